Source: an optimization exercise on an open RTL-to-GDS flow (aim: small area). Production flows keep margins and buffers that such runs may drop. RTL that was checked went through simulation tests only; none was proved equivalent to the original. The runs stand in the order in which they began. Some may have run side by side, so a run need not build on the results above it, and the first need not be the original design. Not every run is shown, and edits may drop behaviour that the tests do not exercise. No functional check of the RTL was part of run 2. Power figures rest on the tool's default switching activity, not on a simulated workload.

`flow/run.sh`:
```
#!/bin/bash
# synth_recipe.tcl (not shown) runs the flow's synth.tcl, then flattens the netlist and writes it again
# the make line also repeats each setting of config.mk as NAME=value (left out here)
make -C /OpenROAD-flow-scripts/flow DESIGN_CONFIG=/design/flow/config.mk WORK_HOME=/design/flow/orfs CLKGATE_MAP_FILE= SYNTH_SCRIPT=/design/flow/synth_recipe.tcl finish
```
`flow/config.mk`:
```
export PLATFORM = sky130hd
export DESIGN_NAME = APB_UART
export DESIGN_NICKNAME = APB_UART
export VERILOG_FILES = /design/flow/design.v
export SDC_FILE = /design/flow/constraint.sdc
export NUM_CORES = 4
export LEC_CHECK = 0
export CAP_MARGIN = 20
export CORE_MARGIN = 2
export CORE_UTILIZATION = 40
export SLEW_MARGIN = 20
```
`flow/constraint.sdc`:
```
create_clock -name core_clock -period 10.0 [get_ports {PCLK}]
set_input_delay 2.0000 -clock core_clock [delete_from_list [all_inputs] [get_ports {PCLK}]]
set_output_delay 2.0000 -clock core_clock [all_outputs]
set_load 0.01 [all_outputs]
```
`flow/design.v`:
```
module APB_UART(
input         PCLK            ,  
input         PRST_N          ,  
input         PSEL            , 
input         PENABLE         ,
input         PWRITE          ,
input  [31:0] PADDR           ,
input  [31:0] PWDATA          ,
output [31:0] PRDATA          ,
output        IRQ             ,
input         Rxd_i           ,
input         ExtClk_i        ,
output        Txd_o           
);
parameter    CTRL_ADDR    = 6'b000001;
parameter    STATUS_ADDR  = 6'b000010;
parameter    SCALER_ADDR  = 6'b000100;
parameter    RHOLD_ADDR   = 6'b001000;
parameter    THOLD_ADDR   = 6'b010000;
reg    [31:0]SCALER          ;
reg          RE              ;  
reg          TE              ;  
reg          PE              ;  
reg          PS              ;  
reg          ECE             ;  
reg          ExtClkQ         ;  
reg    [31:0]ScalerCnt       ;  
reg          iIRQ            ;  
wire   [31:0]ScalerCntNext = ScalerCnt - 1'b1;
wire         Tick          = ECE ? (ExtClk_i & ~ExtClkQ) : (((ScalerCnt[31] == 1'b0) && (ScalerCntNext[31] == 1'b1)) ? 1'b1 : 1'b0);
always @(posedge PCLK or negedge PRST_N) begin
    if (!PRST_N) begin
        SCALER <= 'b0         ; 
    end
    else if(PSEL && PENABLE && PWRITE && (PADDR[5:0] == SCALER_ADDR)) begin
        SCALER <= PWDATA      ;
    end
end
always @(posedge PCLK or negedge PRST_N) begin
    if (!PRST_N) begin
        RE     <= 'b0         ; 
        TE     <= 'b0         ; 
        PE     <= 'b0         ; 
        PS     <= 'b0         ; 
        ECE    <= 'b0         ; 
    end
    else if(PSEL && PENABLE && PWRITE && (PADDR[5:0] == CTRL_ADDR)) begin
        {RE,TE,PE,PS,ECE} <= PWDATA[4:0] ;
    end
end
always @(posedge PCLK or negedge PRST_N) begin
    if (!PRST_N) begin
        ExtClkQ <= 1'b0 ;
    end
    else begin
        ExtClkQ <= ExtClk_i ;
    end
end
always @(posedge PCLK or negedge PRST_N) begin
    if (!PRST_N) begin
        ScalerCnt <= 'b0;
    end 
    else if((ScalerCnt[31] == 1'b0) && (ScalerCntNext[31] == 1'b1) ) begin
        ScalerCnt <= SCALER        ;
    end
    else begin
        ScalerCnt <= ScalerCntNext ;
    end
end
reg          StateRxIdle     ;
reg          StateRxStart    ;
reg          StateRxData     ;
reg          StateRxParity   ;
reg          StateRxStop     ;
reg          Rxd             ;
reg          RxdQ            ;
reg    [ 2:0]RxTickCnt       ; 
reg          RxTick          ;
reg          BreakReceive    ;
reg          OverRun         ;
reg          ParityErr       ;
reg          FrmErr          ;
reg    [ 7:0]RHold[7:0]      ;  
reg    [ 7:0]RShift          ;  
reg          RSEmpty         ;
reg    [ 2:0]RRAddr          ; 
reg    [ 2:0]RWAddr          ; 
reg    [ 3:0]RCnt            ;
reg          RxDataParity    ;
wire         StartRxIdle     ;
wire         StartRxStart    ;
wire         StartRxData     ;
wire         StartRxParity   ;
wire         StartRxStop     ;
wire   [ 2:0]RxTickCntNext   ;
wire         StartToggle     ;
wire         iRFifoFull      ; 
wire         iRFifoHalfFull  ; 
wire         iDataReady      ; 
assign  iRFifoFull    = (RCnt == 8) ? 1'b1 : 1'b0 ;
assign  iRFifoHalfFull= RCnt[3] | RCnt[2] ;
assign  iDataReady    = |RCnt                     ;
assign  RxTickCntNext = RxTickCnt + 1'b1  ;
assign  StartToggle   = ~Rxd & RxdQ ;
assign  StartRxIdle   = (StateRxStart & RxTick & Rxd) | (StateRxStop & RxTick) ;
assign  StartRxStart  = RE & StateRxIdle & StartToggle  ;
assign  StartRxData   = StateRxStart & RxTick & ~Rxd ;
assign  StartRxParity = PE & StateRxData & RxTick & ~RShift[0] ;
assign  StartRxStop   = (~PE & StateRxData & RxTick & ~RShift[0]) | (StateRxParity & RxTick) ;
always @(posedge PCLK or negedge PRST_N) begin
    if (!PRST_N) begin
        RxTickCnt <= 'b0 ;
    end
    else if(StartRxStart) begin
        RxTickCnt <= 3'b100    ;
    end
    else if(Tick) begin
        RxTickCnt <= RxTickCntNext ;
    end
end
always @(posedge PCLK or negedge PRST_N) begin
    if (!PRST_N) begin
        RxTick  <= 1'b0 ;
    end
    else if(StartRxStart) begin
        RxTick  <= 1'b0 ;
    end
    else begin
        RxTick  <= ((RxTickCnt[2] == 1'b1) && (RxTickCntNext[2] == 1'b0) && Tick) ? 1'b1 : 1'b0;
    end
end
reg          RxdQ1            ;
reg          RxdQ2            ;
reg          RxdFilterQ1      ;
reg          RxdFilterQ2      ;
reg          RxdFilterQ3      ;
always @(posedge PCLK or negedge PRST_N) begin
    if (!PRST_N) begin
        RxdQ1       <= 1'b0 ;
        RxdQ2       <= 1'b0 ;
        RxdFilterQ1 <= 1'b0 ;
        RxdFilterQ2 <= 1'b0 ;
        RxdFilterQ3 <= 1'b0 ;
        Rxd         <= 1'b0 ;
        RxdQ        <= 1'b0 ;
    end
    else begin
        RxdQ1       <= Rxd_i ;
        RxdQ2       <= RxdQ1 ;
        if(Tick) begin
            RxdFilterQ1 <= RxdQ2       ;
            RxdFilterQ2 <= RxdFilterQ1 ;
            RxdFilterQ3 <= RxdFilterQ2 ;
        end
        Rxd         <= (RxdFilterQ3 & RxdFilterQ2) | (RxdFilterQ3 & RxdFilterQ1) | (RxdFilterQ2 & RxdFilterQ1) ;
        RxdQ        <= Rxd  ;
    end
end
always @(posedge PCLK or negedge PRST_N) begin
    if (!PRST_N) begin
        StateRxIdle    <= 1'b1  ;
        StateRxStart   <= 1'b0  ;
        StateRxData    <= 1'b0  ;
        StateRxParity  <= 1'b0  ;
        StateRxStop    <= 1'b0  ;
    end
    else begin
        if(StartRxStart)     StateRxIdle <= 1'b0  ;
        else if(StartRxIdle) StateRxIdle <= 1'b1  ;
        if(StartRxIdle | StartRxData) StateRxStart <= 1'b0  ;
        else if(StartRxStart)         StateRxStart <= 1'b1  ;
        if(StartRxParity | StartRxStop) StateRxData <= 1'b0 ;
        else if(StartRxData)            StateRxData <= 1'b1 ;
        if(StartRxStop)        StateRxParity <= 1'b0  ;
        else if(StartRxParity) StateRxParity <= 1'b1  ;
        if(StartRxIdle)        StateRxStop <= 1'b0 ;
        else if(StartRxStop)   StateRxStop <= 1'b1 ;
    end
end
integer      i               ;
always @(posedge PCLK or negedge PRST_N) begin
    if (!PRST_N) begin
        RWAddr     <= 3'b0 ;
        for(i = 0; i < 8; i = i + 1) begin
            RHold[i] <= 'b0;
        end
    end
    else if((StateRxIdle & ~RSEmpty & ~iRFifoFull) | (StateRxStop & RxTick & Rxd & ~RxDataParity & ~RSEmpty & ~iRFifoFull)) begin
        RHold[RWAddr] <= RShift  ;
        RWAddr      <= RWAddr + 1'b1 ;
    end
end
always @(posedge PCLK or negedge PRST_N) begin
    if (!PRST_N) begin
        RCnt <= 4'b0 ;
    end
    else if((StateRxIdle & ~RSEmpty & ~iRFifoFull) | (StateRxStop & RxTick & Rxd & ~RxDataParity & ~RSEmpty & ~iRFifoFull)) begin
        RCnt <= RCnt + 1'b1 ;
    end
    else if(PSEL && PENABLE && ~PWRITE && (PADDR[5:0] == RHOLD_ADDR) && (|RCnt)) begin
        RCnt <= RCnt - 1'b1 ;
    end
end
always @(posedge PCLK or negedge PRST_N) begin
    if (!PRST_N) begin
        RRAddr <= 'b0 ;
    end
    else if(PSEL && PENABLE && ~PWRITE && (PADDR[5:0] == RHOLD_ADDR) && (|RCnt)) begin
        RRAddr <= RRAddr + 1'b1 ;
    end
end
always @(posedge PCLK or negedge PRST_N) begin
    if (!PRST_N) begin
        RShift       <= 8'b0 ;
        RSEmpty      <= 1'b1 ;
        RxDataParity <= 1'b0;
    end
    else begin
        case({StateRxStop, StateRxParity, StateRxData, StateRxStart, StateRxIdle})
            5'b00001 : begin
                if(~RSEmpty & ~iRFifoFull) begin
                    RSEmpty      <= 1'b1 ;
                end
                if(StartRxStart) begin
                    RSEmpty      <= 1'b0  ;
                    RShift       <= 8'hFF ;
                    RxDataParity <= PS    ;
                end
            end
            5'b00010 : begin
                if(RxTick) begin
                    RShift <= {Rxd, RShift[7:1]} ;
                end
                if(StartRxIdle) begin
                    RSEmpty <= 1'b1 ;
                end
            end
            5'b00100 : begin
                if(RxTick) begin
                    RShift <= {Rxd, RShift[7:1]} ;
                    RxDataParity <= RxDataParity ^ Rxd ;
                end
            end
            5'b01000 : begin
                if(RxTick) begin
                    RxDataParity <= RxDataParity ^ Rxd ;
                end
            end
            5'b10000 : begin
                if(RxTick) begin
                    if(Rxd) begin
                        if(~RxDataParity & ~iRFifoFull) begin
                            RSEmpty <= 1'b1 ;
                        end
                    end
                    else begin
                        RSEmpty <= 1'b1 ;
                        RShift  <= 8'b0 ;
                    end
                end
            end
        endcase
    end
end
always @(posedge PCLK or negedge PRST_N) begin
    if (!PRST_N) begin
        FrmErr       <= 1'b0;
        BreakReceive <= 1'b0 ;
        OverRun      <= 1'b0;
        ParityErr    <= 1'b0;
    end
    else if(PSEL && PENABLE && PWRITE && (PADDR[5:0] == STATUS_ADDR)) begin
        {FrmErr, BreakReceive, OverRun, ParityErr} <= PWDATA[3:0] ;
    end
    else begin
        if((StateRxStop & RxTick & ~Rxd) & |RShift) begin
            FrmErr <= 1'b1 ;
        end
        if((StateRxStop & RxTick & ~Rxd) & ~(|RShift)) begin
            BreakReceive <= 1'b1 ;
        end
        if(StateRxIdle & StartToggle & ~RSEmpty) begin
            OverRun <= 1'b1 ;
        end
        if((StateRxStop & RxTick & Rxd) & (ParityErr | RxDataParity)) begin
            ParityErr <= 1'b1 ;
        end
    end
end
reg    [ 7:0]THold[7:0]      ;  
reg    [10:0]TShift          ;  
reg          TSEmpty         ;
reg          TxDataParity    ;
reg    [ 2:0]TWAddr          ; 
reg    [ 2:0]TRAddr          ; 
reg    [ 3:0]TCnt            ;
reg    [ 2:0]TxTickCnt       ; 
reg          TxTick          ;
reg          StateTxIdle     ;
reg          StateTxData     ;
reg          StateTxParity   ;
reg          StateTxStop     ;
wire         StartTxIdle     ;
wire         StartTxData     ;
wire         StartTxParity   ;
wire         StartTxStop     ;
wire   [ 2:0]TxTickCntNext   ;
wire         iTFifoHalfFull  ;
wire         iTFifoFull      ;
wire         iTHEmpty        ;
assign  TxTickCntNext  = TxTickCnt + 1'b1  ;
assign  iTFifoFull     = (TCnt == 8) ? 1'b1 : 1'b0 ;
assign  iTFifoHalfFull = TCnt[3] | TCnt[2] ;
assign  iTHEmpty       = ~(|TCnt)  ;
always @(posedge PCLK or negedge PRST_N) begin
    if (!PRST_N) begin
        TxTickCnt <= 'b0 ;
    end
    else if(StartTxData) begin
        TxTickCnt <= {2'b00,Tick} ;
    end
    else if(Tick) begin
        TxTickCnt <= TxTickCntNext ;
    end
end
always @(posedge PCLK or negedge PRST_N) begin
    if (!PRST_N) begin
        TxTick <= 1'b0 ;
    end
    else if(StartTxData) begin
        TxTick <= 1'b0 ;
    end
    else begin
        TxTick <= ((TxTickCnt[2] == 1'b1) && (TxTickCntNext[2] == 1'b0) && Tick) ? 1'b1 : 1'b0;
    end
end
assign       StartTxIdle   = (StateTxStop & TxTick) ? 1'b1 : 1'b0 ;
assign       StartTxData   = (StateTxIdle & TE & ~iTHEmpty & TxTick) ? 1'b1 : 1'b0 ;
assign       StartTxParity = (StateTxData && TShift[10:1] == 10'b11_1111_1110 && TxTick && PE) ? 1'b1 : 1'b0 ;
assign       StartTxStop   = ((StateTxData && TShift[10:1] == 10'b11_1111_1110 && TxTick && ~PE) | (StateTxParity & TxTick)) ? 1'b1 : 1'b0 ;
always @(posedge PCLK or negedge PRST_N) begin
    if (!PRST_N) begin
        StateTxIdle    <= 1'b1 ;
        StateTxData    <= 1'b0 ;
        StateTxParity  <= 1'b0 ;
        StateTxStop    <= 1'b0 ;
    end
    else begin
        if(StartTxData)       StateTxIdle <= 1'b0 ;
        else if(StartTxIdle)  StateTxIdle <= 1'b1 ;
        if(StartTxParity | StartTxStop) StateTxData <= 1'b0 ;
        else if(StartTxData)            StateTxData <= 1'b1 ;
        if(StartTxStop)       StateTxParity <= 1'b0 ;
        else if(StartTxParity)StateTxParity <= 1'b1 ;
        if(StartTxIdle)       StateTxStop   <= 1'b0 ;
        else if(StartTxStop)  StateTxStop   <= 1'b1 ;
    end
end
always @(posedge PCLK or negedge PRST_N) begin
    if (!PRST_N) begin
        TWAddr     <= 3'b0 ;
        for(i = 0; i < 8; i = i + 1)  begin
            THold[i] <= 8'b0 ;
        end
    end
    else if(PSEL && PENABLE && PWRITE && (PADDR[5:0] == THOLD_ADDR) && ~iTFifoFull) begin
        THold[TWAddr] <= PWDATA[7:0] ;
        TWAddr        <= TWAddr + 1'b1 ;
    end
end
always @(posedge PCLK or negedge PRST_N) begin
    if (!PRST_N) begin
        TRAddr <= 3'b0 ;
    end
    else if(StartTxData) begin
        TRAddr <= TRAddr + 1'b1 ;
    end
end
always @(posedge PCLK or negedge PRST_N) begin
    if (!PRST_N) begin
        TCnt <= 4'b0 ;
    end
    else if(PSEL && PENABLE && PWRITE && (PADDR[5:0] == THOLD_ADDR) && ~iTFifoFull) begin
        TCnt <= TCnt + 1'b1 ;
    end
    else if(StartTxData) begin
        TCnt <= TCnt - 1'b1 ;
    end
end
always @(posedge PCLK or negedge PRST_N) begin
    if (!PRST_N) begin
        TShift       <= 11'b111_1111_1111 ;
        TSEmpty      <= 1'b1 ;
        TxDataParity <= 1'b0 ;
    end
    else begin
        case({StateTxStop, StateTxParity, StateTxData, StateTxIdle})
            4'b0001 : begin
                TSEmpty      <= 1'b1 ;
                if(StartTxData) begin
                    TSEmpty      <= 1'b0 ;
                    TxDataParity <= PS ;
                    TShift       <= {2'b10,THold[TRAddr],1'b0} ;
                end
            end
            4'b0010 : begin
                if(TxTick) begin
                    TShift       <= {1'b1, TShift[10:1]} ;
                    TxDataParity <= TxDataParity ^ TShift[1];
                end
                if(StartTxParity) begin
                    TShift[0]    <= TxDataParity ;
                end
                else if(StartTxStop) begin
                    TShift[0]    <= 1'b1         ;
                end
            end
            4'b0100 : begin
                if(TxTick) begin
                    TShift       <= {1'b1, TShift[10:1]} ;
                end
            end
            4'b1000 : begin
                if(TxTick) begin
                    TShift       <= {1'b1, TShift[10:1]} ;
                end
            end
        endcase
    end
end
reg          Txd             ;
always @(posedge PCLK or negedge PRST_N) begin
    if (!PRST_N) begin
        Txd  <= 1'b0 ;
    end
    else begin
        Txd <= TShift[0] ;
    end
end
reg    [31:0]iPRDATA         ;
always @(*) begin
    iPRDATA = 32'b0 ;
    if(PSEL && PENABLE && ~PWRITE) begin
        case(PADDR[5:0])
            CTRL_ADDR   : begin 
                iPRDATA = {27'b0,RE,TE,PE,PS,ECE}  ;
            end
            STATUS_ADDR : begin 
                iPRDATA =  {28'b0, FrmErr, BreakReceive, OverRun, ParityErr}  ;
            end
            SCALER_ADDR : begin 
                iPRDATA = SCALER  ;
            end
            RHOLD_ADDR  : begin 
                iPRDATA = {24'b0, RHold[RRAddr]} ;
            end
            default     : begin
                iPRDATA = 32'b0 ;
            end
        endcase
    end
    else begin
        iPRDATA = 32'b0 ;
    end
end
always @(posedge PCLK or negedge PRST_N) begin
    if (!PRST_N) begin
        iIRQ <= 1'b0 ;
    end
    else begin
        iIRQ <= iRFifoFull | iTFifoFull | (StateRxStop & RxTick) ;
    end
end
assign       PRDATA = iPRDATA ;
assign       Txd_o  = Txd     ;
assign       IRQ    = iIRQ    ;
endmodule
```
==> impl_metrics.csv, run 1 <==
group,metric,value,unit
run_status,status,"complete, no violations",
floorplanning,ios,105,
critical_path,r2r_slack,5.95,ns
critical_path,required,8.00,ns
routing,postRouteAntennaNets,0,
timing,finalHoldViolCount,0,
global_routing,grt_pass1_wl,48.2,mm
cells_and_area,final_util,0.477,
flow_run,cap_viol_max_count,0,
clock_network,cts.sinks,269,
yosys,synthesis.area,13000,um^2
power,p_int,0.00197,W
routing,wire_per_inst,18.3,um
yosys,ys_warn_count,3,
critical_path,path_class,"in2out",
yosys,seq_area_frac_synth,0.520,
floorplanning,coreArea,31800,um^2
cells_and_area,diodes,0,
power,peakVddDrop,0.000145,V
yosys,synth.area.top_cells,"dfrtp_1, mux2_2, ha_1, nand2_1, dfstp_2",
critical_path,crit_path_cell_trace,"clkdlybuf4s50_1 -> or4_4 -> nor3b_1 -> a22oi_1 -> a31oi_1 -> clkdlybuf4s50_1",
power,pwr-share-comb,0.086,
global_routing,grtUsageMet2,0.301,
power,power_density,173,nW/um^2
yosys,postSynthCellCount,1118,
cells_and_area,layout_common_cells,"dfrtp_1, mux2_2, nand2_1",
critical_path,slowest_stage,"nor3b_1",
global_routing,gr-max-usage-layer,"met2",
timing,min_period,6.79,ns
cells_and_area,drive_gt1_frac,0.231,
clock_network,clk_pin_slew,0.06,ns
clock_network,cts_tree,"done",
critical_path,r2r-end,"RxdFilterQ2",
clock_network,cts_htree_levels,1,
yosys,async_reset_ff_frac,1.00,
critical_path,path_common_cell,"clkdlybuf4s50_1",
floorplanning,dieHeight,184,um
power,power_frac_clock,0.434,
critical_path,cp-start-kind,"primary input",
critical_path,critPathMaxStageDelay,0.69,ns
placement,dp_hpwl,20.0,mm
timing,fin_skew,0.0237,ns
yosys,synth_cell_types,70,
clock_network,post-cts-setup-buffer-count,0,
power,p_leak,6.75,nW
critical_path,path_max_fanout,5,
cells_and_area,mostFrequentLayoutCell,"dfrtp_1",
hold_path,hold_depth,0,
timing,worst_pin_slew,1.03,ns
global_routing,grt_pass1_vias,8879,
routing,num_vias,8703,
critical_path,crit_arrival,4.79,ns
critical_path,endpoint,"PRDATA[2]",
global_routing,grt_max_degree,163,
placement,io_buffers,78,
clock_network,cts.hold.buffers_added,0,
critical_path,rr_worst_depth,10,
cells_and_area,nets,1281,
floorplanning,start_util,0.408,
cells_and_area,area_delta_synth_final,16.8,%
routing,via_per_inst,5.33,
clock_network,post_cts_resized,0,
clock_network,clk_latency,0.56,ns
timing,layout_worst_path_cycle_share,0.679,
yosys,synth_top_cell_area_share,0.493,
global_routing,use_met3,0.0231,
critical_path,r2r_start,"ScalerCnt[12]",
power,switching_share,0.245,
cells_and_area,fillers,2855,
timing,fmax,0.147,GHz
global_routing,antenna_found_initial,0,
yosys,synth.avg_cell_area,11.6,um^2
critical_path,cp-startpoint,"PADDR[3]",
global_routing,grt-ovfl-total,0,
yosys,synth_area_leader_cell,"dfrtp_1",
clock_network,root_buffer,"clkbuf_16",
floorplanning,rows,65,
yosys,synth_flop_cell,"dfrtp_1",
global_routing,track_usage,0.178,
placement,place_congestion,0.763,
critical_path,endpoint_kind,"primary output",
timing,rsz0062_at_grt,"no",
yosys,synth_edf_count,0,
timing,max_slew_margin,0.314,
routing,route.detailed.drc,0,
yosys,syn-num-nets,1226,
yosys,ys_seq_elements,269,
clock_network,cts_inserted_buffers,30,
floorplanning,fp.dieArea,33900,um^2
clock_network,cts.path.max_buffers,3,
timing,setup_violations,0,
hold_path,hp-class,"reg2reg",
routing,firstDrtPassIters,8,
routing,drt_iter0_drc,545,
routing,wl,29.9,mm
timing,tns,0,ns
timing,slew_violations,0,
floorplanning,chipWidth,184,um
global_routing,use_met1,0.242,
power,power_switching,0.000641,W
power,seqPwrFrac,0.480,
-- cell usage after synthesis (all sizes together) (6+ instances only) --
library cell,number
a221oi,6
a22oi,8
a22o,10
nand4,15
nand4b,6
nand2,117
and2,31
a31oi,16
inv,30
mux2,186
xnor2,19
or4,7
dfstp,13
dfrtp,256
o21ai,45
a2bb2oi,8
xor2,24
nand3,17
and3,6
nor2,50
a21oi,30
nor4b,6
ha,35
clkbuf,47
buf,16
nor3,10
a222oi,16
nand3b,6
o211ai,15
nor4,11
-- cell families after synthesis --
family | synth area share
buffers and inverters | 0.0285
adder cells (fa/ha/maj) | 0.0376
XOR/XNOR | 0.0290
multiplexers | 0.165
AND/OR/NAND/NOR | 0.123
flip-flops | 0.520
AO/OA/AOI/OAI | 0.0969
-- layer usage --
metal  wire length, um  vias to the layer above
met4               697                        0
met2             14200                      164
li1                  -                     4135
met3              1070                       45
met5                 0                        -
met1             13900                     4359
-- power by group through the flow --
| stage | combinational, W | sequential (W) | clock [W] |
|---|---|---|---|
| finish | 0.000225 | 0.00126 | 0.00113 |
| global route | 0.000261 | 0.00127 | 0.00121 |
| CTS | 0.000230 | 0.00126 | 0.00116 |
| detailed placement | 0.000228 | 0.00127 | 0 |
| global placement | 0.000222 | 0.00127 | 0 |
| floorplan | 0.000156 | 0.00125 | 0 |
-- cell type report --
cell class              instances  area, um^2  share of cell area
clock inverters                11         141             0.00933
well taps                     435         544              0.0359
inverters                      30         113             0.00743
clock buffers                  45         887              0.0585
flip-flops and latches        269        6750               0.445
repair buffers                 86         858              0.0566
multi-input cells             756        5870               0.387
-- worst min-delay path by stage --
stage	startpoint	endpoint	slack (ns)
final	RxdQ1	RxdQ2	0.35
after global routing	RxdQ1	RxdQ2	0.37
after CTS	RxdQ1	RxdQ2	0.36
after detailed placement	RxdQ1	RxdQ2	0.34
after global placement	RxdQ1	RxdQ2	0.33
after floorplan	RxdQ1	RxdQ2	0.33
-- state kept, by name (all words and copies together), names as in the netlist, 3 cells and up --
signal / cells
RHold: 64
THold: 64
SCALER: 32
ScalerCnt: 32
TShift: 10
RShift: 8
RCnt: 4
TCnt: 4
RRAddr: 3
RWAddr: 3
RxTickCnt: 3
TRAddr: 3
TWAddr: 3
TxTickCnt: 3
-- through the flow --
step	setup WS, ns	hold WS, ns	instance area (um^2)	power [W]	cells
after CTS	3.24	0.357	15200	0.00265	1632
after global placement	3.24	0.333	14100	0.00149	1576
final	3.21	0.353	15200	0.00262	1632
after detailed placement	3.24	0.343	14100	0.00150	1576
after floorplan	4.65	0.331	13000	0.00141	1118
after global routing	3.08	0.370	15200	0.00274	1632
-- worst max-delay path: cells and delay by family --
kind	cells	cell delay, ns
compound gates	2	0.41
simple gates	2	1.26
buf+inv	2	1.12
==> inputs of run 2 (changes only) <==
==> flow/design.v (replaced) <==
module APB_UART(
input         PCLK            ,  
input         PRST_N          ,  
input         PSEL            ,
input         PENABLE         ,
input         PWRITE          ,
input  [31:0] PADDR           ,
input  [31:0] PWDATA          ,
output [31:0] PRDATA          ,
output        IRQ             ,
input         Rxd_i           ,
input         ExtClk_i        ,
output        Txd_o
);
parameter    CTRL_ADDR    = 6'b000001;
parameter    STATUS_ADDR  = 6'b000010;
parameter    SCALER_ADDR  = 6'b000100;
parameter    RHOLD_ADDR   = 6'b001000;
parameter    THOLD_ADDR   = 6'b010000;
wire         Wr   = PSEL & PENABLE &  PWRITE;
wire         Rd   = PSEL & PENABLE & ~PWRITE;
wire         WrCtrl   = Wr & (PADDR[5:0] == CTRL_ADDR);
wire         WrStatus = Wr & (PADDR[5:0] == STATUS_ADDR);
wire         WrScaler = Wr & (PADDR[5:0] == SCALER_ADDR);
wire         WrThold  = Wr & (PADDR[5:0] == THOLD_ADDR);
wire         RdRhold  = Rd & (PADDR[5:0] == RHOLD_ADDR);
reg          RE, TE, PE, PS, ECE;
always @(posedge PCLK or negedge PRST_N) begin
    if (!PRST_N)
        {RE,TE,PE,PS,ECE} <= 5'b0;
    else if (WrCtrl)
        {RE,TE,PE,PS,ECE} <= PWDATA[4:0];
end
reg    [31:0]SCALER;
reg          ScVld;
reg    [31:0]ScalerCnt;
reg          CntVld;
reg          ExtClkQ;
always @(posedge PCLK) begin
    if (WrScaler) SCALER <= PWDATA;
end
always @(posedge PCLK or negedge PRST_N) begin
    if (!PRST_N)       ScVld <= 1'b0;
    else if (WrScaler) ScVld <= 1'b1;
end
wire         CntZero = ~CntVld | (ScalerCnt == 32'b0);
always @(posedge PCLK) begin
    if (CntZero) ScalerCnt <= SCALER;
    else         ScalerCnt <= ScalerCnt - 1'b1;
end
always @(posedge PCLK or negedge PRST_N) begin
    if (!PRST_N)      CntVld <= 1'b0;
    else if (CntZero) CntVld <= ScVld;
end
always @(posedge PCLK or negedge PRST_N) begin
    if (!PRST_N) ExtClkQ <= 1'b0;
    else         ExtClkQ <= ExtClk_i;
end
wire         Tick = ECE ? (ExtClk_i & ~ExtClkQ) : CntZero;
reg          StateRxIdle, StateRxStart, StateRxData, StateRxParity, StateRxStop;
reg          RxdQ1, RxdQ2, RxdFilterQ1, RxdFilterQ2, RxdFilterQ3, Rxd, RxdQ;
reg    [ 2:0]RxTickCnt;
reg          RxTick;
reg          BreakReceive, OverRun, ParityErr, FrmErr;
reg    [ 7:0]RShift;
reg          RSEmpty;
reg          RxDataParity;
reg    [ 2:0]RRAddr, RWAddr;
reg          RWrap;
reg    [ 3:0]RCnt;
reg    [ 7:0]RHold[0:7];
wire         iRFifoFull  = RCnt[3];
wire         StartToggle = ~Rxd & RxdQ;
wire         StartRxIdle   = (StateRxStart & RxTick & Rxd) | (StateRxStop & RxTick);
wire         StartRxStart  = RE & StateRxIdle & StartToggle;
wire         StartRxData   = StateRxStart & RxTick & ~Rxd;
wire         StartRxParity = PE & StateRxData & RxTick & ~RShift[0];
wire         StartRxStop   = (~PE & StateRxData & RxTick & ~RShift[0]) | (StateRxParity & RxTick);
wire         StopTick  = StateRxStop & RxTick;
wire         RWrite    = ~RSEmpty & ~iRFifoFull & (StateRxIdle | (StopTick & Rxd & ~RxDataParity));
wire         RRead     = RdRhold & (|RCnt);
always @(posedge PCLK) begin
    if (StartRxStart) begin
        RxTickCnt <= 3'b100;
        RxTick    <= 1'b0;
    end
    else begin
        if (Tick) RxTickCnt <= RxTickCnt + 1'b1;
        RxTick <= (&RxTickCnt) & Tick;
    end
end
always @(posedge PCLK or negedge PRST_N) begin
    if (!PRST_N) begin
        RxdQ1       <= 1'b0;
        RxdQ2       <= 1'b0;
        RxdFilterQ1 <= 1'b0;
        RxdFilterQ2 <= 1'b0;
        RxdFilterQ3 <= 1'b0;
        Rxd         <= 1'b0;
        RxdQ        <= 1'b0;
    end
    else begin
        RxdQ1 <= Rxd_i;
        RxdQ2 <= RxdQ1;
        if (Tick) begin
            RxdFilterQ1 <= RxdQ2;
            RxdFilterQ2 <= RxdFilterQ1;
            RxdFilterQ3 <= RxdFilterQ2;
        end
        Rxd  <= (RxdFilterQ3 & RxdFilterQ2) | (RxdFilterQ3 & RxdFilterQ1) | (RxdFilterQ2 & RxdFilterQ1);
        RxdQ <= Rxd;
    end
end
always @(posedge PCLK or negedge PRST_N) begin
    if (!PRST_N) begin
        StateRxIdle   <= 1'b1;
        StateRxStart  <= 1'b0;
        StateRxData   <= 1'b0;
        StateRxParity <= 1'b0;
        StateRxStop   <= 1'b0;
    end
    else begin
        if (StartRxStart)     StateRxIdle <= 1'b0;
        else if (StartRxIdle) StateRxIdle <= 1'b1;
        if (StartRxIdle | StartRxData) StateRxStart <= 1'b0;
        else if (StartRxStart)         StateRxStart <= 1'b1;
        if (StartRxParity | StartRxStop) StateRxData <= 1'b0;
        else if (StartRxData)            StateRxData <= 1'b1;
        if (StartRxStop)        StateRxParity <= 1'b0;
        else if (StartRxParity) StateRxParity <= 1'b1;
        if (StartRxIdle)        StateRxStop <= 1'b0;
        else if (StartRxStop)   StateRxStop <= 1'b1;
    end
end
always @(posedge PCLK) begin
    if (StartRxStart) begin
        RShift       <= 8'hFF;
        RxDataParity <= PS;
    end
    else if (RxTick) begin
        if (StateRxStart | StateRxData)
            RShift <= {Rxd, RShift[7:1]};
        if (StateRxData | StateRxParity)
            RxDataParity <= RxDataParity ^ Rxd;
        if (StateRxStop & ~Rxd)
            RShift <= 8'b0;
    end
end
always @(posedge PCLK or negedge PRST_N) begin
    if (!PRST_N)
        RSEmpty <= 1'b1;
    else if (StartRxStart)
        RSEmpty <= 1'b0;
    else if ((StateRxIdle & ~iRFifoFull) | (StateRxStart & StartRxIdle) |
             (StopTick & (~Rxd | (~RxDataParity & ~iRFifoFull))))
        RSEmpty <= 1'b1;
end
always @(posedge PCLK) begin
    if (RWrite) RHold[RWAddr] <= RShift;
end
always @(posedge PCLK or negedge PRST_N) begin
    if (!PRST_N) begin
        RWAddr <= 3'b0;
        RWrap  <= 1'b0;
    end
    else if (RWrite) begin
        RWAddr <= RWAddr + 1'b1;
        if (&RWAddr) RWrap <= 1'b1;
    end
end
always @(posedge PCLK or negedge PRST_N) begin
    if (!PRST_N)     RCnt <= 4'b0;
    else if (RWrite) RCnt <= RCnt + 1'b1;
    else if (RRead)  RCnt <= RCnt - 1'b1;
end
always @(posedge PCLK or negedge PRST_N) begin
    if (!PRST_N)    RRAddr <= 3'b0;
    else if (RRead) RRAddr <= RRAddr + 1'b1;
end
wire         RHoldVld = RWrap | (RRAddr < RWAddr);
always @(posedge PCLK or negedge PRST_N) begin
    if (!PRST_N) begin
        FrmErr       <= 1'b0;
        BreakReceive <= 1'b0;
        OverRun      <= 1'b0;
        ParityErr    <= 1'b0;
    end
    else if (WrStatus) begin
        {FrmErr, BreakReceive, OverRun, ParityErr} <= PWDATA[3:0];
    end
    else begin
        if (StopTick & ~Rxd &  (|RShift)) FrmErr       <= 1'b1;
        if (StopTick & ~Rxd & ~(|RShift)) BreakReceive <= 1'b1;
        if (StateRxIdle & StartToggle & ~RSEmpty) OverRun <= 1'b1;
        if (StopTick & Rxd & RxDataParity) ParityErr <= 1'b1;
    end
end
reg    [ 7:0]THold[0:7];
reg    [ 9:1]TShift;            
reg          TShift0;
reg          TxDataParity;
reg    [ 2:0]TWAddr, TRAddr;
reg          TWrap;
reg    [ 3:0]TCnt;
reg    [ 2:0]TxTickCnt;
reg          TxTick;
reg          StateTxIdle, StateTxData, StateTxParity, StateTxStop;
wire         iTFifoFull = TCnt[3];
wire         iTHEmpty   = ~(|TCnt);
wire         TWrite     = WrThold & ~iTFifoFull;
wire         TLast         = (&TShift[9:2]) & ~TShift[1];
wire         StartTxIdle   = StateTxStop & TxTick;
wire         StartTxData   = StateTxIdle & TE & ~iTHEmpty & TxTick;
wire         StartTxParity = StateTxData & TLast & TxTick & PE;
wire         StartTxStop   = (StateTxData & TLast & TxTick & ~PE) | (StateTxParity & TxTick);
always @(posedge PCLK or negedge PRST_N) begin
    if (!PRST_N)
        TxTickCnt <= 3'b0;
    else if (StartTxData)
        TxTickCnt <= {2'b00, Tick};
    else if (Tick)
        TxTickCnt <= TxTickCnt + 1'b1;
end
always @(posedge PCLK or negedge PRST_N) begin
    if (!PRST_N)
        TxTick <= 1'b0;
    else
        TxTick <= ~StartTxData & (&TxTickCnt) & Tick;
end
always @(posedge PCLK or negedge PRST_N) begin
    if (!PRST_N) begin
        StateTxIdle   <= 1'b1;
        StateTxData   <= 1'b0;
        StateTxParity <= 1'b0;
        StateTxStop   <= 1'b0;
    end
    else begin
        if (StartTxData)      StateTxIdle <= 1'b0;
        else if (StartTxIdle) StateTxIdle <= 1'b1;
        if (StartTxParity | StartTxStop) StateTxData <= 1'b0;
        else if (StartTxData)            StateTxData <= 1'b1;
        if (StartTxStop)        StateTxParity <= 1'b0;
        else if (StartTxParity) StateTxParity <= 1'b1;
        if (StartTxIdle)        StateTxStop <= 1'b0;
        else if (StartTxStop)   StateTxStop <= 1'b1;
    end
end
always @(posedge PCLK) begin
    if (TWrite) THold[TWAddr] <= PWDATA[7:0];
end
always @(posedge PCLK or negedge PRST_N) begin
    if (!PRST_N) begin
        TWAddr <= 3'b0;
        TWrap  <= 1'b0;
    end
    else if (TWrite) begin
        TWAddr <= TWAddr + 1'b1;
        if (&TWAddr) TWrap <= 1'b1;
    end
end
always @(posedge PCLK or negedge PRST_N) begin
    if (!PRST_N)          TRAddr <= 3'b0;
    else if (StartTxData) TRAddr <= TRAddr + 1'b1;
end
always @(posedge PCLK or negedge PRST_N) begin
    if (!PRST_N)          TCnt <= 4'b0;
    else if (TWrite)      TCnt <= TCnt + 1'b1;
    else if (StartTxData) TCnt <= TCnt - 1'b1;
end
wire   [ 7:0]THead = (TWrap | (TRAddr < TWAddr)) ? THold[TRAddr] : 8'b0;
always @(posedge PCLK) begin
    if (StartTxData) begin
        TShift       <= {1'b0, THead};
        TxDataParity <= PS;
    end
    else if (TxTick & ~StateTxIdle) begin
        TShift <= {1'b1, TShift[9:2]};
        if (StateTxData) TxDataParity <= TxDataParity ^ TShift[1];
    end
end
always @(posedge PCLK or negedge PRST_N) begin
    if (!PRST_N)
        TShift0 <= 1'b1;
    else if (StartTxData)
        TShift0 <= 1'b0;
    else if (StartTxParity)
        TShift0 <= TxDataParity;
    else if (StartTxStop)
        TShift0 <= 1'b1;
    else if (TxTick & ~StateTxIdle)
        TShift0 <= TShift[1];
end
reg          Txd;
always @(posedge PCLK or negedge PRST_N) begin
    if (!PRST_N) Txd <= 1'b0;
    else         Txd <= TShift0;
end
reg          iIRQ;
always @(posedge PCLK or negedge PRST_N) begin
    if (!PRST_N) iIRQ <= 1'b0;
    else         iIRQ <= iRFifoFull | iTFifoFull | StopTick;
end
wire         RdSel = Rd;
assign PRDATA[31:8] = (RdSel & (PADDR[5:0] == SCALER_ADDR) & ScVld) ? SCALER[31:8] : 24'b0;
assign PRDATA[7:0]  = ((RdSel & (PADDR[5:0] == SCALER_ADDR) & ScVld) ? SCALER[7:0] : 8'b0) |
                      ((RdSel & (PADDR[5:0] == RHOLD_ADDR) & RHoldVld) ? RHold[RRAddr] : 8'b0) |
                      ((RdSel & (PADDR[5:0] == CTRL_ADDR)) ? {3'b0,RE,TE,PE,PS,ECE} : 8'b0) |
                      ((RdSel & (PADDR[5:0] == STATUS_ADDR)) ? {4'b0,FrmErr,BreakReceive,OverRun,ParityErr} : 8'b0);
assign IRQ   = iIRQ;
assign Txd_o = Txd;
endmodule
==> run 2 against run 1 <==
Worst hold slack got worse by 0.0019 ns. Largest cell class unchanged. Combinational power increased by 35%. Clock power fell by 6%. Sequential share of layout area grew 10 points. Critical path depth up 1. Cell count down 19%. Largest power group unchanged.
==> impl_metrics.csv, run 2 <==
group,metric,value,unit
critical_path,required,8.00,ns
yosys,seq_area_frac_synth,0.649,
global_routing,track_usage,0.158,
flow_run,cap_viol_max_count,0,
critical_path,crit_path_cell_trace,"clkdlybuf4s50_1 -> or4_4 -> nor3b_1 -> and3_1 -> a222oi_1 -> o21ai_0 -> clkdlybuf4s50_1",
placement,dp_hpwl,16.0,mm
floorplanning,fp.dieArea,30100,um^2
power,power_density,204,nW/um^2
yosys,synth_top_cell_area_share,0.444,
timing,max_slew_margin,0.336,
cells_and_area,nets,1004,
yosys,synth.area.mux_share,0.0970,
clock_network,post-cts-setup-buffer-count,0,
clock_network,cts_tree,"done",
yosys,synth_top_family_by_area,"simple AND/OR/NAND/NOR gates",
yosys,synth_flop_cell,"edfxtp_1",
global_routing,antenna_found_initial,0,
yosys,synth_edf_count,170,
critical_path,crit_arrival,5.67,ns
timing,min_period,7.67,ns
yosys,synthesis.area,11500,um^2
timing,layout_worst_path_cycle_share,0.767,
power,p_int,0.00209,W
routing,num_vias,6793,
yosys,synth_most_common_cell,"edfxtp_1",
floorplanning,start_util,0.404,
cells_and_area,diodes,0,
global_routing,grt-ovfl-total,0,
power,switching_share,0.251,
power,p_leak,4.89,nW
floorplanning,dieHeight,174,um
timing,worst_pin_slew,0.993,ns
routing,route.detailed.drc,0,
routing,wire_per_inst,18.0,um
yosys,synth_adder_area_share,0.0239,
cells_and_area,area_delta_synth_final,18.7,%
routing,wl,23.7,mm
timing,finalHoldViolCount,0,
yosys,synth_area_leader_cell,"edfxtp_1",
cells_and_area,final_util,0.479,
critical_path,critPathMaxStageDelay,0.92,ns
timing,tns,0,ns
power,pwr-share-comb,0.109,
critical_path,cp-start-kind,"primary input",
yosys,synth_cell_types,63,
routing,postRouteAntennaNets,0,
timing,slew_violations,0,
cells_and_area,layout_common_cells,"edfxtp_1, nand2_1, clkdlybuf4s50_1",
floorplanning,ios,105,
global_routing,grt_pass1_wl,37.9,mm
power,power,0.00279,W
power,seqPwrFrac,0.511,
placement,place_congestion,0.751,
floorplanning,rows,62,
yosys,yosys-top-cells-count,"edfxtp_1, nand2_1, dfrtp_1",
floorplanning,chipWidth,174,um
critical_path,path_class,"in2out",
global_routing,grt_max_degree,63,
yosys,synthSimpleGateAreaFrac,0.119,
routing,firstDrtPassIters,4,
yosys,synth-compound-area-share,0.0605,
clock_network,cts.path.max_buffers,3,
critical_path,path_buf_inv,2,
critical_path,path_max_fanout,32,
power,power_switching,0.000700,W
floorplanning,coreArea,28500,um^2
yosys,syn-num-nets,920,
critical_path,endpoint_kind,"primary output",
routing,drt_iter0_drc,489,
clock_network,root_buffer,"clkbuf_16",
yosys,synth.avg_cell_area,13.9,um^2
power,peakVddDrop,0.000145,V
clock_network,cts.hold.buffers_added,0,
cells_and_area,drive_gt1_frac,0.131,
cells_and_area,final_cells,1320,
critical_path,crit_family,"simple AND/OR/NAND/NOR gates",
yosys,synth.area.top_cells,"edfxtp_1, dfrtp_1, dfxtp_1, mux4_2, nand2_1",
yosys,ys_seq_elements,273,
clock_network,post_cts_resized,0,
routing,via_per_inst,5.15,
cells_and_area,mostFrequentLayoutCell,"edfxtp_1",
clock_network,cts_htree_levels,1,
cells_and_area,largest_registers,"RHold: 64 flops, THold: 64 flops",
cells_and_area,fillers,2528,
yosys,async_reset_ff_frac,0.212,
clock_network,clk_pin_slew,0.06,ns
run_status,status,"complete, no violations",
clock_network,cts.sinks,273,
clock_network,cts_inserted_buffers,29,
critical_path,slowest_stage,"and3_1",
placement,placedCellCount,1266,
timing,fmax,0.130,GHz
yosys,ys_warn_count,1,
timing,rsz0062_at_grt,"no",
timing,setup_violations,0,
critical_path,path_common_cell,"clkdlybuf4s50_1",
hold_path,hp-class,"reg2reg",
clock_network,clk_latency,0.55,ns
power,power_frac_clock,0.380,
yosys,postSynthCellCount,829,
placement,io_buffers,78,
global_routing,grt_pass1_vias,6846,
yosys,synth_xor_area_frac,0.0327,
timing,fin_skew,0.0194,ns
==> run 2: worst paths after layout <==
kind	slack, ns	depth (start not counted)	to	startpoint
min reg2reg	0.35	0	RxdQ2	RxdQ1
max reg2reg	7.01	5	RHold[6][6]	RxTick
min	0.35	0	RxdQ2	RxdQ1
max	2.33	7	PRDATA[0]	PADDR[1]
min in group asynchronous	1.62	2	Txd	PRST_N
max in group asynchronous	7.86	2	ExtClkQ	PRST_N
==> run 2: layer usage <==
| layer | vias to the layer above | global-route usage | share of wire |
|---|---|---|---|
| met5 | - | 0 | 0 |
| met4 | 0 | 0.0477 | 0.025 |
| met3 | 42 | 0.0261 | 0.044 |
| met2 | 133 | 0.251 | 0.46 |
| met1 | 3354 | 0.225 | 0.47 |
| li1 | 3264 | - | - |
==> run 2: cells by family (layout without fill, tap and decap cells) <==
family	after synthesis	after routing
adder cells (fa/ha/maj)	21	21
multiplexers	69	69
XOR/XNOR	43	43
flip-flops	273	273
AND/OR/NAND/NOR	259	259
AO/OA/AOI/OAI	114	114
buffers and inverters	50	157
==> run 2: power groups by stage <==
stage               combinational, W  sequential [W]  clock, W
detailed placement          0.000306         0.00144         0
finish                      0.000304         0.00142   0.00106
CTS                         0.000309         0.00142   0.00108
global placement            0.000299         0.00144         0
floorplan                   0.000239         0.00141         0
global route                0.000348         0.00144   0.00113
==> run 2: layout make-up <==
cell class	instances	area, um^2	area share
Clock buffer	41	821	0.0601
Clock inverter	13	133	0.00972
Inverter	17	63.8	0.00468
Multi-Input combinational cell	506	3850	0.282
Sequential cell	273	7460	0.547
Tap cell	384	480	0.0352
Timing Repair Buffer	86	836	0.0612
==> run 2: per-stage QoR <==
step	cell area [um^2]	worst slack (ns)	hold slack, ns
after floorplan	11500	4.56	0.331
after global placement	12700	2.38	0.334
after detailed placement	12700	2.38	0.341
after CTS	13600	2.37	0.355
after global routing	13600	2.23	0.365
final	13600	2.33	0.351
==> inputs of run 3 (changes only) <==
--- a/flow/design.v
+++ b/flow/design.v
@@ -43,10 +43,18 @@
     if (!PRST_N)       ScVld <= 1'b0;
     else if (WrScaler) ScVld <= 1'b1;
 end
-wire         CntZero = ~CntVld | (ScalerCnt == 32'b0);
+wire   [32:0]Borrow;
+assign Borrow[0] = 1'b1;
+genvar gi;
+generate
+    for (gi = 0; gi < 32; gi = gi + 1) begin : g_borrow
+        assign Borrow[gi+1] = Borrow[gi] & ~ScalerCnt[gi];
+    end
+endgenerate
+wire         CntZero = ~CntVld | Borrow[32];
 always @(posedge PCLK) begin
     if (CntZero) ScalerCnt <= SCALER;
-    else         ScalerCnt <= ScalerCnt - 1'b1;
+    else         ScalerCnt <= ScalerCnt ^ Borrow[31:0];
 end
 always @(posedge PCLK or negedge PRST_N) begin
     if (!PRST_N)      CntVld <= 1'b0;
@@ -111,26 +119,27 @@
         RxdQ <= Rxd;
     end
 end
+reg    [ 2:0]RxState;
+always @(*) begin
+    StateRxIdle   = (RxState == 3'b000);
+    StateRxStart  = ~RxState[1] & RxState[0];
+    StateRxData   = RxState[1] & ~RxState[0];
+    StateRxParity = RxState[1] & RxState[0];
+    StateRxStop   = RxState[2];
+end
 always @(posedge PCLK or negedge PRST_N) begin
-    if (!PRST_N) begin
-        StateRxIdle   <= 1'b1;
-        StateRxStart  <= 1'b0;
-        StateRxData   <= 1'b0;
-        StateRxParity <= 1'b0;
-        StateRxStop   <= 1'b0;
-    end
-    else begin
-        if (StartRxStart)     StateRxIdle <= 1'b0;
-        else if (StartRxIdle) StateRxIdle <= 1'b1;
-        if (StartRxIdle | StartRxData) StateRxStart <= 1'b0;
-        else if (StartRxStart)         StateRxStart <= 1'b1;
-        if (StartRxParity | StartRxStop) StateRxData <= 1'b0;
-        else if (StartRxData)            StateRxData <= 1'b1;
-        if (StartRxStop)        StateRxParity <= 1'b0;
-        else if (StartRxParity) StateRxParity <= 1'b1;
-        if (StartRxIdle)        StateRxStop <= 1'b0;
-        else if (StartRxStop)   StateRxStop <= 1'b1;
-    end
+    if (!PRST_N)
+        RxState <= 3'b000;
+    else if (StartRxStart)
+        RxState <= 3'b001;
+    else if (StartRxIdle)
+        RxState <= 3'b000;
+    else if (StartRxData)
+        RxState <= 3'b010;
+    else if (StartRxParity)
+        RxState <= 3'b011;
+    else if (StartRxStop)
+        RxState <= 3'b100;
 end
 always @(posedge PCLK) begin
     if (StartRxStart) begin
@@ -142,8 +151,6 @@
             RShift <= {Rxd, RShift[7:1]};
         if (StateRxData | StateRxParity)
             RxDataParity <= RxDataParity ^ Rxd;
-        if (StateRxStop & ~Rxd)
-            RShift <= 8'b0;
     end
 end
 always @(posedge PCLK or negedge PRST_N) begin
@@ -227,23 +234,24 @@
     else
         TxTick <= ~StartTxData & (&TxTickCnt) & Tick;
 end
+reg    [ 1:0]TxState;
+always @(*) begin
+    StateTxIdle   = (TxState == 2'b00);
+    StateTxData   = (TxState == 2'b01);
+    StateTxParity = (TxState == 2'b10);
+    StateTxStop   = (TxState == 2'b11);
+end
 always @(posedge PCLK or negedge PRST_N) begin
-    if (!PRST_N) begin
-        StateTxIdle   <= 1'b1;
-        StateTxData   <= 1'b0;
-        StateTxParity <= 1'b0;
-        StateTxStop   <= 1'b0;
-    end
-    else begin
-        if (StartTxData)      StateTxIdle <= 1'b0;
-        else if (StartTxIdle) StateTxIdle <= 1'b1;
-        if (StartTxParity | StartTxStop) StateTxData <= 1'b0;
-        else if (StartTxData)            StateTxData <= 1'b1;
-        if (StartTxStop)        StateTxParity <= 1'b0;
-        else if (StartTxParity) StateTxParity <= 1'b1;
-        if (StartTxIdle)        StateTxStop <= 1'b0;
-        else if (StartTxStop)   StateTxStop <= 1'b1;
-    end
+    if (!PRST_N)
+        TxState <= 2'b00;
+    else if (StartTxData)
+        TxState <= 2'b01;
+    else if (StartTxParity)
+        TxState <= 2'b10;
+    else if (StartTxStop)
+        TxState <= 2'b11;
+    else if (StartTxIdle)
+        TxState <= 2'b00;
 end
 always @(posedge PCLK) begin
     if (TWrite) THold[TWAddr] <= PWDATA[7:0];
==> flow/flow/run.sh (new file) <==
#!/bin/bash
# Standard ORFS layout (standard.sh, unchanged synthesis), with
# buf_1 port buffers and a clock tree of clustered clkbuf_4 buffers.
set -o pipefail
export BUFFER_PORTS_ARGS="-buffer_cell sky130_fd_sc_hd__buf_1"
export CTS_ARGS="-sink_clustering_enable -repair_clock_nets -buf_list sky130_fd_sc_hd__clkbuf_4 -dont_use_dummy_load -sink_clustering_size 10 -sink_clustering_max_diameter 60"
bash standard.sh > standard.log 2>&1
==> flow/standard.sh (new file) <==
#!/bin/bash
# synth_recipe.tcl (not shown) runs the flow's synth.tcl, then flattens the netlist and writes it again
# the make line also repeats each setting of config.mk as NAME=value (left out here)
make -C /OpenROAD-flow-scripts/flow DESIGN_CONFIG=/design/flow/config.mk WORK_HOME=/design/flow/orfs CLKGATE_MAP_FILE= SYNTH_SCRIPT=/design/flow/synth_recipe.tcl "${@:-finish}"
removed: flow/run.sh
==> run 3 against run 2 <==
Still clean. Sequential share of layout area up 5.3 points. Clock power is 55% lower. Routed wire length down 5.9%. Combinational power up 25%. Total power is 16% lower. Non-clock buffer count up 7. Register-to-register slack lost 4.5 ns. Fmax is 3.0% higher.
==> impl_metrics.csv, run 3 <==
group,metric,value,unit
run_status,status,"complete, no violations",
timing,slew_violations,0,
timing,fmax,0.134,GHz
cells_and_area,multiInputGateArea,3640,um^2
yosys,synth_most_common_cell,"edfxtp_1",
global_routing,grt-ovfl-total,0,
cells_and_area,fillers,2554,
clock_network,cts.path.max_buffers,3,
clock_network,cts_tree,"done",
routing,num_vias,6436,
power,power_density,190,nW/um^2
cells_and_area,mostFrequentLayoutCell,"edfxtp_1",
timing,setup_violations,0,
yosys,yosys-top-cells-count,"edfxtp_1, nand2_1, o21ai_0",
routing,firstDrtPassIters,5,
global_routing,grt_max_degree,67,
routing,wl,22.3,mm
yosys,synth_flop_cell,"edfxtp_1",
timing,fin_skew,0.0999,ns
yosys,syn-num-nets,927,
yosys,postSynthCellCount,803,
clock_network,cts_htree_levels,1,
floorplanning,fp.dieArea,29500,um^2
yosys,synth_top_cell_area_share,0.453,
clock_network,cts.hold.buffers_added,0,
cells_and_area,drive_gt1_frac,0.120,
routing,drt_iter0_drc,453,
floorplanning,dieHeight,172,um
floorplanning,coreArea,27800,um^2
timing,worst_pin_slew,0.957,ns
timing,worst_slack,2.55,ns
timing,min_period,7.45,ns
yosys,async_reset_ff_frac,0.201,
power,p_int,0.00168,W
power,p_leak,4.45,nW
floorplanning,start_util,0.406,
yosys,synth_edf_count,170,
power,power_frac_clock,0.206,
yosys,synth_area_leader_cell,"edfxtp_1",
routing,wire_per_inst,17.5,um
timing,whs,0.381,ns
clock_network,cts_inserted_buffers,31,
clock_network,clk_latency,0.74,ns
critical_path,path_max_fanout,66,
power,pwr-share-comb,0.164,
yosys,seq_area_frac_synth,0.653,
power,peakVddDrop,0.0000846,V
yosys,synth.area.top_cells,"edfxtp_1, dfrtp_1, dfxtp_1, mux4_2, ha_1",
flow_run,cap_viol_max_count,0,
global_routing,track_usage,0.154,
timing,max_slew_margin,0.357,
clock_network,post_cts_resized,0,
yosys,ys_warn_count,1,
placement,io_buffers,78,
power,seqPwrFrac,0.630,
yosys,synth.avg_cell_area,14.0,um^2
cells_and_area,largest_registers,"RHold: 64 flops, THold: 64 flops",
critical_path,cp-start-kind,"flop",
routing,via_per_inst,5.05,
clock_network,clk_pin_slew,0.12,ns
critical_path,path_class,"reg2reg",
yosys,synth_cell_types,58,
critical_path,crit_arrival,8.01,ns
cells_and_area,area_delta_synth_final,8.94,%
floorplanning,ios,105,
critical_path,critPathMaxStageDelay,0.46,ns
power,power_switching,0.000649,W
clock_network,post-cts-setup-buffer-count,0,
timing,tns,0,ns
global_routing,antenna_found_initial,1,
power,power,0.00233,W
critical_path,path_common_cell,"ha_1",
hold_path,hp-class,"reg2reg",
critical_path,required,10.56,ns
clock_network,root_buffer,"clkbuf_4",
cells_and_area,layout_common_cells,"edfxtp_1, nand2_1, buf_1",
placement,place_congestion,0.770,
floorplanning,rows,61,
timing,finalHoldViolCount,0,
yosys,ys_seq_elements,269,
clock_network,cts.sinks,269,
placement,pre_cts_ws,2.58,ns
cells_and_area,seq_area,7360,um^2
global_routing,grt_pass1_wl,34.9,mm
routing,postRouteAntennaNets,0,
timing,rsz0062_at_grt,"no",
power,switching_share,0.279,
placement,dp_hpwl,14.8,mm
cells_and_area,nets,1021,
global_routing,grt_pass1_vias,6389,
routing,route.detailed.drc,0,
critical_path,endpoint_kind,"flop",
timing,layout_worst_path_cycle_share,0.745,
floorplanning,chipWidth,172,um
critical_path,slowest_stage,"mux2_2",
yosys,synthesis.area,11300,um^2
run 3: cell count changes after synthesis, moves of 6 or more:
cell,previous run,this run
buf_2,12,5
ha_1,18,51
xor2_1,18,5
nor2_1,40,25
nand4_1,10,1
nand3_1,8,17
clkbuf_1,16,22
nor3_1,15,8
a21oi_1,17,9
inv_1,17,44
xnor2_1,25,12
run 3: worst paths after layout:
path                               end  slack (ns)  depth (start not counted)          from
min reg2reg                      RxdQ2        0.38                          0         RxdQ1
min                              RxdQ2        0.38                          0         RxdQ1
max                        RxdFilterQ1        2.55                         36  ScalerCnt[0]
max in group asynchronous    TWAddr[1]        7.97                          2        PRST_N
min in group asynchronous    TRAddr[1]        1.42                          2        PRST_N
max reg2reg                RxdFilterQ1        2.55                         36  ScalerCnt[0]
run 3: power by group through the flow:
| stage | clock, W | sequential, W | combinational (W) |
|---|---|---|---|
| 2_1_floorplan | 0 | 0.00145 | 0.000308 |
| 3_3_place_gp | 0 | 0.00149 | 0.000370 |
| 3_5_place_dp | 0 | 0.00149 | 0.000385 |
| 4_1_cts | 0.000505 | 0.00147 | 0.000388 |
| 5_1_grt | 0.000540 | 0.00149 | 0.000443 |
| 6_report | 0.000479 | 0.00147 | 0.000381 |
run 3: cell type report:
class | instances | area share
tap | 378 | 0.0385
timing repair buffer | 93 | 0.0329
sequential | 269 | 0.599
inverter | 44 | 0.0135
multi-input combinational | 458 | 0.297
clock buffer | 31 | 0.0190
antenna | 1 | 0.000204
run 3: stage by stage:
stage                     cells  utilization  area (um^2)
final                      1274        0.442        12300
after global routing       1274        0.442        12300
after CTS                  1272        0.442        12300
after detailed placement   1241        0.433        12000
after global placement     1241        0.433        12000
after floorplan             803            -        11300
run 3: worst max-delay path: cells and delay by family, from the launching register on:
| family | cells | cell delay [ns] |
|---|---|---|
| buf+inv | 2 | 0.34 |
| fa+ha+maj | 31 | 5.67 |
| simple gates | 1 | 0.16 |
| mux | 2 | 0.76 |
| flops | 1 | 0.34 |
run 3: cells by family after synthesis:
kind of cell    share of synthesized area
flops                               0.653
simple gates                        0.100
compound gates                     0.0501
buf+inv                            0.0259
mux                                0.0967
fa+ha+maj                          0.0611
xor+xnor                           0.0132
run 3: per-layer routing:
metal,vias to the layer above,track usage,part of all wire
met5,-,0,0
met2,137,0.241,0.46
met3,30,0.0249,0.052
met1,3163,0.227,0.48
li1,3106,-,-
met4,0,0.0358,0.014
==> inputs of run 4 (changes only) <==
--- a/flow/config.mk
+++ b/flow/config.mk
@@ -7,5 +7,5 @@
 export LEC_CHECK = 0
 export CAP_MARGIN = 20
 export CORE_MARGIN = 2
-export CORE_UTILIZATION = 40
+export CORE_UTILIZATION = 65
 export SLEW_MARGIN = 20
==> run 4 against run 3 <==
Clock power fell by 5.8%. Global-route usage rose by 8.8 points. Register-to-register slack got worse by 0.39 ns. Sequential power barely moved. Setup slack got worse by 0.39 ns. Synthesized area did not move. Critical path type unchanged. Largest cell class unchanged.
==> impl_metrics.csv, run 4 <==
group,metric,value,unit
run_status,status,"complete, no violations",
clock_network,root_buffer,"clkbuf_4",
critical_path,path_class,"reg2reg",
clock_network,cts.hold.buffers_added,0,
yosys,synth_area_leader_cell,"edfxtp_1",
yosys,synth_edf_count,170,
power,power_density,191,nW/um^2
cells_and_area,drive_gt1_frac,0.116,
clock_network,cts.sinks,269,
critical_path,crit_arrival,8.34,ns
timing,finalHoldViolCount,0,
clock_network,post-cts-setup-buffer-count,0,
timing,fmax,0.127,GHz
timing,worst_pin_slew,1.00,ns
routing,postRouteAntennaNets,0,
global_routing,grt_pass1_wl,34.1,mm
yosys,async_reset_ff_frac,0.201,
timing,min_period,7.84,ns
clock_network,clk_pin_slew,0.12,ns
critical_path,crit_family,"adder cells",
timing,setup_violations,0,
critical_path,path_common_cell,"ha_1",
yosys,syn-num-nets,927,
timing,rsz0062_at_grt,"no",
yosys,seq_area_frac_synth,0.653,
timing,layout_worst_path_cycle_share,0.784,
yosys,yosys-top-cells-count,"edfxtp_1, nand2_1, o21ai_0",
flow_run,cap_viol_max_count,0,
critical_path,r2r-end,"RxdFilterQ2",
yosys,ys_seq_elements,269,
hold_path,hold_end,"RxdQ2",
yosys,synth.avg_cell_area,14.0,um^2
clock_network,cts_tree,"done",
critical_path,required,10.49,ns
yosys,synth_cell_types,58,
power,p_leak,4.44,nW
floorplanning,chipWidth,136,um
cells_and_area,layout_common_cells,"edfxtp_1, nand2_1, buf_1",
yosys,ys_warn_count,1,
hold_path,hold_depth,0,
placement,place_congestion,0.873,
clock_network,clk_latency,0.69,ns
critical_path,rr_worst_depth,35,
floorplanning,ios,105,
routing,route.detailed.drc,0,
floorplanning,rows,48,
cells_and_area,largest_registers,"RHold: 64 flops, THold: 64 flops",
hold_path,min_from,"RxdQ1",
yosys,synth.area.top_cells,"edfxtp_1, dfrtp_1, dfxtp_1, mux4_2, ha_1",
routing,firstDrtPassIters,5,
critical_path,cp-start-kind,"flop",
floorplanning,fp.dieArea,18400,um^2
cells_and_area,nets,1017,
timing,max_slew_margin,0.332,
yosys,synthesis.area,11300,um^2
routing,wl,21.1,mm
cells_and_area,mostFrequentLayoutCell,"edfxtp_1",
power,peakVddDrop,0.000143,V
critical_path,r2r_slack,2.16,ns
timing,fin_skew,0.0896,ns
yosys,postSynthCellCount,803,
timing,whs,0.362,ns
routing,drt_iter0_drc,387,
hold_path,hp-class,"reg2reg",
global_routing,antenna_found_initial,1,
floorplanning,coreArea,17100,um^2
clock_network,cts.path.max_buffers,3,
placement,dp_hpwl,14.6,mm
routing,num_vias,6459,
timing,slew_violations,0,
clock_network,post_cts_resized,0,
global_routing,grt_max_degree,67,
routing,via_per_inst,5.78,
critical_path,path_max_fanout,66,
critical_path,critPathMaxStageDelay,0.67,ns
critical_path,r2r_start,"ScalerCnt[0]",
yosys,synth_flop_cell,"edfxtp_1",
floorplanning,dieHeight,136,um
timing,tns,0,ns
floorplanning,start_util,0.659,
cells_and_area,final_util,0.705,
cells_and_area,area_delta_synth_final,6.99,%
clock_network,cts_htree_levels,1,
critical_path,slowest_stage,"mux2_2",
clock_network,cts_inserted_buffers,30,
routing,wire_per_inst,18.9,um
critical_path,endpoint_kind,"flop",
global_routing,grt_pass1_vias,6639,
yosys,synth_most_common_cell,"edfxtp_1",
critical_path,path_buf_inv,1,
yosys,synth_top_cell_area_share,0.453,
placement,io_buffers,78,
global_routing,grt-ovfl-total,0,
global_routing,track_usage,0.242,
==> run 4: cell counts after synthesis <==
No cell type changed its count.
==> run 4: layer usage <==
metal  up-vias  wire [um]  share of wire  track usage
met2       139      10800           0.51        0.421
met4         0        528          0.025       0.0747
met3        47        936          0.044       0.0434
met1      3175       8800           0.42        0.314
met5         -          0              0            0
li1       3098          -              -            -
==> run 4: how the worst max path moves through the flow <==
stage                      start     endpoint  cells past startpoint
finish              ScalerCnt[0]  RxdFilterQ2                     35
global route        ScalerCnt[0]  RxdFilterQ2                     35
CTS                 ScalerCnt[0]  RxdFilterQ2                     35
detailed placement  ScalerCnt[0]  RxdFilterQ1                     35
global placement    ScalerCnt[0]  RxdFilterQ3                     35
floorplan           ScalerCnt[0]  RxdFilterQ1                     36
==> run 4: metrics by stage <==
| step | power (W) | std cells | instance area, um^2 | worst slack (ns) |
|---|---|---|---|---|
| final | 0.00230 | 1117 | 12100 | 2.16 |
| after global routing | 0.00245 | 1117 | 12100 | 1.63 |
| after CTS | 0.00233 | 1116 | 12100 | 2.09 |
| after detailed placement | 0.00188 | 1086 | 11800 | 2.15 |
| after global placement | 0.00184 | 1086 | 11800 | 2.26 |
| after floorplan | 0.00176 | 803 | 11300 | 3.25 |
==> run 4: cell families (layout without fill, tap and decap cells) <==
kind of cell	count (synthesis)	count (layout)	synth area share
flip-flops	269	269	0.653
other	0	1	0
multiplexers	67	67	0.0967
XOR/XNOR	17	17	0.0132
buffers and inverters	76	164	0.0259
AO/OA/AOI/OAI	94	94	0.0501
adder cells (fa/ha/maj)	54	54	0.0611
AND/OR/NAND/NOR	226	226	0.100
==> run 4: power breakdown <==
| part | switching, W | total, W | internal, W |
|---|---|---|---|
| Clock | 0.000313 | 0.000451 | 0.000137 |
| Combinational | 0.000200 | 0.000383 | 0.000182 |
| Sequential | 0.000115 | 0.00147 | 0.00135 |
==> run 4: layout make-up <==
cell class,instances,area (um^2)
multi-input cells,458,3640
flip-flops and latches,269,7360
inverters,44,165
clock buffers,30,225
fillers,1215,5060
repair buffers,90,384
diodes,1,2.50
well taps,225,282
==> inputs of run 5 (changes only) <==
--- a/flow/design.v
+++ b/flow/design.v
@@ -76,7 +76,6 @@
 reg    [ 2:0]RRAddr, RWAddr;
 reg          RWrap;
 reg    [ 3:0]RCnt;
-reg    [ 7:0]RHold[0:7];
 wire         iRFifoFull  = RCnt[3];
 wire         StartToggle = ~Rxd & RxdQ;
 wire         StartRxIdle   = (StateRxStart & RxTick & Rxd) | (StateRxStop & RxTick);
@@ -143,11 +142,12 @@
 end
 always @(posedge PCLK) begin
     if (StartRxStart) begin
-        RShift       <= 8'hFF;
         RxDataParity <= PS;
     end
     else if (RxTick) begin
-        if (StateRxStart | StateRxData)
+        if (StateRxStart)
+            RShift <= {Rxd, 7'h7F};
+        if (StateRxData)
             RShift <= {Rxd, RShift[7:1]};
         if (StateRxData | StateRxParity)
             RxDataParity <= RxDataParity ^ Rxd;
@@ -162,9 +162,32 @@
              (StopTick & (~Rxd | (~RxDataParity & ~iRFifoFull))))
         RSEmpty <= 1'b1;
 end
-always @(posedge PCLK) begin
-    if (RWrite) RHold[RWAddr] <= RShift;
+reg    [63:0]RRing;
+reg    [ 2:0]RPh;
+reg          RPend;
+wire   [ 2:0]RWEntry = RPend ? RWAddr - 1'b1 : RWAddr;
+wire   [ 2:0]RWStage = RWEntry + RPh;
+wire         RWrNow  = (RWrite | RPend) & (&RWStage[1:0]);
+always @(posedge PCLK or negedge PRST_N) begin
+    if (!PRST_N) begin
+        RPh   <= 3'b0;
+        RPend <= 1'b0;
+    end
+    else begin
+        RPh   <= RPh + 1'b1;
+        RPend <= (RWrite | RPend) & ~RWrNow;
+    end
 end
+always @(posedge PCLK) begin
+    RRing[ 7: 0] <= (RWrNow &  RWStage[2]) ? RShift : RRing[63:56];
+    RRing[31: 8] <= RRing[23: 0];
+    RRing[39:32] <= (RWrNow & ~RWStage[2]) ? RShift : RRing[31:24];
+    RRing[63:40] <= RRing[55:32];
+end
+wire   [ 2:0]RRStage = RRAddr + RPh;
+wire   [ 7:0]RRingOut = RRing[RRStage*8 +: 8];
+wire         RBypass  = RPend & (RRAddr == RWAddr - 1'b1);
+wire   [ 7:0]RHoldOut = RBypass ? RShift : RRingOut;
 always @(posedge PCLK or negedge PRST_N) begin
     if (!PRST_N) begin
         RWAddr <= 3'b0;
@@ -311,7 +334,7 @@
 wire         RdSel = Rd;
 assign PRDATA[31:8] = (RdSel & (PADDR[5:0] == SCALER_ADDR) & ScVld) ? SCALER[31:8] : 24'b0;
 assign PRDATA[7:0]  = ((RdSel & (PADDR[5:0] == SCALER_ADDR) & ScVld) ? SCALER[7:0] : 8'b0) |
-                      ((RdSel & (PADDR[5:0] == RHOLD_ADDR) & RHoldVld) ? RHold[RRAddr] : 8'b0) |
+                      ((RdSel & (PADDR[5:0] == RHOLD_ADDR) & RHoldVld) ? RHoldOut : 8'b0) |
                       ((RdSel & (PADDR[5:0] == CTRL_ADDR)) ? {3'b0,RE,TE,PE,PS,ECE} : 8'b0) |
                       ((RdSel & (PADDR[5:0] == STATUS_ADDR)) ? {4'b0,FrmErr,BreakReceive,OverRun,ParityErr} : 8'b0);
 assign IRQ   = iIRQ;
==> flow/flow/run.sh (replaced) <==
#!/bin/bash
# Standard ORFS layout (standard.sh, unchanged synthesis), with
# buf_1 port buffers, a clock tree of clustered clkbuf_4 buffers and
# power recovery (downsizing of cells off the critical paths) after
# global routing.
set -o pipefail
export BUFFER_PORTS_ARGS="-buffer_cell sky130_fd_sc_hd__buf_1"
export CTS_ARGS="-sink_clustering_enable -repair_clock_nets -buf_list sky130_fd_sc_hd__clkbuf_4 -dont_use_dummy_load -sink_clustering_size 10 -sink_clustering_max_diameter 60"
export RECOVER_POWER=100
bash standard.sh > standard.log 2>&1
==> run 5 against run 4 <==
The layout now fails its checks (max-capacitance violations, max-slew violations). Critical path depth up 1. Routed wire length about the same. Sequential share of layout area down 2.9 points. Worst hold slack worse by 0.013 ns. Critical path type unchanged. First-iteration DRC count up 4.9%. Largest cell class unchanged. Die area down 0.70%. Non-clock buffer count down 9. Combinational power up 3%. Clock skew down 0.022 ns. Via count up 3.7%. Sequential power down 7%.
==> impl_metrics.csv, run 5 <==
group,metric,value,unit
timing,fin_skew,0.0679,ns
hold_path,hp-class,"reg2reg",
floorplanning,fp.dieArea,18300,um^2
clock_network,cts.path.max_buffers,3,
power,p_leak,4.60,nW
critical_path,r2r_start,"ScalerCnt[0]",
timing,slew_violations,102,
clock_network,post-cts-setup-buffer-count,0,
flow_run,cap_viol_max_count,3,
critical_path,path_max_fanout,66,
timing,layout_worst_path_cycle_share,0.758,
routing,postRouteAntennaNets,0,
yosys,synth.avg_cell_area,13.2,um^2
yosys,synth_area_leader_cell,"edfxtp_1",
clock_network,cts.sinks,273,
critical_path,cp-start-kind,"flop",
timing,max_slew_margin,-1.08,
cells_and_area,layout_common_cells,"edfxtp_1, dfxtp_1, nand2_1",
routing,drt_iter0_drc,406,
timing,setup_violations,0,
timing,whs,0.349,ns
yosys,syn-num-nets,978,
placement,dp_hpwl,14.8,mm
yosys,synthesis.area,11200,um^2
clock_network,root_buffer,"clkbuf_4",
critical_path,slowest_stage,"mux2_2",
yosys,yosys-top-cells-count,"edfxtp_1, dfxtp_1, nand2_1",
yosys,synth_edf_count,114,
timing,worst_pin_slew,3.12,ns
timing,tns,0,ns
critical_path,required,10.58,ns
placement,place_congestion,0.892,
timing,finalHoldViolCount,0,
yosys,synth_cell_types,59,
global_routing,track_usage,0.238,
yosys,synth_most_common_cell,"edfxtp_1",
critical_path,crit_arrival,8.16,ns
cells_and_area,diodes,0,
cells_and_area,area_delta_synth_final,6.00,%
clock_network,cts.hold.buffers_added,0,
floorplanning,ios,105,
clock_network,clk_latency,0.70,ns
cells_and_area,mostFrequentLayoutCell,"edfxtp_1",
routing,via_per_inst,5.83,
run_status,status,"failed layout checks",
critical_path,r2r_slack,2.42,ns
critical_path,rr_worst_depth,36,
global_routing,grt_pass1_wl,34.1,mm
critical_path,endpoint,"RxdFilterQ1",
cells_and_area,nets,1062,
critical_path,cp-startpoint,"ScalerCnt[0]",
placement,io_buffers,78,
timing,rsz0062_at_grt,"no",
floorplanning,rows,47,
run_status,check.faults,"max-capacitance violations, max-slew violations",
floorplanning,start_util,0.670,
critical_path,r2r-end,"RxdFilterQ1",
cells_and_area,largest_registers,"RRing: 64 flops, THold: 64 flops",
yosys,ys_seq_elements,273,
timing,min_period,7.58,ns
global_routing,grt-ovfl-total,0,
clock_network,cts_inserted_buffers,31,
routing,num_vias,6696,
yosys,ys_warn_count,1,
yosys,synth.area.top_cells,"edfxtp_1, dfxtp_1, dfrtp_1, mux4_2, ha_1",
power,power_density,189,nW/um^2
cells_and_area,fillers,1194,
floorplanning,dieHeight,135,um
power,peakVddDrop,0.000134,V
global_routing,grt_max_degree,67,
clock_network,cts_htree_levels,1,
floorplanning,chipWidth,135,um
routing,route.detailed.drc,0,
yosys,synth_top_cell_area_share,0.306,
routing,wire_per_inst,18.3,um
cells_and_area,drive_gt1_frac,0.107,
clock_network,clk_pin_slew,0.11,ns
yosys,synth_flop_cell,"edfxtp_1",
clock_network,cts_tree,"done",
yosys,seq_area_frac_synth,0.617,
yosys,async_reset_ff_frac,0.212,
global_routing,grt_pass1_vias,6939,
critical_path,critPathMaxStageDelay,0.41,ns
routing,wl,21.1,mm
critical_path,path_common_cell,"ha_1",
critical_path,endpoint_kind,"flop",
routing,firstDrtPassIters,5,
clock_network,post_cts_resized,0,
floorplanning,coreArea,16700,um^2
timing,fmax,0.132,GHz
yosys,postSynthCellCount,847,
global_routing,antenna_found_initial,0,
critical_path,path_class,"reg2reg",
[run 5: changes by cell type after synthesis, sizes merged, moves of 7 or more]
| cell | change |
|---|---|
| edfxtp | -56 |
| mux2i | -8 |
| mux2 | +14 |
| and3 | +10 |
| xnor2 | +7 |
| nand3 | -14 |
| inv | +7 |
| dfxtp | +56 |
| nor2 | +10 |
[run 5: critical path: cells and delay by family (launching register included)]
kind,cells,cell delay (ns)
adder cells (fa/ha/maj),31,5.75
AND/OR/NAND/NOR,2,0.62
multiplexers,1,0.41
flip-flops,1,0.35
AO/OA/AOI/OAI,1,0.26
buffers and inverters,1,0.05
[run 5: area by class of cell]
class / count / area (um^2) / share of cell area
inverters: 51 / 191 / 0.0161
clock buffers: 31 / 233 / 0.0196
multi-input cells: 493 / 3960 / 0.334
repair buffers: 81 / 305 / 0.0257
flip-flops and latches: 273 / 6900 / 0.582
well taps: 220 / 275 / 0.0232
[run 5: metal layers]
metal,part of all wire,global-route usage,vias up
li1,-,-,3174
met1,0.44,0.327,3293
met2,0.48,0.400,182
met3,0.048,0.0344,47
met4,0.028,0.0700,0
met5,0,0,-
[run 5: logic make-up (layout without fill, tap and decap cells)]
logic type,after synthesis,after routing,synth area share
buf+inv,81,163,0.0282
fa+ha+maj,61,61,0.0707
flops,273,273,0.617
compound gates,107,107,0.0585
xor+xnor,27,27,0.0211
mux,73,73,0.104
simple gates,225,225,0.101
[run 5: worst min path at each step]
stage / start / slack (ns) / end / cells after the start
3_5_place_dp: RRing[51] / 0.34 / RRing[59] / 0
2_1_floorplan: RRing[16] / 0.33 / RRing[24] / 0
4_1_cts: RRing[45] / 0.35 / RRing[53] / 0
5_1_grt: RRing[45] / 0.36 / RRing[53] / 0
3_3_place_gp: RRing[37] / 0.33 / RRing[45] / 0
6_report: RRing[11] / 0.35 / RRing[19] / 0
[run 5: power breakdown]
group          switching [W]  internal (W)
Clock               0.000328      0.000141
Combinational       0.000208      0.000186
Sequential         0.0000767       0.00130
[run 5: metrics by stage]
stage,instances,area (um^2),worst slack [ns],total power [W],util
after CTS,1149,11900,2.16,0.00227,0.713
final,1149,11900,2.42,0.00224,0.710
after floorplan,847,11200,3.38,0.00169,-
after global routing,1149,11900,1.98,0.00237,0.710
after global placement,1118,11700,2.30,0.00176,0.698
after detailed placement,1118,11700,2.20,0.00181,0.699
==> inputs of run 6 (changes only) <==
--- a/flow/design.v
+++ b/flow/design.v
@@ -33,7 +33,6 @@
 end
 reg    [31:0]SCALER;
 reg          ScVld;
-reg    [31:0]ScalerCnt;
 reg          CntVld;
 reg          ExtClkQ;
 always @(posedge PCLK) begin
@@ -43,18 +42,19 @@
     if (!PRST_N)       ScVld <= 1'b0;
     else if (WrScaler) ScVld <= 1'b1;
 end
-wire   [32:0]Borrow;
-assign Borrow[0] = 1'b1;
+reg    [31:0]NCnt;
+wire   [32:0]Carry;
+assign Carry[0] = 1'b1;
 genvar gi;
 generate
-    for (gi = 0; gi < 32; gi = gi + 1) begin : g_borrow
-        assign Borrow[gi+1] = Borrow[gi] & ~ScalerCnt[gi];
+    for (gi = 0; gi < 32; gi = gi + 1) begin : g_carry
+        assign Carry[gi+1] = Carry[gi] & NCnt[gi];
     end
 endgenerate
-wire         CntZero = ~CntVld | Borrow[32];
+wire         CntZero = ~CntVld | Carry[32];
 always @(posedge PCLK) begin
-    if (CntZero) ScalerCnt <= SCALER;
-    else         ScalerCnt <= ScalerCnt ^ Borrow[31:0];
+    if (CntZero) NCnt <= ~SCALER;
+    else         NCnt <= NCnt ^ Carry[31:0];
 end
 always @(posedge PCLK or negedge PRST_N) begin
     if (!PRST_N)      CntVld <= 1'b0;
--- a/flow/config.mk
+++ b/flow/config.mk
@@ -8,4 +8,5 @@
 export CAP_MARGIN = 20
 export CORE_MARGIN = 2
 export CORE_UTILIZATION = 65
+export GPL_TIMING_DRIVEN = 0
 export SLEW_MARGIN = 20
==> run 6 against run 5 <==
The layout still fails its checks (max-capacitance violations, max-slew violations). Register-to-register slack gained 0.37 ns. Die area shrank 1.2%. Clock skew shrank 0.0058 ns. Global-route usage grew 1.1 points. Critical path type unchanged. Largest power group unchanged.
==> impl_metrics.csv, run 6 <==
group,metric,value,unit
hold_path,hp-class,"reg2reg",
yosys,synth_cell_types,60,
yosys,synth_most_common_cell,"edfxtp_1",
timing,layout_worst_path_cycle_share,0.722,
yosys,yosys-top-cells-count,"edfxtp_1, dfxtp_1, nand2_1",
global_routing,track_usage,0.249,
yosys,synth_flop_cell,"edfxtp_1",
flow_run,cap_viol_max_count,4,
critical_path,rr_worst_depth,36,
critical_path,crit_family,"adder cells",
routing,drt_iter0_drc,394,
cells_and_area,largest_registers,"RRing: 64 flops, THold: 64 flops",
cells_and_area,drive_gt1_frac,0.112,
yosys,seq_area_frac_synth,0.624,
yosys,synth.area.mux_share,0.107,
power,switching_share,0.275,
routing,wire_per_inst,19.1,um
clock_network,cts.hold.buffers_added,0,
routing,route.detailed.drc,0,
power,p_leak,4.52,nW
placement,io_buffers,78,
timing,tns,0,ns
floorplanning,coreArea,16600,um^2
power,power_density,191,nW/um^2
timing,fmax,0.139,GHz
critical_path,path_max_fanout,10,
critical_path,r2r_slack,2.78,ns
timing,min_period,7.22,ns
power,pwr-share-comb,0.187,
critical_path,path_common_cell,"ha_1",
floorplanning,start_util,0.666,
cells_and_area,mostFrequentLayoutCell,"edfxtp_1",
timing,max_slew_margin,-0.110,
global_routing,antenna_found_initial,1,
critical_path,path_buf_inv,1,
power,seqPwrFrac,0.607,
yosys,synth.avg_cell_area,13.7,um^2
yosys,syn-num-nets,938,
power,power_switching,0.000621,W
routing,firstDrtPassIters,5,
hold_path,min_from,"RRing[16]",
timing,worst_pin_slew,1.66,ns
cells_and_area,final_cells,1140,
yosys,ys_warn_count,1,
critical_path,required,10.54,ns
clock_network,cts_inserted_buffers,31,
clock_network,clk_latency,0.72,ns
critical_path,slowest_stage,"mux2_2",
run_status,check.faults,"max-capacitance violations, max-slew violations",
critical_path,endpoint_kind,"flop",
hold_path,hold_end,"RRing[24]",
routing,wl,21.8,mm
floorplanning,dieHeight,134,um
floorplanning,ios,105,
yosys,synth_top_cell_area_share,0.310,
timing,whs,0.340,ns
floorplanning,rows,47,
critical_path,cp-start-kind,"flop",
critical_path,r2r-end,"RxdFilterQ1",
placement,placedCellCount,1107,
placement,place_congestion,0.822,
power,p_int,0.00164,W
power,power_frac_clock,0.207,
global_routing,grt-ovfl-total,0,
yosys,postSynthCellCount,807,
cells_and_area,nets,1051,
yosys,synth_xor_area_frac,0.0214,
timing,finalHoldViolCount,0,
timing,fin_skew,0.0621,ns
yosys,synth.area.top_cells,"edfxtp_1, dfxtp_1, dfrtp_1, mux4_2, ha_1",
clock_network,post_cts_resized,0,
yosys,synth_adder_area_share,0.0716,
global_routing,grt_pass1_wl,35.1,mm
critical_path,critPathMaxStageDelay,0.36,ns
floorplanning,chipWidth,134,um
global_routing,grt_max_degree,33,
routing,via_per_inst,5.83,
hold_path,hold_depth,0,
floorplanning,fp.dieArea,18100,um^2
routing,num_vias,6644,
power,peakVddDrop,0.000137,V
timing,slew_violations,100,
run_status,status,"failed layout checks",
yosys,synthSimpleGateAreaFrac,0.101,
placement,dp_hpwl,15.5,mm
yosys,synth_top_family_by_area,"multiplexers",
yosys,synthesis.area,11000,um^2
clock_network,cts.sinks,273,
critical_path,path_class,"reg2reg",
yosys,synth-compound-area-share,0.0586,
clock_network,cts_tree,"done",
yosys,async_reset_ff_frac,0.212,
clock_network,root_buffer,"clkbuf_4",
critical_path,r2r_start,"NCnt[0]",
routing,postRouteAntennaNets,0,
clock_network,clk_pin_slew,0.10,ns
power,power,0.00226,W
yosys,synth_edf_count,114,
clock_network,cts.path.max_buffers,3,
timing,rsz0062_at_grt,"no",
yosys,ys_seq_elements,273,
timing,setup_violations,0,
clock_network,cts_htree_levels,1,
cells_and_area,layout_common_cells,"edfxtp_1, dfxtp_1, buf_1",
clock_network,post-cts-setup-buffer-count,0,
global_routing,grt_pass1_vias,6901,
cells_and_area,area_delta_synth_final,7.07,%
yosys,synth_area_leader_cell,"edfxtp_1",
critical_path,crit_arrival,7.76,ns
run 6: changes by cell type in the layout (fill, tap and decap cells not counted), sizes merged, moves of 7 or more:
cell / change
nand2: -31
a21oi: +31
o21ai: -33
buf: +7
inv: -32
clkbuf: +20
nor2: +28
run 6: logic make-up after synthesis:
logic type	Yosys count
flops	273
simple gates	220
compound gates	105
mux	74
fa+ha+maj	61
buf+inv	47
xor+xnor	27
run 6: layout make-up:
class                   count  area [um^2]
multi-input cells         487         3930
diodes                      2         5.00
fillers                  1188         4750
inverters                  19         71.3
well taps                 220          275
clock buffers              31          233
flip-flops and latches    273         6900
plain buffers              28          114
repair buffers             80          300
run 6: through the flow:
step           setup WS (ns)   util  cell area, um^2
4_1_cts                 2.75  0.718            11900
6_report                2.78  0.713            11800
3_3_place_gp            2.90  0.700            11600
3_5_place_dp            2.84  0.704            11700
5_1_grt                 2.42  0.713            11800
2_1_floorplan           3.45      -            11000
run 6: how the worst max path moves through the flow:
stage / from / to / slack, ns / cells after the start
2_1_floorplan: NCnt[1] / RxdFilterQ1 / 3.45 / 36
5_1_grt: NCnt[0] / RxdFilterQ1 / 2.42 / 36
6_report: NCnt[0] / RxdFilterQ1 / 2.78 / 36
4_1_cts: NCnt[0] / RxdFilterQ1 / 2.75 / 36
3_5_place_dp: NCnt[1] / RxdFilterQ1 / 2.84 / 36
3_3_place_gp: NCnt[0] / RxdFilterQ1 / 2.90 / 36
run 6: power groups by stage:
stage	logic [W]	registers, W	clock network [W]
4_1_cts	0.000432	0.00138	0.000485
2_1_floorplan	0.000332	0.00138	0
6_report	0.000422	0.00137	0.000467
3_3_place_gp	0.000398	0.00139	0
3_5_place_dp	0.000430	0.00140	0
5_1_grt	0.000483	0.00139	0.000519
run 6: metal layers:
layer  track usage  routed length [um]  up-vias
met5             0                   0        -
met4        0.0690                 450        0
met3        0.0333                1050       41
met2         0.426               10900      175
met1         0.339                9380     3281
li1              -                   -     3147
==> inputs of run 7 (changes only) <==
==> flow/flow/run.sh (replaced) <==
#!/bin/bash
# Standard ORFS layout (standard.sh, unchanged synthesis), with
# buf_1 port buffers and a clock tree of clustered clkbuf_4 buffers.
set -o pipefail
export BUFFER_PORTS_ARGS="-buffer_cell sky130_fd_sc_hd__buf_1"
export CTS_ARGS="-sink_clustering_enable -repair_clock_nets -buf_list sky130_fd_sc_hd__clkbuf_4 -dont_use_dummy_load -sink_clustering_size 10 -sink_clustering_max_diameter 60"
bash standard.sh > standard.log 2>&1
--- a/flow/config.mk
+++ b/flow/config.mk
@@ -8,5 +8,4 @@
 export CAP_MARGIN = 20
 export CORE_MARGIN = 2
 export CORE_UTILIZATION = 65
-export GPL_TIMING_DRIVEN = 0
 export SLEW_MARGIN = 20
==> run 7 against run 6 <==
Now clean on timing, DRC and antenna. Sequential share of layout area rose by 0.21 points. Non-clock buffer count shrank 24. Fmax up 2.6%. Synthesized cell count unchanged. Design area decreased by 0.34%. Total power down 0.41%. Global-route usage shrank 1.0 points. Critical path depth unchanged. Via count is 1.6% lower. Cell count is 2.2% lower. Die area stayed put. Critical path type unchanged. Highest routed layer unchanged.
==> impl_metrics.csv, run 7 <==
group,metric,value,unit
critical_path,path_common_cell,"ha_1",
cells_and_area,drive_gt1_frac,0.125,
routing,route.detailed.drc,0,
clock_network,cts.hold.buffers_added,0,
global_routing,antenna_found_initial,1,
timing,tns,0,ns
hold_path,hp-class,"reg2reg",
routing,postRouteAntennaNets,0,
yosys,synth_top_cell_area_share,0.310,
clock_network,post-cts-setup-buffer-count,0,
clock_network,clk_latency,0.67,ns
floorplanning,chipWidth,134,um
critical_path,path_max_fanout,11,
power,switching_share,0.272,
cells_and_area,layout_common_cells,"edfxtp_1, dfxtp_1, buf_1",
critical_path,r2r_start,"NCnt[0]",
floorplanning,start_util,0.666,
yosys,ys_seq_elements,273,
clock_network,post_cts_resized,0,
floorplanning,dieHeight,134,um
routing,wl,21.0,mm
critical_path,path_class,"reg2reg",
global_routing,grt_pass1_wl,33.9,mm
critical_path,endpoint,"RxdFilterQ2",
cells_and_area,area_delta_synth_final,6.70,%
timing,worst_pin_slew,0.938,ns
critical_path,critPathMaxStageDelay,0.33,ns
timing,finalHoldViolCount,0,
yosys,synth.area.top_cells,"edfxtp_1, dfxtp_1, dfrtp_1, mux4_2, ha_1",
timing,setup_violations,0,
timing,layout_worst_path_cycle_share,0.703,
yosys,yosys-top-cells-count,"edfxtp_1, dfxtp_1, nand2_1",
power,power_density,191,nW/um^2
routing,via_per_inst,5.86,
yosys,synth_edf_count,114,
critical_path,r2r_slack,2.97,ns
yosys,postSynthCellCount,807,
routing,num_vias,6539,
yosys,synth_cell_types,60,
critical_path,rr_worst_depth,36,
global_routing,track_usage,0.239,
routing,drt_iter0_drc,522,
critical_path,r2r-end,"RxdFilterQ2",
yosys,synth.avg_cell_area,13.7,um^2
yosys,synthesis.area,11000,um^2
placement,io_buffers,78,
power,p_int,0.00164,W
cells_and_area,final_util,0.711,
floorplanning,coreArea,16600,um^2
clock_network,cts_inserted_buffers,31,
timing,slew_violations,0,
yosys,syn-num-nets,938,
timing,fin_skew,0.0880,ns
yosys,ys_warn_count,1,
placement,place_congestion,0.881,
power,pwr-share-comb,0.182,
power,power_frac_clock,0.206,
clock_network,cts_htree_levels,1,
run_status,status,"complete, no violations",
power,p_leak,4.52,nW
global_routing,grt_max_degree,65,
clock_network,cts_tree,"done",
power,seqPwrFrac,0.612,
yosys,seq_area_frac_synth,0.624,
timing,rsz0062_at_grt,"no",
critical_path,crit_arrival,7.50,ns
critical_path,cp-start-kind,"flop",
clock_network,cts.path.max_buffers,3,
floorplanning,fp.dieArea,18100,um^2
global_routing,grtUsageMet2,0.400,
critical_path,required,10.47,ns
timing,fmax,0.142,GHz
global_routing,grt_pass1_vias,6594,
floorplanning,ios,105,
global_routing,use_met3,0.0378,
global_routing,grt-ovfl-total,0,
floorplanning,rows,47,
yosys,synth_flop_cell,"edfxtp_1",
critical_path,cp-startpoint,"NCnt[0]",
global_routing,gr-max-usage-layer,"met2",
flow_run,cap_viol_max_count,0,
cells_and_area,largest_registers,"RRing: 64 flops, THold: 64 flops",
critical_path,endpoint_kind,"flop",
clock_network,root_buffer,"clkbuf_4",
power,peakVddDrop,0.000130,V
critical_path,slowest_stage,"dfxtp_1",
yosys,synth_most_common_cell,"edfxtp_1",
yosys,async_reset_ff_frac,0.212,
timing,max_slew_margin,0.373,
power,power_switching,0.000613,W
cells_and_area,nets,1027,
clock_network,cts.sinks,273,
yosys,synth_area_leader_cell,"edfxtp_1",
global_routing,use_met1,0.332,
placement,dp_hpwl,14.4,mm
clock_network,clk_pin_slew,0.11,ns
timing,min_period,7.03,ns
routing,firstDrtPassIters,5,
cells_and_area,mostFrequentLayoutCell,"edfxtp_1",
routing,wire_per_inst,18.8,um
-- run 7: cell count changes in the layout (fill, tap and decap cells not counted), sizes merged --
cell / before / now
buf: 76 / 83
clkbuf: 63 / 32
diode: 2 / 1
-- run 7: logic make-up after synthesis --
family	count (synthesis)	share of synthesized area
adder cells (fa/ha/maj)	61	0.0716
AND/OR/NAND/NOR	220	0.101
buffers and inverters	47	0.0169
multiplexers	74	0.107
AO/OA/AOI/OAI	105	0.0586
XOR/XNOR	27	0.0214
flip-flops	273	0.624
-- run 7: per-layer routing --
layer  wire length, um  share of wire
met1              9080           0.43
met5                 0              0
met3              1080          0.051
met4               431          0.021
met2             10400           0.49
-- run 7: per-stage QoR --
step	std cells	area (um^2)	hold slack (ns)	total power (W)	setup WS, ns
after CTS	1114	11800	0.312	0.00227	2.88
after global placement	1083	11500	0.329	0.00178	3.13
after floorplan	807	11000	0.326	0.00171	3.45
after global routing	1115	11800	0.327	0.00239	2.61
final	1115	11800	0.320	0.00225	2.97
after detailed placement	1083	11600	0.334	0.00182	3.01
-- run 7: layout make-up --
class,count,area (um^2)
Sequential cell,273,6900
Fill cell,1180,4790
Multi-Input combinational cell,487,3970
Timing Repair Buffer,84,339
Tap cell,220,275
Clock buffer,31,233
Inverter,19,71.3
Antenna cell,1,2.50
-- run 7: critical path, delay by kind of cell, from the launching register on --
family                     cells  cell delay [ns]
and+or+nand+nor                2             0.29
muxes                          1             0.28
AOI/OAI and AO/OA              1             0.06
buffers and inverters          1             0.20
adders and majority gates     31             5.68
DFF                            1             0.33
-- run 7: power groups by stage --
stage          Sequential (W)  Clock, W  Combinational, W
2_1_floorplan         0.00138         0          0.000332
3_3_place_gp          0.00139         0          0.000381
3_5_place_dp          0.00140         0          0.000412
4_1_cts               0.00138  0.000477          0.000414
5_1_grt               0.00140  0.000522          0.000476
6_report              0.00138  0.000464          0.000411
-- run 7: worst min-delay path by stage --
stage                         start         to  cells past startpoint
after CTS                 RRing[37]  RRing[45]                      0
final                     RRing[37]  RRing[45]                      0
after global routing       RRing[5]  RRing[13]                      0
after detailed placement  RRing[13]  RRing[21]                      0
after global placement    RRing[32]  RRing[40]                      0
after floorplan           RRing[16]  RRing[24]                      0
==> inputs of run 8 (changes only) <==
--- a/flow/design.v
+++ b/flow/design.v
@@ -73,6 +73,7 @@
 reg    [ 7:0]RShift;
 reg          RSEmpty;
 reg          RxDataParity;
+reg          RxFirst;
 reg    [ 2:0]RRAddr, RWAddr;
 reg          RWrap;
 reg    [ 3:0]RCnt;
@@ -81,8 +82,9 @@
 wire         StartRxIdle   = (StateRxStart & RxTick & Rxd) | (StateRxStop & RxTick);
 wire         StartRxStart  = RE & StateRxIdle & StartToggle;
 wire         StartRxData   = StateRxStart & RxTick & ~Rxd;
-wire         StartRxParity = PE & StateRxData & RxTick & ~RShift[0];
-wire         StartRxStop   = (~PE & StateRxData & RxTick & ~RShift[0]) | (StateRxParity & RxTick);
+wire         RxLast        = ~RShift[0] & ~RxFirst;
+wire         StartRxParity = PE & StateRxData & RxTick & RxLast;
+wire         StartRxStop   = (~PE & StateRxData & RxTick & RxLast) | (StateRxParity & RxTick);
 wire         StopTick  = StateRxStop & RxTick;
 wire         RWrite    = ~RSEmpty & ~iRFifoFull & (StateRxIdle | (StopTick & Rxd & ~RxDataParity));
 wire         RRead     = RdRhold & (|RCnt);
@@ -141,14 +143,18 @@
         RxState <= 3'b100;
 end
 always @(posedge PCLK) begin
+    if (StartRxData)
+        RxFirst <= 1'b1;
+    else if (StateRxData & RxTick)
+        RxFirst <= 1'b0;
+end
+always @(posedge PCLK) begin
     if (StartRxStart) begin
         RxDataParity <= PS;
     end
     else if (RxTick) begin
-        if (StateRxStart)
-            RShift <= {Rxd, 7'h7F};
         if (StateRxData)
-            RShift <= {Rxd, RShift[7:1]};
+            RShift <= RxFirst ? {Rxd, 7'h3F} : {Rxd, RShift[7:1]};
         if (StateRxData | StateRxParity)
             RxDataParity <= RxDataParity ^ Rxd;
     end
@@ -165,9 +171,8 @@
 reg    [63:0]RRing;
 reg    [ 2:0]RPh;
 reg          RPend;
-wire   [ 2:0]RWEntry = RPend ? RWAddr - 1'b1 : RWAddr;
-wire   [ 2:0]RWStage = RWEntry + RPh;
-wire         RWrNow  = (RWrite | RPend) & (&RWStage[1:0]);
+wire   [ 2:0]RWStage = RWAddr + RPh;
+wire         RWrNow  = (RWrite | RPend) & (&RWStage);
 always @(posedge PCLK or negedge PRST_N) begin
     if (!PRST_N) begin
         RPh   <= 3'b0;
@@ -179,21 +184,19 @@
     end
 end
 always @(posedge PCLK) begin
-    RRing[ 7: 0] <= (RWrNow &  RWStage[2]) ? RShift : RRing[63:56];
-    RRing[31: 8] <= RRing[23: 0];
-    RRing[39:32] <= (RWrNow & ~RWStage[2]) ? RShift : RRing[31:24];
-    RRing[63:40] <= RRing[55:32];
+    RRing[ 7: 0] <= RWrNow ? RShift : RRing[63:56];
+    RRing[63: 8] <= RRing[55: 0];
 end
 wire   [ 2:0]RRStage = RRAddr + RPh;
 wire   [ 7:0]RRingOut = RRing[RRStage*8 +: 8];
-wire         RBypass  = RPend & (RRAddr == RWAddr - 1'b1);
+wire         RBypass  = RPend & (RRAddr == RWAddr);
 wire   [ 7:0]RHoldOut = RBypass ? RShift : RRingOut;
 always @(posedge PCLK or negedge PRST_N) begin
     if (!PRST_N) begin
         RWAddr <= 3'b0;
         RWrap  <= 1'b0;
     end
-    else if (RWrite) begin
+    else if (RWrNow) begin
         RWAddr <= RWAddr + 1'b1;
         if (&RWAddr) RWrap <= 1'b1;
     end
@@ -207,7 +210,7 @@
     if (!PRST_N)    RRAddr <= 3'b0;
     else if (RRead) RRAddr <= RRAddr + 1'b1;
 end
-wire         RHoldVld = RWrap | (RRAddr < RWAddr);
+wire         RHoldVld = RWrap | (RRAddr < RWAddr) | RBypass;
 always @(posedge PCLK or negedge PRST_N) begin
     if (!PRST_N) begin
         FrmErr       <= 1'b0;
@@ -246,8 +249,6 @@
 always @(posedge PCLK or negedge PRST_N) begin
     if (!PRST_N)
         TxTickCnt <= 3'b0;
-    else if (StartTxData)
-        TxTickCnt <= {2'b00, Tick};
     else if (Tick)
         TxTickCnt <= TxTickCnt + 1'b1;
 end
@@ -255,7 +256,7 @@
     if (!PRST_N)
         TxTick <= 1'b0;
     else
-        TxTick <= ~StartTxData & (&TxTickCnt) & Tick;
+        TxTick <= (&TxTickCnt) & Tick;
 end
 reg    [ 1:0]TxState;
 always @(*) begin
==> run 8 against run 7 <==
First-iteration DRC count down 17%. Synthesized area down 2.4%. Core utilization down 0.40 points. Sequential share of layout area up 1.1 points. Design area down 1.6%. Flip-flop and latch count up 1. Critical path type unchanged. Critical endpoint is now RxdFilterQ3. Largest cell class unchanged. Largest power group unchanged.
==> impl_metrics.csv, run 8 <==
group,metric,value,unit
floorplanning,chipWidth,133,um
timing,fmax,0.136,GHz
global_routing,grt_pass1_wl,32.4,mm
clock_network,cts_inserted_buffers,31,
clock_network,cts_htree_levels,1,
flow_run,cap_viol_max_count,0,
floorplanning,dieHeight,133,um
placement,place_congestion,0.820,
clock_network,clk_pin_slew,0.11,ns
yosys,synth_top_cell_area_share,0.318,
routing,postRouteAntennaNets,0,
timing,min_period,7.36,ns
routing,firstDrtPassIters,4,
global_routing,grt-ovfl-total,0,
yosys,synth.area.top_cells,"edfxtp_1, dfxtp_1, dfrtp_1, mux4_2, ha_1",
hold_path,hp-class,"reg2reg",
routing,wl,19.8,mm
yosys,synth.avg_cell_area,14.1,um^2
critical_path,path_common_cell,"ha_1",
floorplanning,fp.dieArea,17600,um^2
timing,rsz0062_at_grt,"no",
yosys,yosys-top-cells-count,"edfxtp_1, dfxtp_1, dfrtp_1",
floorplanning,ios,105,
cells_and_area,final_cells,1079,
yosys,synthSimpleGateAreaFrac,0.0881,
cells_and_area,final_util,0.707,
cells_and_area,drive_gt1_frac,0.136,
yosys,ys_warn_count,1,
timing,max_slew_margin,0.329,
critical_path,r2r_start,"NCnt[1]",
clock_network,cts_tree,"done",
routing,drt_iter0_drc,432,
cells_and_area,fillers,1153,
yosys,synth_edf_count,114,
routing,num_vias,6276,
cells_and_area,seq_area,6920,um^2
timing,finalHoldViolCount,0,
yosys,synth_area_leader_cell,"edfxtp_1",
critical_path,rr_worst_depth,36,
power,peakVddDrop,0.000150,V
routing,route.detailed.drc,0,
yosys,synth.area.mux_share,0.110,
yosys,synth_most_common_cell,"edfxtp_1",
cells_and_area,area_delta_synth_final,7.58,%
critical_path,r2r-end,"RxdFilterQ3",
timing,setup_violations,0,
yosys,seq_area_frac_synth,0.642,
yosys,synth_adder_area_share,0.0675,
yosys,syn-num-nets,890,
timing,fin_skew,0.0498,ns
critical_path,path_depth,36,
clock_network,cts.sinks,274,
yosys,synth_top_family_by_area,"multiplexers",
timing,worst_pin_slew,1.01,ns
placement,io_buffers,78,
timing,layout_worst_path_cycle_share,0.736,
global_routing,track_usage,0.233,
yosys,synth_flop_cell,"edfxtp_1",
placement,placedCellCount,1046,
global_routing,grt_max_degree,66,
critical_path,path_class,"reg2reg",
clock_network,root_buffer,"clkbuf_4",
global_routing,antenna_found_initial,1,
critical_path,cp-startpoint,"NCnt[1]",
critical_path,required,10.56,ns
floorplanning,coreArea,16400,um^2
cells_and_area,layout_common_cells,"edfxtp_1, dfxtp_1, buf_1",
cells_and_area,mostFrequentLayoutCell,"edfxtp_1",
power,power_density,179,nW/um^2
yosys,synth-compound-area-share,0.0605,
critical_path,endpoint_kind,"flop",
critical_path,cp-start-kind,"flop",
clock_network,clk_latency,0.67,ns
run_status,status,"complete, no violations",
placement,dp_hpwl,13.8,mm
timing,tns,0,ns
critical_path,path_max_fanout,65,
routing,via_per_inst,5.82,
critical_path,slowest_stage,"mux2_2",
yosys,synth_cell_types,58,
critical_path,crit_family,"adder cells",
global_routing,grt_pass1_vias,6452,
cells_and_area,multiInputGateArea,3720,um^2
yosys,synthesis.area,10800,um^2
floorplanning,start_util,0.657,
clock_network,post-cts-setup-buffer-count,0,
critical_path,critPathMaxStageDelay,0.37,ns
yosys,postSynthCellCount,764,
critical_path,path_buf_inv,1,
floorplanning,rows,47,
critical_path,crit_arrival,7.92,ns
timing,slew_violations,0,
yosys,synth_xor_area_frac,0.0171,
placement,place_area,11400,um^2
cells_and_area,largest_registers,"RRing: 64 flops, THold: 64 flops",
cells_and_area,fin_area,11600,um^2
power,power,0.00207,W
yosys,ys_seq_elements,274,
clock_network,cts.path.max_buffers,3,
clock_network,cts.hold.buffers_added,0,
clock_network,post_cts_resized,0,
yosys,async_reset_ff_frac,0.212,
routing,wire_per_inst,18.3,um
critical_path,endpoint,"RxdFilterQ3",
cells_and_area,nets,986,
power,p_leak,4.43,nW
critical_path,r2r_slack,2.64,ns
## run 8: changes by cell type after synthesis, moves of 6 or more
cell	previous run	this run
nand2_1	68	48
nand2b_1	13	6
and3_1	12	5
or2_2	1	7
mux2i_1	13	19
nor2_1	61	54
## run 8: metal layers
layer | routed length (um) | up-vias | global-route usage
met5 | 0 | - | 0
met3 | 871 | 52 | 0.0352
met2 | 9610 | 160 | 0.389
met1 | 8710 | 3072 | 0.320
met4 | 573 | 0 | 0.0717
li1 | - | 2992 | -
## run 8: cell families (layout without fill, tap and decap cells)
family                     Yosys count  after routing
xor gates and xnor gates            21             21
AOI/OAI and AO/OA                  108            108
and+or+nand+nor                    187            187
other                                0              1
adders and majority gates           56             56
buffers and inverters               43            137
DFF                                274            274
muxes                               75             75
## run 8: layout make-up
cell class	instances	area share
diodes	1	0.000216
clock buffers	31	0.0201
inverters	16	0.00518
multi-input cells	447	0.321
flip-flops and latches	274	0.597
well taps	220	0.0237
repair buffers	90	0.0334
## run 8: worst min-delay path by stage
stage,from,to,cells after the start
after CTS,RRing[39],RRing[47],0
after detailed placement,RRing[39],RRing[47],0
after global routing,RRing[30],RRing[38],0
after floorplan,RRing[16],RRing[24],0
final,RRing[39],RRing[47],0
after global placement,RRing[33],RRing[41],0
## run 8: power by group
| group | internal [W] | switching [W] | total [W] | leakage, nW |
|---|---|---|---|---|
| logic | 0.000129 | 0.000147 | 0.000275 | 1.72 |
| registers | 0.00127 | 0.0000594 | 0.00133 | 2.57 |
| clock network | 0.000141 | 0.000325 | 0.000466 | 0.143 |
## run 8: per-stage QoR
step           setup WS [ns]  hold slack (ns)
5_1_grt                 2.26            0.354
6_report                2.64            0.348
2_1_floorplan           3.47            0.326
3_5_place_dp            2.65            0.333
4_1_cts                 2.62            0.353
3_3_place_gp            2.79            0.330
==> inputs of run 9 (changes only) <==
--- a/flow/config.mk
+++ b/flow/config.mk
@@ -5,7 +5,8 @@
 export SDC_FILE = /design/flow/constraint.sdc
 export NUM_CORES = 4
 export LEC_CHECK = 0
-export CAP_MARGIN = 20
+export CAP_MARGIN = 5
 export CORE_MARGIN = 2
 export CORE_UTILIZATION = 65
-export SLEW_MARGIN = 20
+export GPL_TIMING_DRIVEN = 0
+export SLEW_MARGIN = 5
==> run 9 against run 8 <==
Still clean. Combinational power is 3% higher. Clock skew is 0.0046 ns lower. Flip-flop and latch count unchanged. Synthesized area stayed put. Sequential power is essentially flat. Critical path type unchanged. Largest cell class unchanged.
==> impl_metrics.csv, run 9 <==
group,metric,value,unit
timing,fin_skew,0.0452,ns
power,pwr-share-comb,0.136,
yosys,syn-num-nets,890,
timing,min_period,7.18,ns
hold_path,hp-class,"reg2reg",
floorplanning,ios,105,
timing,finalHoldViolCount,0,
critical_path,endpoint_kind,"flop",
clock_network,cts.path.max_buffers,3,
cells_and_area,fillers,1134,
power,power_density,178,nW/um^2
cells_and_area,area_delta_synth_final,8.35,%
timing,worst_pin_slew,1.24,ns
critical_path,path_class,"reg2reg",
clock_network,cts_htree_levels,1,
floorplanning,chipWidth,133,um
cells_and_area,largest_registers,"RRing: 64 flops, THold: 64 flops",
critical_path,r2r_start,"NCnt[0]",
placement,place_congestion,0.863,
critical_path,crit_arrival,7.74,ns
cells_and_area,nets,1008,
routing,drt_iter0_drc,400,
timing,whs,0.353,ns
floorplanning,dieHeight,133,um
yosys,postSynthCellCount,764,
power,power_switching,0.000533,W
yosys,synth.avg_cell_area,14.1,um^2
yosys,synth_area_leader_cell,"edfxtp_1",
routing,wl,20.3,mm
clock_network,clk_pin_slew,0.11,ns
critical_path,r2r_slack,2.82,ns
power,p_leak,4.45,nW
critical_path,slowest_stage,"mux2_2",
run_status,status,"complete, no violations",
routing,via_per_inst,5.73,
routing,wire_per_inst,18.5,um
routing,firstDrtPassIters,5,
routing,postRouteAntennaNets,0,
clock_network,clk_latency,0.68,ns
global_routing,grt_pass1_vias,6611,
yosys,synth_most_common_cell,"edfxtp_1",
cells_and_area,final_cells,1101,
floorplanning,fp.dieArea,17600,um^2
timing,rsz0062_at_grt,"no",
hold_path,min_from,"RRing[4]",
clock_network,cts_tree,"done",
routing,route.detailed.drc,0,
critical_path,critPathMaxStageDelay,0.34,ns
yosys,yosys-top-cells-count,"edfxtp_1, dfxtp_1, dfrtp_1",
critical_path,cp-start-kind,"flop",
power,power,0.00208,W
global_routing,grt-ovfl-total,0,
global_routing,grt_pass1_wl,33.2,mm
yosys,synthesis.area,10800,um^2
placement,dp_hpwl,14.7,mm
yosys,synth.area.top_cells,"edfxtp_1, dfxtp_1, dfrtp_1, mux4_2, ha_1",
yosys,synth_cell_types,58,
placement,placedCellCount,1068,
placement,io_buffers,78,
floorplanning,coreArea,16400,um^2
clock_network,post-cts-setup-buffer-count,0,
routing,num_vias,6310,
critical_path,path_max_fanout,10,
global_routing,track_usage,0.237,
critical_path,rr_worst_depth,36,
timing,layout_worst_path_cycle_share,0.718,
timing,max_slew_margin,0.170,
global_routing,grt_max_degree,39,
critical_path,path_common_cell,"ha_1",
floorplanning,start_util,0.657,
critical_path,r2r-end,"RxdFilterQ3",
power,p_int,0.00155,W
yosys,synth_top_cell_area_share,0.318,
timing,tns,0,ns
critical_path,required,10.56,ns
critical_path,endpoint,"RxdFilterQ3",
clock_network,cts_inserted_buffers,31,
power,power_frac_clock,0.223,
clock_network,post_cts_resized,0,
cells_and_area,drive_gt1_frac,0.134,
yosys,ys_warn_count,1,
cells_and_area,layout_common_cells,"edfxtp_1, dfxtp_1, buf_1",
power,switching_share,0.256,
flow_run,cap_viol_max_count,0,
floorplanning,rows,47,
yosys,synth_flop_cell,"edfxtp_1",
clock_network,cts.sinks,274,
yosys,async_reset_ff_frac,0.212,
clock_network,root_buffer,"clkbuf_4",
power,seqPwrFrac,0.641,
power,peakVddDrop,0.000121,V
timing,setup_violations,0,
timing,slew_violations,0,
clock_network,cts.hold.buffers_added,0,
timing,fmax,0.139,GHz
yosys,seq_area_frac_synth,0.642,
critical_path,cp-startpoint,"NCnt[0]",
yosys,synth_edf_count,114,
cells_and_area,mostFrequentLayoutCell,"edfxtp_1",
yosys,ys_seq_elements,274,
global_routing,antenna_found_initial,1,
==> run 9: worst max-delay path, delay by kind of cell (launching register included) <==
kind	cells	cell delay [ns]
buffers and inverters	1	0.28
adders and majority gates	31	5.70
AOI/OAI and AO/OA	1	0.08
DFF	1	0.33
and+or+nand+nor	2	0.35
muxes	1	0.34
==> run 9: through the flow <==
stage / instance area (um^2) / utilization / setup slack [ns]
floorplan: 10800 / - / 3.47
global placement: 11300 / 0.692 / 2.30
detailed placement: 11400 / 0.696 / 2.82
CTS: 11700 / 0.710 / 2.77
global route: 11700 / 0.712 / 2.40
finish: 11700 / 0.712 / 2.82
==> run 9: cell families after synthesis <==
kind of cell / count (synthesis) / share of synthesized area
muxes: 75 / 0.110
AOI/OAI and AO/OA: 108 / 0.0605
xor gates and xnor gates: 21 / 0.0171
DFF: 274 / 0.642
and+or+nand+nor: 187 / 0.0881
adders and majority gates: 56 / 0.0675
buffers and inverters: 43 / 0.0154
==> run 9: worst min path at each step <==
| stage | endpoint | cells past startpoint |
|---|---|---|
| global route | RRing[56] | 0 |
| CTS | RRing[56] | 0 |
| detailed placement | RRing[39] | 0 |
| floorplan | RRing[24] | 0 |
| global placement | RRing[45] | 0 |
| finish | RRing[12] | 0 |
==> run 9: cell type report <==
cell class                 instances  area (um^2)  area share
inverter                          16         60.1     0.00514
tap                              220          275      0.0236
sequential                       274         6920       0.592
multi-input combinational        447         3730       0.319
buffer                            27          106     0.00911
timing repair buffer              85          357      0.0305
clock buffer                      31          233      0.0199
antenna                            1         2.50    0.000214
==> run 9: power by group through the flow <==
stage	clock network, W	registers (W)	logic [W]
floorplan	0	0.00134	0.000214
global placement	0	0.00135	0.000260
detailed placement	0	0.00136	0.000283
CTS	0.000479	0.00133	0.000286
global route	0.000516	0.00134	0.000333
finish	0.000464	0.00133	0.000283
==> run 9: layer usage <==
layer  global-route usage  share of wire  vias up
met5                    0              0        -
met4               0.0544          0.017        0
met3               0.0379          0.049       31
met2                0.404           0.50      151
met1                0.326           0.44     3099
li1                     -              -     3029
==> inputs of run 10 (changes only) <==
==> flow/config.mk (replaced) <==
export PLATFORM = sky130hd
export DESIGN_NAME = APB_UART
export DESIGN_NICKNAME = APB_UART
export VERILOG_FILES = /design/flow/design.v
export SDC_FILE = /design/flow/constraint.sdc
export NUM_CORES = 4
export LEC_CHECK = 0
export CAP_MARGIN = 20
export CORE_MARGIN = 2
export CORE_UTILIZATION = 80
export SLEW_MARGIN = 20
==> run 10 against run 9 <==
Via count is 3.3% higher. Non-clock buffer count is 27 lower. Combinational power hardly changed. Core utilization is 16 points higher. Routed wire length is 3.9% higher. Critical endpoint is now TxTickCnt[2]. Largest power group unchanged.
==> impl_metrics.csv, run 10 <==
group,metric,value,unit
floorplanning,dieHeight,120,um
critical_path,path_common_cell,"ha_1",
cells_and_area,fin_area,11500,um^2
critical_path,cp-startpoint,"NCnt[0]",
power,peakVddDrop,0.000137,V
critical_path,slowest_stage,"nand2b_4",
yosys,async_reset_ff_frac,0.212,
power,p_leak,4.41,nW
clock_network,cts.hold.buffers_added,0,
yosys,synth.area.mux_share,0.110,
global_routing,grt_pass1_vias,6781,
yosys,ys_seq_elements,274,
yosys,synth_adder_area_share,0.0675,
yosys,seq_area_frac_synth,0.642,
critical_path,path_depth,35,
power,power,0.00209,W
clock_network,cts.sinks,274,
timing,layout_worst_path_cycle_share,0.733,
timing,fin_skew,0.0551,ns
routing,firstDrtPassIters,5,
timing,rsz0062_at_grt,"no",
yosys,synth_top_cell_area_share,0.318,
critical_path,endpoint_kind,"flop",
floorplanning,start_util,0.817,
clock_network,clk_latency,0.69,ns
hold_path,hp-class,"reg2reg",
critical_path,critPathMaxStageDelay,0.44,ns
timing,slew_violations,0,
clock_network,root_buffer,"clkbuf_4",
critical_path,crit_family,"adder cells",
flow_run,cap_viol_max_count,0,
yosys,postSynthCellCount,764,
yosys,yosys-top-cells-count,"edfxtp_1, dfxtp_1, dfrtp_1",
hold_path,min_from,"RRing[36]",
floorplanning,rows,42,
yosys,synth_top_family_by_area,"multiplexers",
power,power_density,181,nW/um^2
clock_network,cts_htree_levels,1,
cells_and_area,mostFrequentLayoutCell,"edfxtp_1",
placement,io_buffers,78,
cells_and_area,nets,981,
run_status,status,"complete, no violations",
yosys,synth_edf_count,114,
global_routing,antenna_found_initial,0,
floorplanning,chipWidth,120,um
placement,place_congestion,0.851,
global_routing,grt-ovfl-total,0,
critical_path,crit_arrival,7.90,ns
floorplanning,ios,105,
global_routing,grt_max_degree,66,
hold_path,hold_depth,0,
yosys,synth-compound-area-share,0.0605,
clock_network,post-cts-setup-buffer-count,0,
yosys,syn-num-nets,890,
yosys,synth_xor_area_frac,0.0171,
yosys,ys_warn_count,1,
critical_path,path_max_fanout,65,
floorplanning,coreArea,13200,um^2
critical_path,required,10.56,ns
routing,via_per_inst,6.34,
routing,route.detailed.drc,0,
critical_path,r2r_start,"NCnt[0]",
global_routing,grt_pass1_wl,33.6,mm
routing,drt_iter0_drc,666,
placement,dp_hpwl,14.7,mm
yosys,synthSimpleGateAreaFrac,0.0881,
yosys,synth_cell_types,58,
yosys,synth_area_leader_cell,"edfxtp_1",
routing,wl,21.1,mm
timing,min_period,7.33,ns
timing,setup_violations,0,
routing,postRouteAntennaNets,0,
timing,fmax,0.136,GHz
clock_network,clk_pin_slew,0.10,ns
yosys,synth_flop_cell,"edfxtp_1",
yosys,synth.avg_cell_area,14.1,um^2
timing,max_slew_margin,0.316,
global_routing,track_usage,0.302,
cells_and_area,diodes,0,
yosys,synth.area.top_cells,"edfxtp_1, dfxtp_1, dfrtp_1, mux4_2, ha_1",
timing,finalHoldViolCount,0,
yosys,synth_most_common_cell,"edfxtp_1",
critical_path,cp-start-kind,"flop",
critical_path,path_buf_inv,0,
cells_and_area,layout_common_cells,"edfxtp_1, dfxtp_1, buf_1",
yosys,synthesis.area,10800,um^2
placement,place_area,11300,um^2
clock_network,cts_tree,"done",
clock_network,post_cts_resized,0,
clock_network,cts_inserted_buffers,31,
cells_and_area,area_delta_synth_final,6.89,%
cells_and_area,largest_registers,"RRing: 64 flops, THold: 64 flops",
routing,wire_per_inst,20.5,um
routing,num_vias,6521,
critical_path,path_class,"reg2reg",
clock_network,cts.path.max_buffers,3,
cells_and_area,drive_gt1_frac,0.137,
timing,tns,0,ns
floorplanning,fp.dieArea,14400,um^2
timing,worst_pin_slew,1.03,ns
cells_and_area,final_util,0.874,
critical_path,rr_worst_depth,35,
==> run 10: logic make-up (layout without fill, tap and decap cells) <==
group                    count (synthesis)  count (layout)
XOR/XNOR                                21              21
multiplexers                            75              75
flip-flops                             274             274
AND/OR/NAND/NOR                        187             187
AO/OA/AOI/OAI                          108             108
buffers and inverters                   43             132
adder cells (fa/ha/maj)                 56              56
==> run 10: report_power, final <==
part	leakage, nW	switching (W)	internal (W)
clock	0.143	0.000321	0.000142
sequential	2.57	0.0000663	0.00127
combinational	1.69	0.000156	0.000129
==> run 10: path summary, 6_finish.rpt <==
check	to	slack [ns]
min reg2reg	RRing[44]	0.35
max	TxTickCnt[2]	2.67
max reg2reg	TxTickCnt[2]	2.67
min	RRing[44]	0.35
max in group asynchronous	CntVld	8.03
min in group asynchronous	ScVld	1.45
==> run 10: metal layers <==
metal / part of all wire / vias to the layer above / GRT usage / wire, um
li1: - / 2980 / - / -
met2: 0.51 / 296 / 0.520 / 10800
met1: 0.39 / 3181 / 0.397 / 8240
met3: 0.068 / 64 / 0.0466 / 1440
met5: 0 / - / 0 / 0
met4: 0.030 / 0 / 0.104 / 630
==> run 10: stage by stage <==
step,instances,hold WS (ns),setup WS (ns)
after global placement,997,0.329,2.43
after detailed placement,997,0.333,2.25
final,1029,0.349,2.67
after floorplan,764,0.326,3.47
after CTS,1028,0.351,2.20
after global routing,1029,0.356,2.28
==> run 10: layout make-up <==
class	instances	area (um^2)
multi-input cells	447	3740
flip-flops and latches	274	6920
clock buffers	31	233
repair buffers	85	347
inverters	16	60.1
well taps	176	220
fillers	589	1670
==> inputs of run 11 (changes only) <==
==> flow/flow/run.sh (replaced) <==
#!/bin/bash
# The standard layout (standard.sh's ORFS make line), except:
#  - synthesis uses flow/synth_area.tcl: synth_recipe.tcl unchanged, but the
#    final ABC mapping uses the area-oriented flow/area.abc;
#  - buf_1 port buffers;
#  - a clock tree of clustered clkbuf_4 buffers.
set -o pipefail
HERE=$(pwd)
export AREA_ABC_SCRIPT=$HERE/flow/area.abc
export FLOW_SYNTH_TCL=$HERE/synth_recipe.tcl
export BUFFER_PORTS_ARGS="-buffer_cell sky130_fd_sc_hd__buf_1"
export CTS_ARGS="-sink_clustering_enable -repair_clock_nets -buf_list sky130_fd_sc_hd__clkbuf_4 -dont_use_dummy_load -sink_clustering_size 10 -sink_clustering_max_diameter 60"
sed "s#SYNTH_SCRIPT=[^ ]*#SYNTH_SCRIPT=$HERE/flow/synth_area.tcl#" standard.sh > standard_area.sh
grep -q "SYNTH_SCRIPT=$HERE/flow/synth_area.tcl" standard_area.sh || { echo "could not set SYNTH_SCRIPT" > run_error.log; exit 1; }
bash standard_area.sh > standard.log 2>&1
==> flow/flow/area.abc (new file) <==
strash
dch -f
amap -F 4 -A 8 -m
topo
==> flow/flow/synth_area.tcl (new file) <==
# The standard flow's synthesis script (synth_recipe.tcl, sourced unchanged) with the
# final ABC technology mapping run with an area-oriented script
# (flow/area.abc) instead of ORFS's delay-oriented one.  Registers are
# mapped before ABC runs, so they are the same as the standard synthesis's.
proc abc {args} {
  set i [lsearch -exact $args -script]
  if { $i >= 0 } {
    lset args [expr { $i + 1 }] $::env(AREA_ABC_SCRIPT)
  }
  yosys abc {*}$args
}
source $::env(FLOW_SYNTH_TCL)
--- a/flow/config.mk
+++ b/flow/config.mk
@@ -7,5 +7,5 @@
 export LEC_CHECK = 0
 export CAP_MARGIN = 20
 export CORE_MARGIN = 2
-export CORE_UTILIZATION = 80
+export CORE_UTILIZATION = 65
 export SLEW_MARGIN = 20
==> run 11 against run 10 <==
Routed wire length increased by 1.4%. Still clean. Clock skew decreased by 0.019 ns. Count of clock-buffer cells in the layout unchanged. Fmax decreased by 1.6%. Highest routed layer unchanged. Register-to-register slack got worse by 0.12 ns. Synthesized cell count increased by 8.8%. Setup slack got worse by 0.12 ns.
==> impl_metrics.csv, run 11 <==
group,metric,value,unit
clock_network,cts_inserted_buffers,31,
power,p_leak,4.06,nW
global_routing,track_usage,0.255,
yosys,synth_most_common_cell,"edfxtp_1",
clock_network,cts_tree,"done",
yosys,synth.area.top_cells,"edfxtp_1, dfxtp_1, dfrtp_1, ha_1, o22ai_1",
floorplanning,rows,46,
timing,min_period,7.45,ns
timing,rsz0062_at_grt,"no",
hold_path,min_from,"RRing[21]",
floorplanning,ios,105,
routing,wl,21.4,mm
yosys,async_reset_ff_frac,0.212,
routing,firstDrtPassIters,5,
cells_and_area,seq_area,6920,um^2
critical_path,r2r-end,"RxTickCnt[0]",
global_routing,grt_pass1_vias,6927,
clock_network,cts.path.max_buffers,3,
hold_path,hold_end,"RRing[29]",
yosys,syn-num-nets,957,
timing,layout_worst_path_cycle_share,0.745,
cells_and_area,area_delta_synth_final,8.83,%
global_routing,antenna_found_initial,0,
power,peakVddDrop,0.000132,V
timing,fin_skew,0.0366,ns
timing,tns,0,ns
clock_network,cts_htree_levels,1,
global_routing,grt_max_degree,64,
timing,setup_violations,0,
yosys,synthesis.area,10400,um^2
cells_and_area,layout_common_cells,"edfxtp_1, dfxtp_1, o22ai_1",
routing,num_vias,7180,
critical_path,crit_arrival,8.03,ns
critical_path,critPathMaxStageDelay,0.41,ns
hold_path,hold_depth,0,
critical_path,path_class,"reg2reg",
critical_path,path_depth,37,
critical_path,path_buf_inv,1,
yosys,ys_warn_count,1,
clock_network,cts.hold.buffers_added,0,
routing,via_per_inst,6.14,
yosys,ys_seq_elements,274,
critical_path,endpoint_kind,"flop",
yosys,postSynthCellCount,831,
routing,wire_per_inst,18.3,um
cells_and_area,multiInputGateArea,3320,um^2
timing,slew_violations,0,
critical_path,required,10.58,ns
floorplanning,fp.dieArea,17100,um^2
floorplanning,dieHeight,131,um
yosys,synth_area_leader_cell,"edfxtp_1",
timing,worst_pin_slew,0.939,ns
yosys,synth_edf_count,114,
placement,io_buffers,78,
yosys,yosys-top-cells-count,"edfxtp_1, dfxtp_1, o22ai_1",
routing,route.detailed.drc,0,
yosys,synth.avg_cell_area,12.6,um^2
floorplanning,start_util,0.662,
timing,max_slew_margin,0.370,
yosys,seq_area_frac_synth,0.663,
yosys,synth_cell_types,40,
floorplanning,chipWidth,131,um
critical_path,crit_family,"adder cells",
cells_and_area,drive_gt1_frac,0.0556,
global_routing,grt_pass1_wl,34.1,mm
run_status,status,"complete, no violations",
power,power_density,207,nW/um^2
floorplanning,coreArea,15800,um^2
placement,pre_cts_ws,2.52,ns
critical_path,slowest_stage,"nor2b_1",
clock_network,clk_pin_slew,0.10,ns
cells_and_area,mostFrequentLayoutCell,"edfxtp_1",
power,power,0.00236,W
cells_and_area,fillers,1154,
clock_network,post-cts-setup-buffer-count,0,
hold_path,hp-class,"reg2reg",
critical_path,cp-start-kind,"flop",
timing,worst_slack,2.55,ns
placement,place_congestion,0.881,
placement,dp_hpwl,14.9,mm
clock_network,clk_latency,0.69,ns
critical_path,path_common_cell,"ha_1",
timing,finalHoldViolCount,0,
cells_and_area,largest_registers,"RRing: 64 flops, THold: 64 flops",
critical_path,rr_worst_depth,37,
cells_and_area,diodes,0,
routing,postRouteAntennaNets,0,
yosys,synth_flop_cell,"edfxtp_1",
clock_network,post_cts_resized,0,
cells_and_area,nets,1081,
global_routing,grt-ovfl-total,0,
clock_network,root_buffer,"clkbuf_4",
critical_path,path_max_fanout,11,
critical_path,r2r_start,"NCnt[1]",
flow_run,cap_viol_max_count,0,
yosys,synth_top_cell_area_share,0.328,
clock_network,cts.sinks,274,
routing,drt_iter0_drc,538,
timing,fmax,0.134,GHz
critical_path,r2r_slack,2.55,ns
## run 11: cell count changes in the layout (fill, tap and decap cells not counted), moves of 22 or more
| cell | change |
|---|---|
| mux4_2 | -32 |
| mux2_2 | -24 |
| nand2_1 | -25 |
| o22ai_1 | +85 |
| a21oi_1 | +27 |
| clkinv_1 | +62 |
| nor2b_1 | +22 |
| and2_1 | -25 |
## run 11: cell families after synthesis
group / count (synthesis) / share of synthesized area
flip-flops: 274 / 0.663
AO/OA/AOI/OAI: 257 / 0.162
AND/OR/NAND/NOR: 181 / 0.0835
buffers and inverters: 63 / 0.0226
adder cells (fa/ha/maj): 55 / 0.0688
XOR/XNOR: 1 / 0.000839
## run 11: cell type report
class                           count  share of cell area
Inverter                           63              0.0208
Multi-Input combinational cell    494               0.292
Timing Repair Buffer               91              0.0345
Sequential cell                   274               0.609
Clock buffer                       31              0.0205
Tap cell                          216              0.0238
## run 11: power breakdown
| part | total (W) | switching, W | internal [W] |
|---|---|---|---|
| Combinational | 0.000474 | 0.000268 | 0.000206 |
| Clock | 0.000466 | 0.000324 | 0.000142 |
| Sequential | 0.00142 | 0.0000951 | 0.00132 |
## run 11: stage by stage
step	area (um^2)	std cells	util	hold WS, ns
after floorplan	10400	831	-	0.331
after global placement	11100	1138	0.704	0.334
after detailed placement	11100	1138	0.706	0.337
after CTS	11400	1169	0.721	0.352
after global routing	11400	1169	0.721	0.359
final	11400	1169	0.721	0.353
## run 11: layer usage
layer / routed length [um] / vias up / track usage
met1: 9310 / 3458 / 0.358
li1: - / 3418 / -
met2: 10200 / 267 / 0.418
met3: 1500 / 37 / 0.0423
met5: 0 / - / 0
met4: 376 / 0 / 0.0720
## run 11: how the worst max path moves through the flow
stage                         to  startpoint
floorplan                NCnt[0]     NCnt[1]
global placement    RxTickCnt[0]     NCnt[0]
detailed placement  RxTickCnt[0]     NCnt[1]
CTS                 RxTickCnt[0]     NCnt[1]
global route        RxTickCnt[0]     NCnt[0]
finish              RxTickCnt[0]     NCnt[1]
==> inputs of run 12 (changes only) <==
==> flow/flow/run.sh (replaced) <==
#!/bin/bash
# The standard layout (standard.sh's ORFS make line), except:
#  - synthesis uses flow/synth_area.tcl: synth_recipe.tcl unchanged, but the
#    final ABC mapping uses the area-oriented flow/area.abc, and adders are
#    left to ABC (ADDER_MAP_FILE empty: no half/full adder cells);
#  - buf_1 port buffers;
#  - a clock tree of clustered clkbuf_4 buffers.
set -o pipefail
HERE=$(pwd)
export AREA_ABC_SCRIPT=$HERE/flow/area.abc
export FLOW_SYNTH_TCL=$HERE/synth_recipe.tcl
export BUFFER_PORTS_ARGS="-buffer_cell sky130_fd_sc_hd__buf_1"
export CTS_ARGS="-sink_clustering_enable -repair_clock_nets -buf_list sky130_fd_sc_hd__clkbuf_4 -dont_use_dummy_load -sink_clustering_size 10 -sink_clustering_max_diameter 60"
sed "s#SYNTH_SCRIPT=[^ ]*#SYNTH_SCRIPT=$HERE/flow/synth_area.tcl ADDER_MAP_FILE=#" standard.sh > standard_area.sh
grep -q "SYNTH_SCRIPT=$HERE/flow/synth_area.tcl" standard_area.sh || { echo "could not set SYNTH_SCRIPT" > run_error.log; exit 1; }
bash standard_area.sh > standard.log 2>&1
==> flow/flow/area.abc (replaced) <==
strash
dch
amap -F 4 -A 8
strash
dch
amap -F 4 -A 8
topo
==> run 12 against run 11 <==
Clock power hardly changed. Via count is 2.8% higher. Worst hold slack worse by 0.0064 ns. Design area is 2.4% lower. Flip-flop and latch count stayed put. Critical path type unchanged.
==> impl_metrics.csv, run 12 <==
group,metric,value,unit
cells_and_area,fin_area,11100,um^2
power,power_density,213,nW/um^2
timing,min_period,6.83,ns
critical_path,path_class,"reg2reg",
cells_and_area,largest_registers,"RRing: 64 flops, THold: 64 flops",
timing,finalHoldViolCount,0,
yosys,synth_edf_count,114,
critical_path,path_common_cell,"nand2_1",
clock_network,cts.hold.buffers_added,0,
routing,postRouteAntennaNets,0,
timing,tns,0,ns
hold_path,min_from,"RRing[12]",
critical_path,r2r_slack,3.17,ns
floorplanning,fp.dieArea,16600,um^2
floorplanning,chipWidth,129,um
routing,wl,21.5,mm
hold_path,hold_end,"RRing[20]",
global_routing,track_usage,0.263,
timing,fin_skew,0.0427,ns
critical_path,slowest_stage,"clkinv_1",
clock_network,clk_latency,0.68,ns
clock_network,cts.sinks,274,
timing,max_slew_margin,0.347,
yosys,synthSimpleGateAreaFrac,0.0971,
power,power,0.00236,W
yosys,async_reset_ff_frac,0.212,
yosys,synth.area.top_cells,"edfxtp_1, dfxtp_1, dfrtp_1, o22ai_1, o21ai_0",
critical_path,crit_arrival,7.40,ns
critical_path,path_max_fanout,34,
yosys,synthesis.area,10200,um^2
power,p_leak,3.79,nW
clock_network,cts_inserted_buffers,31,
yosys,seq_area_frac_synth,0.681,
cells_and_area,drive_gt1_frac,0.0536,
critical_path,required,10.57,ns
yosys,synth_cell_types,37,
critical_path,path_buf_inv,31,
routing,num_vias,7380,
critical_path,critPathMaxStageDelay,0.80,ns
yosys,synth_top_cell_area_share,0.337,
floorplanning,start_util,0.666,
run_status,status,"complete, no violations",
yosys,postSynthCellCount,883,
power,peakVddDrop,0.000138,V
cells_and_area,seq_area,6920,um^2
timing,setup_violations,0,
routing,wire_per_inst,17.6,um
critical_path,cp-start-kind,"flop",
timing,worst_pin_slew,0.973,ns
cells_and_area,nets,1081,
clock_network,post_cts_resized,0,
cells_and_area,final_util,0.727,
timing,rsz0062_at_grt,"no",
yosys,yosys-top-cells-count,"o22ai_1, edfxtp_1, clkinv_1",
timing,layout_worst_path_cycle_share,0.683,
timing,slew_violations,0,
global_routing,grt_pass1_wl,34.5,mm
floorplanning,dieHeight,129,um
placement,io_buffers,78,
cells_and_area,multiInputGateArea,2870,um^2
clock_network,clk_pin_slew,0.11,ns
critical_path,crit_family,"buffers and inverters",
floorplanning,coreArea,15300,um^2
critical_path,r2r-end,"NCnt[0]",
floorplanning,rows,45,
clock_network,cts_tree,"done",
yosys,synth_xor_area_frac,0,
yosys,synth-compound-area-share,0.184,
cells_and_area,area_delta_synth_final,9.19,%
hold_path,hold_depth,0,
routing,firstDrtPassIters,7,
critical_path,rr_worst_depth,64,
yosys,synth_most_common_cell,"o22ai_1",
hold_path,hp-class,"reg2reg",
cells_and_area,layout_common_cells,"o22ai_1, edfxtp_1, clkinv_1",
yosys,synth_top_family_by_area,"compound AO/OA/AOI/OAI gates",
critical_path,endpoint_kind,"flop",
global_routing,grt_pass1_vias,7058,
floorplanning,ios,105,
global_routing,grt-ovfl-total,0,
yosys,synth.avg_cell_area,11.5,um^2
flow_run,cap_viol_max_count,0,
placement,place_area,10800,um^2
global_routing,grt_max_degree,59,
critical_path,r2r_start,"NCnt[0]",
clock_network,post-cts-setup-buffer-count,0,
yosys,synth_flop_cell,"edfxtp_1",
clock_network,cts_htree_levels,1,
clock_network,root_buffer,"clkbuf_4",
placement,place_congestion,0.904,
cells_and_area,mostFrequentLayoutCell,"o22ai_1",
cells_and_area,fillers,1069,
routing,route.detailed.drc,0,
clock_network,cts.path.max_buffers,3,
placement,dp_hpwl,14.6,mm
global_routing,antenna_found_initial,1,
yosys,syn-num-nets,954,
yosys,synth_adder_area_share,0,
timing,whs,0.347,ns
yosys,synth_area_leader_cell,"edfxtp_1",
routing,via_per_inst,6.05,
yosys,ys_seq_elements,274,
yosys,ys_warn_count,1,
yosys,synth.area.mux_share,0,
routing,drt_iter0_drc,683,
timing,fmax,0.146,GHz
run 12: cell count changes after synthesis, moves of 13 or more:
| cell | delta |
|---|---|
| nor2_1 | -13 |
| a22oi_1 | +18 |
| o22ai_1 | +37 |
| a21oi_1 | -41 |
| ha_1 | -51 |
| o22a_1 | -16 |
| o21ai_0 | +54 |
| nand2_1 | +40 |
| clkinv_1 | +40 |
run 12: area by class of cell:
type / instances / area share
inverters: 103 / 0.0349
well taps: 211 / 0.0238
flip-flops and latches: 274 / 0.624
multi-input cells: 506 / 0.259
repair buffers: 94 / 0.0373
clock buffers: 31 / 0.0210
diodes: 1 / 0.000226
run 12: stage by stage:
step,setup WS (ns),instances
after floorplan,2.93,883
after global placement,3.57,1188
after detailed placement,3.19,1188
after CTS,3.12,1219
after global routing,2.12,1220
final,3.17,1220
run 12: per-layer routing:
layer / up-vias / wire [um] / global-route usage
met4: 0 / 446 / 0.0652
met1: 3518 / 9260 / 0.364
met3: 38 / 1440 / 0.0441
li1: 3562 / - / -
met5: - / 0 / 0
met2: 262 / 10300 / 0.441
run 12: logic make-up (layout without fill, tap and decap cells):
| kind of cell | Yosys count | in the layout |
|---|---|---|
| compound gates | 295 | 295 |
| flops | 274 | 274 |
| simple gates | 211 | 211 |
| buf+inv | 103 | 228 |
| other cells | 0 | 1 |
run 12: worst register-to-register path: cells and delay by family, from the launching register on:
| kind | cells | cell delay, ns |
|---|---|---|
| buffers and inverters | 31 | 3.32 |
| AND/OR/NAND/NOR | 31 | 2.62 |
| AO/OA/AOI/OAI | 2 | 0.49 |
| flip-flops | 1 | 0.33 |
run 12: how the worst max path moves through the flow:
stage               startpoint  endpoint  slack (ns)  depth (start not counted)
floorplan              NCnt[0]   NCnt[0]        2.93                         63
global placement       NCnt[0]   NCnt[0]        3.57                         64
detailed placement     NCnt[0]   NCnt[0]        3.19                         64
CTS                    NCnt[0]   NCnt[0]        3.12                         64
global route           NCnt[0]  NCnt[26]        2.12                         64
finish                 NCnt[0]   NCnt[0]        3.17                         64
run 12: report_power, final:
part	total [W]	internal [W]	switching (W)
registers	0.00150	0.00138	0.000120
clock network	0.000467	0.000142	0.000325
logic	0.000393	0.000173	0.000220
total	0.00236	0.00170	0.000665
==> inputs of run 13 (changes only) <==
--- a/flow/design.v
+++ b/flow/design.v
@@ -188,7 +188,14 @@
     RRing[63: 8] <= RRing[55: 0];
 end
 wire   [ 2:0]RRStage = RRAddr + RPh;
-wire   [ 7:0]RRingOut = RRing[RRStage*8 +: 8];
+wire   [ 7:0]RRSel = 8'b1 << RRStage;
+reg    [ 7:0]RRingOut;
+integer ri;
+always @(*) begin
+    RRingOut = 8'b0;
+    for (ri = 0; ri < 8; ri = ri + 1)
+        RRingOut = RRingOut | ({8{RRSel[ri]}} & RRing[ri*8 +: 8]);
+end
 wire         RBypass  = RPend & (RRAddr == RWAddr);
 wire   [ 7:0]RHoldOut = RBypass ? RShift : RRingOut;
 always @(posedge PCLK or negedge PRST_N) begin
@@ -299,7 +306,14 @@
     else if (TWrite)      TCnt <= TCnt + 1'b1;
     else if (StartTxData) TCnt <= TCnt - 1'b1;
 end
-wire   [ 7:0]THead = (TWrap | (TRAddr < TWAddr)) ? THold[TRAddr] : 8'b0;
+wire   [ 7:0]TRSel = (TWrap | (TRAddr < TWAddr)) ? (8'b1 << TRAddr) : 8'b0;
+reg    [ 7:0]THead;
+integer ti;
+always @(*) begin
+    THead = 8'b0;
+    for (ti = 0; ti < 8; ti = ti + 1)
+        THead = THead | ({8{TRSel[ti]}} & THold[ti]);
+end
 always @(posedge PCLK) begin
     if (StartTxData) begin
         TShift       <= {1'b0, THead};
==> run 13 against run 12 <==
Synthesized area fell by 1.5%. Clock power hardly changed. Routed wire length is 2.6% higher. Global-route usage up 0.75 points. Sequential share of layout area grew 1.2 points. Count of clock-buffer cells in the layout unchanged. Clock skew rose by 0.015 ns. First-iteration DRC count up 29%. Flip-flop and latch count is the same. Core utilization is 0.86 points lower. Largest power group unchanged.
==> impl_metrics.csv, run 13 <==
group,metric,value,unit
power,power_density,210,nW/um^2
timing,fin_skew,0.0581,ns
placement,place_congestion,0.861,
clock_network,cts.hold.buffers_added,0,
global_routing,use_met1,0.378,
timing,finalHoldViolCount,0,
timing,slew_violations,0,
cells_and_area,area_delta_synth_final,8.73,%
floorplanning,rows,45,
yosys,synth-compound-area-share,0.163,
yosys,synth.area.top_cells,"edfxtp_1, dfxtp_1, dfrtp_1, clkinv_1, o21ai_0",
flow_run,cap_viol_max_count,0,
yosys,synth_xor_area_frac,0,
routing,drt_iter0_drc,880,
yosys,synth_cell_types,41,
critical_path,cp-startpoint,"NCnt[0]",
hold_path,hold_depth,0,
yosys,synth_edf_count,114,
power,p_int,0.00166,W
cells_and_area,final_cells,1151,
critical_path,critPathMaxStageDelay,0.83,ns
yosys,synth_top_cell_area_share,0.342,
timing,min_period,6.87,ns
power,power,0.00228,W
timing,tns,0,ns
yosys,synth.avg_cell_area,11.9,um^2
global_routing,track_usage,0.271,
routing,wire_per_inst,19.2,um
critical_path,path_class,"reg2reg",
timing,layout_worst_path_cycle_share,0.687,
cells_and_area,layout_common_cells,"edfxtp_1, dfxtp_1, clkinv_1",
global_routing,use_met3,0.0426,
global_routing,grtUsageMet2,0.441,
hold_path,min_from,"RRing[7]",
clock_network,post_cts_resized,0,
power,peakVddDrop,0.000130,V
global_routing,grt-ovfl-total,0,
yosys,ys_seq_elements,274,
global_routing,gr-max-usage-layer,"met2",
clock_network,post-cts-setup-buffer-count,0,
yosys,yosys-top-cells-count,"edfxtp_1, dfxtp_1, clkinv_1",
cells_and_area,final_util,0.718,
critical_path,endpoint_kind,"flop",
power,pwr-share-comb,0.138,
cells_and_area,nets,1035,
placement,placedCellCount,1119,
timing,worst_pin_slew,1.15,ns
routing,postRouteAntennaNets,0,
critical_path,required,10.58,ns
clock_network,cts_tree,"done",
power,power_frac_clock,0.204,
clock_network,clk_latency,0.68,ns
yosys,synthSimpleGateAreaFrac,0.107,
clock_network,cts.path.max_buffers,3,
critical_path,path_common_cell,"nand2_1",
yosys,postSynthCellCount,842,
global_routing,grt_pass1_wl,34.6,mm
yosys,seq_area_frac_synth,0.692,
yosys,synth_most_common_cell,"edfxtp_1",
critical_path,r2r_start,"NCnt[0]",
power,power_switching,0.000628,W
critical_path,rr_worst_depth,64,
cells_and_area,mostFrequentLayoutCell,"edfxtp_1",
floorplanning,dieHeight,128,um
floorplanning,ios,105,
power,p_leak,3.74,nW
routing,route.detailed.drc,0,
critical_path,r2r_slack,3.13,ns
critical_path,crit_arrival,7.45,ns
routing,via_per_inst,6.20,
timing,fmax,0.146,GHz
clock_network,cts_inserted_buffers,31,
floorplanning,start_util,0.661,
yosys,async_reset_ff_frac,0.212,
placement,io_buffers,78,
yosys,synth_flop_cell,"edfxtp_1",
floorplanning,fp.dieArea,16400,um^2
yosys,synth_area_leader_cell,"edfxtp_1",
yosys,synthesis.area,10000,um^2
yosys,ys_warn_count,1,
floorplanning,coreArea,15100,um^2
timing,max_slew_margin,0.230,
power,seqPwrFrac,0.658,
yosys,synth_adder_area_share,0,
clock_network,clk_pin_slew,0.11,ns
critical_path,slowest_stage,"clkinv_1",
floorplanning,chipWidth,128,um
timing,worst_slack,3.13,ns
placement,dp_hpwl,15.2,mm
hold_path,hp-class,"reg2reg",
clock_network,cts.sinks,274,
timing,setup_violations,0,
routing,num_vias,7136,
critical_path,cp-start-kind,"flop",
clock_network,root_buffer,"clkbuf_4",
global_routing,antenna_found_initial,1,
placement,pre_cts_ws,3.19,ns
cells_and_area,largest_registers,"RRing: 64 flops, THold: 64 flops",
run_status,status,"complete, no violations",
clock_network,cts_htree_levels,1,
critical_path,path_max_fanout,34,
global_routing,grt_pass1_vias,6894,
routing,wl,22.0,mm
yosys,synth_top_family_by_area,"compound AO/OA/AOI/OAI gates",
global_routing,grt_max_degree,59,
cells_and_area,drive_gt1_frac,0.0520,
timing,rsz0062_at_grt,"no",
routing,firstDrtPassIters,6,
cells_and_area,fillers,1083,
yosys,syn-num-nets,913,
yosys,synth.area.mux_share,0,
power,switching_share,0.275,
run 13: cell types whose count changed after synthesis, sizes merged, moves of 6 or more:
cell / change
o22ai: -73
a222oi: +32
a22oi: -17
nor2: +14
nor3: -9
o21ai: -7
a31oi: +6
run 13: worst max-delay path: cells and delay by family, from the launching register on:
kind	cells	cell delay, ns
AOI/OAI and AO/OA	2	0.51
and+or+nand+nor	31	2.60
DFF	1	0.34
buffers and inverters	31	3.31
run 13: layer usage:
layer,vias up,wire length (um),share of wire
met4,0,737,0.033
met1,3392,9140,0.41
li1,3394,-,-
met2,292,10500,0.48
met5,-,0,0
met3,58,1630,0.074
run 13: worst paths after layout:
check                                 end
min in group asynchronous             Txd
worst max register to register    NCnt[0]
max in group asynchronous          RPh[1]
worst max-delay path              NCnt[0]
worst min register to register  RRing[15]
worst min-delay path            RRing[15]
run 13: kinds of logic (layout without fill, tap and decap cells):
group                  Yosys count  in the layout
DFF                            274            274
buffers and inverters          101            221
and+or+nand+nor                229            229
other                            0              1
AOI/OAI and AO/OA              238            238
run 13: layout make-up:
| class | count | area (um^2) | area share |
|---|---|---|---|
| Multi-Input combinational cell | 467 | 2730 | 0.251 |
| Clock buffer | 31 | 233 | 0.0214 |
| Inverter | 101 | 379 | 0.0349 |
| Tap cell | 188 | 235 | 0.0216 |
| Timing Repair Buffer | 89 | 377 | 0.0346 |
| Sequential cell | 274 | 6920 | 0.636 |
| Antenna cell | 1 | 2.50 | 0.000230 |
run 13: through the flow:
step                instance area (um^2)  hold WS, ns
finish                             10900        0.287
floorplan                          10000        0.330
global route                       10900        0.290
global placement                   10600        0.332
detailed placement                 10600        0.337
CTS                                10900        0.295
run 13: power groups by stage:
stage               combinational [W]  sequential (W)  clock (W)
finish                       0.000314         0.00150   0.000467
global route                 0.000356         0.00153   0.000514
detailed placement           0.000310         0.00152          0
CTS                          0.000312         0.00150   0.000477
floorplan                    0.000234         0.00148          0
global placement             0.000290         0.00151          0
==> inputs of run 14 (changes only) <==
--- a/flow/config.mk
+++ b/flow/config.mk
@@ -7,5 +7,5 @@
 export LEC_CHECK = 0
 export CAP_MARGIN = 20
 export CORE_MARGIN = 2
-export CORE_UTILIZATION = 65
+export CORE_UTILIZATION = 80
 export SLEW_MARGIN = 20
==> run 14 against run 13 <==
Synthesized cell count is the same. Total power is 1.1% higher. Core utilization grew 18 points. Count of clock-buffer cells in the layout unchanged. Critical endpoint is now RxTickCnt[2].
==> impl_metrics.csv, run 14 <==
group,metric,value,unit
cells_and_area,final_util,0.895,
power,power_frac_clock,0.201,
timing,tns,0,ns
cells_and_area,mostFrequentLayoutCell,"edfxtp_1",
critical_path,crit_arrival,7.74,ns
hold_path,hp-class,"reg2reg",
cells_and_area,area_delta_synth_final,8.38,%
clock_network,cts.sinks,274,
routing,postRouteAntennaNets,0,
yosys,synth.area.top_cells,"edfxtp_1, dfxtp_1, dfrtp_1, clkinv_1, o21ai_0",
global_routing,antenna_found_initial,1,
run_status,status,"complete, no violations",
power,seqPwrFrac,0.655,
yosys,synth_most_common_cell,"edfxtp_1",
routing,firstDrtPassIters,6,
yosys,synth_cell_types,41,
timing,max_slew_margin,0.246,
placement,dp_hpwl,16.7,mm
global_routing,grt_pass1_wl,36.9,mm
routing,wire_per_inst,21.0,um
clock_network,root_buffer,"clkbuf_4",
routing,via_per_inst,6.72,
cells_and_area,largest_registers,"RRing: 64 flops, THold: 64 flops",
global_routing,grt-ovfl-total,0,
yosys,seq_area_frac_synth,0.692,
yosys,ys_warn_count,1,
yosys,syn-num-nets,913,
timing,finalHoldViolCount,0,
timing,fin_skew,0.0679,ns
critical_path,critPathMaxStageDelay,0.39,ns
clock_network,cts_inserted_buffers,31,
global_routing,grt_pass1_vias,7754,
critical_path,cp-start-kind,"flop",
timing,rsz0062_at_grt,"no",
timing,fmax,0.140,GHz
clock_network,post-cts-setup-buffer-count,0,
floorplanning,ios,105,
cells_and_area,layout_common_cells,"edfxtp_1, dfxtp_1, clkinv_1",
cells_and_area,drive_gt1_frac,0.0509,
floorplanning,dieHeight,116,um
power,power_density,213,nW/um^2
flow_run,cap_viol_max_count,0,
power,switching_share,0.283,
power,peakVddDrop,0.000165,V
floorplanning,chipWidth,116,um
global_routing,grt_max_degree,59,
placement,place_congestion,0.891,
timing,layout_worst_path_cycle_share,0.713,
floorplanning,rows,40,
routing,drt_iter0_drc,1033,
timing,setup_violations,0,
timing,slew_violations,0,
timing,worst_pin_slew,1.12,ns
critical_path,endpoint_kind,"flop",
routing,route.detailed.drc,0,
yosys,synth_area_leader_cell,"edfxtp_1",
global_routing,track_usage,0.359,
routing,wl,23.8,mm
yosys,yosys-top-cells-count,"edfxtp_1, dfxtp_1, clkinv_1",
yosys,synth_flop_cell,"edfxtp_1",
yosys,ys_seq_elements,274,
yosys,synth_edf_count,114,
critical_path,path_max_fanout,33,
critical_path,path_common_cell,"nand2_1",
routing,num_vias,7610,
floorplanning,coreArea,12100,um^2
floorplanning,fp.dieArea,13400,um^2
power,p_int,0.00166,W
cells_and_area,final_cells,1132,
clock_network,clk_latency,0.69,ns
clock_network,cts_htree_levels,1,
critical_path,path_class,"reg2reg",
cells_and_area,fin_area,10800,um^2
yosys,synthesis.area,10000,um^2
placement,placedCellCount,1100,
clock_network,cts.path.max_buffers,3,
critical_path,required,10.61,ns
yosys,async_reset_ff_frac,0.212,
floorplanning,start_util,0.826,
yosys,synth.avg_cell_area,11.9,um^2
yosys,postSynthCellCount,842,
critical_path,slowest_stage,"buf_4",
power,power_switching,0.000653,W
clock_network,clk_pin_slew,0.11,ns
power,pwr-share-comb,0.143,
clock_network,cts.hold.buffers_added,0,
power,p_leak,3.75,nW
clock_network,cts_tree,"done",
cells_and_area,nets,1036,
yosys,synth_top_cell_area_share,0.342,
clock_network,post_cts_resized,0,
timing,min_period,7.13,ns
placement,io_buffers,78,
placement,place_area,10600,um^2
power,power,0.00231,W
## run 14: cell counts after synthesis
Identical to the previous run, type by type.
## run 14: kinds of logic (layout without fill, tap and decap cells)
kind of cell | after synthesis | in the layout | share of synthesized area
simple gates | 229 | 229 | 0.107
other cells | 0 | 1 | 0
flops | 274 | 274 | 0.692
compound gates | 238 | 238 | 0.163
buf+inv | 101 | 222 | 0.0379
## run 14: cell type report
| cell class | count | area [um^2] |
|---|---|---|
| Tap cell | 168 | 210 |
| Clock buffer | 31 | 233 |
| Sequential cell | 274 | 6920 |
| Fill cell | 560 | 1270 |
| Inverter | 101 | 379 |
| Multi-Input combinational cell | 467 | 2720 |
| Antenna cell | 1 | 2.50 |
| Timing Repair Buffer | 90 | 382 |
## run 14: per-layer routing
layer / GRT usage / share of wire / vias to the layer above
li1: - / - / 3398
met1: 0.448 / 0.37 / 3584
met2: 0.608 / 0.49 / 525
met3: 0.0737 / 0.10 / 103
met4: 0.168 / 0.038 / 0
met5: 0 / 0 / -
## run 14: final timing paths
| kind | from | to | slack, ns | cells after the start |
|---|---|---|---|---|
| max in group asynchronous | PRST_N | RWAddr[1] | 8.00 | 2 |
| min | RRing[53] | RRing[61] | 0.35 | 0 |
| max reg2reg | NCnt[1] | RxTickCnt[2] | 2.87 | 66 |
| min reg2reg | RRing[53] | RRing[61] | 0.35 | 0 |
| min in group asynchronous | PRST_N | TRAddr[1] | 1.47 | 2 |
| max | NCnt[1] | RxTickCnt[2] | 2.87 | 66 |
## run 14: critical path: cells and delay by family (launching register included)
family / cells / cell delay (ns)
and+or+nand+nor: 33 / 3.36
AOI/OAI and AO/OA: 3 / 0.54
buffers and inverters: 30 / 2.76
DFF: 1 / 0.34
## run 14: power groups by stage
stage	Combinational, W	Sequential (W)	Clock, W
6_report	0.000331	0.00151	0.000465
5_1_grt	0.000366	0.00153	0.000499
4_1_cts	0.000323	0.00151	0.000460
3_5_place_dp	0.000321	0.00153	0
3_3_place_gp	0.000286	0.00151	0
2_1_floorplan	0.000234	0.00148	0
## run 14: stage by stage
step	hold WS, ns	worst slack (ns)
after detailed placement	0.338	3.07
after CTS	0.345	2.99
after floorplan	0.330	2.93
final	0.354	2.87
after global placement	0.331	3.85
after global routing	0.353	1.98
==> inputs of run 15 (changes only) <==
--- a/flow/config.mk
+++ b/flow/config.mk
@@ -5,7 +5,7 @@
 export SDC_FILE = /design/flow/constraint.sdc
 export NUM_CORES = 4
 export LEC_CHECK = 0
-export CAP_MARGIN = 20
+export CAP_MARGIN = 10
 export CORE_MARGIN = 2
 export CORE_UTILIZATION = 80
-export SLEW_MARGIN = 20
+export SLEW_MARGIN = 10
==> run 15 against run 14 <==
Still clean on timing, DRC and antenna. Synthesized area stayed put. Clock skew is 0.025 ns lower. First-iteration DRC count is 18% higher. Die area stayed put. Non-clock buffer count is 1 lower. Count of clock-buffer cells in the layout stayed put. Critical path type unchanged.
==> impl_metrics.csv, run 15 <==
group,metric,value,unit
routing,drt_iter0_drc,1214,
clock_network,root_buffer,"clkbuf_4",
cells_and_area,layout_common_cells,"edfxtp_1, dfxtp_1, clkinv_1",
cells_and_area,drive_gt1_frac,0.0499,
clock_network,post-cts-setup-buffer-count,0,
timing,fin_skew,0.0431,ns
critical_path,path_common_cell,"nand2_1",
yosys,synth_top_family_by_area,"compound AO/OA/AOI/OAI gates",
timing,whs,0.307,ns
critical_path,path_class,"reg2reg",
yosys,synth-compound-area-share,0.163,
cells_and_area,mostFrequentLayoutCell,"edfxtp_1",
clock_network,cts.sinks,274,
yosys,synth_flop_cell,"edfxtp_1",
floorplanning,ios,105,
yosys,async_reset_ff_frac,0.212,
routing,postRouteAntennaNets,0,
routing,wire_per_inst,21.2,um
yosys,ys_warn_count,1,
clock_network,clk_latency,0.66,ns
placement,io_buffers,78,
yosys,synth_adder_area_share,0,
floorplanning,dieHeight,116,um
yosys,yosys-top-cells-count,"edfxtp_1, dfxtp_1, clkinv_1",
routing,firstDrtPassIters,7,
yosys,syn-num-nets,913,
yosys,postSynthCellCount,842,
placement,pre_cts_ws,3.08,ns
routing,wl,24.0,mm
clock_network,cts_inserted_buffers,31,
hold_path,hp-class,"reg2reg",
global_routing,antenna_found_initial,1,
timing,layout_worst_path_cycle_share,0.724,
timing,rsz0062_at_grt,"no",
global_routing,grt_max_degree,59,
power,power_density,213,nW/um^2
critical_path,endpoint_kind,"flop",
critical_path,required,10.56,ns
yosys,synth_top_cell_area_share,0.342,
yosys,synth.area.mux_share,0,
yosys,synth_cell_types,41,
timing,fmax,0.138,GHz
clock_network,post_cts_resized,0,
cells_and_area,final_util,0.895,
placement,place_congestion,0.891,
clock_network,cts_htree_levels,1,
yosys,synthSimpleGateAreaFrac,0.107,
timing,worst_pin_slew,1.23,ns
global_routing,grt_pass1_vias,7686,
floorplanning,fp.dieArea,13400,um^2
timing,worst_slack,2.76,ns
yosys,synth.avg_cell_area,11.9,um^2
floorplanning,chipWidth,116,um
clock_network,cts.path.max_buffers,3,
routing,num_vias,7666,
yosys,synth_most_common_cell,"edfxtp_1",
global_routing,track_usage,0.362,
routing,route.detailed.drc,0,
yosys,seq_area_frac_synth,0.692,
run_status,status,"complete, no violations",
timing,slew_violations,0,
clock_network,cts_tree,"done",
floorplanning,rows,40,
critical_path,cp-start-kind,"flop",
critical_path,crit_arrival,7.80,ns
critical_path,critPathMaxStageDelay,0.39,ns
floorplanning,start_util,0.826,
cells_and_area,nets,1035,
global_routing,grt-ovfl-total,0,
global_routing,grt_pass1_wl,37.4,mm
critical_path,path_max_fanout,33,
floorplanning,coreArea,12100,um^2
yosys,ys_seq_elements,274,
placement,dp_hpwl,16.5,mm
yosys,synth.area.top_cells,"edfxtp_1, dfxtp_1, dfrtp_1, clkinv_1, o21ai_0",
yosys,synth_edf_count,114,
clock_network,cts.hold.buffers_added,0,
timing,finalHoldViolCount,0,
timing,tns,0,ns
clock_network,clk_pin_slew,0.11,ns
timing,max_slew_margin,0.175,
timing,setup_violations,0,
routing,via_per_inst,6.78,
yosys,synth_xor_area_frac,0,
power,p_leak,3.74,nW
yosys,synthesis.area,10000,um^2
power,peakVddDrop,0.000177,V
critical_path,slowest_stage,"buf_4",
flow_run,cap_viol_max_count,0,
timing,min_period,7.24,ns
cells_and_area,area_delta_synth_final,8.33,%
cells_and_area,largest_registers,"RRing: 64 flops, THold: 64 flops",
yosys,synth_area_leader_cell,"edfxtp_1",
## run 15: cell counts after synthesis
No cell type changed its count.
## run 15: path summary, 6_finish.rpt
| check | startpoint | endpoint | slack [ns] | cells after the start |
|---|---|---|---|---|
| max | NCnt[1] | RxTickCnt[2] | 2.76 | 66 |
| min | RRing[7] | RRing[15] | 0.31 | 0 |
| max reg2reg | NCnt[1] | RxTickCnt[2] | 2.76 | 66 |
| min reg2reg | RRing[7] | RRing[15] | 0.31 | 0 |
| max in group asynchronous | PRST_N | RRAddr[0] | 7.98 | 2 |
| min in group asynchronous | PRST_N | ScVld | 1.51 | 2 |
## run 15: stage by stage
stage / power [W] / instance area (um^2) / instances
4_1_cts: 0.00229 / 10800 / 1130
2_1_floorplan: 0.00172 / 10000 / 842
6_report: 0.00231 / 10800 / 1131
3_3_place_gp: 0.00179 / 10600 / 1099
5_1_grt: 0.00240 / 10800 / 1131
3_5_place_dp: 0.00185 / 10600 / 1099
## run 15: area by class of cell
cell class / count / area (um^2)
Inverter: 101 / 379
Fill cell: 529 / 1270
Tap cell: 168 / 210
Clock buffer: 31 / 233
Timing Repair Buffer: 89 / 377
Antenna cell: 1 / 2.50
Sequential cell: 274 / 6920
Multi-Input combinational cell: 467 / 2720
## run 15: cell families (layout without fill, tap and decap cells)
logic type,after synthesis,in the layout
simple gates,229,229
flops,274,274
buf+inv,101,221
compound gates,238,238
other cells,0,1
## run 15: worst max-delay path: cells and delay by family, from the launching register on
kind	cells	cell delay, ns
AND/OR/NAND/NOR	33	3.47
AO/OA/AOI/OAI	3	0.54
flip-flops	1	0.34
buffers and inverters	30	2.82
## run 15: metal layers
metal | vias to the layer above | track usage | routed length, um
met5 | - | 0 | 0
li1 | 3392 | - | -
met1 | 3605 | 0.456 | 8570
met4 | 0 | 0.158 | 883
met3 | 97 | 0.0722 | 2710
met2 | 572 | 0.618 | 11900
## run 15: power by group
group	internal [W]	switching, W
clock network	0.000142	0.000317
registers	0.00138	0.000137
logic	0.000134	0.000198
total	0.00166	0.000652
==> inputs of run 16 (changes only) <==
--- a/flow/design.v
+++ b/flow/design.v
@@ -42,7 +42,9 @@
     if (!PRST_N)       ScVld <= 1'b0;
     else if (WrScaler) ScVld <= 1'b1;
 end
-reg    [31:0]NCnt;
+localparam   CntPol = 32'h55555555;
+reg    [31:0]CntQ;
+wire   [31:0]NCnt = CntQ ^ CntPol;
 wire   [32:0]Carry;
 assign Carry[0] = 1'b1;
 genvar gi;
@@ -53,8 +55,8 @@
 endgenerate
 wire         CntZero = ~CntVld | Carry[32];
 always @(posedge PCLK) begin
-    if (CntZero) NCnt <= ~SCALER;
-    else         NCnt <= NCnt ^ Carry[31:0];
+    if (CntZero) CntQ <= ~SCALER ^ CntPol;
+    else         CntQ <= (NCnt ^ Carry[31:0]) ^ CntPol;
 end
 always @(posedge PCLK or negedge PRST_N) begin
     if (!PRST_N)      CntVld <= 1'b0;
--- a/flow/config.mk
+++ b/flow/config.mk
@@ -5,7 +5,7 @@
 export SDC_FILE = /design/flow/constraint.sdc
 export NUM_CORES = 4
 export LEC_CHECK = 0
-export CAP_MARGIN = 10
+export CAP_MARGIN = 20
 export CORE_MARGIN = 2
 export CORE_UTILIZATION = 80
-export SLEW_MARGIN = 10
+export SLEW_MARGIN = 20
==> run 16 against run 15 <==
Still clean on timing, DRC and antenna. Largest cell class unchanged. Non-clock buffer count fell by 3. Global-route usage is 0.63 points lower. Sequential share of layout area grew 0.50 points. Worst hold slack worse by 0.010 ns. Clock power hardly changed. Combinational power grew 18%. Setup slack got worse by 1.1 ns. Largest power group unchanged. Critical path type unchanged. Flip-flop and latch count stayed put. Register-to-register slack got worse by 1.1 ns. Cell count decreased by 1.1%. Routed wire length down 3.0%. Design area decreased by 0.77%.
==> impl_metrics.csv, run 16 <==
group,metric,value,unit
run_status,status,"complete, no violations",
clock_network,cts.hold.buffers_added,0,
timing,min_period,8.37,ns
routing,firstDrtPassIters,6,
critical_path,path_class,"reg2reg",
timing,fmax,0.120,GHz
timing,fin_skew,0.0453,ns
global_routing,grt_pass1_vias,7428,
power,p_leak,3.72,nW
routing,via_per_inst,6.72,
yosys,synth_xor_area_frac,0.000881,
global_routing,track_usage,0.356,
routing,wire_per_inst,20.8,um
yosys,synth_most_common_cell,"edfxtp_1",
yosys,synth_area_leader_cell,"edfxtp_1",
floorplanning,ios,105,
clock_network,root_buffer,"clkbuf_4",
global_routing,antenna_found_initial,0,
routing,route.detailed.drc,0,
clock_network,cts.path.max_buffers,3,
clock_network,clk_pin_slew,0.11,ns
cells_and_area,layout_common_cells,"edfxtp_1, dfxtp_1, nor2_1",
clock_network,cts_inserted_buffers,31,
routing,num_vias,7508,
yosys,seq_area_frac_synth,0.696,
yosys,synth_edf_count,114,
timing,max_slew_margin,0.372,
floorplanning,start_util,0.824,
critical_path,cp-start-kind,"flop",
hold_path,hp-class,"reg2reg",
power,power_density,219,nW/um^2
yosys,synth.area.top_cells,"edfxtp_1, dfxtp_1, dfrtp_1, nor2_1, clkinv_1",
timing,layout_worst_path_cycle_share,0.837,
critical_path,required,10.57,ns
yosys,synth_top_family_by_area,"compound AO/OA/AOI/OAI gates",
critical_path,slowest_stage,"clkinv_1",
yosys,async_reset_ff_frac,0.212,
floorplanning,coreArea,12100,um^2
timing,worst_pin_slew,0.939,ns
floorplanning,chipWidth,115,um
yosys,synth.avg_cell_area,11.9,um^2
floorplanning,dieHeight,115,um
cells_and_area,largest_registers,"RRing: 64 flops, THold: 64 flops",
clock_network,cts_tree,"done",
timing,finalHoldViolCount,0,
flow_run,cap_viol_max_count,0,
yosys,synth_flop_cell,"edfxtp_1",
critical_path,crit_arrival,8.93,ns
placement,io_buffers,78,
critical_path,endpoint_kind,"flop",
yosys,ys_warn_count,1,
cells_and_area,diodes,0,
yosys,synth_top_cell_area_share,0.344,
yosys,synthesis.area,9940,um^2
critical_path,path_max_fanout,36,
global_routing,grt_pass1_wl,36.3,mm
clock_network,post-cts-setup-buffer-count,0,
clock_network,post_cts_resized,0,
placement,place_congestion,0.932,
placement,dp_hpwl,16.3,mm
critical_path,path_common_cell,"nand2_1",
yosys,postSynthCellCount,833,
yosys,synth_cell_types,42,
floorplanning,rows,40,
timing,whs,0.297,ns
cells_and_area,area_delta_synth_final,8.20,%
clock_network,clk_latency,0.68,ns
floorplanning,fp.dieArea,13300,um^2
clock_network,cts.sinks,274,
yosys,synth_adder_area_share,0,
timing,tns,0,ns
global_routing,grt_max_degree,59,
timing,slew_violations,0,
timing,setup_violations,0,
global_routing,grt-ovfl-total,0,
yosys,syn-num-nets,904,
clock_network,cts_htree_levels,1,
power,peakVddDrop,0.000198,V
yosys,ys_seq_elements,274,
yosys,synth-compound-area-share,0.167,
yosys,yosys-top-cells-count,"edfxtp_1, dfxtp_1, nor2_1",
routing,wl,23.3,mm
routing,postRouteAntennaNets,0,
critical_path,critPathMaxStageDelay,0.66,ns
timing,rsz0062_at_grt,"no",
yosys,synth.area.mux_share,0,
cells_and_area,drive_gt1_frac,0.0495,
cells_and_area,mostFrequentLayoutCell,"edfxtp_1",
cells_and_area,nets,1023,
yosys,synthSimpleGateAreaFrac,0.101,
routing,drt_iter0_drc,1060,
==> run 16: cell count changes after synthesis, moves of 3 or more <==
cell,change
o21ai_0,-13
nor2b_1,-12
nor2_1,+27
nand2_1,-11
o22ai_1,+3
a31oi_1,-3
clkinv_1,-8
a21oi_1,+14
nor3_1,-6
==> run 16: path summary, 6_finish.rpt <==
check                           cells past startpoint      start      endpoint  slack (ns)
worst max-delay path                               41    CntQ[0]  TxTickCnt[2]        1.63
worst min-delay path                                0  RRing[41]     RRing[49]        0.30
worst max register to register                     41    CntQ[0]  TxTickCnt[2]        1.63
worst min register to register                      0  RRing[41]     RRing[49]        0.30
max in group asynchronous                           2     PRST_N     TRAddr[1]        8.05
min in group asynchronous                           2     PRST_N         RxdQ2        1.44
==> run 16: kinds of logic (layout without fill, tap and decap cells) <==
family / after synthesis / count (layout)
buffers and inverters: 93 / 210
flip-flops: 274 / 274
AO/OA/AOI/OAI: 241 / 241
AND/OR/NAND/NOR: 224 / 224
XOR/XNOR: 1 / 1
==> run 16: worst max-delay path, delay by kind of cell (launching register included) <==
kind	cells	cell delay [ns]
simple gates	35	5.92
buf+inv	4	1.43
compound gates	2	0.54
flops	1	0.33
==> run 16: layer usage <==
| metal | share of wire | track usage | wire length [um] | vias to the layer above |
|---|---|---|---|---|
| met2 | 0.51 | 0.620 | 11900 | 499 |
| met3 | 0.093 | 0.0554 | 2170 | 78 |
| li1 | - | - | - | 3368 |
| met5 | 0 | 0 | 0 | - |
| met1 | 0.36 | 0.457 | 8480 | 3563 |
| met4 | 0.034 | 0.133 | 791 | 0 |
==> run 16: area by class of cell <==
| class | instances | area (um^2) |
|---|---|---|
| multi-input cells | 466 | 2690 |
| flip-flops and latches | 274 | 6920 |
| well taps | 168 | 210 |
| clock buffers | 31 | 233 |
| inverters | 93 | 349 |
| repair buffers | 86 | 352 |
| fillers | 521 | 1310 |
==> run 16: power breakdown <==
part           switching, W  total, W  internal [W]  leakage [nW]
sequential         0.000128   0.00150       0.00137          2.54
combinational      0.000238  0.000391      0.000153          1.03
clock              0.000319  0.000461      0.000142         0.143
total              0.000685   0.00235       0.00167          3.72
==> run 16: stage by stage <==
stage | instances | cell area (um^2) | power, W | utilization | setup slack, ns
floorplan | 833 | 9940 | 0.00175 | - | 3.54
global placement | 1086 | 10500 | 0.00184 | 0.870 | 2.57
detailed placement | 1087 | 10500 | 0.00190 | 0.871 | 1.51
CTS | 1118 | 10700 | 0.00234 | 0.890 | 1.36
global route | 1118 | 10800 | 0.00245 | 0.892 | 0.746
finish | 1118 | 10800 | 0.00235 | 0.892 | 1.63
==> inputs of run 17 (changes only) <==
--- a/flow/config.mk
+++ b/flow/config.mk
@@ -7,5 +7,5 @@
 export LEC_CHECK = 0
 export CAP_MARGIN = 20
 export CORE_MARGIN = 2
-export CORE_UTILIZATION = 80
+export CORE_UTILIZATION = 65
 export SLEW_MARGIN = 20
==> run 17 against run 16 <==
Still clean on timing, DRC and antenna. Sequential power is essentially flat. Flip-flop and latch count unchanged. Non-clock buffer count grew 3. Cell count up 2.1%. Worst hold slack better by 0.0091 ns. Fmax is 22% higher. Largest cell class unchanged.
==> impl_metrics.csv, run 17 <==
group,metric,value,unit
run_status,status,"complete, no violations",
yosys,syn-num-nets,904,
yosys,synth_cell_types,42,
yosys,synth_flop_cell,"edfxtp_1",
timing,layout_worst_path_cycle_share,0.683,
cells_and_area,layout_common_cells,"edfxtp_1, dfxtp_1, nor2_1",
global_routing,grt_pass1_vias,6869,
placement,io_buffers,78,
floorplanning,ios,105,
critical_path,path_max_fanout,27,
power,p_leak,3.74,nW
routing,routed.top_layer,"met4",
yosys,synth_most_common_cell,"edfxtp_1",
floorplanning,rows,45,
clock_network,cts.path.max_buffers,3,
cells_and_area,nets,1026,
cells_and_area,area_delta_synth_final,8.67,%
clock_network,clk_pin_slew,0.10,ns
routing,dr_wl_met2,10.3,mm
cells_and_area,mostFrequentLayoutCell,"edfxtp_1",
clock_network,cts.hold.buffers_added,0,
clock_network,cts.sinks,274,
clock_network,cts_inserted_buffers,31,
clock_network,root_buffer,"clkbuf_4",
yosys,postSynthCellCount,833,
yosys,seq_area_frac_synth,0.696,
global_routing,antenna_found_initial,1,
critical_path,r2r-end,"TxTickCnt[2]",
placement,place_area,10600,um^2
power,peakVddDrop,0.000157,V
yosys,ys_warn_count,1,
yosys,synth_edf_count,114,
routing,drt_iter0_drc,774,
cells_and_area,multiInputGateArea,2690,um^2
routing,postRouteAntennaNets,0,
timing,whs,0.306,ns
yosys,synth.avg_cell_area,11.9,um^2
routing,route.detailed.drc,0,
timing,max_slew_margin,0.379,
yosys,ys_seq_elements,274,
floorplanning,chipWidth,128,um
timing,fmax,0.146,GHz
timing,worst_pin_slew,0.930,ns
floorplanning,start_util,0.659,
critical_path,endpoint_kind,"primary output",
timing,tns,0,ns
yosys,synthesis.area,9940,um^2
hold_path,hold_end,"RRing[59]",
yosys,yosys-top-cells-count,"edfxtp_1, dfxtp_1, nor2_1",
clock_network,post_cts_resized,0,
power,power_density,216,nW/um^2
cells_and_area,fin_area,10800,um^2
critical_path,required,8.00,ns
hold_path,hp-class,"reg2reg",
cells_and_area,seq_area,6920,um^2
cells_and_area,largest_registers,"RRing: 64 flops, THold: 64 flops",
critical_path,r2r_start,"CntQ[0]",
hold_path,min_from,"RRing[51]",
yosys,synth_area_leader_cell,"edfxtp_1",
placement,dp_hpwl,14.8,mm
floorplanning,coreArea,15100,um^2
clock_network,post-cts-setup-buffer-count,0,
routing,wl,21.7,mm
critical_path,path_class,"in2out",
routing,firstDrtPassIters,8,
yosys,synth.area.top_cells,"edfxtp_1, dfxtp_1, dfrtp_1, nor2_1, clkinv_1",
floorplanning,fp.dieArea,16300,um^2
routing,wl_met1,9.24,mm
clock_network,cts_htree_levels,1,
clock_network,clk_latency,0.67,ns
global_routing,track_usage,0.268,
routing,wl_met3,1.78,mm
flow_run,cap_viol_max_count,0,
critical_path,r2r_slack,3.28,ns
placement,place_congestion,0.923,
floorplanning,dieHeight,128,um
yosys,synth_top_cell_area_share,0.344,
timing,setup_violations,0,
hold_path,hold_depth,0,
routing,num_vias,7151,
timing,finalHoldViolCount,0,
timing,rsz0062_at_grt,"no",
cells_and_area,drive_gt1_frac,0.0493,
global_routing,grt-ovfl-total,0,
global_routing,grt_max_degree,59,
routing,via_per_inst,6.26,
timing,min_period,6.83,ns
critical_path,rr_worst_depth,41,
timing,slew_violations,0,
timing,fin_skew,0.0447,ns
critical_path,cp-start-kind,"primary input",
yosys,async_reset_ff_frac,0.212,
global_routing,grt_pass1_wl,34.5,mm
routing,wire_per_inst,19.0,um
cells_and_area,fillers,1120,
critical_path,crit_arrival,4.83,ns
power,power,0.00233,W
clock_network,cts_tree,"done",
cells_and_area,final_util,0.716,
## run 17: cell counts after synthesis
Identical to the previous run, type by type.
## run 17: worst max path at each step
| stage | startpoint | endpoint | slack, ns |
|---|---|---|---|
| floorplan | CntQ[0] | TxTickCnt[2] | 3.54 |
| global placement | PADDR[5] | PRDATA[6] | 3.33 |
| detailed placement | CntQ[0] | TxTickCnt[2] | 3.10 |
| CTS | CntQ[0] | TxTickCnt[2] | 3.03 |
| global route | CntQ[0] | TxTickCnt[2] | 2.12 |
| finish | PADDR[5] | PRDATA[4] | 3.17 |
## run 17: power breakdown
| part | internal [W] | switching, W | total [W] |
|---|---|---|---|
| combinational | 0.000154 | 0.000221 | 0.000375 |
| sequential | 0.00137 | 0.000119 | 0.00149 |
| clock | 0.000142 | 0.000323 | 0.000465 |
## run 17: area by class of cell
cell class | count | area share
sequential | 274 | 0.641
timing repair buffer | 89 | 0.0349
tap | 188 | 0.0218
inverter | 93 | 0.0323
multi-input combinational | 466 | 0.249
antenna | 1 | 0.000232
clock buffer | 31 | 0.0215
## run 17: per-stage QoR
step	worst slack [ns]	cells
3_5_place_dp	3.10	1110
3_3_place_gp	3.33	1110
4_1_cts	3.03	1141
2_1_floorplan	3.54	833
5_1_grt	2.12	1142
6_report	3.17	1142
## run 17: logic make-up (layout without fill, tap and decap cells)
family          count (synthesis)  count (layout)  synth area share
xor+xnor                        1               1          0.000881
flops                         274             274             0.696
compound gates                241             241             0.167
other cells                     0               1                 0
simple gates                  224             224             0.101
buf+inv                        93             213            0.0351
## run 17: layer usage
metal	track usage	vias to the layer above
li1	-	3390
met3	0.0488	36
met1	0.380	3444
met2	0.435	281
met5	0	-
met4	0.0724	0
## run 17: worst max-delay path, cell delays in order
cell	delay [ns]
buf_1	0.08
or2_0	0.26
nor2_1	0.10
nand4_1	0.25
nor3b_1	0.63
clkinv_1	0.82
o221ai_1	0.46
buf_1	0.23
==> inputs of run 18 (changes only) <==
--- a/flow/config.mk
+++ b/flow/config.mk
@@ -7,5 +7,6 @@
 export LEC_CHECK = 0
 export CAP_MARGIN = 20
 export CORE_MARGIN = 2
-export CORE_UTILIZATION = 65
+export CORE_UTILIZATION = 80
+export GPL_ROUTABILITY_DRIVEN = 0
 export SLEW_MARGIN = 20
==> run 18 against run 17 <==
Register-to-register slack lost 1.4 ns. Routed wire length grew 15%. Design area shrank 0.44%. Critical path depth grew 33. Combinational power grew 8.5%. Synthesized area is the same. Worst hold slack lost 0.0078 ns. Core utilization grew 18 points. Non-clock buffer count shrank 4. Total power grew 2.5%. Clock skew grew 0.0025 ns. First-iteration DRC count grew 43%.
==> impl_metrics.csv, run 18 <==
group,metric,value,unit
run_status,status,"complete, no violations",
power,p_leak,3.72,nW
cells_and_area,largest_registers,"RRing: 64 flops, THold: 64 flops",
routing,drt_iter0_drc,1103,
power,pwr-share-comb,0.170,
yosys,synth_xor_area_frac,0.000881,
cells_and_area,final_cells,1117,
critical_path,path_max_fanout,36,
power,switching_share,0.303,
power,p_int,0.00167,W
hold_path,hold_end,"RRing[34]",
cells_and_area,mostFrequentLayoutCell,"edfxtp_1",
clock_network,cts_tree,"done",
placement,io_buffers,78,
clock_network,root_buffer,"clkbuf_4",
critical_path,required,10.61,ns
yosys,synth.area.top_cells,"edfxtp_1, dfxtp_1, dfrtp_1, nor2_1, clkinv_1",
clock_network,post_cts_resized,0,
yosys,synthesis.area,9940,um^2
routing,postRouteAntennaNets,0,
critical_path,path_buf_inv,4,
clock_network,cts.sinks,274,
timing,finalHoldViolCount,0,
clock_network,cts_inserted_buffers,31,
clock_network,cts.path.max_buffers,3,
timing,slew_violations,0,
cells_and_area,area_delta_synth_final,8.20,%
hold_path,hold_depth,0,
yosys,ys_warn_count,1,
routing,num_vias,7745,
critical_path,path_common_cell,"nand2_1",
yosys,postSynthCellCount,833,
critical_path,r2r_start,"CntQ[0]",
yosys,synth_edf_count,114,
critical_path,r2r_slack,1.87,ns
floorplanning,rows,40,
floorplanning,ios,105,
power,power_density,222,nW/um^2
clock_network,clk_pin_slew,0.12,ns
yosys,syn-num-nets,904,
cells_and_area,drive_gt1_frac,0.0495,
critical_path,path_class,"reg2reg",
yosys,async_reset_ff_frac,0.212,
floorplanning,coreArea,12100,um^2
yosys,seq_area_frac_synth,0.696,
timing,whs,0.298,ns
timing,layout_worst_path_cycle_share,0.813,
critical_path,endpoint_kind,"flop",
yosys,synth-compound-area-share,0.167,
floorplanning,dieHeight,115,um
global_routing,grt-ovfl-total,0,
clock_network,cts_htree_levels,1,
yosys,synth_top_cell_area_share,0.344,
floorplanning,start_util,0.824,
global_routing,grt_max_degree,59,
routing,via_per_inst,6.93,
power,power_frac_clock,0.200,
timing,tns,0,ns
floorplanning,chipWidth,115,um
timing,setup_violations,0,
cells_and_area,diodes,0,
critical_path,rr_worst_depth,41,
global_routing,grt_pass1_vias,7706,
hold_path,min_from,"RRing[26]",
timing,rsz0062_at_grt,"no",
timing,fmax,0.123,GHz
critical_path,cp-start-kind,"flop",
cells_and_area,nets,1022,
critical_path,r2r-end,"TxTickCnt[2]",
yosys,synth.avg_cell_area,11.9,um^2
hold_path,hp-class,"reg2reg",
yosys,synth_adder_area_share,0,
global_routing,track_usage,0.377,
power,seqPwrFrac,0.629,
timing,min_period,8.13,ns
global_routing,grt_pass1_wl,38.5,mm
critical_path,crit_arrival,8.73,ns
yosys,synth_area_leader_cell,"edfxtp_1",
floorplanning,fp.dieArea,13300,um^2
clock_network,cts.hold.buffers_added,0,
critical_path,slowest_stage,"nand2_2",
cells_and_area,fin_area,10800,um^2
routing,wl,24.9,mm
yosys,yosys-top-cells-count,"edfxtp_1, dfxtp_1, nor2_1",
timing,worst_pin_slew,0.974,ns
placement,placedCellCount,1086,
yosys,synth_most_common_cell,"edfxtp_1",
critical_path,critPathMaxStageDelay,0.55,ns
routing,wire_per_inst,22.3,um
routing,route.detailed.drc,0,
clock_network,post-cts-setup-buffer-count,0,
yosys,synth_cell_types,42,
yosys,synth_flop_cell,"edfxtp_1",
timing,fin_skew,0.0472,ns
yosys,synth.area.mux_share,0,
flow_run,cap_viol_max_count,0,
routing,firstDrtPassIters,6,
cells_and_area,layout_common_cells,"edfxtp_1, dfxtp_1, nor2_1",
placement,dp_hpwl,16.1,mm
clock_network,clk_latency,0.69,ns
placement,place_area,10500,um^2
yosys,synth_top_family_by_area,"compound AO/OA/AOI/OAI gates",
yosys,ys_seq_elements,274,
timing,max_slew_margin,0.349,
yosys,synthSimpleGateAreaFrac,0.101,
global_routing,antenna_found_initial,0,
power,power_switching,0.000723,W
power,peakVddDrop,0.000178,V
critical_path,crit_family,"simple AND/OR/NAND/NOR gates",
## run 18: metrics by stage
| step | total power (W) | utilization | setup slack (ns) |
|---|---|---|---|
| 2_1_floorplan | 0.00175 | - | 3.54 |
| 3_3_place_gp | 0.00184 | 0.870 | 2.91 |
| 3_5_place_dp | 0.00190 | 0.870 | 1.91 |
| 4_1_cts | 0.00235 | 0.890 | 1.74 |
| 5_1_grt | 0.00248 | 0.892 | 0.998 |
| 6_report | 0.00239 | 0.892 | 1.87 |
## run 18: cells by family (layout without fill, tap and decap cells)
group                  count (synthesis)  in the layout
flip-flops                           274            274
AO/OA/AOI/OAI                        241            241
AND/OR/NAND/NOR                      224            224
buffers and inverters                 93            209
XOR/XNOR                               1              1
## run 18: worst max path at each step
stage	start	endpoint	slack [ns]	depth (start not counted)
after floorplan	CntQ[0]	TxTickCnt[2]	3.54	40
after global placement	CntQ[0]	TxTickCnt[2]	2.91	41
after detailed placement	CntQ[0]	TxTickCnt[2]	1.91	41
after CTS	CntQ[0]	TxTickCnt[2]	1.74	41
after global routing	CntQ[0]	TxTickCnt[2]	1.0	41
final	CntQ[0]	TxTickCnt[2]	1.87	41
## run 18: layer usage
layer  GRT usage  wire, um
met1       0.464      8630
met2       0.659     12300
met3      0.0732      2640
met4       0.157      1310
met5           0         0
## run 18: cell type report
type / instances / area, um^2
Multi-Input combinational cell: 466 / 2700
Inverter: 93 / 349
Sequential cell: 274 / 6920
Fill cell: 511 / 1310
Clock buffer: 31 / 233
Timing Repair Buffer: 85 / 347
Tap cell: 168 / 210
## run 18: power by group through the flow
| stage | Combinational, W | Clock (W) | Sequential [W] |
|---|---|---|---|
| 2_1_floorplan | 0.000275 | 0 | 0.00148 |
| 3_3_place_gp | 0.000343 | 0 | 0.00150 |
| 3_5_place_dp | 0.000381 | 0 | 0.00152 |
| 4_1_cts | 0.000389 | 0.000468 | 0.00150 |
| 5_1_grt | 0.000441 | 0.000513 | 0.00153 |
| 6_report | 0.000407 | 0.000478 | 0.00150 |
==> inputs of run 19 (changes only) <==
--- a/flow/config.mk
+++ b/flow/config.mk
@@ -8,5 +8,5 @@
 export CAP_MARGIN = 20
 export CORE_MARGIN = 2
 export CORE_UTILIZATION = 80
-export GPL_ROUTABILITY_DRIVEN = 0
+export GPL_TIMING_DRIVEN = 0
 export SLEW_MARGIN = 20
==> run 19 against run 18 <==
Global-route usage shrank 1.5 points. Highest routed layer unchanged. Core utilization rose by 0.55 points. Design area up 0.62%. Sequential power barely moved. Largest cell class unchanged. Via count shrank 1.9%. Critical path type unchanged.
==> impl_metrics.csv, run 19 <==
group,metric,value,unit
floorplanning,start_util,0.824,
clock_network,root_buffer,"clkbuf_4",
cells_and_area,diodes,0,
timing,finalHoldViolCount,0,
yosys,seq_area_frac_synth,0.696,
yosys,synth_most_common_cell,"edfxtp_1",
placement,placedCellCount,1086,
timing,tns,0,ns
yosys,ys_warn_count,1,
timing,fmax,0.118,GHz
global_routing,grt_pass1_wl,37.1,mm
yosys,synth_flop_cell,"edfxtp_1",
global_routing,grt_pass1_vias,7630,
floorplanning,dieHeight,115,um
timing,layout_worst_path_cycle_share,0.846,
yosys,synth.avg_cell_area,11.9,um^2
timing,fin_skew,0.0449,ns
critical_path,path_max_fanout,36,
cells_and_area,drive_gt1_frac,0.0527,
yosys,synth.area.top_cells,"edfxtp_1, dfxtp_1, dfrtp_1, nor2_1, clkinv_1",
timing,setup_violations,0,
power,p_leak,3.74,nW
floorplanning,rows,40,
floorplanning,chipWidth,115,um
routing,postRouteAntennaNets,0,
power,power_density,219,nW/um^2
timing,min_period,8.46,ns
yosys,synthSimpleGateAreaFrac,0.101,
cells_and_area,largest_registers,"RRing: 64 flops, THold: 64 flops",
routing,drt_iter0_drc,1138,
critical_path,endpoint_kind,"flop",
power,peakVddDrop,0.000177,V
clock_network,cts_htree_levels,1,
global_routing,grt_max_degree,37,
yosys,synth_xor_area_frac,0.000881,
placement,place_congestion,0.903,
yosys,syn-num-nets,904,
yosys,synth_adder_area_share,0,
routing,via_per_inst,6.80,
yosys,synth-compound-area-share,0.167,
cells_and_area,final_cells,1117,
routing,firstDrtPassIters,8,
timing,slew_violations,0,
global_routing,track_usage,0.361,
yosys,ys_seq_elements,274,
yosys,async_reset_ff_frac,0.212,
clock_network,clk_pin_slew,0.10,ns
cells_and_area,area_delta_synth_final,8.86,%
placement,io_buffers,78,
cells_and_area,nets,1022,
clock_network,cts_tree,"done",
hold_path,hold_depth,0,
routing,num_vias,7599,
routing,route.detailed.drc,0,
critical_path,crit_arrival,9.03,ns
timing,rsz0062_at_grt,"no",
critical_path,rr_worst_depth,40,
critical_path,cp-start-kind,"flop",
timing,worst_pin_slew,0.973,ns
critical_path,r2r_slack,1.54,ns
global_routing,antenna_found_initial,0,
critical_path,path_common_cell,"nand2_1",
run_status,status,"complete, no violations",
yosys,synthesis.area,9940,um^2
yosys,synth_top_cell_area_share,0.344,
yosys,synth_top_family_by_area,"compound AO/OA/AOI/OAI gates",
routing,wl,23.7,mm
cells_and_area,layout_common_cells,"edfxtp_1, dfxtp_1, nor2_1",
yosys,postSynthCellCount,833,
clock_network,cts.hold.buffers_added,0,
clock_network,cts.path.max_buffers,3,
yosys,synth_area_leader_cell,"edfxtp_1",
routing,wire_per_inst,21.3,um
clock_network,cts.sinks,274,
floorplanning,fp.dieArea,13300,um^2
floorplanning,coreArea,12100,um^2
critical_path,path_class,"reg2reg",
clock_network,post_cts_resized,0,
clock_network,cts_inserted_buffers,31,
global_routing,grt-ovfl-total,0,
placement,dp_hpwl,16.5,mm
clock_network,clk_latency,0.69,ns
yosys,yosys-top-cells-count,"edfxtp_1, dfxtp_1, nor2_1",
critical_path,critPathMaxStageDelay,0.94,ns
yosys,synth_edf_count,114,
critical_path,required,10.57,ns
flow_run,cap_viol_max_count,0,
cells_and_area,mostFrequentLayoutCell,"edfxtp_1",
timing,max_slew_margin,0.349,
yosys,synth.area.mux_share,0,
yosys,synth_cell_types,42,
hold_path,hp-class,"reg2reg",
floorplanning,ios,105,
critical_path,slowest_stage,"clkinv_1",
clock_network,post-cts-setup-buffer-count,0,
==> run 19: area by class of cell <==
type	instances	area, um^2
Fill cell	520	1240
Multi-Input combinational cell	466	2720
Clock buffer	31	233
Tap cell	168	210
Inverter	93	349
Timing Repair Buffer	85	389
Sequential cell	274	6920
==> run 19: stage by stage <==
| step | cell area, um^2 | power, W | util | hold slack, ns | setup WS (ns) |
|---|---|---|---|---|---|
| after CTS | 10800 | 0.00235 | 0.895 | 0.316 | 1.18 |
| after floorplan | 9940 | 0.00175 | - | 0.330 | 3.54 |
| after global routing | 10800 | 0.00246 | 0.897 | 0.314 | 0.401 |
| after detailed placement | 10600 | 0.00190 | 0.876 | 0.340 | 1.29 |
| after global placement | 10400 | 0.00184 | 0.866 | 0.334 | 2.17 |
| final | 10800 | 0.00237 | 0.897 | 0.318 | 1.54 |
==> run 19: routing by layer <==
| metal | routed length (um) | global-route usage |
|---|---|---|
| met5 | 0 | 0 |
| met4 | 1090 | 0.171 |
| met3 | 2430 | 0.0800 |
| met2 | 11800 | 0.614 |
| met1 | 8410 | 0.446 |
==> run 19: cells by family after synthesis <==
group,count (synthesis)
AOI/OAI and AO/OA,241
buffers and inverters,93
xor gates and xnor gates,1
DFF,274
and+or+nand+nor,224
==> run 19: worst paths after layout <==
kind	start	endpoint
min in group asynchronous	PRST_N	TCnt[2]
worst min register to register	RRing[33]	RRing[41]
worst max-delay path	CntQ[0]	TxTickCnt[2]
max in group asynchronous	PRST_N	TShift0
worst min-delay path	RRing[33]	RRing[41]
worst max register to register	CntQ[0]	TxTickCnt[2]
==> run 19: critical path: cells and delay by family, from the launching register on <==
family	cells	cell delay, ns
compound gates	2	0.90
buf+inv	3	1.33
flops	1	0.33
simple gates	35	5.75
==> run 19: power breakdown <==
part           internal, W  total [W]  switching [W]
clock network     0.000142   0.000470       0.000328
registers          0.00137    0.00150       0.000128
logic             0.000154   0.000400       0.000247

[port drivers added, routing unchanged]
No port has a modelled driver above. Below, the same layouts with a new extraction and two added sets of constraints.
Step 1, drivers: a clkbuf_16 drives PCLK and a buf_2 each remaining input, both assumed.
Step 2, shift: input delay + t, output delay - t, t = (earliest + latest rising clock arrival at the registers) / 2. This alone moves slack from input paths to output paths.
Slacks: ideal / step 1 / step 2; pairs: ideal / step 1.
| run | t (ns) | setup WS [ns] | worst setup path at the end | clock arrival spread, ns |
|---|---|---|---|---|
| run 1 | 0.595 | 3.206 / 3.183 / 3.183 | input to output | 0.025 / 0.026 |
| run 2 | 0.587 | 2.329 / 2.309 / 2.309 | input to output | 0.019 / 0.019 |
| run 3 | 0.727 | 2.550 / 2.550 / 2.550 | register to register | 0.118 / 0.119 |
| run 4 | 0.684 | 2.157 / 2.157 / 2.157 | register to register | 0.089 / 0.089 |
| run 5 | 0.705 | 2.415 / 2.415 / 2.415 | register to register | 0.068 / 0.069 |
| run 6 | 0.726 | 2.783 / 2.783 / 2.783 | register to register | 0.062 / 0.063 |
| run 7 | 0.668 | 2.966 / 2.966 / 2.966 | register to register | 0.090 / 0.091 |
| run 8 | 0.695 | 2.638 / 2.638 / 2.638 | register to register | 0.067 / 0.068 |
| run 9 | 0.697 | 2.818 / 2.818 / 2.818 | register to register | 0.046 / 0.046 |
| run 10 | 0.701 | 2.668 / 2.668 / 2.668 | register to register | 0.056 / 0.055 |
| run 11 | 0.704 | 2.549 / 2.549 / 2.549 | register to register | 0.036 / 0.036 |
| run 12 | 0.697 | 3.171 / 3.171 / 3.171 | register to register | 0.044 / 0.043 |
| run 13 | 0.687 | 3.130 / 3.130 / 3.130 | register to register | 0.058 / 0.058 |
| run 14 | 0.689 | 2.867 / 2.867 / 2.867 | register to register | 0.070 / 0.070 |
| run 15 | 0.675 | 2.758 / 2.758 / 2.758 | register to register | 0.047 / 0.047 |
| run 16 | 0.693 | 1.633 / 1.633 / 1.633 | register to register | 0.054 / 0.053 |
| run 17 | 0.690 | 3.170 / 3.147 / 3.147 | input to output | 0.044 / 0.044 |
| run 18 | 0.709 | 1.871 / 1.871 / 1.871 | register to register | 0.070 / 0.070 |
| run 19 | 0.698 | 1.543 / 1.543 / 1.543 | register to register | 0.045 / 0.045 |
